From an optimization exercise on the open Yosys and OpenROAD flow, aimed at small area, a short achievable clock period and few clock cycles per item; shortcuts taken in it are not production practice. Where RTL was checked, it was by simulation tests only, not by an equivalence proof against the original. The runs stand in the order in which they began. Some may have run side by side, so a run need not build on the results above it, and the first need not be the original design. The series may have gaps, and a smaller design here may also do less where the tests do not look. For runs 3 to 12, only the layout was checked, not whether the RTL still works.

===== design/flow/design.v =====
module binary_division #(
    parameter   INTEGER_SIZE = 16,
                FRACT_SIZE = 16
) (
    input   wire                                            clk, rst, start_div,
    input   wire signed[INTEGER_SIZE+FRACT_SIZE-1:0]        dividend, divisor,
    output  reg  signed[INTEGER_SIZE+FRACT_SIZE-1:0]        Q_output,        
    output  reg                                             end_div
);
localparam NO_ITERATIONS = INTEGER_SIZE+2*FRACT_SIZE;
localparam  IDLE = 0,
            SHIFT_A = 1,
            END_OPERATION = 2;
reg  signed [NO_ITERATIONS-1:0]             Q_comb, Q_reg;
reg         [NO_ITERATIONS-1:0]             A_comb, A_reg;
reg  signed [INTEGER_SIZE+FRACT_SIZE-1:0]   M_comb, M_reg;
reg         [$clog2(NO_ITERATIONS):0]       counter, counter_seq;
reg         [1:0]                           current_state, next_state;
reg                                         sign_comb, sign_seq;
always @(posedge clk or negedge rst) begin
    if(!rst) begin
        Q_reg <= 'b0;
        M_reg <= 'b0;
        A_reg <= 'b0;
        counter_seq <= 'b0;
        current_state <= 'b0;
        sign_seq <= 1'b0;
    end
    else begin
        Q_reg <= Q_comb;
        M_reg <= M_comb;
        A_reg <= A_comb;
        counter_seq <= counter;
        current_state <= next_state;
        sign_seq <= sign_comb;
    end
end
always @(*) begin
    Q_output = 'b0;
    end_div = 'b0;
    Q_comb = 'b0;
    M_comb = 'b0;
    A_comb = 'b0;
    counter = 'b0;
    next_state = IDLE;
    sign_comb = 1'b0;
    case (current_state)
    IDLE: begin
        if(start_div) begin
            next_state = SHIFT_A;
            sign_comb = dividend[INTEGER_SIZE+FRACT_SIZE-1] ^ divisor[INTEGER_SIZE+FRACT_SIZE-1];
            if(dividend[INTEGER_SIZE+FRACT_SIZE-1]) begin
                Q_comb = (-dividend)<<FRACT_SIZE;
            end
            else begin
                Q_comb = (dividend)<<FRACT_SIZE;
            end
            if(divisor[INTEGER_SIZE+FRACT_SIZE-1]) begin
                M_comb = -divisor;
            end
            else begin
                M_comb = divisor;
            end
            A_comb = 'b0;
        end
        else begin
            next_state = IDLE;
        end
    end 
    SHIFT_A: begin
        M_comb = M_reg;
        sign_comb = sign_seq;
        if(A_reg[NO_ITERATIONS-1]) begin
            A_comb = {A_reg[NO_ITERATIONS-2:0],Q_reg[NO_ITERATIONS-1]} + M_reg;
        end
        else begin
            A_comb = {A_reg[NO_ITERATIONS-2:0],Q_reg[NO_ITERATIONS-1]} - M_reg;
        end
        if(A_comb[NO_ITERATIONS-1]) begin
            Q_comb = (Q_reg<<1);
        end
        else begin
            Q_comb = (Q_reg<<1) + 1'b1;
        end
        counter = counter_seq + 1'b1;
        if(counter == NO_ITERATIONS) begin
            next_state = END_OPERATION;
        end 
        else begin
            next_state = SHIFT_A;
        end
    end
    END_OPERATION: begin
        if(sign_seq) begin
            Q_output = -Q_reg[NO_ITERATIONS-1:0];
        end
        else begin
            Q_output = Q_reg[NO_ITERATIONS-1:0];
        end
        end_div = 1'b1;
        next_state = IDLE;
    end
    endcase
end
endmodule

===== design/flow/run.sh =====
#!/bin/bash
# synth_recipe.tcl (not shown) runs the flow's synth.tcl, then flattens the netlist and writes it again
# the make line also repeats each setting of config.mk as NAME=value (left out here)
make -C /OpenROAD-flow-scripts/flow DESIGN_CONFIG=/design/flow/config.mk WORK_HOME=/design/flow/orfs CLKGATE_MAP_FILE= SYNTH_SCRIPT=/design/flow/synth_recipe.tcl finish

===== design/flow/config.mk =====
export PLATFORM = sky130hd
export DESIGN_NAME = binary_division
export DESIGN_NICKNAME = binary_division
export VERILOG_FILES = /design/flow/design.v
export SDC_FILE = /design/flow/constraint.sdc
export NUM_CORES = 4
export LEC_CHECK = 0
export CAP_MARGIN = 20
export CORE_MARGIN = 2
export CORE_UTILIZATION = 40
export SLEW_MARGIN = 20

===== design/flow/constraint.sdc =====
create_clock -name core_clock -period 6.0 [get_ports {clk}]
set_input_delay 1.2000 -clock core_clock [delete_from_list [all_inputs] [get_ports {clk}]]
set_output_delay 1.2000 -clock core_clock [all_outputs]
set_load 0.01 [all_outputs]

==> results of run 1 <==
-- path summary, 6_finish.rpt --
| check | from | to | cells after the start |
|---|---|---|---|
| worst max register to register | M_reg[5]$_DFFE_PN0N_ | A_reg[45]$_DFF_PN0_ | 15 |
| min in group asynchronous | rst | Q_reg[42]$_DFF_PN0_ | 1 |
| max in group asynchronous | rst | A_reg[30]$_DFF_PN0_ | 2 |
| worst min-delay path | Q_reg[44]$_DFF_PN0_ | Q_reg[45]$_DFF_PN0_ | 2 |
| worst min register to register | Q_reg[44]$_DFF_PN0_ | Q_reg[45]$_DFF_PN0_ | 2 |
| worst max-delay path | Q_reg[0]$_DFF_PN0_ | Q_output[30] | 11 |
-- logic make-up after synthesis --
group | count (synthesis) | synth area share, %
AOI/OAI and AO/OA | 349 | 21.1
xor gates and xnor gates | 158 | 13.4
adders and majority gates | 54 | 6.61
buffers and inverters | 99 | 3.59
DFF | 138 | 33.4
muxes | 5 | 0.496
and+or+nand+nor | 460 | 21.4
-- cell type report --
cell class,count,area (um2)
Fill cell,2507,13100
Timing Repair Buffer,110,1070
Tap cell,330,413
Multi-Input combinational cell,1026,6540
Clock inverter,14,150
Sequential cell,138,3450
Clock buffer,18,439
Inverter,36,135
-- through the flow --
step	utilization, %	cell area (um2)	std cells
after floorplan	-	10300	1263
after global placement	46.0	11600	1640
after detailed placement	46.0	11600	1640
after CTS	48.3	12200	1672
after global routing	48.3	12200	1672
final	48.3	12200	1672
-- layout by cell type (no fill, tap or decap), drive strengths merged, types with 13 or more instances in the layout --
| cell | instances |
|---|---|
| nand2 | 140 |
| nor2 | 139 |
| dfrtp | 138 |
| o21ai | 118 |
| xor2 | 117 |
| clkdlybuf4s50 | 97 |
| a21oi | 81 |
| ha | 53 |
| inv | 45 |
| xnor2 | 41 |
| o31ai | 30 |
| nor3 | 26 |
| a21o | 26 |
| and2 | 22 |
| nand4 | 20 |
| or4 | 20 |
| nand3 | 19 |
| or3 | 19 |
| clkbuf | 18 |
| o21a | 14 |
| o41ai | 13 |
| buf | 13 |
-- per-layer routing --
metal  wire [um]  GRT usage [%]
met5           0              0
met4         380           5.14
met3        1520           4.82
met2       12400           33.4
met1       13600           30.5
-- critical path, cell delays in order, from the launching register on --
cell	delay (ns)
sky130_fd_sc_hd__dfrtp_1	0.39
sky130_fd_sc_hd__inv_1	0.12
sky130_fd_sc_hd__ha_1	0.18
sky130_fd_sc_hd__or3b_2	0.48
sky130_fd_sc_hd__or4_1	0.50
sky130_fd_sc_hd__or4_1	0.52
sky130_fd_sc_hd__nor4_1	0.21
sky130_fd_sc_hd__nand2_1	0.15
sky130_fd_sc_hd__o41ai_1	0.34
sky130_fd_sc_hd__xor2_1	0.13
sky130_fd_sc_hd__nor2_1	0.11
sky130_fd_sc_hd__clkdlybuf4s50_1	0.55
==> impl_metrics.tcl, run 1 <==
set metrics [dict create \
    antennaDiodeCount 0 \
    drt_first_iter_violations 578 \
    timing.final.ws_setup_ns 0.683 \
    synth-seq-area-share_pct 33.4 \
    timing.slew.headroom_pct 39.2 \
    drt-total-wl_mm 27.9 \
    final_antenna_net_count 0 \
    antenna_found_initial 1 \
    path_max_fanout 5 \
    place.gp.congestion 0.892 \
    synthArstFlopShare_pct 100 \
    min_hold_slack_ns 0.456 \
    fp.dieH_um 165 \
    final_period_minus_worst_setup_slack_ns 5.32 \
    reg2reg_slack_ns 1.10 \
    report.final.slew_viol_count 0 \
    die_w_um 165 \
    worst_skew_pair.late_latency_ns 0.43 \
    type_of_the_setup_path_with_the_least_slack "reg -> out" \
    maxClockFrequency_mhz 188 \
    design.die.area_mm2 0.0271 \
    synth_largest_area_cell "sky130_fd_sc_hd__dfrtp_1" \
    postSynthNetCount 1384 \
    ratio_of_cells_with_drive_above_1_in_the_final_layout_pct 5.37 \
    cts.clk_slew.worst_paths_ns 0.07 \
    endpoint_class_of_the_critical_path "primary output" \
    timing.setup.tns_ns 0 \
    worst_pin_slew_ns 0.912 \
    ys_warn_count 1 \
    postSynthRegisterBits 138 \
    max_cap_viol_count 0 \
    setup_viol 0 \
    hpwl_mm 20.4 \
    grt_util_all_layers_pct 21.5 \
    finalCritPeriodShare_pct 88.6 \
    first_pass_grt_wire_length_mm 46.5 \
    io-pin-count 100 \
    grt_overflow 0 \
    post_drt_wl_per_cell_um 16.7 \
    final.setup_skew_ns 0.0136 \
    ys_dominant_reg_cell "sky130_fd_sc_hd__dfrtp_1" \
    htree_num_levels 4 \
    post_synthesis_cells 1263 \
    net_total_in_the_final_layout 1450 \
    core_area_mm2 0.0253 \
    start_util_pct 40.9 \
    cts_sinks 138 \
    cp.required_ns 4.80 \
    place_worst_setup_slack_ns 1.17 \
    synth-edff-count 0 \
    cts_tree "yes" \
    numPortBuffers 99 \
    ys_types 67 \
    grt_start_max_net_pins 97 \
    first_global_vias 9012 \
    ys_top_cells_by_area "sky130_fd_sc_hd__dfrtp_1, sky130_fd_sc_hd__xor2_1, sky130_fd_sc_hd__ha_1, sky130_fd_sc_hd__o21ai_0, sky130_fd_sc_hd__nand2_1" \
    final-hold-violation-count 0 \
    critPathArrivalTime_ns 4.12 \
    drt-pass1-iter-count 5 \
    start_kind "register" \
    clock_tree.root_cell "sky130_fd_sc_hd__clkbuf_16" \
    cts_buffers 17 \
    post-cts-setup-buffer-count 0 \
    drc_errors 0 \
    post_cts_resize_count 0 \
    syn-cell-area_mm2 0.0103 \
    outcome "finished clean" \
    hold_path.class "reg -> reg" \
    vias_per_cell 5.53 \
    postSynthAreaPerCell_um2 8.19 \
    dominant_cell_by_count_in_the_synthesized_netlist "sky130_fd_sc_hd__nand2_1" \
    cts.hold.buffers_added 0 \
    detailed_route_via_count 9241 \
    placementRows 58 \
    post_synth_most_frequent_cells "sky130_fd_sc_hd__nand2_1, sky130_fd_sc_hd__nor2_1, sky130_fd_sc_hd__dfrtp_1" \
    area_growth_syn_to_layout_pct 18.0 \
    synth.top_cell.area_share_pct 33.4 \
    cts_max_path_buffers 2 \
    unrepaired_setup_endpoints_after_global_routing "false" \
]
Testbench counts, summed over its fixed seeds: cycles 79,992, items 1,600.
Power of run 1 is not shown: the default activity estimate is doubtful for this run.
==> inputs of run 2 (changes only) <==
==> design/flow/design.v (replaced) <==
module binary_division #(
    parameter   INTEGER_SIZE = 16,
                FRACT_SIZE = 16
) (
    input   wire                                            clk, rst, start_div,
    input   wire signed[INTEGER_SIZE+FRACT_SIZE-1:0]        dividend, divisor,
    output  reg  signed[INTEGER_SIZE+FRACT_SIZE-1:0]        Q_output,
    output  reg                                             end_div
);
localparam W = INTEGER_SIZE+FRACT_SIZE;        
localparam NBITS = INTEGER_SIZE+2*FRACT_SIZE;  
localparam [2:0] IDLE = 3'd0, ABS = 3'd1, ITER = 3'd2, NEG = 3'd3, DONE = 3'd4;
reg  [2:0]   st;
reg  [5:0]   cnt;       
reg  [W-1:0] R;         
reg  [W-1:0] Q;         
reg  [W-1:0] M;         
reg          s;         
reg          nmin;      
wire         neg_en = (st == ABS) ? Q[W-1] : s;
wire [W-1:0] Qneg   = neg_en ? (~Q + 1'b1) : Q;
wire [W-1:0] mc = M ^ {W{M[W-1]}};             
reg  [W-1:0] mhi;                               
integer k;
always @(*) begin
    mhi[W-1] = mc[W-1];
    for (k = W-2; k >= 0; k = k - 1)
        mhi[k] = mhi[k+1] | mc[k];
end
wire [W-1:0] mmask = ~{1'b0, mhi[W-1:1]};       
wire mzero = ~mhi[0] & ~M[W-1];                 
wire         b    = Q[W-1] & ~cnt[5];           
wire         sub  = ~R[W-1] ^ M[W-1];
wire [W:0]   sum  = {R, b} + ({M[W-1], M} ^ {(W+1){sub}}) + sub;
wire         last = (cnt == NBITS-1);
wire         qbit = mzero ? ~(nmin & last) : ~sum[W-1];
reg  [7:0]   fed;
integer j;
always @(*)
    for (j = 0; j < 8; j = j + 1)
        fed[7-j] = Q[W-1-j] & ~cnt[5] & ({1'b0, cnt[4:0]} + j < 32);
wire [W-1:0] R8   = {R[W-9:0], fed};
wire         skip = ~R[W-1] & ~|R[W-2:W-9] & ~|(R8 & mmask) & ~mzero & (cnt <= NBITS-8);
wire [5:0]   cnt_n = cnt + (skip ? 6'd8 : 6'd1);
always @(posedge clk or negedge rst) begin
    if (!rst)
        st <= IDLE;
    else case (st)
        IDLE: if (start_div) st <= dividend[W-1] ? ABS : ITER;
        ABS:  st <= ITER;
        ITER: if (cnt_n == NBITS) st <= s ? NEG : DONE;
        NEG:  st <= DONE;
        default: st <= IDLE;
    endcase
end
always @(posedge clk) begin
    case (st)
        IDLE: begin
            Q    <= dividend;
            M    <= divisor;
            R    <= 0;
            cnt  <= 0;
            s    <= dividend[W-1] ^ divisor[W-1];
            nmin <= (dividend == {1'b1, {(W-1){1'b0}}});
        end
        ITER: begin
            cnt <= cnt_n;
            if (skip) begin
                R <= R8;
                Q <= Q << 8;
            end else begin
                R <= sum[W-1:0];
                Q <= {Q[W-2:0], qbit};
            end
        end
        default: Q <= Qneg;    
    endcase
end
always @(*) begin
    Q_output = Q;
    end_div  = (st == DONE);
end
endmodule
==> run 2 against run 1 <==
  * Worst hold slack better by 0.090 ns
  * Non-clock buffer count decreased by 2
  * Synthesized area decreased by 22%
  * Flip-flop and latch count is 31 lower
  * Register-to-register slack improved by 0.15 ns
  * First-iteration DRC count shrank 5.5%
  * Final area is 21% lower
  * Wire length decreased by 14%
  * Critical path depth up 3
  * Die area fell by 21%
  * Count of clock-buffer cells in the layout decreased by 6
  * Synthesized cell count fell by 34%
  * Critical path type is now reg -> reg
==> impl_metrics.tcl, run 2 <==
set metrics [dict create \
    hold_path.class "reg -> reg" \
    area_growth_syn_to_layout_pct 18.6 \
    worst_skew_pair.late_latency_ns 0.37 \
    cp.required_ns 6.10 \
    numPortBuffers 99 \
    layout.cells.most_common "sky130_fd_sc_hd__edfxtp_1" \
    place.gp.congestion 0.868 \
    unrepaired_setup_endpoints_after_global_routing "false" \
    cts_sinks 107 \
    grt_overflow 0 \
    postSynthRegisterBits 107 \
    syn-cell-area_mm2 0.00809 \
    rr_worst_depth 14 \
    final.setup_skew_ns 0.0138 \
    io-pin-count 100 \
    ys_types 66 \
    synth_largest_area_cell "sky130_fd_sc_hd__edfxtp_1" \
    cts_buffers 9 \
    critPathMaxStageDelay_ns 1.04 \
    synth.top_cell.area_share_pct 38.6 \
    first_global_vias 6599 \
    endpoint_class_of_the_critical_path "register" \
    cts_tree "yes" \
    finalCritPeriodShare_pct 79.1 \
    routed.top_layer "met4" \
    setup_viol 0 \
    cts.clk_slew.worst_paths_ns 0.08 \
    timing.slew.headroom_pct 30.3 \
    htree_num_levels 3 \
    postSynthAreaPerCell_um2 9.67 \
    worstHoldStart "st[2]$_DFFE_PN0P_" \
    met2_length_mm 11.0 \
    type_of_the_setup_path_with_the_least_slack "reg -> reg" \
    timing.setup.tns_ns 0 \
    grt_start_max_net_pins 54 \
    synth-seq-area-share_pct 39.5 \
    first_pass_grt_wire_length_mm 37.5 \
    core_area_mm2 0.0200 \
    drt_first_iter_violations 546 \
    hold_endpoint "st[2]$_DFFE_PN0P_" \
    die_w_um 146 \
    path_max_fanout 28 \
    hold_path_depth 1 \
    final_period_minus_worst_setup_slack_ns 4.75 \
    grt_util_all_layers_pct 22.2 \
    dominant_cell_by_count_in_the_synthesized_netlist "sky130_fd_sc_hd__edfxtp_1" \
    reg2reg_slack_ns 1.25 \
    net_total_in_the_final_layout 1018 \
    postSynthNetCount 939 \
    start_kind "register" \
    fp.dieH_um 146 \
    clock_tree.root_cell "sky130_fd_sc_hd__clkbuf_16" \
    outcome "finished clean" \
    cts.hold.buffers_added 0 \
    worst_pin_slew_ns 1.05 \
    ratio_of_cells_with_drive_above_1_in_the_final_layout_pct 3.80 \
    antennaDiodeCount 0 \
    regToRegStartpoint "M[31]$_DFFE_PP_" \
    detail_route.wirelength.met1_mm 11.2 \
    antenna_found_initial 0 \
    post_drt_wl_per_cell_um 20.1 \
    final_cell_mix "sky130_fd_sc_hd__edfxtp_1, sky130_fd_sc_hd__clkdlybuf4s50_1, sky130_fd_sc_hd__xnor2_1" \
    maxClockFrequency_mhz 211 \
    detailed_route_via_count 6947 \
    detailroute.wirelength.met3_mm 1.16 \
    path_cells "xor2_4 -> buf_4 -> xnor2_1 -> ha_1 -> a21o_1 -> a21o_1 -> a21oi_1 -> nor2b_1 -> a21oi_1 -> o211ai_1 -> a221oi_1 -> xnor2_1 -> mux2i_1 -> o21ai_0" \
    post_cts_resize_count 0 \
    cts_max_path_buffers 2 \
    design.die.area_mm2 0.0214 \
    drt-pass1-iter-count 5 \
    max_cap_viol_count 0 \
    final_antenna_net_count 0 \
    synthArstFlopShare_pct 2.80 \
    ys_dominant_reg_cell "sky130_fd_sc_hd__edfxtp_1" \
    synth-edff-count 104 \
    post-cts-setup-buffer-count 0 \
    hpwl_mm 17.2 \
    critical_path_s_slowest_cell "sky130_fd_sc_hd__edfxtp_1" \
    start_util_pct 40.4 \
    vias_per_cell 5.83 \
    placementRows 52 \
    ys_warn_count 1 \
    final-hold-violation-count 0 \
    report.final.slew_viol_count 0 \
    drc_errors 0 \
    critPathArrivalTime_ns 4.84 \
    ys_top_cells_by_area "sky130_fd_sc_hd__edfxtp_1, sky130_fd_sc_hd__xnor2_1, sky130_fd_sc_hd__mux2i_1, sky130_fd_sc_hd__ha_1, sky130_fd_sc_hd__o21ai_0" \
    post_synth_most_frequent_cells "sky130_fd_sc_hd__edfxtp_1, sky130_fd_sc_hd__xnor2_1, sky130_fd_sc_hd__nor2_1" \
    drt-total-wl_mm 23.9 \
    post_synthesis_cells 837 \
]
==> run 2: cell types whose count changed after synthesis, sizes merged, moves of 20 or more <==
cell	before	now
nor2	139	64
edfxtp	0	104
xor2	117	21
nor3b	1	27
clkbuf	52	23
nand2	140	40
dfrtp	138	3
a21oi	81	61
mux2i	4	43
xnor2	41	74
o21ai	118	66
o31ai	30	7
==> run 2: worst max-delay path: cells and delay by family, from the launching register on <==
family                     cells  cell delay (ns)
DFF                            1             1.04
and+or+nand+nor                1             0.07
xor gates and xnor gates       3             0.81
muxes                          1             0.14
AOI/OAI and AO/OA              7             1.65
adders and majority gates      1             0.31
buffers and inverters          1             0.46
==> run 2: worst max-delay path by stage <==
stage,start,endpoint,slack [ns]
2_1_floorplan,M[31]$_DFFE_PP_,R[30]$_SDFFCE_PN0N_,2.22
3_3_place_gp,M[31]$_DFFE_PP_,register,1.53
3_5_place_dp,M[31]$_DFFE_PP_,register,1.33
4_1_cts,M[31]$_DFFE_PP_,register,1.32
5_1_grt,M[31]$_DFFE_PP_,st[2]$_DFFE_PN0P_,0.91
6_report,M[31]$_DFFE_PP_,register,1.25
==> run 2: routing by layer <==
metal | global-route usage, % | up-vias
met5 | 0 | -
met4 | 6.84 | 0
met3 | 3.56 | 36
met2 | 35.2 | 230
met1 | 31.2 | 3368
li1 | - | 3313
==> run 2: final cells by class <==
cell class	count	area, um2
multi-input cells	672	4650
repair buffers	108	1060
fillers	1929	10400
clock inverters	4	31.3
inverters	18	67.6
well taps	270	338
flip-flops and latches	107	3200
clock buffers	12	256
==> run 2: through the flow <==
step	instance area, um2	hold slack (ns)	setup WS (ns)	utilization (%)	std cells
after global routing	9600	0.608	0.907	47.9	1191
after detailed placement	9310	0.545	1.33	46.5	1175
after floorplan	8090	0.474	2.22	-	837
final	9600	0.546	1.25	47.9	1191
after CTS	9600	0.555	1.32	47.9	1191
after global placement	9310	0.530	1.53	46.5	1175
==> run 2: cells by family (layout without fill, tap and decap cells) <==
logic type	count (synthesis)	after routing	share of synthesized area (%)
AOI/OAI and AO/OA	227	227	17.8
xor gates and xnor gates	95	95	10.3
adders and majority gates	35	35	5.50
buffers and inverters	58	142	3.56
DFF	107	107	39.5
muxes	43	43	5.32
and+or+nand+nor	272	272	18.0
Testbench counts for the RTL of run 2, summed over its fixed seeds: cycles 45,623, items 1,600.
Power of run 2 is not shown: the default activity estimate is doubtful for this run.
==> inputs of run 3 (changes only) <==
--- a/design/flow/design.v
+++ b/design/flow/design.v
@@ -55,25 +55,14 @@
 end
 always @(posedge clk) begin
-    case (st)
-        IDLE: begin
-            Q    <= dividend;
-            M    <= divisor;
-            R    <= 0;
-            cnt  <= 0;
-            s    <= dividend[W-1] ^ divisor[W-1];
-            nmin <= (dividend == {1'b1, {(W-1){1'b0}}});
-        end
-        ITER: begin
-            cnt <= cnt_n;
-            if (skip) begin
-                R <= R8;
-                Q <= Q << 8;
-            end else begin
-                R <= sum[W-1:0];
-                Q <= {Q[W-2:0], qbit};
-            end
-        end
-        default: Q <= Qneg;    
-    endcase
+    if (st == IDLE) begin
+        M    <= divisor;
+        s    <= dividend[W-1] ^ divisor[W-1];
+        nmin <= (dividend == {1'b1, {(W-1){1'b0}}});
+    end
+    R   <= (st != ITER) ? {W{1'b0}} : skip ? R8 : sum[W-1:0];
+    cnt <= (st != ITER) ? 6'd0 : cnt_n;
+    Q   <= (st == IDLE) ? dividend :
+           (st != ITER) ? Qneg :
+           skip         ? Q << 8 : {Q[W-2:0], qbit};
 end
 always @(*) begin
--- a/design/flow/config.mk
+++ b/design/flow/config.mk
@@ -9,3 +9,4 @@
 export CORE_MARGIN = 2
 export CORE_UTILIZATION = 40
+export SETUP_SLACK_MARGIN = 3.0
 export SLEW_MARGIN = 20
==> run 3 against run 2 <==
  * Synthesized area decreased by 0.94%
  * Wire length increased by 21%
  * Synthesized cell count increased by 9.1%
  * Utilization increased by 11 points
  * First-iteration DRC count increased by 58%
  * Register-to-register slack improved by 1.0 ns
  * Highest routed layer unchanged
  * Flip-flop and latch count unchanged
  * Maximum frequency increased by 27%
  * Sequential share of layout area decreased by 8.8 points
  * Largest cell class unchanged
  * Final area increased by 20%
  * Count of clock-buffer cells in the layout decreased by 2
  * Still clean on timing, DRC and antenna
  * Global-route usage increased by 3.1 points
==> impl_metrics.tcl, run 3 <==
set metrics [dict create \
    outcome "finished clean" \
    synth-edff-count 66 \
    hold_endpoint "st[2]$_DFFE_PN0P_" \
    antenna_found_initial 0 \
    worst_skew_pair.late_latency_ns 0.37 \
    ys_dominant_reg_cell "sky130_fd_sc_hd__edfxtp_1" \
    die_w_um 146 \
    grt_overflow 0 \
    max_cap_viol_count 0 \
    first_pass_grt_wire_length_mm 42.9 \
    placementRows 51 \
    reg2reg_slack_ns 2.28 \
    final_antenna_net_count 0 \
    core_area_mm2 0.0196 \
    maxClockFrequency_mhz 268 \
    final-hold-violation-count 0 \
    path_max_fanout 5 \
    net_total_in_the_final_layout 1201 \
    hold_path.class "reg -> reg" \
    drt_first_iter_violations 862 \
    cts_buffers 9 \
    synthArstFlopShare_pct 2.80 \
    endpoint_class_of_the_critical_path "register" \
    n_fill_cell 1688 \
    hold_path_depth 1 \
    antennaDiodeCount 0 \
    design.die.area_mm2 0.0212 \
    grt_util_all_layers_pct 25.3 \
    regToRegStartpoint "M[31]$_DFFE_PP_" \
    syn-cell-area_mm2 0.00802 \
    cts_sinks 107 \
    finalCritPeriodShare_pct 62.1 \
    timing.slew.headroom_pct 37.3 \
    cts.hold.buffers_added 0 \
    drc_errors 0 \
    detailed_route_via_count 8275 \
    postSynthRegisterBits 107 \
    synth.top_cell.area_share_pct 24.7 \
    hpwl_mm 17.9 \
    drt-total-wl_mm 29.0 \
    postSynthAreaPerCell_um2 8.78 \
    ys_top_cells_by_area "sky130_fd_sc_hd__edfxtp_1, sky130_fd_sc_hd__dfxtp_1, sky130_fd_sc_hd__xnor2_1, sky130_fd_sc_hd__ha_1, sky130_fd_sc_hd__mux2i_1" \
    synth_largest_area_cell "sky130_fd_sc_hd__edfxtp_1" \
    worstHoldStart "st[2]$_DFFE_PN0P_" \
    place.gp.congestion 0.893 \
    numPortBuffers 99 \
    postSynthNetCount 1015 \
    ys_types 75 \
    final_design_area_no_fill_mm2 0.0115 \
    start_kind "register" \
    clock_tree.root_cell "sky130_fd_sc_hd__clkbuf_16" \
    unrepaired_setup_endpoints_after_global_routing "true" \
    worstReg2RegEnd "st[1]$_DFFE_PN0P_" \
    vias_per_cell 6.04 \
    first_global_vias 7703 \
    ys_warn_count 1 \
    critPathArrivalTime_ns 3.97 \
    fin_cells 1369 \
    grt_start_max_net_pins 48 \
    layout.cells.most_common "sky130_fd_sc_hd__clkdlybuf4s50_1" \
    io-pin-count 100 \
    cp.required_ns 6.25 \
    timing.final.ws_setup_ns 2.28 \
    drt-pass1-iter-count 7 \
    worst_pin_slew_ns 0.939 \
    cts.clk_slew.worst_paths_ns 0.07 \
    start_util_pct 40.9 \
    final_cell_mix "sky130_fd_sc_hd__clkdlybuf4s50_1, sky130_fd_sc_hd__buf_4, sky130_fd_sc_hd__nand2_1" \
    type_of_the_setup_path_with_the_least_slack "reg -> reg" \
    final_period_minus_worst_setup_slack_ns 3.73 \
    place_worst_setup_slack_ns 1.90 \
    timing.setup.tns_ns 0 \
    fp.dieH_um 146 \
    final.setup_skew_ns 0.00791 \
    setup_viol 0 \
    cts_max_path_buffers 2 \
    ratio_of_cells_with_drive_above_1_in_the_final_layout_pct 25.4 \
    placement.cell_area_mm2 0.00932 \
    synth-seq-area-share_pct 35.1 \
    post_synth_most_frequent_cells "sky130_fd_sc_hd__nand2_1, sky130_fd_sc_hd__edfxtp_1, sky130_fd_sc_hd__nor2_1" \
    post_drt_wl_per_cell_um 21.2 \
    cell_count_after_placement 1242 \
    dominant_cell_by_count_in_the_synthesized_netlist "sky130_fd_sc_hd__nand2_1" \
    cts_tree "yes" \
    htree_num_levels 3 \
    post_synthesis_cells 913 \
    report.final.slew_viol_count 0 \
    area_growth_syn_to_layout_pct 43.5 \
    rr_worst_depth 15 \
]
## run 3: cell type report
| type | count | area (um2) | area share, % |
|---|---|---|---|
| clock buffer | 10 | 229 | 1.99 |
| clock inverter | 6 | 41.3 | 0.359 |
| inverter | 29 | 111 | 0.968 |
| multi-input combinational | 734 | 5810 | 50.5 |
| sequential | 107 | 2820 | 24.5 |
| tap | 265 | 332 | 2.88 |
| timing repair buffer | 218 | 2160 | 18.8 |
## run 3: worst max path at each step
stage | from | to | slack, ns | cells past startpoint
2_1_floorplan | M[31]$_DFFE_PP_ | R[20]$_SDFF_PN0_ | 2.38 | 15
3_3_place_gp | M[31]$_DFFE_PP_ | R[20]$_SDFF_PN0_ | 1.95 | 13
3_5_place_dp | M[31]$_DFFE_PP_ | R[20]$_SDFF_PN0_ | 1.90 | 13
4_1_cts | M[31]$_DFFE_PP_ | st[1]$_DFFE_PN0P_ | 2.38 | 19
5_1_grt | M[31]$_DFFE_PP_ | st[1]$_DFFE_PN0P_ | 2.11 | 15
6_report | M[31]$_DFFE_PP_ | st[1]$_DFFE_PN0P_ | 2.28 | 15
## run 3: metrics by stage
step / util (%) / hold WS (ns)
6_report: 58.7 / 0.487
5_1_grt: 58.7 / 0.519
4_1_cts: 54.1 / 0.473
3_5_place_dp: 47.6 / 0.464
3_3_place_gp: 47.6 / 0.468
2_1_floorplan: - / 0.434
## run 3: cells by family (layout without fill, tap and decap cells)
family	after synthesis	in the layout	synth area share, %
XOR/XNOR	90	90	9.83
AO/OA/AOI/OAI	245	245	20.3
flip-flops	107	107	35.1
AND/OR/NAND/NOR	335	336	21.8
adder cells (fa/ha/maj)	35	35	5.56
multiplexers	28	28	3.50
buffers and inverters	73	263	3.85
## run 3: per-layer routing
metal | track usage, % | routed length [um] | share of wire [%] | vias up
li1 | - | - | - | 3818
met1 | 35.4 | 12700 | 44 | 4033
met2 | 39.7 | 13300 | 46 | 351
met3 | 4.80 | 2080 | 7.2 | 73
met4 | 7.75 | 883 | 3.0 | 0
met5 | 0 | 0 | 0 | -
## run 3: critical path, stage by stage (launching register included)
cell and delay (ns):
sky130_fd_sc_hd__edfxtp_1 0.46, sky130_fd_sc_hd__buf_12 0.18, sky130_fd_sc_hd__or3_4 0.33, sky130_fd_sc_hd__or4_4 0.51, sky130_fd_sc_hd__a2111oi_4 0.43, sky130_fd_sc_hd__o21a_1 0.24, sky130_fd_sc_hd__or4_4 0.16, sky130_fd_sc_hd__nor2_4 0.05
sky130_fd_sc_hd__ha_4 0.29, sky130_fd_sc_hd__inv_4 0.05, sky130_fd_sc_hd__o21ai_2 0.14, sky130_fd_sc_hd__nand2_1 0.11, sky130_fd_sc_hd__xnor2_2 0.18, sky130_fd_sc_hd__nor4_2 0.22, sky130_fd_sc_hd__o21ai_1 0.12, sky130_fd_sc_hd__o311a_1 0.14
## run 3: what timing repair did
item,4_1_cts,5_1_grt
pin swaps,64,78
setup buffers,65,38
endpoints found under the setup margin,74,73
cloned,3,4
gates resized for setup,111,117
Power of run 3 is not shown: the default activity estimate is doubtful for this run.
==> inputs of run 4 (changes only) <==
--- a/design/flow/config.mk
+++ b/design/flow/config.mk
@@ -9,4 +9,4 @@
 export CORE_MARGIN = 2
 export CORE_UTILIZATION = 40
-export SETUP_SLACK_MARGIN = 3.0
+export SETUP_SLACK_MARGIN = 3.6
 export SLEW_MARGIN = 20
==> run 4 against run 3 <==
  * Utilization rose by 1.6 points
  * Flip-flop and latch count did not move
  * Non-clock buffer count rose by 50
  * First-iteration DRC count rose by 11%
  * Wire length rose by 7.3%
  * Maximum frequency fell by 3.2%
==> impl_metrics.tcl, run 4 <==
set metrics [dict create \
    outcome "finished clean" \
    unrepaired_setup_endpoints_after_global_routing "true" \
    worstReg2RegEnd "st[1]$_DFFE_PN0P_" \
    synth-edff-count 66 \
    worst_skew_pair.late_latency_ns 0.37 \
    grt_start_max_net_pins 48 \
    area_growth_syn_to_layout_pct 47.4 \
    hold_path.class "reg -> reg" \
    net_total_in_the_final_layout 1253 \
    drt_first_iter_violations 957 \
    first_global_vias 7812 \
    finalCritPeriodShare_pct 64.2 \
    maxClockFrequency_mhz 260 \
    final-hold-violation-count 0 \
    fin_cells 1421 \
    synth.top_cell.area_share_pct 24.7 \
    numPortBuffers 99 \
    path_max_fanout 6 \
    post_synth_most_frequent_cells "sky130_fd_sc_hd__nand2_1, sky130_fd_sc_hd__edfxtp_1, sky130_fd_sc_hd__nor2_1" \
    critical_path_s_slowest_cell "sky130_fd_sc_hd__or4_4" \
    hold_endpoint "R[11]$_SDFF_PN0_" \
    critPathArrivalTime_ns 4.10 \
    worstHoldStart "R[3]$_SDFF_PN0_" \
    path_cells "buf_6 -> buf_12 -> or3_4 -> or4_4 -> a2111oi_4 -> o21a_1 -> or4_4 -> nor2_4 -> inv_2 -> ha_4 -> ha_4 -> xnor2_2 -> nand2_1 -> a21oi_2 -> a31oi_2 -> nor4_2 -> o21ai_1 -> o311a_1" \
    cts_max_path_buffers 2 \
    grt_overflow 0 \
    syn-cell-area_mm2 0.00802 \
    ys_dominant_reg_cell "sky130_fd_sc_hd__edfxtp_1" \
    io-pin-count 100 \
    antenna_found_initial 0 \
    finalCoreUtilization_pct 60.3 \
    grt_util_all_layers_pct 26.4 \
    hold_path_depth 2 \
    post_synthesis_cells 913 \
    start_kind "register" \
    final_period_minus_worst_setup_slack_ns 3.85 \
    start_util_pct 40.9 \
    ys_warn_count 1 \
    fp.dieH_um 146 \
    postSynthNetCount 1015 \
    postSynthAreaPerCell_um2 8.78 \
    timing.final.ws_setup_ns 2.15 \
    setup_viol 0 \
    die_w_um 146 \
    drc_errors 0 \
    type_of_the_setup_path_with_the_least_slack "reg -> reg" \
    postSynthRegisterBits 107 \
    final_antenna_net_count 0 \
    core_area_mm2 0.0196 \
    placementRows 51 \
    timing.setup.tns_ns 0 \
    worst_pin_slew_ns 0.749 \
    critPathMaxStageDelay_ns 0.50 \
    drt-pass1-iter-count 12 \
    cts.clk_slew.worst_paths_ns 0.08 \
    hpwl_mm 18.2 \
    synth_largest_area_cell "sky130_fd_sc_hd__edfxtp_1" \
    endpoint_class_of_the_critical_path "register" \
    dominant_cell_by_count_in_the_synthesized_netlist "sky130_fd_sc_hd__nand2_1" \
    final.setup_skew_ns 0.0127 \
    report.final.slew_viol_count 0 \
    drt-total-wl_mm 31.1 \
    rr_worst_depth 18 \
    clock_tree.root_cell "sky130_fd_sc_hd__clkbuf_16" \
    vias_per_cell 6.17 \
    cell_count_after_placement 1242 \
    ys_types 75 \
    synthArstFlopShare_pct 2.80 \
    reg2reg_slack_ns 2.15 \
    post_drt_wl_per_cell_um 21.9 \
    place.gp.congestion 0.903 \
    cts_sinks 107 \
    first_pass_grt_wire_length_mm 44.3 \
    design.die.area_mm2 0.0212 \
    cp.required_ns 6.25 \
    layout.cells.most_common "sky130_fd_sc_hd__buf_4" \
    htree_num_levels 3 \
    final_cell_mix "sky130_fd_sc_hd__buf_4, sky130_fd_sc_hd__edfxtp_1, sky130_fd_sc_hd__nand2_1" \
    timing.slew.headroom_pct 50.0 \
    regToRegStartpoint "M[31]$_DFFE_PP_" \
    place_worst_setup_slack_ns 1.95 \
    synth-seq-area-share_pct 35.1 \
    ratio_of_cells_with_drive_above_1_in_the_final_layout_pct 29.3 \
    detailed_route_via_count 8765 \
    cts_buffers 9 \
    antennaDiodeCount 0 \
    max_cap_viol_count 0 \
    cts_tree "yes" \
    ys_top_cells_by_area "sky130_fd_sc_hd__edfxtp_1, sky130_fd_sc_hd__dfxtp_1, sky130_fd_sc_hd__xnor2_1, sky130_fd_sc_hd__ha_1, sky130_fd_sc_hd__mux2i_1" \
]
[run 4: cell count changes in the layout (fill, tap and decap cells not counted), moves of 7 or more]
cell / change
sky130_fd_sc_hd__o21ai_1: +13
sky130_fd_sc_hd__o21ai_0: -13
sky130_fd_sc_hd__clkdlybuf4s50_1: -34
sky130_fd_sc_hd__buf_4: +33
sky130_fd_sc_hd__ha_1: +8
sky130_fd_sc_hd__buf_2: +7
sky130_fd_sc_hd__dlygate4sd2_1: +9
sky130_fd_sc_hd__buf_6: +29
[run 4: cell families (layout without fill, tap and decap cells)]
kind of cell | Yosys count | in the layout | share of synthesized area, %
AO/OA/AOI/OAI | 245 | 245 | 20.3
flip-flops | 107 | 107 | 35.1
XOR/XNOR | 90 | 91 | 9.83
AND/OR/NAND/NOR | 335 | 337 | 21.8
multiplexers | 28 | 28 | 3.50
adder cells (fa/ha/maj) | 35 | 35 | 5.56
buffers and inverters | 73 | 313 | 3.85
[run 4: area by class of cell]
class                           count  area, um2
Clock inverter                      5       37.5
Tap cell                          265        332
Fill cell                        1665       7770
Multi-Input combinational cell    736       5720
Sequential cell                   107       2830
Clock buffer                       11        233
Timing Repair Buffer              268       2560
Inverter                           29        111
[run 4: per-stage QoR]
stage	area, um2	hold slack (ns)
2_1_floorplan	8250	0.434
3_3_place_gp	9360	0.482
3_5_place_dp	9360	0.468
4_1_cts	10800	0.477
5_1_grt	11800	0.525
6_report	11800	0.522
[run 4: repair_timing]
item                       in CTS  in global routing
setup buffers                  95                 56
pin swaps                      33                 62
setup endpoints to repair     107                 93
hold buffers                    0                  0
resized for setup             183                127
cloned                          6                  5
[run 4: worst max-delay path by stage]
stage / startpoint / end / slack, ns / depth (start not counted)
2_1_floorplan: M[31]$_DFFE_PP_ / R[20]$_SDFF_PN0_ / 2.38 / 15
3_3_place_gp: M[31]$_DFFE_PP_ / st[1]$_DFFE_PN0P_ / 2.05 / 15
3_5_place_dp: M[31]$_DFFE_PP_ / st[1]$_DFFE_PN0P_ / 1.95 / 15
4_1_cts: M[31]$_DFFE_PP_ / st[1]$_DFFE_PN0P_ / 2.39 / 19
5_1_grt: M[31]$_DFFE_PP_ / st[1]$_DFFE_PN0P_ / 2.02 / 19
6_report: M[31]$_DFFE_PP_ / st[1]$_DFFE_PN0P_ / 2.15 / 18
[run 4: metal layers]
metal | up-vias | part of all wire, % | track usage, %
met4 | 0 | 2.7 | 7.45
met2 | 499 | 46 | 41.2
met5 | - | 0 | 0
li1 | 3924 | - | -
met1 | 4252 | 42 | 37.6
met3 | 90 | 9.2 | 4.80
[run 4: worst max-delay path: cells and delay by family (launching register included)]
kind,cells,cell delay [ns]
AO/OA/AOI/OAI,6,1.25
XOR/XNOR,1,0.12
adder cells (fa/ha/maj),2,0.31
buffers and inverters,3,0.34
flip-flops,1,0.42
AND/OR/NAND/NOR,6,1.31
Power of run 4 is not shown: the default activity estimate is doubtful for this run.
==> inputs of run 5 (changes only) <==
--- a/design/flow/design.v
+++ b/design/flow/design.v
@@ -18,19 +18,23 @@
 reg          s;         
 reg          nmin;      
+reg          sub;       
 wire         neg_en = (st == ABS) ? Q[W-1] : s;
-wire [W-1:0] Qneg   = neg_en ? (~Q + 1'b1) : Q;
+wire [W-1:0] qor;                               
+pfor #(.N(W)) u_qor (.x(Q), .y(qor));
+wire [W-1:0] qlow = {qor[W-2:0], 1'b0};         
+wire [W-1:0] Qneg = Q ^ (qlow & {W{neg_en}});
 wire [W-1:0] mc = M ^ {W{M[W-1]}};             
-reg  [W-1:0] mhi;                               
-integer k;
-always @(*) begin
-    mhi[W-1] = mc[W-1];
-    for (k = W-2; k >= 0; k = k - 1)
-        mhi[k] = mhi[k+1] | mc[k];
-end
+wire [W-1:0] mcr, mhir, mhi;                    
+genvar gi;
+generate for (gi = 0; gi < W; gi = gi + 1) begin : g_rev
+    assign mcr[gi] = mc[W-1-gi];
+    assign mhi[gi] = mhir[W-1-gi];
+end endgenerate
+pfor #(.N(W)) u_mhi (.x(mcr), .y(mhir));
 wire [W-1:0] mmask = ~{1'b0, mhi[W-1:1]};       
 wire mzero = ~mhi[0] & ~M[W-1];                 
 wire         b    = Q[W-1] & ~cnt[5];           
-wire         sub  = ~R[W-1] ^ M[W-1];
-wire [W:0]   sum  = {R, b} + ({M[W-1], M} ^ {(W+1){sub}}) + sub;
+wire [W-1:0] sum;
+padd #(.N(W), .KIND(1)) u_add (.a({R[W-2:0], b}), .b(M ^ {W{sub}}), .cin(sub), .s(sum));
 wire         last = (cnt == NBITS-1);
 wire         qbit = mzero ? ~(nmin & last) : ~sum[W-1];
@@ -43,4 +47,6 @@
 wire         skip = ~R[W-1] & ~|R[W-2:W-9] & ~|(R8 & mmask) & ~mzero & (cnt <= NBITS-8);
 wire [5:0]   cnt_n = cnt + (skip ? 6'd8 : 6'd1);
+wire [W-1:0] R_n   = skip ? R8 : sum;
+wire         fin = skip ? (cnt == NBITS-8) : last;
 always @(posedge clk or negedge rst) begin
     if (!rst)
@@ -49,5 +55,5 @@
         IDLE: if (start_div) st <= dividend[W-1] ? ABS : ITER;
         ABS:  st <= ITER;
-        ITER: if (cnt_n == NBITS) st <= s ? NEG : DONE;
+        ITER: if (fin) st <= s ? NEG : DONE;
         NEG:  st <= DONE;
         default: st <= IDLE;
@@ -60,5 +66,6 @@
         nmin <= (dividend == {1'b1, {(W-1){1'b0}}});
     end
-    R   <= (st != ITER) ? {W{1'b0}} : skip ? R8 : sum[W-1:0];
+    R   <= (st != ITER) ? {W{1'b0}} : R_n;
+    sub <= (st == IDLE) ? ~divisor[W-1] : (st != ITER) ? ~M[W-1] : ~(R_n[W-1] ^ M[W-1]);
     cnt <= (st != ITER) ? 6'd0 : cnt_n;
     Q   <= (st == IDLE) ? dividend :
@@ -71,2 +78,68 @@
 end
 endmodule
+module padd #(parameter N = 33, parameter KIND = 0) (
+    input  wire [N-1:0] a, b,
+    input  wire         cin,
+    output wire [N-1:0] s
+);
+    reg [N-1:0] G, P, Gn, Pn;
+    integer i, l, j, d;
+    wire [N-1:0] p = a ^ b;
+    wire [N-1:0] g = a & b;
+    always @(*) begin
+        G = g; P = p;
+        G[0] = g[0] | (p[0] & cin);
+        if (KIND == 0) begin             
+            for (i = 1; i < N; i = i + 1) begin G[i] = G[i] | (P[i] & G[i-1]); P[i] = P[i] & P[i-1]; end
+        end else if (KIND == 1) begin    
+            for (l = 0; (1 << l) < N; l = l + 1) begin
+                Gn = G; Pn = P;
+                for (i = 0; i < N; i = i + 1)
+                    if ((i >> l) & 1) begin
+                        j = ((i >> l) << l) - 1;
+                        Gn[i] = G[i] | (P[i] & G[j]); Pn[i] = P[i] & P[j];
+                    end
+                G = Gn; P = Pn;
+            end
+        end else if (KIND == 2) begin    
+            for (l = 0; (1 << l) < N; l = l + 1) begin
+                Gn = G; Pn = P;
+                for (i = 0; i < N; i = i + 1)
+                    if (i >= (1 << l)) begin
+                        j = i - (1 << l);
+                        Gn[i] = G[i] | (P[i] & G[j]); Pn[i] = P[i] & P[j];
+                    end
+                G = Gn; P = Pn;
+            end
+        end else begin                   
+            for (l = 0; (1 << l) < N; l = l + 1)
+                for (i = 0; i < N; i = i + 1)
+                    if ((i % (2 << l)) == (2 << l) - 1) begin
+                        G[i] = G[i] | (P[i] & G[i-(1<<l)]); P[i] = P[i] & P[i-(1<<l)];
+                    end
+            for (l = 5; l >= 0; l = l - 1)
+                for (i = 0; i < N; i = i + 1)
+                    if (i >= (3 << l) - 1 && (i % (2 << l)) == (1 << l) - 1) begin
+                        G[i] = G[i] | (P[i] & G[i-(1<<l)]); P[i] = P[i] & P[i-(1<<l)];
+                    end
+        end
+    end
+    assign s = p ^ {G[N-2:0], cin};
+endmodule
+module pfor #(parameter N = 32) (
+    input  wire [N-1:0] x,
+    output reg  [N-1:0] y
+);
+    reg [N-1:0] t;
+    integer i, l;
+    always @(*) begin
+        y = x;
+        for (l = 0; (1 << l) < N; l = l + 1) begin
+            t = y;
+            for (i = 0; i < N; i = i + 1)
+                if ((i >> l) & 1)
+                    t[i] = y[i] | y[((i >> l) << l) - 1];
+            y = t;
+        end
+    end
+endmodule
--- a/design/flow/config.mk
+++ b/design/flow/config.mk
@@ -9,4 +9,3 @@
 export CORE_MARGIN = 2
 export CORE_UTILIZATION = 40
-export SETUP_SLACK_MARGIN = 3.6
 export SLEW_MARGIN = 20
==> run 5 against run 4 <==
  * Still clean on timing, DRC and antenna
  * Count of clock-buffer cells in the layout stayed put
  * Via count fell by 26%
  * Clock skew decreased by 0.0015 ns
  * Worst setup slack lost 0.28 ns
  * Critical path depth down 8
  * Sequential share of layout area rose by 4.4 points
  * Global-route usage shrank 4.6 points
  * Register-to-register slack worse by 0.28 ns
  * First-iteration DRC count is 54% lower
  * Wire length fell by 33%
  * Worst hold slack better by 0.0028 ns
  * Die area down 7.1%
==> impl_metrics.tcl, run 5 <==
set metrics [dict create \
    postSynthAreaPerCell_um2 8.82 \
    timing.setup.tns_ns 0 \
    start_kind "register" \
    first_global_vias 6353 \
    numPortBuffers 99 \
    maxClockFrequency_mhz 242 \
    ys_types 73 \
    cts.clk_slew.worst_paths_ns 0.08 \
    clock_tree.root_cell "sky130_fd_sc_hd__clkbuf_16" \
    dominant_cell_by_count_in_the_synthesized_netlist "sky130_fd_sc_hd__nor2_1" \
    cts_tree "yes" \
    ratio_of_cells_with_drive_above_1_in_the_final_layout_pct 4.97 \
    cts_buffers 9 \
    synth.top_cell.area_share_pct 18.9 \
    type_of_the_setup_path_with_the_least_slack "reg -> reg" \
    rr_worst_depth 10 \
    regArea_mm2 0.00253 \
    placementRows 49 \
    grt_overflow 0 \
    post_synthesis_cells 843 \
    vias_per_cell 5.62 \
    final_period_minus_worst_setup_slack_ns 4.13 \
    unrepaired_setup_endpoints_after_global_routing "false" \
    regToRegStartpoint "sub$_DFF_P_" \
    ys_top_cells_by_area "sky130_fd_sc_hd__dfxtp_1, sky130_fd_sc_hd__edfxtp_1, sky130_fd_sc_hd__mux2i_1, sky130_fd_sc_hd__xor2_1, sky130_fd_sc_hd__ha_1" \
    post-cts-setup-buffer-count 0 \
    drt_first_iter_violations 437 \
    cts_max_path_buffers 2 \
    area_growth_syn_to_layout_pct 19.9 \
    cp.required_ns 6.11 \
    setup_viol 0 \
    multi_input_comb_area_mm2 0.00459 \
    synth-edff-count 35 \
    worstHoldStart "st[2]$_DFFE_PN0P_" \
    net_total_in_the_final_layout 1025 \
    first_pass_grt_wire_length_mm 34.3 \
    report.final.slew_viol_count 0 \
    drt-pass1-iter-count 5 \
    hold_path_depth 1 \
    postSynthNetCount 947 \
    drt-total-wl_mm 21.0 \
    synth-seq-area-share_pct 34.0 \
    detailed_route_via_count 6495 \
    hpwl_mm 15.3 \
    max_cap_viol_count 0 \
    io-pin-count 100 \
    final.setup_skew_ns 0.0111 \
    n_fill_cell 1667 \
    worst_skew_pair.late_latency_ns 0.36 \
    antenna_found_initial 0 \
    timing.slew.headroom_pct 31.5 \
    layout.cells.most_common "sky130_fd_sc_hd__clkdlybuf4s50_1" \
    cts.hold.buffers_added 0 \
    syn-cell-area_mm2 0.00743 \
    final-hold-violation-count 0 \
    path_max_fanout 32 \
    worst_pin_slew_ns 1.03 \
    reg2reg_slack_ns 1.87 \
    cts_sinks 108 \
    htree_num_levels 3 \
    post_cts_resize_count 0 \
    hold_endpoint "st[2]$_DFFE_PN0P_" \
    drc_errors 0 \
    final_cell_mix "sky130_fd_sc_hd__clkdlybuf4s50_1, sky130_fd_sc_hd__nor2_1, sky130_fd_sc_hd__a21oi_1" \
    ys_warn_count 3 \
    antennaDiodeCount 0 \
    fp.dieH_um 140 \
    synthArstFlopShare_pct 2.78 \
    postSynthRegisterBits 108 \
    synth_largest_area_cell "sky130_fd_sc_hd__dfxtp_1" \
    post_synth_most_frequent_cells "sky130_fd_sc_hd__nor2_1, sky130_fd_sc_hd__a21oi_1, sky130_fd_sc_hd__dfxtp_1" \
    post_drt_wl_per_cell_um 18.1 \
    hold_path.class "reg -> reg" \
    final_antenna_net_count 0 \
    grt_util_all_layers_pct 21.8 \
    die_w_um 140 \
    endpoint_class_of_the_critical_path "register" \
    critPathArrivalTime_ns 4.24 \
    outcome "finished clean" \
    grt_start_max_net_pins 42 \
    core_area_mm2 0.0181 \
    ys_dominant_reg_cell "sky130_fd_sc_hd__dfxtp_1" \
    start_util_pct 41.1 \
    finalCritPeriodShare_pct 68.9 \
    place.gp.congestion 0.852 \
    design.die.area_mm2 0.0197 \
    worstReg2RegEnd "Q[0]$_DFFE_PP_" \
]
run 5: worst max path at each step:
stage,startpoint,endpoint,cells past startpoint
floorplan,sub$_DFF_P_,Q[0]$_DFFE_PP_,13
global placement,sub$_DFF_P_,Q[0]$_DFFE_PP_,10
detailed placement,sub$_DFF_P_,Q[0]$_DFFE_PP_,10
CTS,M[31]$_DFFE_PP_,st[2]$_DFFE_PN0P_,10
global route,sub$_DFF_P_,Q[0]$_DFFE_PP_,10
finish,sub$_DFF_P_,Q[0]$_DFFE_PP_,10
run 5: per-stage QoR:
stage / instances / worst slack, ns / hold WS [ns] / instance area (um2) / util [%]
after floorplan: 843 / 2.57 / 0.454 / 7430 / -
after global placement: 1137 / 1.96 / 0.505 / 8560 / 47.3
after detailed placement: 1137 / 1.87 / 0.504 / 8560 / 47.3
after CTS: 1153 / 1.84 / 0.522 / 8880 / 49.1
after global routing: 1155 / 1.44 / 0.541 / 8920 / 49.3
final: 1155 / 1.87 / 0.524 / 8920 / 49.3
run 5: per-layer routing:
| layer | vias up | global-route usage (%) | routed length, um |
|---|---|---|---|
| met4 | 0 | 6.01 | 347 |
| met1 | 3056 | 30.6 | 10000 |
| li1 | 3239 | - | - |
| met3 | 26 | 4.14 | 1050 |
| met5 | - | 0 | 0 |
| met2 | 174 | 34.5 | 9530 |
run 5: cells by family after synthesis:
| logic type | synth area share, % |
|---|---|
| AOI/OAI and AO/OA | 17.8 |
| xor gates and xnor gates | 11.2 |
| adders and majority gates | 6.73 |
| buffers and inverters | 4.44 |
| DFF | 34.0 |
| muxes | 6.35 |
| and+or+nand+nor | 19.5 |
run 5: area by class of cell:
cell class / instances / area share, %
clock inverters: 5 / 0.758
multi-input cells: 667 / 51.4
inverters: 24 / 1.01
repair buffers: 111 / 12.4
flip-flops and latches: 108 / 28.4
clock buffers: 11 / 2.83
well taps: 229 / 3.21
run 5: worst max-delay path, cell delays in order (launching register included):
cell	delay (ns)
sky130_fd_sc_hd__dfxtp_2	0.94
sky130_fd_sc_hd__mux2i_1	0.23
sky130_fd_sc_hd__fa_1	0.46
sky130_fd_sc_hd__nand2b_1	0.18
sky130_fd_sc_hd__a21oi_1	0.31
sky130_fd_sc_hd__o211ai_1	0.25
sky130_fd_sc_hd__a2111oi_0	0.82
sky130_fd_sc_hd__nor2_1	0.15
sky130_fd_sc_hd__o211a_1	0.31
sky130_fd_sc_hd__mux2i_1	0.14
sky130_fd_sc_hd__o21ai_0	0.08
Power of run 5 is not shown: the default activity estimate is doubtful for this run.
==> inputs of run 6 (changes only) <==
--- a/design/flow/config.mk
+++ b/design/flow/config.mk
@@ -9,3 +9,4 @@
 export CORE_MARGIN = 2
 export CORE_UTILIZATION = 40
+export SETUP_SLACK_MARGIN = 3.0
 export SLEW_MARGIN = 20
==> run 6 against run 5 <==
  * Still clean
  * Utilization is 5.0 points higher
  * Global-route usage up 1.4 points
  * Final cell count up 4.6%
  * Flip-flop and latch count did not move
  * Die area stayed put
  * Critical endpoint is now cnt[4]$_SDFF_PN0_
  * Largest cell class unchanged
  * Highest routed layer unchanged
==> impl_metrics.tcl, run 6 <==
set metrics [dict create \
    ratio_of_cells_with_drive_above_1_in_the_final_layout_pct 15.0 \
    critPathMaxStageDelay_ns 0.50 \
    final_cell_mix "sky130_fd_sc_hd__clkdlybuf4s50_1, sky130_fd_sc_hd__nor2_1, sky130_fd_sc_hd__dfxtp_1, sky130_fd_sc_hd__a21oi_1, sky130_fd_sc_hd__xor2_1" \
    drt-pass1-iter-count 5 \
    drt-total-wl_mm 24.2 \
    path_cells "buf_12 -> and4_4 -> mux2i_4 -> a211oi_2 -> o2bb2ai_1 -> o2111ai_2 -> a31oi_2 -> nor2b_4 -> or2_4 -> ha_1 -> ha_2 -> a31oi_1 -> xor2_1 -> nor2_1" \
    start_kind "register" \
    grt_overflow 0 \
    numPortBuffers 99 \
    postSynthRegisterBits 108 \
    critical_path_s_slowest_cell "sky130_fd_sc_hd__edfxtp_1" \
    outcome "finished clean" \
    unrepaired_setup_endpoints_after_global_routing "true" \
    syn-cell-area_mm2 0.00743 \
    hpwl_mm 15.6 \
    timing.critical_path.max_delay_family "compound AO/OA/AOI/OAI gates" \
    antennaDiodeCount 0 \
    layout.cells.most_common "sky130_fd_sc_hd__clkdlybuf4s50_1" \
    final_period_minus_worst_setup_slack_ns 3.05 \
    synthArstFlopShare_pct 2.78 \
    final-hold-violation-count 0 \
    cts_buffers 9 \
    worstReg2RegEnd "cnt[4]$_SDFF_PN0_" \
    first_pass_grt_wire_length_mm 35.9 \
    maxClockFrequency_mhz 328 \
    final_antenna_net_count 0 \
    finalCritPeriodShare_pct 50.9 \
    core_area_mm2 0.0181 \
    hold_path.class "reg -> reg" \
    ys_top_cells_by_area "sky130_fd_sc_hd__dfxtp_1, sky130_fd_sc_hd__edfxtp_1, sky130_fd_sc_hd__mux2i_1, sky130_fd_sc_hd__xor2_1, sky130_fd_sc_hd__ha_1" \
    vias_per_cell 5.71 \
    cp-startpoint "M[31]$_DFFE_PP_" \
    postSynthNetCount 947 \
    crit_path_end "cnt[4]$_SDFF_PN0_" \
    drc_errors 0 \
    dominant_cell_by_count_in_the_synthesized_netlist "sky130_fd_sc_hd__nor2_1" \
    ys_warn_count 3 \
    crit_cells 14 \
    synth-edff-count 35 \
    critPathArrivalTime_ns 3.30 \
    worst_pin_slew_ns 0.914 \
    net_total_in_the_final_layout 1078 \
    type_of_the_setup_path_with_the_least_slack "reg -> reg" \
    start_util_pct 41.1 \
    post_drt_wl_per_cell_um 20.0 \
    grt_start_max_net_pins 41 \
    path_max_fanout 15 \
    synth.top_cell.area_share_pct 18.9 \
    report.final.slew_viol_count 0 \
    cts.clk_slew.worst_paths_ns 0.07 \
    grt_util_all_layers_pct 23.3 \
    regToRegStartpoint "M[31]$_DFFE_PP_" \
    place.gp.congestion 0.871 \
    crit_buf_inv 1 \
    timing.setup.tns_ns 0 \
    ys_dominant_reg_cell "sky130_fd_sc_hd__dfxtp_1" \
    htree_num_levels 3 \
    reg2reg_slack_ns 2.95 \
    setup_viol 0 \
    placementRows 49 \
    timing.slew.headroom_pct 38.9 \
    io-pin-count 100 \
    endpoint_class_of_the_critical_path "register" \
    cts_max_path_buffers 2 \
    die_w_um 140 \
    max_cap_viol_count 0 \
    detailed_route_via_count 6902 \
    postSynthAreaPerCell_um2 8.82 \
    post_synth_most_frequent_cells "sky130_fd_sc_hd__nor2_1, sky130_fd_sc_hd__a21oi_1, sky130_fd_sc_hd__dfxtp_1" \
    rr_worst_depth 14 \
    post_synthesis_cells 843 \
    synth-seq-area-share_pct 34.0 \
    design.die.area_mm2 0.0197 \
    area_growth_syn_to_layout_pct 32.2 \
    clock_tree.root_cell "sky130_fd_sc_hd__clkbuf_16" \
    first_global_vias 6337 \
    final.setup_skew_ns 0.0127 \
    cts_tree "yes" \
    cts.hold.buffers_added 0 \
    synth_largest_area_cell "sky130_fd_sc_hd__dfxtp_1" \
    antenna_found_initial 0 \
    ys_types 73 \
    fp.dieH_um 140 \
    drt_first_iter_violations 634 \
    cp.required_ns 6.25 \
    cts_sinks 108 \
    worst_skew_pair.late_latency_ns 0.37 \
]
run 6: cell type report:
| cell class | count | area, um2 |
|---|---|---|
| Timing Repair Buffer | 164 | 1710 |
| Inverter | 24 | 90.1 |
| Fill cell | 1663 | 8260 |
| Clock inverter | 5 | 52.6 |
| Tap cell | 229 | 287 |
| Multi-Input combinational cell | 667 | 4910 |
| Sequential cell | 108 | 2540 |
| Clock buffer | 11 | 233 |
run 6: timing repair:
item	4_1_cts	5_1_grt
gates cloned	2	5
setup endpoints to repair	74	64
pin swaps	15	38
setup buffers	18	31
gates resized for setup	35	51
run 6: cell families (layout without fill, tap and decap cells):
kind of cell | Yosys count | after routing | share of synthesized area (%)
buffers and inverters | 68 | 204 | 4.44
XOR/XNOR | 95 | 95 | 11.2
AND/OR/NAND/NOR | 281 | 281 | 19.5
adder cells (fa/ha/maj) | 37 | 37 | 6.73
multiplexers | 47 | 47 | 6.35
flip-flops | 108 | 108 | 34.0
AO/OA/AOI/OAI | 207 | 207 | 17.8
run 6: metrics by stage:
| step | utilization [%] | cell area (um2) | setup WS [ns] | cells | hold WS [ns] |
|---|---|---|---|---|---|
| floorplan | - | 7460 | 2.95 | 843 | 0.454 |
| global placement | 47.3 | 8560 | 2.30 | 1135 | 0.503 |
| detailed placement | 47.3 | 8560 | 2.24 | 1135 | 0.506 |
| CTS | 51.1 | 9240 | 2.97 | 1171 | 0.508 |
| global route | 54.3 | 9830 | 2.81 | 1208 | 0.527 |
| finish | 54.3 | 9830 | 2.95 | 1208 | 0.516 |
run 6: worst min-delay path, cell delays in order (launching register included):
cell and delay (ns):
sky130_fd_sc_hd__dfxtp_1 0.34, sky130_fd_sc_hd__nand2_1 0.07, sky130_fd_sc_hd__a21oi_1 0.06
run 6: how the worst min path moves through the flow:
stage	slack [ns]	from	to	depth (start not counted)
final	0.52	R[6]$_SDFF_PN0_	R[14]$_SDFF_PN0_	2
after global routing	0.53	R[14]$_SDFF_PN0_	R[22]$_SDFF_PN0_	2
after CTS	0.51	R[14]$_SDFF_PN0_	R[22]$_SDFF_PN0_	2
after detailed placement	0.51	R[14]$_SDFF_PN0_	R[22]$_SDFF_PN0_	2
after global placement	0.50	st[2]$_DFFE_PN0P_	st[2]$_DFFE_PN0P_	1
after floorplan	0.45	R[6]$_SDFF_PN0_	R[14]$_SDFF_PN0_	2
run 6: per-layer routing:
metal | GRT usage (%) | part of all wire, %
met5 | 0 | 0
met4 | 6.54 | 2.2
met2 | 35.1 | 45
met1 | 34.0 | 47
met3 | 4.38 | 5.4
Power of run 6 is not shown: the default activity estimate is doubtful for this run.
==> inputs of run 7 (changes only) <==
--- a/design/flow/config.mk
+++ b/design/flow/config.mk
@@ -9,4 +9,4 @@
 export CORE_MARGIN = 2
 export CORE_UTILIZATION = 40
-export SETUP_SLACK_MARGIN = 3.0
+export SETUP_SLACK_MARGIN = 4.0
 export SLEW_MARGIN = 20
==> run 7 against run 6 <==
  * Synthesized cell count is the same
  * Count of clock-buffer cells in the layout grew 1
  * Critical path type unchanged
  * Die area is the same
  * Utilization grew 11 points
  * Register-to-register slack gained 0.02 ns
  * Highest routed layer unchanged
  * Still clean on timing, DRC and antenna
==> impl_metrics.tcl, run 7 <==
set metrics [dict create \
    outcome "finished clean" \
    max_cap_viol_count 0 \
    finalCritPeriodShare_pct 50.6 \
    vias_per_cell 5.89 \
    synth_largest_area_cell "sky130_fd_sc_hd__dfxtp_1" \
    grt_overflow 0 \
    busiest_metal_layer_after_global_routing "met2" \
    final_cell_mix "sky130_fd_sc_hd__buf_4, sky130_fd_sc_hd__buf_6, sky130_fd_sc_hd__nor2_1" \
    postSynthRegisterBits 108 \
    worst_pin_slew_ns 0.662 \
    final-hold-violation-count 0 \
    start_util_pct 41.1 \
    io-pin-count 100 \
    drt_first_iter_violations 791 \
    final.setup_skew_ns 0.0123 \
    hpwl_mm 16.1 \
    syn-cell-area_mm2 0.00743 \
    antenna_found_initial 0 \
    core_area_mm2 0.0181 \
    cts_sinks 108 \
    detailed_route_via_count 7743 \
    postSynthAreaPerCell_um2 8.82 \
    placementRows 49 \
    die_w_um 140 \
    post_drt_wl_per_cell_um 21.4 \
    use_met2_pct 42.9 \
    area_growth_syn_to_layout_pct 58.2 \
    synth-edff-count 35 \
    synthArstFlopShare_pct 2.78 \
    post_synth_most_frequent_cells "sky130_fd_sc_hd__nor2_1, sky130_fd_sc_hd__a21oi_1, sky130_fd_sc_hd__dfxtp_1" \
    dominant_cell_by_count_in_the_synthesized_netlist "sky130_fd_sc_hd__nor2_1" \
    grt_util_all_layers_pct 27.2 \
    place.gp.congestion 0.895 \
    reg2reg_slack_ns 2.97 \
    clock_tree.root_cell "sky130_fd_sc_hd__clkbuf_16" \
    unrepaired_setup_endpoints_after_global_routing "true" \
    cts.clk_slew.worst_paths_ns 0.07 \
    ys_dominant_reg_cell "sky130_fd_sc_hd__dfxtp_1" \
    ys_top_cells_by_area "sky130_fd_sc_hd__dfxtp_1, sky130_fd_sc_hd__edfxtp_1, sky130_fd_sc_hd__mux2i_1, sky130_fd_sc_hd__xor2_1, sky130_fd_sc_hd__ha_1" \
    drc_errors 0 \
    cts_max_path_buffers 2 \
    final_design_area_no_fill_mm2 0.0118 \
    postSynthNetCount 947 \
    grt_start_max_net_pins 40 \
    ys_types 73 \
    net_total_in_the_final_layout 1185 \
    timing.setup.tns_ns 0 \
    path_max_fanout 8 \
    drt-total-wl_mm 28.2 \
    final_period_minus_worst_setup_slack_ns 3.03 \
    cp.required_ns 6.29 \
    cts.hold.buffers_added 0 \
    placement.cell_area_mm2 0.00875 \
    post_synthesis_cells 843 \
    endpoint_class_of_the_critical_path "register" \
    cts_buffers 9 \
    antennaDiodeCount 0 \
    type_of_the_setup_path_with_the_least_slack "reg -> reg" \
    cell_count_after_placement 1136 \
    timing.slew.headroom_pct 55.8 \
    design.die.area_mm2 0.0197 \
    final_antenna_net_count 0 \
    fp.dieH_um 140 \
    fin_cells 1315 \
    layout.cells.most_common "sky130_fd_sc_hd__buf_4" \
    synth.top_cell.area_share_pct 18.9 \
    met1_usage_pct 38.4 \
    ys_warn_count 3 \
    synth-seq-area-share_pct 34.0 \
    regArea_mm2 0.00266 \
    critPathArrivalTime_ns 3.33 \
    worst_skew_pair.late_latency_ns 0.37 \
    globalRouteMet3Util_pct 4.68 \
    start_kind "register" \
    maxClockFrequency_mhz 330 \
    ratio_of_cells_with_drive_above_1_in_the_final_layout_pct 36.9 \
    n_fill_cell 1381 \
    cts_tree "yes" \
    drt-pass1-iter-count 7 \
    setup_viol 0 \
    numPortBuffers 99 \
    finalCoreUtilization_pct 65.0 \
    hold_path.class "reg -> reg" \
    first_global_vias 7346 \
    htree_num_levels 3 \
    first_pass_grt_wire_length_mm 41.6 \
    report.final.slew_viol_count 0 \
    multi_input_comb_area_mm2 0.00552 \
]
==> run 7: kinds of logic (layout without fill, tap and decap cells) <==
kind of cell	Yosys count	count (layout)	synth area share, %
buffers and inverters	68	310	4.44
adder cells (fa/ha/maj)	37	37	6.73
AND/OR/NAND/NOR	281	282	19.5
multiplexers	47	47	6.35
XOR/XNOR	95	95	11.2
flip-flops	108	108	34.0
AO/OA/AOI/OAI	207	207	17.8
==> run 7: critical path, stage by stage (launching register included) <==
cell                       delay (ns)
sky130_fd_sc_hd__edfxtp_1        0.43
sky130_fd_sc_hd__buf_12          0.18
sky130_fd_sc_hd__buf_6           0.12
sky130_fd_sc_hd__nor4_4          0.19
sky130_fd_sc_hd__mux2i_4         0.13
sky130_fd_sc_hd__a21oi_4         0.18
sky130_fd_sc_hd__nor3b_4         0.35
sky130_fd_sc_hd__and3_4          0.28
sky130_fd_sc_hd__a221oi_4        0.07
sky130_fd_sc_hd__buf_6           0.15
sky130_fd_sc_hd__buf_6           0.12
sky130_fd_sc_hd__buf_16          0.13
sky130_fd_sc_hd__or4_1           0.51
sky130_fd_sc_hd__o211ai_1        0.10
==> run 7: metal layers <==
metal  wire length (um)  up-vias
li1                   -     3562
met1              12500     3797
met2              13200      325
met3               1760       59
met4                776        0
met5                  0        -
==> run 7: through the flow <==
step / setup slack [ns] / hold WS (ns)
floorplan: 2.96 / 0.454
global placement: 2.32 / 0.503
detailed placement: 2.25 / 0.506
CTS: 3.00 / 0.518
global route: 2.82 / 0.572
finish: 2.97 / 0.532
==> run 7: final timing paths <==
kind | startpoint | to | cells past startpoint
worst min register to register | st[2]$_DFFE_PN0P_ | st[2]$_DFFE_PN0P_ | 1
worst max register to register | M[31]$_DFFE_PP_ | R[23]$_SDFF_PN0_ | 13
worst max-delay path | M[31]$_DFFE_PP_ | R[23]$_SDFF_PN0_ | 13
worst min-delay path | st[2]$_DFFE_PN0P_ | st[2]$_DFFE_PN0P_ | 1
max in group asynchronous | rst | st[1]$_DFFE_PN0P_ | 1
min in group asynchronous | rst | st[2]$_DFFE_PN0P_ | 1
==> run 7: what timing repair did <==
item                       4_1_cts  5_1_grt
resized for setup              349      108
cloned                          11        2
pin swaps                       57       78
setup endpoints to repair      142      127
setup buffers                  103       47
==> run 7: final cells by class <==
| class | instances | share of cell area, % |
|---|---|---|
| flip-flops and latches | 108 | 22.6 |
| inverters | 24 | 0.766 |
| well taps | 229 | 2.44 |
| clock buffers | 12 | 2.01 |
| multi-input cells | 668 | 46.9 |
| repair buffers | 270 | 24.8 |
| clock inverters | 4 | 0.426 |
Power of run 7 is not shown: the default activity estimate is doubtful for this run.
==> inputs of run 8 (changes only) <==
--- a/design/flow/config.mk
+++ b/design/flow/config.mk
@@ -9,4 +9,4 @@
 export CORE_MARGIN = 2
 export CORE_UTILIZATION = 40
-export SETUP_SLACK_MARGIN = 4.0
+export SETUP_SLACK_MARGIN = 3.5
 export SLEW_MARGIN = 20
==> run 8 against run 7 <==
  * Synthesized area unchanged
  * Critical path type unchanged
  * Die area unchanged
  * Flip-flop and latch count unchanged
  * Maximum frequency down 1.3%
  * Still clean on timing, DRC and antenna
  * Utilization down 5.3 points
  * Largest cell class unchanged
  * Worst setup slack worse by 0.040 ns
  * Via count down 4.2%
==> impl_metrics.tcl, run 8 <==
set metrics [dict create \
    synth_largest_area_cell "sky130_fd_sc_hd__dfxtp_1" \
    ys_top_cells_by_area "sky130_fd_sc_hd__dfxtp_1, sky130_fd_sc_hd__edfxtp_1, sky130_fd_sc_hd__mux2i_1, sky130_fd_sc_hd__xor2_1, sky130_fd_sc_hd__ha_1" \
    outcome "finished clean" \
    net_total_in_the_final_layout 1128 \
    grt_start_max_net_pins 40 \
    ys_warn_count 3 \
    ys_dominant_reg_cell "sky130_fd_sc_hd__dfxtp_1" \
    area_growth_syn_to_layout_pct 45.4 \
    critPathMaxStageDelay_ns 0.37 \
    htree_num_levels 3 \
    drt-pass1-iter-count 5 \
    cell_count_after_placement 1136 \
    synthArstFlopShare_pct 2.78 \
    synth-simple-area-share_pct 19.5 \
    report.final.slew_viol_count 0 \
    final-hold-violation-count 0 \
    post_synthesis_cells 843 \
    grt_overflow 0 \
    yosys.area_share.xor_xnor_pct 11.2 \
    timing.slew.headroom_pct 55.1 \
    path_max_fanout 4 \
    multi_input_comb_area_mm2 0.00524 \
    syn-cell-area_mm2 0.00743 \
    timing.critical_path.max_delay_family "compound AO/OA/AOI/OAI gates" \
    final.setup_skew_ns 0.0110 \
    postSynthAreaPerCell_um2 8.82 \
    placementRows 49 \
    path_cells "buf_12 -> buf_8 -> xor2_2 -> ha_1 -> o211ai_1 -> a21oi_4 -> buf_6 -> o211ai_1 -> nand3b_1 -> a221oi_2 -> o21ai_2 -> buf_4 -> or3b_1 -> a21oi_1" \
    rr_worst_depth 14 \
    antenna_found_initial 0 \
    crit_path_end "R[22]$_SDFF_PN0_" \
    die_w_um 140 \
    final_cell_mix "sky130_fd_sc_hd__nor2_1, sky130_fd_sc_hd__clkdlybuf4s50_1, sky130_fd_sc_hd__buf_4" \
    first_pass_grt_wire_length_mm 38.9 \
    regArea_mm2 0.00260 \
    synth.top_cell.area_share_pct 18.9 \
    hold_path.class "reg -> reg" \
    start_util_pct 41.1 \
    final_period_minus_worst_setup_slack_ns 3.07 \
    synth_top_family_by_area "simple AND/OR/NAND/NOR gates" \
    design.die.area_mm2 0.0197 \
    drt-total-wl_mm 26.3 \
    crit_cells 14 \
    worst_pin_slew_ns 0.667 \
    endpoint_class_of_the_critical_path "register" \
    timing.setup.tns_ns 0 \
    drt_first_iter_violations 684 \
    maxClockFrequency_mhz 325 \
    synth.area.mux_share_pct 6.35 \
    fp.dieH_um 140 \
    drc_errors 0 \
    vias_per_cell 5.90 \
    finalCritPeriodShare_pct 51.2 \
    antennaDiodeCount 0 \
    cp-startpoint "sub$_DFF_P_" \
    first_global_vias 6781 \
    timing.final.ws_setup_ns 2.93 \
    cp.required_ns 6.30 \
    cts_tree "yes" \
    synth-edff-count 35 \
    cts_sinks 108 \
    worstReg2RegEnd "R[22]$_SDFF_PN0_" \
    post_drt_wl_per_cell_um 20.9 \
    synth_compound_area_share_pct 17.8 \
    setup_viol 0 \
    synthAdderAreaFrac_pct 6.73 \
    n_fill_cell 1496 \
    timing.critical_path.mode_cell "sky130_fd_sc_hd__o211ai_1" \
    reg2reg_slack_ns 2.93 \
    cts.hold.buffers_added 0 \
    ratio_of_cells_with_drive_above_1_in_the_final_layout_pct 27.0 \
    postSynthNetCount 947 \
    core_area_mm2 0.0181 \
    postSynthRegisterBits 108 \
    post_synth_most_frequent_cells "sky130_fd_sc_hd__nor2_1, sky130_fd_sc_hd__a21oi_1, sky130_fd_sc_hd__dfxtp_1" \
    type_of_the_setup_path_with_the_least_slack "reg -> reg" \
    critPathArrivalTime_ns 3.38 \
    regToRegStartpoint "sub$_DFF_P_" \
    ys_types 73 \
    start_kind "register" \
    fin_cells 1258 \
    layout.cells.most_common "sky130_fd_sc_hd__nor2_1" \
    unrepaired_setup_endpoints_after_global_routing "true" \
    cts.clk_slew.worst_paths_ns 0.08 \
    io-pin-count 100 \
    numPortBuffers 99 \
    place_worst_setup_slack_ns 2.19 \
    critical_path_s_slowest_cell "sky130_fd_sc_hd__dfxtp_4" \
    hpwl_mm 15.8 \
    max_cap_viol_count 0 \
    cts_buffers 9 \
    grt_util_all_layers_pct 25.3 \
    worst_skew_pair.late_latency_ns 0.37 \
    crit_buf_inv 4 \
    detailed_route_via_count 7420 \
    clock_tree.root_cell "sky130_fd_sc_hd__clkbuf_16" \
    dominant_cell_by_count_in_the_synthesized_netlist "sky130_fd_sc_hd__nor2_1" \
    synth-seq-area-share_pct 34.0 \
    place.gp.congestion 0.863 \
    cts_max_path_buffers 2 \
    final_antenna_net_count 0 \
]
==> run 8: repair_timing <==
| item | 4_1_cts | 5_1_grt |
|---|---|---|
| cloned | 8 | 3 |
| buffers inserted | 67 | 27 |
| gates resized for setup | 186 | 63 |
| pin swaps | 76 | 70 |
| endpoints found under the setup margin | 107 | 76 |
| hold endpoints to repair | 0 | 0 |
==> run 8: worst min-delay path, stage by stage, from the launching register on <==
cell and delay [ns]:
sky130_fd_sc_hd__dfxtp_1 0.35, sky130_fd_sc_hd__nand2_1 0.07, sky130_fd_sc_hd__a21oi_1 0.05
==> run 8: cell families after synthesis <==
family                     count (synthesis)
AOI/OAI and AO/OA                        207
buffers and inverters                     68
adders and majority gates                 37
xor gates and xnor gates                  95
DFF                                      108
muxes                                     47
and+or+nand+nor                          281
==> run 8: metal layers <==
metal  GRT usage [%]  routed length (um)  vias up
li1                -                   -     3441
met1            36.1               11600     3609
met2            40.3               12500      322
met3            3.86                1640       48
met4            6.38                 522        0
met5               0                   0        -
==> run 8: metrics by stage <==
step,cell area (um2),hold slack [ns],utilization (%)
3_3_place_gp,8650,0.502,47.8
2_1_floorplan,7580,0.454,-
5_1_grt,10800,0.537,59.8
4_1_cts,10200,0.513,56.5
6_report,10800,0.510,59.8
3_5_place_dp,8650,0.500,47.8
==> run 8: worst min path at each step <==
stage	from	end	slack (ns)	cells past startpoint
after detailed placement	st[2]$_DFFE_PN0P_	st[2]$_DFFE_PN0P_	0.50	1
after floorplan	R[6]$_SDFF_PN0_	R[14]$_SDFF_PN0_	0.45	2
final	R[14]$_SDFF_PN0_	R[22]$_SDFF_PN0_	0.51	2
after global placement	st[2]$_DFFE_PN0P_	st[2]$_DFFE_PN0P_	0.50	1
after CTS	R[14]$_SDFF_PN0_	R[22]$_SDFF_PN0_	0.51	2
after global routing	R[14]$_SDFF_PN0_	R[22]$_SDFF_PN0_	0.54	2
==> run 8: final cells by class <==
class | instances | area share [%]
clock buffer | 12 | 2.48
clock inverter | 4 | 0.475
inverter | 24 | 0.834
multi-input combinational | 667 | 48.4
sequential | 108 | 24.0
tap | 229 | 2.65
timing repair buffer | 214 | 21.1
Power of run 8 is not shown: the default activity estimate is doubtful for this run.
==> inputs of run 9 (changes only) <==
--- a/design/flow/design.v
+++ b/design/flow/design.v
@@ -11,9 +11,11 @@
 localparam NBITS = INTEGER_SIZE+2*FRACT_SIZE;  
 localparam [2:0] IDLE = 3'd0, ABS = 3'd1, ITER = 3'd2, NEG = 3'd3, DONE = 3'd4;
+localparam SA = 8, SB = 16;               
 reg  [2:0]   st;
 reg  [5:0]   cnt;       
 reg  [W-1:0] R;         
 reg  [W-1:0] Q;         
-reg  [W-1:0] M;         
+reg  [W-2:0] Mc;        
+reg          mneg;      
 reg          s;         
 reg          nmin;      
@@ -22,31 +24,37 @@
 wire [W-1:0] qor;                               
 pfor #(.N(W)) u_qor (.x(Q), .y(qor));
-wire [W-1:0] qlow = {qor[W-2:0], 1'b0};         
-wire [W-1:0] Qneg = Q ^ (qlow & {W{neg_en}});
-wire [W-1:0] mc = M ^ {W{M[W-1]}};             
-wire [W-1:0] mcr, mhir, mhi;                    
+wire [W-1:0] Qneg = Q ^ ({qor[W-2:0], 1'b0} & {W{neg_en}});
+wire [W-2:0] mcr, mhir, mhi;                    
 genvar gi;
-generate for (gi = 0; gi < W; gi = gi + 1) begin : g_rev
-    assign mcr[gi] = mc[W-1-gi];
-    assign mhi[gi] = mhir[W-1-gi];
+generate for (gi = 0; gi < W-1; gi = gi + 1) begin : g_rev
+    assign mcr[gi] = Mc[W-2-gi];
+    assign mhi[gi] = mhir[W-2-gi];
 end endgenerate
-pfor #(.N(W)) u_mhi (.x(mcr), .y(mhir));
-wire [W-1:0] mmask = ~{1'b0, mhi[W-1:1]};       
-wire mzero = ~mhi[0] & ~M[W-1];                 
+pfor #(.N(W-1)) u_mhi (.x(mcr), .y(mhir));
+wire [W-1:0] mmask = ~{2'b00, mhi[W-2:1]};      
+wire         mzero = ~mhi[0] & ~mneg;           
 wire         b    = Q[W-1] & ~cnt[5];           
 wire [W-1:0] sum;
-padd #(.N(W), .KIND(1)) u_add (.a({R[W-2:0], b}), .b(M ^ {W{sub}}), .cin(sub), .s(sum));
+padd #(.N(W), .KIND(1)) u_add (.a({R[W-2:0], b}), .b({sub, Mc ^ {(W-1){sub}}}),
+                                   .cin(sub ^ mneg), .s(sum));
 wire         last = (cnt == NBITS-1);
 wire         qbit = mzero ? ~(nmin & last) : ~sum[W-1];
-reg  [7:0]   fed;
+reg  [SA-1:0] fedA;
+reg  [SB-1:0] fedB;
 integer j;
-always @(*)
-    for (j = 0; j < 8; j = j + 1)
-        fed[7-j] = Q[W-1-j] & ~cnt[5] & ({1'b0, cnt[4:0]} + j < 32);
-wire [W-1:0] R8   = {R[W-9:0], fed};
-wire         skip = ~R[W-1] & ~|R[W-2:W-9] & ~|(R8 & mmask) & ~mzero & (cnt <= NBITS-8);
-wire [5:0]   cnt_n = cnt + (skip ? 6'd8 : 6'd1);
-wire [W-1:0] R_n   = skip ? R8 : sum;
-wire         fin = skip ? (cnt == NBITS-8) : last;
+always @(*) begin
+    for (j = 0; j < SA; j = j + 1)
+        fedA[SA-1-j] = Q[W-1-j] & ~cnt[5] & ({1'b0, cnt[4:0]} + j < 32);
+    for (j = 0; j < SB; j = j + 1)
+        fedB[SB-1-j] = Q[W-1-j] & ~cnt[5] & ({1'b0, cnt[4:0]} + j < 32);
+end
+wire [W-1:0] RA  = {R[W-1-SA:0], fedA};
+wire [W-1:0] RB  = {R[W-1-SB:0], fedB};
+wire         okA = ~R[W-1] & ~|R[W-2:W-1-SA] & ~|(RA & mmask) & ~mzero & (cnt <= NBITS-SA);
+wire         okB = ~R[W-1] & ~|R[W-2:W-1-SB] & ~|(RB & mmask) & ~mzero & (cnt <= NBITS-SB);
+wire         skip = okA | okB;
+wire [5:0]   cnt_n = cnt + (okB ? SB : okA ? SA : 6'd1);
+wire [W-1:0] R_n   = skip ? (okB ? RB : RA) : sum;
+wire         fin   = okB ? (cnt == NBITS-SB) : okA ? (cnt == NBITS-SA) : last;
 always @(posedge clk or negedge rst) begin
     if (!rst)
@@ -62,14 +70,16 @@
 always @(posedge clk) begin
     if (st == IDLE) begin
-        M    <= divisor;
+        Mc   <= divisor[W-2:0] ^ {(W-1){divisor[W-1]}};
+        mneg <= divisor[W-1];
         s    <= dividend[W-1] ^ divisor[W-1];
         nmin <= (dividend == {1'b1, {(W-1){1'b0}}});
     end
     R   <= (st != ITER) ? {W{1'b0}} : R_n;
-    sub <= (st == IDLE) ? ~divisor[W-1] : (st != ITER) ? ~M[W-1] : ~(R_n[W-1] ^ M[W-1]);
+    sub <= (st != ITER) ? 1'b1 : ~R_n[W-1];
     cnt <= (st != ITER) ? 6'd0 : cnt_n;
     Q   <= (st == IDLE) ? dividend :
            (st != ITER) ? Qneg :
-           skip         ? Q << 8 : {Q[W-2:0], qbit};
+           okB          ? Q << SB :
+           okA          ? Q << SA : {Q[W-2:0], qbit};
 end
 always @(*) begin
--- a/design/flow/config.mk
+++ b/design/flow/config.mk
@@ -9,4 +9,4 @@
 export CORE_MARGIN = 2
 export CORE_UTILIZATION = 40
-export SETUP_SLACK_MARGIN = 3.5
+export SETUP_SLACK_MARGIN = 3.0
 export SLEW_MARGIN = 20
==> run 9 against run 8 <==
  * First-iteration DRC count increased by 42%
  * Critical path depth decreased by 3
  * Critical endpoint is now Q[14]$_DFF_P_
  * Maximum frequency decreased by 5.0%
  * Register-to-register slack got worse by 0.16 ns
  * Utilization decreased by 3.5 points
  * Via count increased by 15%
  * Final area increased by 4.7%
  * Die area increased by 8.9%
  * Wire length increased by 15%
  * Sequential share of layout area decreased by 1.5 points
  * Worst hold slack improved by 0.045 ns
==> impl_metrics.tcl, run 9 <==
set metrics [dict create \
    area_growth_syn_to_layout_pct 39.4 \
    min_hold_slack_ns 0.555 \
    synthArstFlopShare_pct 2.78 \
    hold_path.class "reg -> reg" \
    drt_first_iter_violations 973 \
    timing.critical_path.mode_cell "sky130_fd_sc_hd__buf_4" \
    n_fill_cell 1752 \
    net_total_in_the_final_layout 1222 \
    ys_dominant_reg_cell "sky130_fd_sc_hd__dfxtp_1" \
    type_of_the_setup_path_with_the_least_slack "reg -> reg" \
    timing.critical_path.max_delay_family "compound AO/OA/AOI/OAI gates" \
    drt-pass1-iter-count 6 \
    synth_largest_area_cell "sky130_fd_sc_hd__dfxtp_1" \
    outcome "finished clean" \
    cts.clk_slew.worst_paths_ns 0.08 \
    worst_pin_slew_ns 1.02 \
    critical_path_s_slowest_cell "sky130_fd_sc_hd__o311ai_1" \
    post_synth_most_frequent_cells "sky130_fd_sc_hd__a21oi_1, sky130_fd_sc_hd__nand2_1, sky130_fd_sc_hd__xor2_1" \
    endpoint_class_of_the_critical_path "register" \
    ys_types 78 \
    cp.required_ns 6.30 \
    postSynthNetCount 1069 \
    critPathArrivalTime_ns 3.54 \
    detailed_route_via_count 8556 \
    start_kind "register" \
    syn-cell-area_mm2 0.00812 \
    synth-edff-count 35 \
    post_drt_wl_per_cell_um 21.7 \
    layout.cells.most_common "sky130_fd_sc_hd__clkdlybuf4s50_1" \
    clock_tree.root_cell "sky130_fd_sc_hd__clkbuf_16" \
    placement.cell_area_mm2 0.00933 \
    unrepaired_setup_endpoints_after_global_routing "true" \
    grt_overflow 0 \
    worst_skew_pair.late_latency_ns 0.37 \
    ys_warn_count 4 \
    cts_sinks 108 \
    setup_viol 0 \
    htree_num_levels 3 \
    ys_top_cells_by_area "sky130_fd_sc_hd__dfxtp_1, sky130_fd_sc_hd__edfxtp_1, sky130_fd_sc_hd__xor2_1, sky130_fd_sc_hd__a21oi_1, sky130_fd_sc_hd__ha_1" \
    antennaDiodeCount 0 \
    max_cap_viol_count 0 \
    antenna_found_initial 1 \
    synth-seq-area-share_pct 31.1 \
    hpwl_mm 20.3 \
    finalCritPeriodShare_pct 53.9 \
    postSynthAreaPerCell_um2 8.43 \
    final_period_minus_worst_setup_slack_ns 3.23 \
    start_util_pct 40.4 \
    cts_tree "yes" \
    first_global_vias 7872 \
    first_pass_grt_wire_length_mm 44.7 \
    io-pin-count 100 \
    critPathMaxStageDelay_ns 0.75 \
    ratio_of_cells_with_drive_above_1_in_the_final_layout_pct 23.6 \
    crit_buf_inv 3 \
    die_w_um 146 \
    core_area_mm2 0.0201 \
    drt-total-wl_mm 30.2 \
    final_design_area_no_fill_mm2 0.0113 \
    place.gp.congestion 0.945 \
    maxClockFrequency_mhz 309 \
    final_antenna_net_count 0 \
    cts.hold.buffers_added 0 \
    post_synthesis_cells 963 \
    numPortBuffers 99 \
    place_worst_setup_slack_ns 2.13 \
    final.setup_skew_ns 0.0113 \
    path_cells "buf_4 -> buf_4 -> o211ai_1 -> and4_1 -> a31oi_1 -> o311ai_1 -> a311o_2 -> nor2_4 -> buf_6 -> or4_1 -> a21oi_1" \
    design.die.area_mm2 0.0215 \
    final_cell_mix "sky130_fd_sc_hd__clkdlybuf4s50_1, sky130_fd_sc_hd__xor2_1, sky130_fd_sc_hd__a21oi_1" \
    grt_util_all_layers_pct 26.4 \
    timing.setup.tns_ns 0 \
    cts_buffers 9 \
    drc_errors 0 \
    timing.final.ws_setup_ns 2.77 \
    report.final.slew_viol_count 0 \
    vias_per_cell 6.15 \
    synth.top_cell.area_share_pct 17.3 \
    dominant_cell_by_count_in_the_synthesized_netlist "sky130_fd_sc_hd__a21oi_1" \
    postSynthRegisterBits 108 \
    final-hold-violation-count 0 \
    path_max_fanout 27 \
    grt_start_max_net_pins 59 \
    fp.dieH_um 146 \
    placementRows 52 \
    timing.slew.headroom_pct 32.1 \
    cts_max_path_buffers 2 \
]
## run 9: metrics by stage
| stage | util (%) | instances |
|---|---|---|
| 6_report | 56.3 | 1391 |
| 5_1_grt | 56.3 | 1391 |
| 3_3_place_gp | 46.4 | 1281 |
| 4_1_cts | 52.1 | 1357 |
| 2_1_floorplan | - | 963 |
| 3_5_place_dp | 46.4 | 1281 |
## run 9: cell type report
cell class / instances / area (um2) / area share (%)
clock buffers: 13 / 294 / 2.60
clock inverters: 3 / 47.5 / 0.420
inverters: 34 / 131 / 1.16
multi-input cells: 760 / 5970 / 52.8
flip-flops and latches: 108 / 2550 / 22.6
well taps: 270 / 338 / 2.99
repair buffers: 203 / 1980 / 17.5
## run 9: tightest hold or removal path, cell delays in order, from the launching register on
cell and delay (ns):
sky130_fd_sc_hd__dfxtp_1 0.37, sky130_fd_sc_hd__nand2_1 0.08, sky130_fd_sc_hd__a21oi_1 0.06
## run 9: kinds of logic after synthesis
kind of cell / after synthesis / synth area share, %
AOI/OAI and AO/OA: 318 / 26.0
and+or+nand+nor: 284 / 18.5
xor gates and xnor gates: 114 / 12.3
DFF: 108 / 31.1
buffers and inverters: 96 / 4.96
adders and majority gates: 39 / 6.57
muxes: 4 / 0.524
## run 9: timing repair
item / CTS / global route
endpoints found under the hold margin: 0 / 0
gates cloned: 3 / 1
resized for setup: 82 / 118
endpoints found under the setup margin: 73 / 67
pin swaps: 34 / 61
setup buffers: 57 / 33
## run 9: routing by layer
| metal | share of wire (%) | global-route usage (%) |
|---|---|---|
| met5 | 0 | 0 |
| met4 | 3.4 | 10.3 |
| met3 | 7.8 | 5.25 |
| met2 | 46 | 41.0 |
| met1 | 43 | 36.2 |
## run 9: final timing paths
check	from	endpoint	slack (ns)	depth (start not counted)
worst max register to register	cnt[1]$_SDFF_PN0_	Q[14]$_DFF_P_	2.77	11
worst min-delay path	R[5]$_SDFF_PN0_	R[13]$_SDFF_PN0_	0.55	2
worst min register to register	R[5]$_SDFF_PN0_	R[13]$_SDFF_PN0_	0.55	2
min in group asynchronous	rst	st[1]$_DFFE_PN0P_	1.01	1
max in group asynchronous	rst	st[0]$_DFFE_PN0P_	4.85	1
worst max-delay path	cnt[1]$_SDFF_PN0_	Q[14]$_DFF_P_	2.77	11
Power of run 9 is not shown: the default activity estimate is doubtful for this run.
==> inputs of run 10 (changes only) <==
--- a/design/flow/design.v
+++ b/design/flow/design.v
@@ -11,5 +11,5 @@
 localparam NBITS = INTEGER_SIZE+2*FRACT_SIZE;  
 localparam [2:0] IDLE = 3'd0, ABS = 3'd1, ITER = 3'd2, NEG = 3'd3, DONE = 3'd4;
-localparam SA = 8, SB = 16;               
+localparam SA = 3, SB = 14;               
 reg  [2:0]   st;
 reg  [5:0]   cnt;       
==> run 10 against run 9 <==
  * Synthesized area rose by 2.3%
  * Critical endpoint is now R[22]$_SDFF_PN0_
  * Highest routed layer unchanged
  * Synthesized cell count unchanged
  * Critical path type unchanged
  * Maximum frequency grew 3.2%
  * Final cell count fell by 1.8%
  * Worst setup slack improved by 0.10 ns
==> impl_metrics.tcl, run 10 <==
set metrics [dict create \
    grt_start_max_net_pins 45 \
    synth.area.mux_share_pct 2.43 \
    critPathArrivalTime_ns 3.38 \
    cts.hold.buffers_added 0 \
    first_global_vias 7805 \
    path_cells "or4_1 -> or3_4 -> buf_4 -> a311oi_4 -> a21boi_0 -> mux2i_1 -> a21oi_1" \
    cp-startpoint "R[28]$_SDFF_PN0_" \
    synth-simple-area-share_pct 20.3 \
    drt_first_iter_violations 1176 \
    hold_path.class "reg -> reg" \
    detailed_route_via_count 8518 \
    yosys.area_share.xor_xnor_pct 11.9 \
    cts.clk_slew.worst_paths_ns 0.08 \
    outcome "finished clean" \
    antennaDiodeCount 0 \
    cts_sinks 108 \
    post_drt_wl_per_cell_um 23.7 \
    core_area_mm2 0.0203 \
    unrepaired_setup_endpoints_after_global_routing "true" \
    ys_types 84 \
    crit_buf_inv 1 \
    maxClockFrequency_mhz 319 \
    clock_tree.root_cell "sky130_fd_sc_hd__clkbuf_16" \
    ratio_of_cells_with_drive_above_1_in_the_final_layout_pct 19.3 \
    htree_num_levels 3 \
    postSynthNetCount 1070 \
    n_fill_cell 1884 \
    drt-pass1-iter-count 7 \
    synth-seq-area-share_pct 30.4 \
    timing.setup.tns_ns 0 \
    ys_top_cells_by_area "sky130_fd_sc_hd__dfxtp_1, sky130_fd_sc_hd__edfxtp_1, sky130_fd_sc_hd__xor2_1, sky130_fd_sc_hd__ha_1, sky130_fd_sc_hd__a21oi_1" \
    grt_util_all_layers_pct 27.7 \
    fp.dieH_um 148 \
    report.final.slew_viol_count 0 \
    drt-total-wl_mm 32.3 \
    worst_skew_pair.late_latency_ns 0.38 \
    numPortBuffers 99 \
    dominant_cell_by_count_in_the_synthesized_netlist "sky130_fd_sc_hd__xor2_1" \
    area_growth_syn_to_layout_pct 32.0 \
    final.setup_skew_ns 0.0135 \
    cts_buffers 9 \
    postSynthAreaPerCell_um2 8.62 \
    drc_errors 0 \
    synth_largest_area_cell "sky130_fd_sc_hd__dfxtp_1" \
    postSynthRegisterBits 108 \
    start_kind "register" \
    start_util_pct 40.9 \
    timing.slew.headroom_pct 21.8 \
    hpwl_mm 21.6 \
    cp.required_ns 6.25 \
    finalCritPeriodShare_pct 52.2 \
    final_antenna_net_count 0 \
    placementRows 52 \
    net_total_in_the_final_layout 1198 \
    post_synthesis_cells 963 \
    type_of_the_setup_path_with_the_least_slack "reg -> reg" \
    design.die.area_mm2 0.0219 \
    critPathMaxStageDelay_ns 0.93 \
    placement.cell_area_mm2 0.00945 \
    worstHoldStart "R[25]$_SDFF_PN0_" \
    cts_tree "yes" \
    regToRegStartpoint "R[28]$_SDFF_PN0_" \
    vias_per_cell 6.24 \
    layout.cells.most_common "sky130_fd_sc_hd__clkdlybuf4s50_1" \
    io-pin-count 100 \
    worst_pin_slew_ns 1.17 \
    final-hold-violation-count 0 \
    place.gp.congestion 0.978 \
    final_cell_mix "sky130_fd_sc_hd__clkdlybuf4s50_1, sky130_fd_sc_hd__xor2_1, sky130_fd_sc_hd__dfxtp_1, sky130_fd_sc_hd__a21oi_1, sky130_fd_sc_hd__buf_4" \
    timing.critical_path.max_delay_family "compound AO/OA/AOI/OAI gates" \
    cts_max_path_buffers 2 \
    path_max_fanout 20 \
    setup_viol 0 \
    synth.top_cell.area_share_pct 16.9 \
    ys_dominant_reg_cell "sky130_fd_sc_hd__dfxtp_1" \
    endpoint_class_of_the_critical_path "register" \
    syn-cell-area_mm2 0.00830 \
    die_w_um 148 \
    grt_overflow 0 \
    synth-edff-count 35 \
    first_pass_grt_wire_length_mm 46.8 \
    min_hold_slack_ns 0.538 \
    post_synth_most_frequent_cells "sky130_fd_sc_hd__xor2_1, sky130_fd_sc_hd__dfxtp_1, sky130_fd_sc_hd__a21oi_1" \
    synth_compound_area_share_pct 23.0 \
    antenna_found_initial 0 \
    final_period_minus_worst_setup_slack_ns 3.13 \
    synthArstFlopShare_pct 2.78 \
    synthAdderAreaFrac_pct 6.66 \
    critical_path_s_slowest_cell "sky130_fd_sc_hd__a311oi_4" \
    synth_top_family_by_area "compound AO/OA/AOI/OAI gates" \
    max_cap_viol_count 0 \
    ys_warn_count 4 \
    final_design_area_no_fill_mm2 0.0110 \
]
==> run 10: changes by cell type in the layout (fill, tap and decap cells not counted), moves of 10 or more <==
| cell | previous run | this run |
|---|---|---|
| sky130_fd_sc_hd__nor3_1 | 15 | 28 |
| sky130_fd_sc_hd__buf_4 | 70 | 58 |
| sky130_fd_sc_hd__nand2_1 | 63 | 40 |
| sky130_fd_sc_hd__a21oi_2 | 22 | 3 |
| sky130_fd_sc_hd__xnor2_1 | 40 | 28 |
| sky130_fd_sc_hd__a211oi_1 | 1 | 11 |
| sky130_fd_sc_hd__mux2i_1 | 2 | 19 |
| sky130_fd_sc_hd__nand3_1 | 20 | 52 |
| sky130_fd_sc_hd__buf_6 | 24 | 3 |
==> run 10: worst paths after layout <==
path / to / slack [ns] / depth (start not counted)
max in group asynchronous: st[0]$_DFFE_PN0P_ / 4.86 / 1
min in group asynchronous: st[1]$_DFFE_PN0P_ / 1.00 / 1
setup reg to reg: R[22]$_SDFF_PN0_ / 2.87 / 7
hold / removal: R[28]$_SDFF_PN0_ / 0.54 / 2
hold reg to reg: R[28]$_SDFF_PN0_ / 0.54 / 2
setup / recovery: R[22]$_SDFF_PN0_ / 2.87 / 7
==> run 10: final cells by class <==
| type | instances | area (um2) | share of cell area [%] |
|---|---|---|---|
| Multi-Input combinational cell | 759 | 5950 | 54.3 |
| Sequential cell | 108 | 2550 | 23.3 |
| Timing Repair Buffer | 168 | 1620 | 14.7 |
| Tap cell | 270 | 338 | 3.08 |
| Clock buffer | 11 | 254 | 2.32 |
| Inverter | 44 | 181 | 1.66 |
| Clock inverter | 5 | 57.6 | 0.525 |
| Timing Repair inverter | 1 | 8.76 | 0.0799 |
==> run 10: per-stage QoR <==
stage	util (%)	setup slack, ns	std cells
floorplan	-	3.01	963
global placement	46.5	2.01	1284
detailed placement	46.5	1.90	1284
CTS	50.4	2.76	1326
global route	54.0	2.76	1366
finish	54.0	2.87	1366
==> run 10: metal layers <==
layer	global-route usage [%]	routed length [um]	up-vias
met3	6.63	3390	87
li1	-	-	3851
met5	0	0	-
met4	9.81	1060	0
met1	40.5	13900	4067
met2	39.9	14000	513
==> run 10: tightest hold or removal path: stages, from the launching register on <==
cell and delay, ns:
sky130_fd_sc_hd__dfxtp_1 0.36, sky130_fd_sc_hd__nand2_1 0.07, sky130_fd_sc_hd__a21oi_1 0.06
==> run 10: logic make-up after synthesis <==
logic type,Yosys count
fa+ha+maj,40
mux,20
buf+inv,100
xor+xnor,113
simple gates,302
flops,108
compound gates,280
==> run 10: what timing repair did <==
item,CTS,global route
hold endpoints to repair,0,0
gates resized for setup,53,89
endpoints found under the setup margin,107,102
pin swaps,18,50
buffers inserted,24,36
gates cloned,2,4
Power of run 10 is not shown: the default activity estimate is doubtful for this run.
==> inputs of run 11 (changes only) <==
--- a/design/flow/design.v
+++ b/design/flow/design.v
@@ -11,5 +11,4 @@
 localparam NBITS = INTEGER_SIZE+2*FRACT_SIZE;  
 localparam [2:0] IDLE = 3'd0, ABS = 3'd1, ITER = 3'd2, NEG = 3'd3, DONE = 3'd4;
-localparam SA = 3, SB = 14;               
 reg  [2:0]   st;
 reg  [5:0]   cnt;       
@@ -40,21 +39,20 @@
 wire         last = (cnt == NBITS-1);
 wire         qbit = mzero ? ~(nmin & last) : ~sum[W-1];
-reg  [SA-1:0] fedA;
-reg  [SB-1:0] fedB;
+localparam SK = 8;
+reg          skp;
+reg  [2*SK-1:0] fed2;                            
 integer j;
-always @(*) begin
-    for (j = 0; j < SA; j = j + 1)
-        fedA[SA-1-j] = Q[W-1-j] & ~cnt[5] & ({1'b0, cnt[4:0]} + j < 32);
-    for (j = 0; j < SB; j = j + 1)
-        fedB[SB-1-j] = Q[W-1-j] & ~cnt[5] & ({1'b0, cnt[4:0]} + j < 32);
-end
-wire [W-1:0] RA  = {R[W-1-SA:0], fedA};
-wire [W-1:0] RB  = {R[W-1-SB:0], fedB};
-wire         okA = ~R[W-1] & ~|R[W-2:W-1-SA] & ~|(RA & mmask) & ~mzero & (cnt <= NBITS-SA);
-wire         okB = ~R[W-1] & ~|R[W-2:W-1-SB] & ~|(RB & mmask) & ~mzero & (cnt <= NBITS-SB);
-wire         skip = okA | okB;
-wire [5:0]   cnt_n = cnt + (okB ? SB : okA ? SA : 6'd1);
-wire [W-1:0] R_n   = skip ? (okB ? RB : RA) : sum;
-wire         fin   = okB ? (cnt == NBITS-SB) : okA ? (cnt == NBITS-SA) : last;
+always @(*)
+    for (j = 0; j < 2*SK; j = j + 1)
+        fed2[2*SK-1-j] = Q[W-1-j] & ~cnt[5] & ({1'b0, cnt[4:0]} + j < 32);
+wire [W-1:0] RS   = {R[W-1-SK:0], fed2[2*SK-1:SK]};        
+wire [W-1:0] RS2  = {R[W-1-2*SK:0], fed2};                 
+wire         ok2  = ~|R[W-1:W-2*SK] & ~|(RS2 & mmask) & (cnt <= NBITS-2*SK);
+wire [W-2:0] mc_in  = divisor[W-2:0] ^ {(W-1){divisor[W-1]}};
+wire         top0   = dividend[W-1] ? &dividend[W-1:W-1-SK] : ~|dividend[W-1:W-SK];
+wire         ok_in  = (top0 | (|mc_in[W-2:SK])) & (|divisor);
+wire [5:0]   cnt_n = skp ? cnt + SK : cnt + 1'b1;
+wire [W-1:0] R_n   = skp ? RS : sum;
+wire         fin   = skp ? (cnt == NBITS-SK) : last;
 always @(posedge clk or negedge rst) begin
     if (!rst)
@@ -78,8 +76,8 @@
     sub <= (st != ITER) ? 1'b1 : ~R_n[W-1];
     cnt <= (st != ITER) ? 6'd0 : cnt_n;
+    skp <= (st == IDLE) ? ok_in : (st == ITER) ? skp & ok2 : skp;
     Q   <= (st == IDLE) ? dividend :
            (st != ITER) ? Qneg :
-           okB          ? Q << SB :
-           okA          ? Q << SA : {Q[W-2:0], qbit};
+           skp          ? Q << SK : {Q[W-2:0], qbit};
 end
 always @(*) begin
==> run 11 against run 10 <==
  * Still clean
  * Final cell count is 16% lower
  * Global-route usage is 5.5 points lower
  * Critical path depth is 5 higher
  * Via count is 24% lower
  * Synthesized area is 11% lower
  * Wire length is 32% lower
  * Worst hold slack worse by 0.029 ns
  * Sequential share of layout area is 4.6 points higher
  * Utilization is 3.1 points lower
  * Worst setup slack better by 0.011 ns
  * Critical path type unchanged
==> impl_metrics.tcl, run 11 <==
set metrics [dict create \
    outcome "finished clean" \
    worstReg2RegEnd "R[20]$_SDFF_PN0_" \
    dominant_cell_by_count_in_the_synthesized_netlist "sky130_fd_sc_hd__xor2_1" \
    final_design_area_no_fill_mm2 0.00917 \
    net_total_in_the_final_layout 1017 \
    grt_util_all_layers_pct 22.3 \
    start_util_pct 40.9 \
    place_worst_setup_slack_ns 2.26 \
    regToRegStartpoint "Mc[0]$_DFFE_PP_" \
    detailed_route_via_count 6448 \
    cts.hold.buffers_added 0 \
    postSynthRegisterBits 109 \
    synth-seq-area-share_pct 34.7 \
    synth_top_family_by_area "compound AO/OA/AOI/OAI gates" \
    timing.final.ws_setup_ns 2.88 \
    postSynthNetCount 927 \
    finalCoreUtilization_pct 50.9 \
    placementRows 49 \
    ys_types 62 \
    synth_largest_area_cell "sky130_fd_sc_hd__dfxtp_1" \
    first_pass_grt_wire_length_mm 34.5 \
    postSynthAreaPerCell_um2 9.01 \
    ratio_of_cells_with_drive_above_1_in_the_final_layout_pct 9.08 \
    rr_worst_depth 12 \
    cts_sinks 109 \
    worst_skew_pair.late_latency_ns 0.37 \
    antennaDiodeCount 0 \
    final.setup_skew_ns 0.0117 \
    type_of_the_setup_path_with_the_least_slack "reg -> reg" \
    path_max_fanout 6 \
    numPortBuffers 99 \
    drt_first_iter_violations 493 \
    yosys.area_share.xor_xnor_pct 14.4 \
    area_growth_syn_to_layout_pct 24.3 \
    hold_path_depth 2 \
    worst_pin_slew_ns 1.10 \
    io-pin-count 100 \
    drt-pass1-iter-count 4 \
    finalCritPeriodShare_pct 52.0 \
    clock_tree.root_cell "sky130_fd_sc_hd__clkbuf_16" \
    antenna_found_initial 0 \
    timing.slew.headroom_pct 24.6 \
    ys_warn_count 4 \
    setup_viol 0 \
    hpwl_mm 16.2 \
    report.final.slew_viol_count 0 \
    grt_overflow 0 \
    max_cap_viol_count 0 \
    place.gp.congestion 0.937 \
    post_synthesis_cells 819 \
    cp.required_ns 6.27 \
    drt-total-wl_mm 22.0 \
    cts_max_path_buffers 2 \
    final_period_minus_worst_setup_slack_ns 3.12 \
    synthArstFlopShare_pct 2.75 \
    htree_num_levels 3 \
    vias_per_cell 5.64 \
    drc_errors 0 \
    synth.top_cell.area_share_pct 19.0 \
    final_cell_mix "sky130_fd_sc_hd__clkdlybuf4s50_1, sky130_fd_sc_hd__xor2_1, sky130_fd_sc_hd__nor2_1" \
    cts.clk_slew.worst_paths_ns 0.09 \
    cts_tree "yes" \
    synth.area.mux_share_pct 4.51 \
    synth-edff-count 36 \
    endpoint_class_of_the_critical_path "register" \
    hold_path.class "reg -> reg" \
    cp-startpoint "Mc[0]$_DFFE_PP_" \
    placement.cell_area_mm2 0.00857 \
    crit_path_end "R[20]$_SDFF_PN0_" \
    fp.dieH_um 140 \
    synthAdderAreaFrac_pct 7.56 \
    grt_start_max_net_pins 65 \
    post_synth_most_frequent_cells "sky130_fd_sc_hd__xor2_1, sky130_fd_sc_hd__nor2_1, sky130_fd_sc_hd__a21oi_1, sky130_fd_sc_hd__dfxtp_1, sky130_fd_sc_hd__edfxtp_1" \
    start_kind "register" \
    maxClockFrequency_mhz 320 \
    unrepaired_setup_endpoints_after_global_routing "true" \
    final-hold-violation-count 0 \
    ys_top_cells_by_area "sky130_fd_sc_hd__dfxtp_1, sky130_fd_sc_hd__edfxtp_1, sky130_fd_sc_hd__xor2_1, sky130_fd_sc_hd__ha_1, sky130_fd_sc_hd__a21oi_1" \
    cts_buffers 9 \
    timing.setup.tns_ns 0 \
    reg2reg_slack_ns 2.88 \
    final_antenna_net_count 0 \
    post_drt_wl_per_cell_um 19.2 \
    die_w_um 140 \
    layout.cells.most_common "sky130_fd_sc_hd__clkdlybuf4s50_1" \
    first_global_vias 6201 \
    design.die.area_mm2 0.0195 \
    synth_compound_area_share_pct 18.3 \
    syn-cell-area_mm2 0.00738 \
    core_area_mm2 0.0180 \
    ys_dominant_reg_cell "sky130_fd_sc_hd__dfxtp_1" \
    critPathArrivalTime_ns 3.39 \
    synth-simple-area-share_pct 16.8 \
]
-- run 11: cell count changes after synthesis, moves of 14 or more --
cell,delta
sky130_fd_sc_hd__nand3_1,-46
sky130_fd_sc_hd__nor2_1,+33
sky130_fd_sc_hd__a211oi_1,+16
sky130_fd_sc_hd__nor3_1,-14
sky130_fd_sc_hd__nand2_1,-14
sky130_fd_sc_hd__o21ai_0,-21
-- run 11: kinds of logic after synthesis --
logic type	Yosys count
flip-flops	109
adder cells (fa/ha/maj)	41
AND/OR/NAND/NOR	237
multiplexers	33
AO/OA/AOI/OAI	202
buffers and inverters	76
XOR/XNOR	121
-- run 11: final cells by class --
| type | instances | area [um2] |
|---|---|---|
| tap | 229 | 287 |
| inverter | 35 | 131 |
| clock inverter | 7 | 91.3 |
| clock buffer | 9 | 225 |
| multi-input combinational | 634 | 4710 |
| timing repair buffer | 120 | 1170 |
| fill | 1733 | 8850 |
| sequential | 109 | 2560 |
-- run 11: metrics by stage --
stage,hold WS (ns),instances
after floorplan,0.459,819
after global placement,0.504,1112
after detailed placement,0.498,1112
after CTS,0.510,1136
after global routing,0.532,1143
final,0.508,1143
-- run 11: worst max-delay path, stage by stage, from the launching register on --
cell	delay [ns]
sky130_fd_sc_hd__edfxtp_1	0.53
sky130_fd_sc_hd__xor2_2	0.20
sky130_fd_sc_hd__fa_2	0.37
sky130_fd_sc_hd__inv_2	0.06
sky130_fd_sc_hd__fa_2	0.22
sky130_fd_sc_hd__nor2b_4	0.06
sky130_fd_sc_hd__o2111ai_4	0.19
sky130_fd_sc_hd__a311oi_2	0.12
sky130_fd_sc_hd__buf_4	0.17
sky130_fd_sc_hd__o211ai_1	0.32
sky130_fd_sc_hd__a31oi_4	0.19
sky130_fd_sc_hd__or3_1	0.34
sky130_fd_sc_hd__a32o_1	0.26
-- run 11: routing by layer --
layer | track usage (%) | wire length [um] | part of all wire, % | vias to the layer above
met5 | 0 | 0 | 0 | -
met2 | 34.7 | 9780 | 45 | 176
met1 | 32.1 | 10800 | 49 | 3084
li1 | - | - | - | 3175
met3 | 4.58 | 1210 | 5.5 | 13
met4 | 4.32 | 174 | 0.79 | 0
-- run 11: worst min path at each step --
stage	start	to
6_report	R[0]$_SDFF_PN0_	R[8]$_SDFF_PN0_
5_1_grt	st[2]$_DFFE_PN0P_	st[2]$_DFFE_PN0P_
4_1_cts	st[2]$_DFFE_PN0P_	st[2]$_DFFE_PN0P_
3_5_place_dp	st[2]$_DFFE_PN0P_	st[2]$_DFFE_PN0P_
3_3_place_gp	st[2]$_DFFE_PN0P_	st[2]$_DFFE_PN0P_
2_1_floorplan	R[11]$_SDFF_PN0_	R[19]$_SDFF_PN0_
-- run 11: repair_timing --
action,4_1_cts,5_1_grt
setup endpoints to repair,30,23
pin swaps,10,13
cloned,0,0
gates resized for setup,16,18
setup buffers,8,7
Power of run 11 is not shown: the default activity estimate is doubtful for this run.
==> inputs of run 12 (changes only) <==
--- a/design/flow/design.v
+++ b/design/flow/design.v
@@ -35,5 +35,5 @@
 wire         b    = Q[W-1] & ~cnt[5];           
 wire [W-1:0] sum;
-padd #(.N(W), .KIND(1)) u_add (.a({R[W-2:0], b}), .b({sub, Mc ^ {(W-1){sub}}}),
+padd #(.N(W), .KIND(3)) u_add (.a({R[W-2:0], b}), .b({sub, Mc ^ {(W-1){sub}}}),
                                    .cin(sub ^ mneg), .s(sum));
 wire         last = (cnt == NBITS-1);
==> run 12 against run 11 <==
  * Utilization fell by 0.25 points
  * Register-to-register slack got worse by 0.45 ns
  * First-iteration DRC count fell by 1.4%
  * Highest routed layer unchanged
  * Still clean
==> impl_metrics.tcl, run 12 <==
set metrics [dict create \
    worstReg2RegEnd "Q[0]$_DFFE_PP_" \
    first_global_vias 6090 \
    ys_dominant_reg_cell "sky130_fd_sc_hd__dfxtp_1" \
    reg2reg_slack_ns 2.43 \
    crit_buf_inv 1 \
    endpoint_class_of_the_critical_path "register" \
    start_util_pct 40.4 \
    rr_worst_depth 16 \
    final_cell_mix "sky130_fd_sc_hd__nor2_1, sky130_fd_sc_hd__clkdlybuf4s50_1, sky130_fd_sc_hd__xor2_1" \
    min_hold_slack_ns 0.497 \
    finalCritPeriodShare_pct 59.5 \
    postSynthRegisterBits 109 \
    ys_warn_count 4 \
    vias_per_cell 5.58 \
    fp.dieH_um 141 \
    critPathMaxStageDelay_ns 0.44 \
    cts.clk_slew.worst_paths_ns 0.08 \
    cts.hold.buffers_added 0 \
    cp-startpoint "Mc[0]$_DFFE_PP_" \
    crit_cells 16 \
    crit_path_end "Q[0]$_DFFE_PP_" \
    path_max_fanout 2 \
    placement.cell_area_mm2 0.00871 \
    type_of_the_setup_path_with_the_least_slack "reg -> reg" \
    timing.slew.headroom_pct 36.8 \
    htree_num_levels 3 \
    n_fill_cell 1772 \
    path_cells "xor2_2 -> fa_2 -> inv_2 -> fa_2 -> nand2b_4 -> a21oi_4 -> o21ai_2 -> a211oi_2 -> o2111ai_2 -> nand3_2 -> o41ai_2 -> fa_2 -> xor2_2 -> xnor2_1 -> mux2i_1 -> a22o_1" \
    setup_viol 0 \
    area_growth_syn_to_layout_pct 25.3 \
    numPortBuffers 99 \
    syn-cell-area_mm2 0.00748 \
    max_cap_viol_count 0 \
    final-hold-violation-count 0 \
    outcome "finished clean" \
    drc_errors 0 \
    timing.critical_path.max_delay_family "compound AO/OA/AOI/OAI gates" \
    timing.critical_path.mode_cell "sky130_fd_sc_hd__fa_2" \
    synth.top_cell.area_share_pct 18.7 \
    io-pin-count 100 \
    antennaDiodeCount 0 \
    unrepaired_setup_endpoints_after_global_routing "true" \
    final_antenna_net_count 0 \
    worst_skew_pair.late_latency_ns 0.37 \
    core_area_mm2 0.0185 \
    place.gp.congestion 0.874 \
    final_period_minus_worst_setup_slack_ns 3.57 \
    antenna_found_initial 0 \
    critical_path_s_slowest_cell "sky130_fd_sc_hd__edfxtp_1" \
    die_w_um 141 \
    design.die.area_mm2 0.0198 \
    cts_sinks 109 \
    final.setup_skew_ns 0.0134 \
    drt-pass1-iter-count 5 \
    regToRegStartpoint "Mc[0]$_DFFE_PP_" \
    first_pass_grt_wire_length_mm 33.8 \
    maxClockFrequency_mhz 280 \
    ys_top_cells_by_area "sky130_fd_sc_hd__dfxtp_1, sky130_fd_sc_hd__edfxtp_1, sky130_fd_sc_hd__xor2_1, sky130_fd_sc_hd__ha_1, sky130_fd_sc_hd__nor2_1" \
    ratio_of_cells_with_drive_above_1_in_the_final_layout_pct 11.6 \
    hpwl_mm 15.8 \
    post_drt_wl_per_cell_um 18.4 \
    layout.cells.most_common "sky130_fd_sc_hd__nor2_1" \
    grt_start_max_net_pins 77 \
    post_synthesis_cells 854 \
    ys_types 60 \
    placementRows 50 \
    critPathArrivalTime_ns 3.70 \
    cts_max_path_buffers 2 \
    postSynthAreaPerCell_um2 8.76 \
    hold_path.class "reg -> reg" \
    drt-total-wl_mm 21.8 \
    cp.required_ns 6.13 \
    synth-seq-area-share_pct 34.2 \
    clock_tree.root_cell "sky130_fd_sc_hd__clkbuf_16" \
    start_kind "register" \
    synth_largest_area_cell "sky130_fd_sc_hd__dfxtp_1" \
    timing.setup.tns_ns 0 \
    net_total_in_the_final_layout 1061 \
    postSynthNetCount 972 \
    detailed_route_via_count 6592 \
    grt_overflow 0 \
    synthArstFlopShare_pct 2.75 \
    worst_pin_slew_ns 0.948 \
    cts_tree "yes" \
    fin_cells 1182 \
    dominant_cell_by_count_in_the_synthesized_netlist "sky130_fd_sc_hd__nor2_1" \
    final_design_area_no_fill_mm2 0.00938 \
    drt_first_iter_violations 486 \
    report.final.slew_viol_count 0 \
    cell_count_after_placement 1150 \
    post_synth_most_frequent_cells "sky130_fd_sc_hd__nor2_1, sky130_fd_sc_hd__xor2_1, sky130_fd_sc_hd__a21oi_1" \
    synth-edff-count 36 \
    cts_buffers 9 \
    grt_util_all_layers_pct 21.7 \
    hold_path_depth 1 \
]
[run 12: cells by family (layout without fill, tap and decap cells)]
logic type	Yosys count	after routing	share of synthesized area [%]
mux	30	30	4.23
simple gates	272	272	18.3
xor+xnor	111	111	13.0
fa+ha+maj	51	51	10.2
buf+inv	87	181	4.45
flops	109	109	34.2
compound gates	194	194	15.6
[run 12: worst min path at each step]
stage,startpoint,to,slack (ns)
6_report,st[2]$_DFFE_PN0P_,st[2]$_DFFE_PN0P_,0.50
5_1_grt,st[2]$_DFFE_PN0P_,st[2]$_DFFE_PN0P_,0.52
4_1_cts,st[2]$_DFFE_PN0P_,st[2]$_DFFE_PN0P_,0.50
3_5_place_dp,st[2]$_DFFE_PN0P_,st[2]$_DFFE_PN0P_,0.48
3_3_place_gp,st[2]$_DFFE_PN0P_,st[2]$_DFFE_PN0P_,0.48
2_1_floorplan,st[2]$_DFFE_PN0P_,st[2]$_DFFE_PN0P_,0.45
[run 12: area by class of cell]
class | instances | area, um2 | area share (%)
Timing Repair Buffer | 122 | 1200 | 12.8
Clock inverter | 7 | 72.6 | 0.774
Inverter | 43 | 161 | 1.72
Multi-Input combinational cell | 658 | 4860 | 51.8
Clock buffer | 9 | 225 | 2.40
Sequential cell | 109 | 2570 | 27.4
Tap cell | 234 | 293 | 3.12
[run 12: metal layers]
metal	track usage [%]	vias up	wire, um
li1	-	3205	-
met1	30.4	3171	10100
met2	34.9	191	10200
met3	3.91	25	1100
met4	5.11	0	313
met5	0	-	0
[run 12: timing repair]
item	4_1_cts	5_1_grt
pin swaps	2	11
setup buffers	10	6
setup endpoints to repair	36	32
resized for setup	16	34
[run 12: through the flow]
stage	utilization (%)	worst slack, ns
after floorplan	-	2.54
after global placement	47.0	1.87
after CTS	49.6	2.46
after detailed placement	47.0	1.84
after global routing	50.6	2.26
final	50.6	2.43
Power of run 12 is not shown: the default activity estimate is doubtful for this run.
==> inputs of run 13 (changes only) <==
--- a/design/flow/design.v
+++ b/design/flow/design.v
@@ -35,5 +35,5 @@
 wire         b    = Q[W-1] & ~cnt[5];           
 wire [W-1:0] sum;
-padd #(.N(W), .KIND(3)) u_add (.a({R[W-2:0], b}), .b({sub, Mc ^ {(W-1){sub}}}),
+padd #(.N(W), .KIND(1)) u_add (.a({R[W-2:0], b}), .b({sub, Mc ^ {(W-1){sub}}}),
                                    .cin(sub ^ mneg), .s(sum));
 wire         last = (cnt == NBITS-1);
@@ -73,5 +73,5 @@
         nmin <= (dividend == {1'b1, {(W-1){1'b0}}});
     end
-    R   <= (st != ITER) ? {W{1'b0}} : R_n;
+    R   <= (skp | (st != ITER)) ? (RS & {W{st == ITER}}) : sum;
     sub <= (st != ITER) ? 1'b1 : ~R_n[W-1];
     cnt <= (st != ITER) ? 6'd0 : cnt_n;
@@ -152,2 +152,53 @@
     end
 endmodule
+module nradd #(parameter N = 33, parameter KIND = 0) (
+    input  wire [N-1:0] a, m,
+    input  wire         sub,
+    input  wire         cin,
+    output wire [N-1:0] s
+);
+    reg [N-1:0] G, P, Gn, Pn;
+    integer i, l, j, d;
+    wire [N-1:0] x = a ^ m;
+    wire [N-1:0] p = x ^ {N{sub}};
+    wire [N-1:0] g = sub ? (a & ~m) : (a & m);
+    always @(*) begin
+        G = g; P = p;
+        G[0] = g[0] | (p[0] & cin);
+        if (KIND == 0) begin             
+            for (i = 1; i < N; i = i + 1) begin G[i] = G[i] | (P[i] & G[i-1]); P[i] = P[i] & P[i-1]; end
+        end else if (KIND == 1) begin    
+            for (l = 0; (1 << l) < N; l = l + 1) begin
+                Gn = G; Pn = P;
+                for (i = 0; i < N; i = i + 1)
+                    if ((i >> l) & 1) begin
+                        j = ((i >> l) << l) - 1;
+                        Gn[i] = G[i] | (P[i] & G[j]); Pn[i] = P[i] & P[j];
+                    end
+                G = Gn; P = Pn;
+            end
+        end else if (KIND == 2) begin    
+            for (l = 0; (1 << l) < N; l = l + 1) begin
+                Gn = G; Pn = P;
+                for (i = 0; i < N; i = i + 1)
+                    if (i >= (1 << l)) begin
+                        j = i - (1 << l);
+                        Gn[i] = G[i] | (P[i] & G[j]); Pn[i] = P[i] & P[j];
+                    end
+                G = Gn; P = Pn;
+            end
+        end else begin                   
+            for (l = 0; (1 << l) < N; l = l + 1)
+                for (i = 0; i < N; i = i + 1)
+                    if ((i % (2 << l)) == (2 << l) - 1) begin
+                        G[i] = G[i] | (P[i] & G[i-(1<<l)]); P[i] = P[i] & P[i-(1<<l)];
+                    end
+            for (l = 5; l >= 0; l = l - 1)
+                for (i = 0; i < N; i = i + 1)
+                    if (i >= (3 << l) - 1 && (i % (2 << l)) == (1 << l) - 1) begin
+                        G[i] = G[i] | (P[i] & G[i-(1<<l)]); P[i] = P[i] & P[i-(1<<l)];
+                    end
+        end
+    end
+    assign s = p ^ {G[N-2:0], cin};
+endmodule
==> run 13 against run 12 <==
  * Still clean
  * Synthesized area is 0.87% higher
  * Final cell count grew 4.1%
  * Wire length grew 4.9%
  * Flip-flop and latch count is the same
==> impl_metrics.tcl, run 13 <==
set metrics [dict create \
    min_hold_slack_ns 0.513 \
    final-hold-violation-count 0 \
    synthArstFlopShare_pct 2.75 \
    report.final.slew_viol_count 0 \
    final_antenna_net_count 0 \
    unrepaired_setup_endpoints_after_global_routing "true" \
    first_pass_grt_wire_length_mm 34.8 \
    placementRows 50 \
    reg2reg_slack_ns 2.80 \
    first_global_vias 6384 \
    cts_tree "yes" \
    worst_skew_pair.late_latency_ns 0.36 \
    io-pin-count 100 \
    ys_top_cells_by_area "sky130_fd_sc_hd__dfxtp_1, sky130_fd_sc_hd__edfxtp_1, sky130_fd_sc_hd__xor2_1, sky130_fd_sc_hd__a21oi_1, sky130_fd_sc_hd__ha_1" \
    clock_tree.root_cell "sky130_fd_sc_hd__clkbuf_16" \
    post_synth_most_frequent_cells "sky130_fd_sc_hd__nor2_1, sky130_fd_sc_hd__a21oi_1, sky130_fd_sc_hd__xor2_1" \
    postSynthAreaPerCell_um2 8.46 \
    final_period_minus_worst_setup_slack_ns 3.20 \
    finalCritPeriodShare_pct 53.4 \
    numPortBuffers 99 \
    antenna_found_initial 0 \
    dominant_cell_by_count_in_the_synthesized_netlist "sky130_fd_sc_hd__nor2_1" \
    final.setup_skew_ns 0.0100 \
    cts_max_path_buffers 2 \
    layout.cells.most_common "sky130_fd_sc_hd__nor2_1" \
    timing.setup.tns_ns 0 \
    vias_per_cell 5.65 \
    rr_worst_depth 14 \
    post_synthesis_cells 892 \
    timing.slew.headroom_pct 46.0 \
    area_growth_syn_to_layout_pct 26.9 \
    maxClockFrequency_mhz 312 \
    hpwl_mm 16.2 \
    hold_endpoint "R[19]$_DFF_P_" \
    cts.hold.buffers_added 0 \
    postSynthRegisterBits 109 \
    place.gp.congestion 0.851 \
    cp.required_ns 6.30 \
    worstReg2RegEnd "R[22]$_DFF_P_" \
    cts.clk_slew.worst_paths_ns 0.07 \
    endpoint_class_of_the_critical_path "register" \
    fp.dieH_um 141 \
    drt-pass1-iter-count 5 \
    antennaDiodeCount 0 \
    synth-seq-area-share_pct 33.9 \
    hold_path_depth 2 \
    final_cell_mix "sky130_fd_sc_hd__nor2_1, sky130_fd_sc_hd__xor2_1, sky130_fd_sc_hd__clkdlybuf4s50_1" \
    synth.top_cell.area_share_pct 18.6 \
    ratio_of_cells_with_drive_above_1_in_the_final_layout_pct 10.7 \
    post_drt_wl_per_cell_um 18.6 \
    grt_start_max_net_pins 47 \
    postSynthNetCount 1000 \
    hold_path.class "reg -> reg" \
    ys_types 62 \
    design.die.area_mm2 0.0200 \
    regToRegStartpoint "sub$_SDFF_PN1_" \
    critPathArrivalTime_ns 3.50 \
    grt_util_all_layers_pct 22.4 \
    cts_buffers 9 \
    grt_overflow 0 \
    outcome "finished clean" \
    net_total_in_the_final_layout 1101 \
    start_util_pct 40.5 \
    syn-cell-area_mm2 0.00755 \
    drt-total-wl_mm 22.8 \
    detailed_route_via_count 6958 \
    place_worst_setup_slack_ns 2.22 \
    ys_warn_count 4 \
    die_w_um 141 \
    drc_errors 0 \
    synth_largest_area_cell "sky130_fd_sc_hd__dfxtp_1" \
    htree_num_levels 3 \
    fin_cells 1231 \
    drt_first_iter_violations 456 \
    setup_viol 0 \
    core_area_mm2 0.0186 \
    timing.final.ws_setup_ns 2.80 \
    worstHoldStart "R[11]$_DFF_P_" \
    type_of_the_setup_path_with_the_least_slack "reg -> reg" \
    start_kind "register" \
    synth-edff-count 36 \
    path_max_fanout 6 \
    worst_pin_slew_ns 0.787 \
    ys_dominant_reg_cell "sky130_fd_sc_hd__dfxtp_1" \
    max_cap_viol_count 0 \
    cell_count_after_placement 1186 \
    cts_sinks 109 \
]
## run 13: changes by cell type in the layout (fill, tap and decap cells not counted), sizes merged, moves of 8 or more
cell	change
mux2i	+11
a21o	+9
inv	-17
nand2	+9
fa	-11
buf	+13
clkdlybuf4s50	-9
dlymetal6s2s	+9
and2	+8
o22ai	-13
mux2	-12
a21oi	+11
## run 13: layout make-up
type	count	area [um2]
tap	234	293
fill	1777	9060
inverter	31	120
sequential	109	2570
timing repair buffer	135	1360
multi-input combinational	707	4930
clock inverter	5	76.3
clock buffer	10	229
## run 13: metal layers
metal  track usage, %  share of wire, %  vias up
met5                0                 0        -
met3             4.15               7.3       30
met4             6.05               2.1        0
met2             35.6                45      257
li1                 -                 -     3413
met1             31.4                45     3258
## run 13: kinds of logic after synthesis
kind of cell,synth area share (%)
simple gates,20.9
compound gates,17.5
xor+xnor,12.6
flops,33.9
buf+inv,3.78
fa+ha+maj,7.39
mux,3.86
## run 13: worst max path at each step
stage                              start        endpoint  slack (ns)  cells after the start
after global placement    sub$_SDFF_PN1_   R[26]$_DFF_P_        2.26                     12
after global routing      sub$_SDFF_PN1_   R[22]$_DFF_P_        2.71                     14
after floorplan           sub$_SDFF_PN1_   R[22]$_DFF_P_        2.96                     14
final                     sub$_SDFF_PN1_   R[22]$_DFF_P_        2.80                     14
after CTS                 sub$_SDFF_PN1_  Q[0]$_DFFE_PP_        2.87                     13
after detailed placement  sub$_SDFF_PN1_   R[26]$_DFF_P_        2.22                     12
## run 13: stage by stage
| step | util [%] | cell area (um2) |
|---|---|---|
| 2_1_floorplan | - | 7700 |
| 3_3_place_gp | 46.9 | 8750 |
| 3_5_place_dp | 46.9 | 8750 |
| 4_1_cts | 50.1 | 9330 |
| 5_1_grt | 51.4 | 9580 |
| 6_report | 51.4 | 9580 |
## run 13: what timing repair did
item / 4_1_cts / 5_1_grt
setup endpoints to repair: 53 / 25
gates resized for setup: 21 / 47
pin swaps: 12 / 32
setup buffers: 20 / 10
## run 13: worst max-delay path, stage by stage, from the launching register on
cell,delay (ns)
sky130_fd_sc_hd__dfxtp_4,0.42
sky130_fd_sc_hd__buf_6,0.14
sky130_fd_sc_hd__xor2_2,0.16
sky130_fd_sc_hd__fa_2,0.22
sky130_fd_sc_hd__inv_2,0.04
sky130_fd_sc_hd__fa_2,0.34
sky130_fd_sc_hd__nand2b_4,0.15
sky130_fd_sc_hd__a21o_1,0.19
sky130_fd_sc_hd__a211o_4,0.36
sky130_fd_sc_hd__buf_6,0.12
sky130_fd_sc_hd__a21o_1,0.17
sky130_fd_sc_hd__a211oi_2,0.24
sky130_fd_sc_hd__o22ai_1,0.12
sky130_fd_sc_hd__or4_1,0.40
sky130_fd_sc_hd__nand3_1,0.07
Testbench counts for the RTL of run 13, summed over its fixed seeds: cycles 46,113, items 1,600.
Power of run 13 is not shown: the default activity estimate is doubtful for this run.
==> inputs of run 14 (changes only) <==
==> design/flow/flow/run.sh (new file) <==
#!/bin/bash
# The standard ORFS layout, with one change: the port buffers that
# global placement adds use the smallest buffer cell (buf_1) instead of the
# resizer's default pick. Every port still gets its own buffer.
set -euo pipefail
export BUFFER_PORTS_ARGS="-buffer_cell sky130_fd_sc_hd__buf_1"
bash standard.sh finish > standard_flow.log 2>&1
==> design/flow/standard.sh (new file) <==
#!/bin/bash
# synth_recipe.tcl (not shown) runs the flow's synth.tcl, then flattens the netlist and writes it again
# the make line also repeats each setting of config.mk as NAME=value (left out here)
make -C /OpenROAD-flow-scripts/flow DESIGN_CONFIG=/design/flow/config.mk WORK_HOME=/design/flow/orfs CLKGATE_MAP_FILE= SYNTH_SCRIPT=/design/flow/synth_recipe.tcl "${@:-finish}"
removed: design/flow/run.sh
==> run 14 against run 13 <==
  * Still clean on timing, DRC and antenna
  * Utilization fell by 3.7 points
  * Non-clock buffer count rose by 6
  * Die area did not move
  * First-iteration DRC count rose by 4.6%
  * Worst setup slack improved by 0.072 ns
  * Wire length fell by 0.17%
  * Critical path type unchanged
  * Critical endpoint is now R[8]$_DFF_P_
  * Highest routed layer unchanged
==> impl_metrics.tcl, run 14 <==
set metrics [dict create \
    ys_top_cells_by_area "sky130_fd_sc_hd__dfxtp_1, sky130_fd_sc_hd__edfxtp_1, sky130_fd_sc_hd__xor2_1, sky130_fd_sc_hd__a21oi_1, sky130_fd_sc_hd__ha_1" \
    final_antenna_net_count 0 \
    dominant_cell_by_count_in_the_synthesized_netlist "sky130_fd_sc_hd__nor2_1" \
    worstHoldStart "R[9]$_DFF_P_" \
    ratio_of_cells_with_drive_above_1_in_the_final_layout_pct 10.8 \
    detailed_route_via_count 6959 \
    timing.slew.headroom_pct 42.9 \
    fp.dieH_um 141 \
    cp.required_ns 6.29 \
    worst_skew_pair.late_latency_ns 0.37 \
    placement.cell_area_mm2 0.00814 \
    vias_per_cell 5.62 \
    post_synthesis_cells 892 \
    htree_num_levels 3 \
    synth_largest_area_cell "sky130_fd_sc_hd__dfxtp_1" \
    cts.hold.buffers_added 0 \
    numPortBuffers 99 \
    path_max_fanout 13 \
    ys_dominant_reg_cell "sky130_fd_sc_hd__dfxtp_1" \
    grt_overflow 0 \
    synth-edff-count 36 \
    cp-startpoint "sub$_SDFF_PN1_" \
    synthArstFlopShare_pct 2.75 \
    grt_start_max_net_pins 62 \
    regToRegStartpoint "sub$_SDFF_PN1_" \
    start_util_pct 40.5 \
    grt_util_all_layers_pct 22.3 \
    cts_max_path_buffers 2 \
    timing.critical_path.max_delay_family "adder cells" \
    rr_worst_depth 15 \
    place.gp.congestion 0.888 \
    postSynthNetCount 1000 \
    drt_first_iter_violations 477 \
    cts_tree "yes" \
    post_drt_wl_per_cell_um 18.4 \
    cts_buffers 9 \
    outcome "finished clean" \
    ys_warn_count 4 \
    hold_path.class "reg -> reg" \
    layout.cells.most_common "sky130_fd_sc_hd__nor2_1" \
    antenna_found_initial 0 \
    first_pass_grt_wire_length_mm 34.8 \
    timing.final.ws_setup_ns 2.87 \
    clock_tree.root_cell "sky130_fd_sc_hd__clkbuf_16" \
    design.die.area_mm2 0.0200 \
    final-hold-violation-count 0 \
    hpwl_mm 16.2 \
    synth-seq-area-share_pct 33.9 \
    cts.clk_slew.worst_paths_ns 0.07 \
    core_area_mm2 0.0186 \
    hold_path_depth 2 \
    start_kind "register" \
    setup_viol 0 \
    hold_endpoint "R[17]$_DFF_P_" \
    multi_input_comb_area_mm2 0.00487 \
    first_global_vias 6340 \
    critical_path_s_slowest_cell "sky130_fd_sc_hd__fa_2" \
    maxClockFrequency_mhz 320 \
    final_period_minus_worst_setup_slack_ns 3.13 \
    placementRows 50 \
    postSynthRegisterBits 109 \
    critPathMaxStageDelay_ns 0.53 \
    path_cells "buf_4 -> buf_12 -> buf_16 -> xor2_1 -> ha_1 -> o211ai_1 -> a21o_1 -> buf_4 -> buf_4 -> nand2_1 -> a21o_1 -> a21o_1 -> fa_2 -> mux2i_1 -> nor2_1" \
    reg2reg_slack_ns 2.87 \
    place_worst_setup_slack_ns 2.26 \
    ys_types 62 \
    post_synth_most_frequent_cells "sky130_fd_sc_hd__nor2_1, sky130_fd_sc_hd__a21oi_1, sky130_fd_sc_hd__xor2_1" \
    synth.top_cell.area_share_pct 18.6 \
    timing.setup.tns_ns 0 \
    antennaDiodeCount 0 \
    postSynthAreaPerCell_um2 8.46 \
    report.final.slew_viol_count 0 \
    area_growth_syn_to_layout_pct 17.8 \
    drt-total-wl_mm 22.8 \
    regArea_mm2 0.00257 \
    final.setup_skew_ns 0.0146 \
    die_w_um 141 \
    n_fill_cell 1859 \
    worstReg2RegEnd "R[8]$_DFF_P_" \
    net_total_in_the_final_layout 1107 \
    unrepaired_setup_endpoints_after_global_routing "true" \
    syn-cell-area_mm2 0.00755 \
    max_cap_viol_count 0 \
    cts_sinks 109 \
    critPathArrivalTime_ns 3.42 \
    finalCritPeriodShare_pct 52.1 \
    type_of_the_setup_path_with_the_least_slack "reg -> reg" \
    final_cell_mix "sky130_fd_sc_hd__nor2_1, sky130_fd_sc_hd__buf_1, sky130_fd_sc_hd__xor2_1" \
    final_design_area_no_fill_mm2 0.00889 \
    crit_buf_inv 5 \
    worst_pin_slew_ns 0.832 \
    drc_errors 0 \
    endpoint_class_of_the_critical_path "register" \
    io-pin-count 100 \
    drt-pass1-iter-count 5 \
]
run 14: cell counts after synthesis:
No cell type changed its count.
run 14: layout make-up:
| class | count | area share (%) |
|---|---|---|
| Clock buffer | 11 | 3.09 |
| Clock inverter | 5 | 0.408 |
| Inverter | 31 | 1.32 |
| Multi-Input combinational cell | 707 | 54.8 |
| Sequential cell | 109 | 28.9 |
| Tap cell | 234 | 3.29 |
| Timing Repair Buffer | 141 | 8.26 |
run 14: repair_timing:
action / 4_1_cts / 5_1_grt
pin swaps: 13 / 24
setup buffers: 22 / 14
resized for setup: 20 / 25
endpoints found under the setup margin: 43 / 23
run 14: worst register-to-register path: stages, from the launching register on:
cell and delay, ns:
sky130_fd_sc_hd__dfxtp_4 0.38, sky130_fd_sc_hd__buf_4 0.15, sky130_fd_sc_hd__buf_12 0.12, sky130_fd_sc_hd__buf_16 0.15, sky130_fd_sc_hd__xor2_1 0.17, sky130_fd_sc_hd__ha_1 0.31, sky130_fd_sc_hd__o211ai_1 0.17, sky130_fd_sc_hd__a21o_1 0.16
sky130_fd_sc_hd__buf_4 0.13, sky130_fd_sc_hd__buf_4 0.10, sky130_fd_sc_hd__nand2_1 0.08, sky130_fd_sc_hd__a21o_1 0.21, sky130_fd_sc_hd__a21o_1 0.19, sky130_fd_sc_hd__fa_2 0.53, sky130_fd_sc_hd__mux2i_1 0.07, sky130_fd_sc_hd__nor2_1 0.13
run 14: cells by family (layout without fill, tap and decap cells):
kind of cell	count (synthesis)	after routing	synth area share, %
fa+ha+maj	41	41	7.39
buf+inv	76	188	3.78
flops	109	109	33.9
mux	29	29	3.86
simple gates	310	310	20.9
xor+xnor	109	109	12.6
compound gates	218	218	17.5
run 14: worst max-delay path by stage:
stage | slack [ns] | end | cells past startpoint
after CTS | 2.92 | R[22]$_DFF_P_ | 13
after floorplan | 2.96 | R[22]$_DFF_P_ | 14
after global placement | 2.31 | R[26]$_DFF_P_ | 12
after global routing | 2.77 | R[22]$_DFF_P_ | 13
final | 2.87 | R[8]$_DFF_P_ | 15
after detailed placement | 2.26 | R[26]$_DFF_P_ | 12
run 14: routing by layer:
metal | track usage (%) | part of all wire, %
met5 | 0 | 0
met4 | 6.47 | 1.5
met3 | 3.75 | 6.9
met2 | 35.4 | 46
met1 | 31.5 | 46
run 14: through the flow:
step	utilization [%]	hold WS, ns	instances
4_1_cts	46.7	0.505	1224
3_3_place_gp	43.6	0.491	1186
5_1_grt	47.7	0.546	1238
6_report	47.7	0.507	1238
2_1_floorplan	-	0.458	892
3_5_place_dp	43.6	0.495	1186
Power of run 14 is not shown: the default activity estimate is doubtful for this run.
==> inputs of run 15 (changes only) <==
--- a/design/flow/config.mk
+++ b/design/flow/config.mk
@@ -8,5 +8,5 @@
 export CAP_MARGIN = 20
 export CORE_MARGIN = 2
-export CORE_UTILIZATION = 40
+export CORE_UTILIZATION = 60
 export SETUP_SLACK_MARGIN = 3.0
 export SLEW_MARGIN = 20
==> run 15 against run 14 <==
  * Flip-flop and latch count unchanged
  * Sequential share of layout area is 0.69 points higher
  * Via count is 1.5% higher
  * Clock skew shrank 0.0047 ns
  * Highest routed layer unchanged
  * Largest cell class unchanged
  * Utilization rose by 24 points
  * Critical endpoint is now Q[0]$_DFFE_PP_
==> impl_metrics.tcl, run 15 <==
set metrics [dict create \
    outcome "finished clean" \
    finalCritPeriodShare_pct 51.8 \
    cts_buffers 9 \
    postSynthRegisterBits 109 \
    hold_path_depth 2 \
    placementRows 40 \
    design.die.area_mm2 0.0135 \
    final_period_minus_worst_setup_slack_ns 3.11 \
    area_growth_syn_to_layout_pct 15.2 \
    regToRegStartpoint "sub$_SDFF_PN1_" \
    regArea_mm2 0.00257 \
    start_util_pct 62.1 \
    hpwl_mm 15.7 \
    synth-edff-count 36 \
    core_area_mm2 0.0122 \
    synth.top_cell.area_share_pct 18.6 \
    drt_first_iter_violations 870 \
    worst_pin_slew_ns 0.982 \
    ys_dominant_reg_cell "sky130_fd_sc_hd__dfxtp_1" \
    net_total_in_the_final_layout 1091 \
    postSynthAreaPerCell_um2 8.46 \
    setup_viol 0 \
    timing.setup.tns_ns 0 \
    grt_overflow 0 \
    dominant_cell_by_count_in_the_synthesized_netlist "sky130_fd_sc_hd__nor2_1" \
    max_cap_viol_count 0 \
    cts_sinks 109 \
    ys_top_cells_by_area "sky130_fd_sc_hd__dfxtp_1, sky130_fd_sc_hd__edfxtp_1, sky130_fd_sc_hd__xor2_1, sky130_fd_sc_hd__a21oi_1, sky130_fd_sc_hd__ha_1" \
    cp-startpoint "sub$_SDFF_PN1_" \
    report.final.slew_viol_count 0 \
    cts.hold.buffers_added 0 \
    unrepaired_setup_endpoints_after_global_routing "true" \
    postSynthNetCount 1000 \
    multi_input_comb_area_mm2 0.00492 \
    drt-total-wl_mm 22.5 \
    type_of_the_setup_path_with_the_least_slack "reg -> reg" \
    final_cell_mix "sky130_fd_sc_hd__nor2_1, sky130_fd_sc_hd__buf_1, sky130_fd_sc_hd__xor2_1" \
    cts_tree "yes" \
    start_kind "register" \
    final_antenna_net_count 0 \
    ys_types 62 \
    drc_errors 0 \
    endpoint_class_of_the_critical_path "register" \
    worstReg2RegEnd "Q[0]$_DFFE_PP_" \
    cts_max_path_buffers 2 \
    grt_start_max_net_pins 74 \
    antenna_found_initial 0 \
    drt-pass1-iter-count 5 \
    clock_tree.root_cell "sky130_fd_sc_hd__clkbuf_16" \
    rr_worst_depth 12 \
    final.setup_skew_ns 0.00992 \
    post_drt_wl_per_cell_um 19.4 \
    ys_warn_count 4 \
    numPortBuffers 99 \
    place.gp.congestion 0.934 \
    final-hold-violation-count 0 \
    finalCoreUtilization_pct 71.5 \
    path_max_fanout 6 \
    antennaDiodeCount 0 \
    worst_skew_pair.late_latency_ns 0.37 \
    post_synth_most_frequent_cells "sky130_fd_sc_hd__nor2_1, sky130_fd_sc_hd__a21oi_1, sky130_fd_sc_hd__xor2_1" \
    maxClockFrequency_mhz 322 \
    min_hold_slack_ns 0.518 \
    hold_path.class "reg -> reg" \
    htree_num_levels 3 \
    layout.cells.most_common "sky130_fd_sc_hd__nor2_1" \
    synth_largest_area_cell "sky130_fd_sc_hd__dfxtp_1" \
    reg2reg_slack_ns 2.89 \
    die_w_um 116 \
    io-pin-count 100 \
    vias_per_cell 6.11 \
    n_fill_cell 1023 \
    grt_util_all_layers_pct 33.1 \
    detailed_route_via_count 7062 \
    critPathArrivalTime_ns 3.23 \
    crit_path_end "Q[0]$_DFFE_PP_" \
    synth-seq-area-share_pct 33.9 \
    first_pass_grt_wire_length_mm 33.9 \
    post_synthesis_cells 892 \
    timing.slew.headroom_pct 34.6 \
    fp.dieH_um 116 \
    synthArstFlopShare_pct 2.75 \
    first_global_vias 6380 \
    syn-cell-area_mm2 0.00755 \
    cp.required_ns 6.12 \
    cts.clk_slew.worst_paths_ns 0.08 \
    ratio_of_cells_with_drive_above_1_in_the_final_layout_pct 9.72 \
]
run 15: cell types whose count changed in the layout (fill, tap and decap cells not counted), sizes merged:
cell	change
or2	+1
clkbuf	-2
inv	-1
clkinvlp	+1
buf	-16
clkinv	+1
run 15: worst min-delay path by stage:
| stage | startpoint | slack (ns) | endpoint |
|---|---|---|---|
| final | R[12]$_DFF_P_ | 0.52 | R[20]$_DFF_P_ |
| after CTS | R[12]$_DFF_P_ | 0.51 | R[20]$_DFF_P_ |
| after global placement | R[12]$_DFF_P_ | 0.49 | R[20]$_DFF_P_ |
| after detailed placement | R[12]$_DFF_P_ | 0.50 | R[20]$_DFF_P_ |
| after floorplan | R[9]$_DFF_P_ | 0.46 | R[17]$_DFF_P_ |
| after global routing | R[9]$_DFF_P_ | 0.54 | R[17]$_DFF_P_ |
run 15: repair_timing:
| action | in CTS | in global routing |
|---|---|---|
| setup buffers | 17 | 4 |
| gates resized for setup | 30 | 20 |
| hold endpoints to repair | 0 | 0 |
| pin swaps | 18 | 13 |
| gates cloned | 0 | 1 |
| setup endpoints to repair | 39 | 25 |
run 15: through the flow:
step / area [um2] / setup slack (ns) / instances
after floorplan: 7700 / 2.96 / 892
after global placement: 8040 / 2.31 / 1118
after detailed placement: 8040 / 2.25 / 1118
after CTS: 8580 / 2.97 / 1151
after global routing: 8700 / 2.81 / 1156
final: 8700 / 2.89 / 1156
run 15: logic make-up (layout without fill, tap and decap cells):
group | count (synthesis) | in the layout | share of synthesized area [%]
compound gates | 218 | 218 | 17.5
xor+xnor | 109 | 109 | 12.6
fa+ha+maj | 41 | 41 | 7.39
buf+inv | 76 | 171 | 3.78
flops | 109 | 109 | 33.9
mux | 29 | 29 | 3.86
simple gates | 310 | 311 | 20.9
run 15: routing by layer:
metal	up-vias	global-route usage [%]	share of wire, %
met5	-	0	0
met3	36	5.24	7.5
met1	3307	47.3	44
li1	3386	-	-
met4	0	7.94	1.6
met2	333	53.1	47
run 15: layout make-up:
class | count | area share (%)
repair buffers | 124 | 6.89
multi-input cells | 708 | 56.6
well taps | 168 | 2.42
inverters | 31 | 1.34
clock inverters | 6 | 0.618
flip-flops and latches | 109 | 29.6
clock buffers | 10 | 2.63
run 15: critical path, stage by stage (launching register included):
cell and delay, ns:
sky130_fd_sc_hd__dfxtp_4 0.46, sky130_fd_sc_hd__xor2_2 0.18, sky130_fd_sc_hd__fa_2 0.22, sky130_fd_sc_hd__inv_2 0.04, sky130_fd_sc_hd__fa_2 0.33, sky130_fd_sc_hd__nand2b_4 0.15
sky130_fd_sc_hd__a21o_1 0.20, sky130_fd_sc_hd__a211o_4 0.38, sky130_fd_sc_hd__a211oi_4 0.31, sky130_fd_sc_hd__nor2_4 0.08, sky130_fd_sc_hd__a21oi_2 0.19, sky130_fd_sc_hd__o21ai_2 0.10
sky130_fd_sc_hd__a31o_2 0.23
Power of run 15 is not shown: the default activity estimate is doubtful for this run.
==> inputs of run 16 (changes only) <==
--- a/design/flow/config.mk
+++ b/design/flow/config.mk
@@ -8,5 +8,5 @@
 export CAP_MARGIN = 20
 export CORE_MARGIN = 2
-export CORE_UTILIZATION = 60
+export CORE_UTILIZATION = 70
 export SETUP_SLACK_MARGIN = 3.0
 export SLEW_MARGIN = 20
==> run 16 against run 15 <==
  * Still clean
  * Flip-flop and latch count unchanged
  * First-iteration DRC count increased by 43%
  * Register-to-register slack got worse by 0.02 ns
  * Final area decreased by 0.32%
  * Final cell count decreased by 1.9%
  * Non-clock buffer count increased by 10
  * Maximum frequency decreased by 0.73%
  * Critical path depth decreased by 1
  * Synthesized cell count unchanged
  * Highest routed layer unchanged
==> impl_metrics.tcl, run 16 <==
set metrics [dict create \
    grt_util_all_layers_pct 39.1 \
    drt-total-wl_mm 23.4 \
    ys_types 62 \
    timing.slew.headroom_pct 28.1 \
    synth-seq-area-share_pct 33.9 \
    clock_tree.root_cell "sky130_fd_sc_hd__clkbuf_8" \
    setup_viol 0 \
    core_area_mm2 0.0104 \
    maxClockFrequency_mhz 319 \
    critPathArrivalTime_ns 3.30 \
    antenna_found_initial 0 \
    cts.clk_slew.worst_paths_ns 0.11 \
    fp.dieH_um 108 \
    synthArstFlopShare_pct 2.75 \
    type_of_the_setup_path_with_the_least_slack "reg -> reg" \
    cts.hold.buffers_added 0 \
    dominant_cell_by_count_in_the_synthesized_netlist "sky130_fd_sc_hd__nor2_1" \
    cts_tree "yes" \
    htree_num_levels 3 \
    reg2reg_slack_ns 2.87 \
    n_fill_cell 623 \
    endpoint_class_of_the_critical_path "register" \
    postSynthNetCount 1000 \
    final_period_minus_worst_setup_slack_ns 3.13 \
    design.die.area_mm2 0.0116 \
    final_antenna_net_count 0 \
    cts_buffers 9 \
    hold_path.class "reg -> reg" \
    final.setup_skew_ns 0.00822 \
    grt_start_max_net_pins 74 \
    detailed_route_via_count 7603 \
    drc_errors 0 \
    report.final.slew_viol_count 0 \
    first_pass_grt_wire_length_mm 34.9 \
    min_hold_slack_ns 0.524 \
    ratio_of_cells_with_drive_above_1_in_the_final_layout_pct 11.0 \
    synth.top_cell.area_share_pct 18.6 \
    antennaDiodeCount 0 \
    die_w_um 108 \
    regArea_mm2 0.00257 \
    max_cap_viol_count 0 \
    synth-edff-count 36 \
    start_util_pct 72.5 \
    worst_skew_pair.late_latency_ns 0.40 \
    numPortBuffers 99 \
    drt-pass1-iter-count 6 \
    cts_sinks 109 \
    place.gp.congestion 0.955 \
    start_kind "register" \
    ys_top_cells_by_area "sky130_fd_sc_hd__dfxtp_1, sky130_fd_sc_hd__edfxtp_1, sky130_fd_sc_hd__xor2_1, sky130_fd_sc_hd__a21oi_1, sky130_fd_sc_hd__ha_1" \
    ys_warn_count 4 \
    grt_overflow 0 \
    ys_dominant_reg_cell "sky130_fd_sc_hd__dfxtp_1" \
    synth_largest_area_cell "sky130_fd_sc_hd__dfxtp_1" \
    postSynthAreaPerCell_um2 8.46 \
    placement.cell_area_mm2 0.00800 \
    finalCoreUtilization_pct 83.3 \
    cp.required_ns 6.17 \
    final_cell_mix "sky130_fd_sc_hd__nor2_1, sky130_fd_sc_hd__buf_1, sky130_fd_sc_hd__xor2_1" \
    rr_worst_depth 11 \
    placementRows 37 \
    post_synthesis_cells 892 \
    post_drt_wl_per_cell_um 20.6 \
    hold_endpoint "R[28]$_DFF_P_" \
    unrepaired_setup_endpoints_after_global_routing "true" \
    postSynthRegisterBits 109 \
    layout.cells.most_common "sky130_fd_sc_hd__nor2_1" \
    worst_pin_slew_ns 1.08 \
    vias_per_cell 6.70 \
    path_max_fanout 9 \
    cp-startpoint "sub$_SDFF_PN1_" \
    worstHoldStart "R[20]$_DFF_P_" \
    finalCritPeriodShare_pct 52.2 \
    hold_path_depth 2 \
    regToRegStartpoint "sub$_SDFF_PN1_" \
    outcome "finished clean" \
    multi_input_comb_area_mm2 0.00495 \
    timing.setup.tns_ns 0 \
    worstReg2RegEnd "Q[0]$_DFFE_PP_" \
    net_total_in_the_final_layout 1101 \
    hpwl_mm 15.7 \
    drt_first_iter_violations 1243 \
    area_growth_syn_to_layout_pct 14.9 \
    io-pin-count 100 \
    cts_max_path_buffers 2 \
    post_synth_most_frequent_cells "sky130_fd_sc_hd__nor2_1, sky130_fd_sc_hd__a21oi_1, sky130_fd_sc_hd__xor2_1" \
    syn-cell-area_mm2 0.00755 \
    first_global_vias 6906 \
    final-hold-violation-count 0 \
    final_design_area_no_fill_mm2 0.00867 \
]
run 16: cell type report:
class,instances,share of cell area [%]
Clock buffer,9,1.43
Clock inverter,7,0.592
Inverter,31,1.34
Multi-Input combinational cell,708,57.1
Sequential cell,109,29.6
Tap cell,136,1.96
Timing Repair Buffer,134,8.01
run 16: repair_timing:
action	in CTS	in global routing
resized for setup	29	28
endpoints found under the setup margin	35	26
pin swaps	18	33
cloned	0	1
buffers inserted	16	15
run 16: worst max path at each step:
stage                           to  slack (ns)
global route         R[22]$_DFF_P_        2.75
finish              Q[0]$_DFFE_PP_        2.87
floorplan            R[22]$_DFF_P_        2.96
global placement     R[26]$_DFF_P_        2.34
detailed placement   R[26]$_DFF_P_        2.27
CTS                  R[22]$_DFF_P_        2.88
run 16: metrics by stage:
step	cells	setup slack, ns
6_report	1134	2.87
5_1_grt	1134	2.75
4_1_cts	1118	2.88
3_5_place_dp	1086	2.27
3_3_place_gp	1086	2.34
2_1_floorplan	892	2.96
run 16: cells by family (layout without fill, tap and decap cells):
| logic type | count (synthesis) | after routing | share of synthesized area, % |
|---|---|---|---|
| AO/OA/AOI/OAI | 218 | 218 | 17.5 |
| XOR/XNOR | 109 | 109 | 12.6 |
| adder cells (fa/ha/maj) | 41 | 41 | 7.39 |
| buffers and inverters | 76 | 181 | 3.78 |
| flip-flops | 109 | 109 | 33.9 |
| multiplexers | 29 | 29 | 3.86 |
| AND/OR/NAND/NOR | 310 | 311 | 20.9 |
run 16: routing by layer:
layer	part of all wire, %	track usage [%]
met5	0	0
met4	4.3	16.3
met3	12	9.26
met2	46	61.7
met1	38	51.6
run 16: critical path, stage by stage, from the launching register on:
cell and delay (ns):
sky130_fd_sc_hd__dfxtp_4 0.46, sky130_fd_sc_hd__buf_12 0.17, sky130_fd_sc_hd__xor2_1 0.19, sky130_fd_sc_hd__ha_1 0.27
sky130_fd_sc_hd__a21o_1 0.21, sky130_fd_sc_hd__a31o_2 0.25, sky130_fd_sc_hd__a221o_1 0.33, sky130_fd_sc_hd__and2_4 0.17
sky130_fd_sc_hd__nor2_4 0.11, sky130_fd_sc_hd__a21oi_2 0.08, sky130_fd_sc_hd__or3_4 0.41, sky130_fd_sc_hd__a31o_2 0.24
Power of run 16 is not shown: the default activity estimate is doubtful for this run.
==> inputs of run 17 (changes only) <==
--- a/design/flow/design.v
+++ b/design/flow/design.v
@@ -35,6 +35,12 @@
 wire         b    = Q[W-1] & ~cnt[5];           
 wire [W-1:0] sum;
-padd #(.N(W), .KIND(1)) u_add (.a({R[W-2:0], b}), .b({sub, Mc ^ {(W-1){sub}}}),
-                                   .cin(sub ^ mneg), .s(sum));
+wire [W-1:0] opv = {sub, Mc ^ {(W-1){sub}}};
+wire         a0   = b;
+wire         g0s  = (a0 & ~Mc[0]) | (a0 & ~mneg) | (~Mc[0] & ~mneg);
+wire         g0a  = (a0 & Mc[0]) | (a0 & mneg) | (Mc[0] & mneg);
+wire         c1   = sub ? g0s : g0a;
+wire [W-1:1] sumh;
+padd2 #(.N(W-1)) u_add (.a(R[W-2:0]), .b(opv[W-1:1]), .cin(c1), .s(sumh));
+assign sum = {sumh, a0 ^ Mc[0] ^ mneg};
 wire         last = (cnt == NBITS-1);
 wire         qbit = mzero ? ~(nmin & last) : ~sum[W-1];
@@ -49,7 +55,7 @@
 wire [W-1:0] RS2  = {R[W-1-2*SK:0], fed2};                 
 wire         ok2  = ~|R[W-1:W-2*SK] & ~|(RS2 & mmask) & (cnt <= NBITS-2*SK);
-wire [W-2:0] mc_in  = divisor[W-2:0] ^ {(W-1){divisor[W-1]}};
 wire         top0   = dividend[W-1] ? &dividend[W-1:W-1-SK] : ~|dividend[W-1:W-SK];
-wire         ok_in  = (top0 | (|mc_in[W-2:SK])) & (|divisor);
+wire         mbig   = divisor[W-1] ? ~&divisor[W-2:SK] : |divisor[W-2:SK];
+wire         ok_in  = (top0 | mbig) & (|divisor);
 wire [5:0]   cnt_n = skp ? cnt + SK : cnt + 1'b1;
 wire [W-1:0] R_n   = skp ? RS : sum;
@@ -86,4 +92,28 @@
 end
 endmodule
+module padd2 #(parameter N = 32) (
+    input  wire [N-1:0] a, b,
+    input  wire         cin,
+    output wire [N-1:0] s
+);
+    reg [N-1:0] G, P, Gn, Pn;
+    integer i, l, j;
+    wire [N-1:0] p = a ^ b;
+    wire [N-1:0] g = a & b;
+    always @(*) begin
+        G = g; P = p;
+        for (l = 0; (1 << l) < N; l = l + 1) begin
+            Gn = G; Pn = P;
+            for (i = 0; i < N; i = i + 1)
+                if ((i >> l) & 1) begin
+                    j = ((i >> l) << l) - 1;
+                    Gn[i] = G[i] | (P[i] & G[j]); Pn[i] = P[i] & P[j];
+                end
+            G = Gn; P = Pn;
+        end
+    end
+    wire [N-1:0] c = {G[N-2:0] | (P[N-2:0] & {(N-1){cin}}), cin};
+    assign s = p ^ c;
+endmodule
 module padd #(parameter N = 33, parameter KIND = 0) (
     input  wire [N-1:0] a, b,
--- a/design/flow/config.mk
+++ b/design/flow/config.mk
@@ -8,5 +8,5 @@
 export CAP_MARGIN = 20
 export CORE_MARGIN = 2
-export CORE_UTILIZATION = 70
+export CORE_UTILIZATION = 60
 export SETUP_SLACK_MARGIN = 3.0
 export SLEW_MARGIN = 20
==> run 17 against run 16 <==
  * Still clean on timing, DRC and antenna
  * Worst setup slack improved by 0.075 ns
  * Maximum frequency increased by 2.4%
  * Critical path depth fell by 1
  * Final cell count shrank 4.6%
  * Via count shrank 9.8%
  * Critical path type unchanged
  * Critical endpoint unchanged
==> impl_metrics.tcl, run 17 <==
set metrics [dict create \
    grt_start_max_net_pins 51 \
    cts_buffers 9 \
    postSynthNetCount 952 \
    synth-edff-count 36 \
    die_w_um 115 \
    htree_num_levels 3 \
    numPortBuffers 99 \
    detailed_route_via_count 6855 \
    ratio_of_cells_with_drive_above_1_in_the_final_layout_pct 5.78 \
    layout.cells.most_common "sky130_fd_sc_hd__buf_1" \
    grt_util_all_layers_pct 33.3 \
    ys_types 62 \
    antenna_found_initial 0 \
    cts_tree "yes" \
    cp.required_ns 6.09 \
    clock_tree.root_cell "sky130_fd_sc_hd__clkbuf_16" \
    timing.slew.headroom_pct 43.2 \
    final-hold-violation-count 0 \
    place.gp.congestion 0.975 \
    start_kind "register" \
    cts_sinks 109 \
    critical_path_s_slowest_cell "sky130_fd_sc_hd__edfxtp_1" \
    cts.hold.buffers_added 0 \
    ys_top_cells_by_area "sky130_fd_sc_hd__dfxtp_1, sky130_fd_sc_hd__edfxtp_1, sky130_fd_sc_hd__xor2_1, sky130_fd_sc_hd__ha_1, sky130_fd_sc_hd__mux2i_1" \
    type_of_the_setup_path_with_the_least_slack "reg -> reg" \
    fp.dieH_um 115 \
    first_global_vias 6399 \
    hpwl_mm 15.8 \
    ys_dominant_reg_cell "sky130_fd_sc_hd__dfxtp_1" \
    antennaDiodeCount 0 \
    worst_pin_slew_ns 0.850 \
    n_fill_cell 1003 \
    synth-seq-area-share_pct 34.8 \
    final_cell_mix "sky130_fd_sc_hd__buf_1, sky130_fd_sc_hd__nor2_1, sky130_fd_sc_hd__xor2_1" \
    ys_warn_count 4 \
    final_antenna_net_count 0 \
    path_max_fanout 6 \
    finalCritPeriodShare_pct 50.9 \
    drt-pass1-iter-count 6 \
    first_pass_grt_wire_length_mm 33.7 \
    drt_first_iter_violations 755 \
    path_cells "xor2_1 -> ha_1 -> a21o_1 -> a22o_1 -> a221o_2 -> a22oi_2 -> a211oi_2 -> or3_4 -> a31oi_1 -> o21ai_1" \
    vias_per_cell 6.34 \
    drc_errors 0 \
    unrepaired_setup_endpoints_after_global_routing "true" \
    critPathMaxStageDelay_ns 0.41 \
    timing.critical_path.max_delay_family "compound AO/OA/AOI/OAI gates" \
    syn-cell-area_mm2 0.00735 \
    dominant_cell_by_count_in_the_synthesized_netlist "sky130_fd_sc_hd__nor2_1" \
    io-pin-count 100 \
    crit_buf_inv 0 \
    setup_viol 0 \
    area_growth_syn_to_layout_pct 11.9 \
    post_synth_most_frequent_cells "sky130_fd_sc_hd__nor2_1, sky130_fd_sc_hd__xor2_1, sky130_fd_sc_hd__dfxtp_1" \
    maxClockFrequency_mhz 327 \
    core_area_mm2 0.0120 \
    net_total_in_the_final_layout 1036 \
    endpoint_class_of_the_critical_path "register" \
    synth_largest_area_cell "sky130_fd_sc_hd__dfxtp_1" \
    max_cap_viol_count 0 \
    design.die.area_mm2 0.0132 \
    start_util_pct 61.4 \
    placementRows 40 \
    post_synthesis_cells 846 \
    synthArstFlopShare_pct 2.75 \
    outcome "finished clean" \
    drt-total-wl_mm 21.6 \
    grt_overflow 0 \
    cts_max_path_buffers 2 \
    postSynthRegisterBits 109 \
    critPathArrivalTime_ns 3.15 \
    multi_input_comb_area_mm2 0.00457 \
    final.setup_skew_ns 0.00894 \
    report.final.slew_viol_count 0 \
    regArea_mm2 0.00256 \
    final_period_minus_worst_setup_slack_ns 3.06 \
    synth.top_cell.area_share_pct 19.1 \
    cts.clk_slew.worst_paths_ns 0.08 \
    post_drt_wl_per_cell_um 19.9 \
    worst_skew_pair.late_latency_ns 0.36 \
    hold_path.class "reg -> reg" \
    postSynthAreaPerCell_um2 8.69 \
    timing.setup.tns_ns 0 \
]
-- run 17: metal layers --
metal	vias up	part of all wire [%]	GRT usage, %
met1	3254	43	45.8
met3	49	8.0	8.05
li1	3244	-	-
met5	-	0	0
met2	308	46	51.6
met4	0	2.7	11.0
-- run 17: path summary, 6_finish.rpt --
check	depth (start not counted)	end	from	slack, ns
min	2	R[22]$_DFF_P_	R[14]$_DFF_P_	0.52
min in group asynchronous	1	st[2]$_DFFE_PN0P_	rst	0.63
max reg2reg	10	Q[0]$_DFFE_PP_	Mc[2]$_DFFE_PP_	2.94
max in group asynchronous	1	st[1]$_DFFE_PN0P_	rst	5.22
min reg2reg	2	R[22]$_DFF_P_	R[14]$_DFF_P_	0.52
max	10	Q[0]$_DFFE_PP_	Mc[2]$_DFFE_PP_	2.94
-- run 17: final cells by class --
cell class | instances | share of cell area, %
Clock inverter | 6 | 0.487
Sequential cell | 109 | 31.2
Clock buffer | 10 | 2.78
Multi-Input combinational cell | 661 | 55.6
Tap cell | 147 | 2.24
Inverter | 34 | 1.60
Timing Repair Buffer | 114 | 6.06
Timing Repair inverter | 1 | 0.0609
-- run 17: cells by family (layout without fill, tap and decap cells) --
group,count (synthesis),count (layout),share of synthesized area (%)
adder cells (fa/ha/maj),39,39,6.95
AND/OR/NAND/NOR,262,262,17.3
flip-flops,109,109,34.8
multiplexers,36,36,4.92
AO/OA/AOI/OAI,208,208,18.4
buffers and inverters,76,165,3.90
XOR/XNOR,116,116,13.8
-- run 17: through the flow --
step | setup WS [ns] | util, % | cell area, um2 | cells | hold slack, ns
after floorplan | 3.00 | - | 7380 | 846 | 0.448
after global placement | 2.35 | 65.3 | 7810 | 1058 | 0.494
after detailed placement | 2.23 | 65.3 | 7810 | 1058 | 0.507
after CTS | 3.01 | 68.1 | 8150 | 1080 | 0.524
after global routing | 2.86 | 68.8 | 8220 | 1082 | 0.543
final | 2.94 | 68.8 | 8220 | 1082 | 0.521
-- run 17: tightest hold or removal path: cells and delay by family, from the launching register on --
kind | cells | cell delay, ns
simple gates | 1 | 0.06
compound gates | 1 | 0.06
flops | 1 | 0.34
-- run 17: repair_timing --
action | CTS | global route
cloned | 0 | 1
buffers inserted | 6 | 1
gates resized for setup | 9 | 14
pin swaps | 4 | 8
setup endpoints to repair | 27 | 32
Testbench counts for the RTL of run 17, summed over its fixed seeds: cycles 46,113, items 1,600.
Power of run 17 is not shown: the default activity estimate is doubtful for this run.
==> inputs of run 18 (changes only) <==
--- a/design/flow/config.mk
+++ b/design/flow/config.mk
@@ -9,4 +9,4 @@
 export CORE_MARGIN = 2
 export CORE_UTILIZATION = 60
-export SETUP_SLACK_MARGIN = 3.0
+export SETUP_SLACK_MARGIN = 3.5
 export SLEW_MARGIN = 20
==> run 18 against run 17 <==
  * Clock skew hardly changed
  * Worst setup slack worse by 0.0063 ns
  * Still clean on timing, DRC and antenna
  * Synthesized area stayed put
==> impl_metrics.tcl, run 18 <==
set metrics [dict create \
    globalRouteMet3Util_pct 7.04 \
    grt_overflow 0 \
    die_w_um 115 \
    setup_viol 0 \
    fp.dieH_um 115 \
    critPathMaxStageDelay_ns 0.49 \
    design.die.area_mm2 0.0132 \
    area_growth_syn_to_layout_pct 18.7 \
    unrepaired_setup_endpoints_after_global_routing "true" \
    critical_path_s_slowest_cell "sky130_fd_sc_hd__edfxtp_1" \
    maxClockFrequency_mhz 327 \
    first_pass_grt_wire_length_mm 33.8 \
    path_cells "xor2_1 -> ha_1 -> and3_4 -> a22o_1 -> a221o_2 -> a22oi_2 -> a211oi_2 -> or3_4 -> a31oi_1 -> o21ai_1" \
    start_kind "register" \
    drt-total-wl_mm 22.2 \
    net_total_in_the_final_layout 1065 \
    endpoint_class_of_the_critical_path "register" \
    drt_first_iter_violations 765 \
    clock_tree.root_cell "sky130_fd_sc_hd__clkbuf_16" \
    synth_largest_area_cell "sky130_fd_sc_hd__dfxtp_1" \
    io-pin-count 100 \
    max_cap_viol_count 0 \
    n_fill_cell 933 \
    outcome "finished clean" \
    layout.cells.most_common "sky130_fd_sc_hd__buf_1" \
    ys_dominant_reg_cell "sky130_fd_sc_hd__dfxtp_1" \
    cp.required_ns 6.10 \
    ys_top_cells_by_area "sky130_fd_sc_hd__dfxtp_1, sky130_fd_sc_hd__edfxtp_1, sky130_fd_sc_hd__xor2_1, sky130_fd_sc_hd__ha_1, sky130_fd_sc_hd__mux2i_1" \
    grt_start_max_net_pins 49 \
    multi_input_comb_area_mm2 0.00475 \
    post_synth_most_frequent_cells "sky130_fd_sc_hd__nor2_1, sky130_fd_sc_hd__xor2_1, sky130_fd_sc_hd__dfxtp_1" \
    place.gp.congestion 0.958 \
    timing.setup.tns_ns 0 \
    hold_path.class "reg -> reg" \
    postSynthNetCount 952 \
    synth.top_cell.area_share_pct 19.1 \
    final_antenna_net_count 0 \
    rr_worst_depth 10 \
    detailed_route_via_count 7016 \
    dominant_cell_by_count_in_the_synthesized_netlist "sky130_fd_sc_hd__nor2_1" \
    final.setup_skew_ns 0.00867 \
    final_period_minus_worst_setup_slack_ns 3.06 \
    first_global_vias 6454 \
    cts_sinks 109 \
    cts_max_path_buffers 2 \
    regArea_mm2 0.00256 \
    antenna_found_initial 0 \
    busiest_metal_layer_after_global_routing "met2" \
    ys_warn_count 4 \
    met1_usage_pct 45.2 \
    synth-edff-count 36 \
    synthArstFlopShare_pct 2.75 \
    postSynthAreaPerCell_um2 8.69 \
    worst_pin_slew_ns 0.970 \
    placementRows 40 \
    cts.hold.buffers_added 0 \
    critPathArrivalTime_ns 3.16 \
    grt_util_all_layers_pct 33.2 \
    worst_skew_pair.late_latency_ns 0.36 \
    timing.slew.headroom_pct 35.1 \
    post_synthesis_cells 846 \
    hpwl_mm 15.7 \
    drc_errors 0 \
    type_of_the_setup_path_with_the_least_slack "reg -> reg" \
    synth-seq-area-share_pct 34.8 \
    cts_tree "yes" \
    cts_buffers 9 \
    report.final.slew_viol_count 0 \
    postSynthRegisterBits 109 \
    vias_per_cell 6.32 \
    hold_path_depth 2 \
    numPortBuffers 99 \
    start_util_pct 61.4 \
    finalCritPeriodShare_pct 51.0 \
    path_max_fanout 5 \
    use_met2_pct 51.2 \
    drt-pass1-iter-count 5 \
    syn-cell-area_mm2 0.00735 \
    core_area_mm2 0.0120 \
    antennaDiodeCount 0 \
    ys_types 62 \
    ratio_of_cells_with_drive_above_1_in_the_final_layout_pct 11.6 \
    cts.clk_slew.worst_paths_ns 0.07 \
    final_cell_mix "sky130_fd_sc_hd__buf_1, sky130_fd_sc_hd__nor2_1, sky130_fd_sc_hd__xor2_1" \
    post_drt_wl_per_cell_um 19.9 \
    htree_num_levels 3 \
    final-hold-violation-count 0 \
]
-- run 18: cell counts after synthesis --
No cell type changed its count.
-- run 18: cells by family after synthesis --
family,Yosys count,share of synthesized area (%)
simple gates,262,17.3
fa+ha+maj,39,6.95
mux,36,4.92
buf+inv,76,3.90
compound gates,208,18.4
xor+xnor,116,13.8
flops,109,34.8
-- run 18: critical path: cells and delay by family, from the launching register on --
kind	cells	cell delay, ns
DFF	1	0.49
adders and majority gates	1	0.37
and+or+nand+nor	2	0.57
xor gates and xnor gates	1	0.19
AOI/OAI and AO/OA	6	1.17
-- run 18: area by class of cell --
class | count | share of cell area (%)
sequential | 109 | 29.4
clock buffer | 13 | 2.98
clock inverter | 3 | 0.516
inverter | 34 | 1.51
multi-input combinational | 661 | 54.5
timing repair buffer | 144 | 8.99
tap | 147 | 2.11
-- run 18: what timing repair did --
item / in CTS / in global routing
setup buffers: 23 / 14
pin swaps: 18 / 22
gates resized for setup: 38 / 27
setup endpoints to repair: 77 / 67
cloned: 1 / 0
-- run 18: metrics by stage --
step	setup WS (ns)	instances	cell area [um2]	hold WS (ns)	util, %
finish	2.94	1111	8720	0.526	72.9
global route	2.89	1111	8720	0.538	72.9
detailed placement	2.04	1057	7830	0.513	65.4
global placement	2.15	1057	7830	0.498	65.4
floorplan	3.00	846	7400	0.448	-
CTS	3.05	1097	8500	0.524	71.0
-- run 18: layer usage --
metal	vias to the layer above	wire (um)
met5	-	0
met4	0	662
met3	49	1880
met2	342	10200
met1	3321	9430
li1	3304	-
-- run 18: worst paths after layout --
path | from | end | slack (ns)
worst max-delay path | Mc[3]$_DFFE_PP_ | Q[0]$_DFFE_PP_ | 2.94
max in group asynchronous | rst | st[1]$_DFFE_PN0P_ | 5.20
worst min register to register | R[0]$_DFF_P_ | R[8]$_DFF_P_ | 0.53
worst max register to register | Mc[3]$_DFFE_PP_ | Q[0]$_DFFE_PP_ | 2.94
worst min-delay path | R[0]$_DFF_P_ | R[8]$_DFF_P_ | 0.53
min in group asynchronous | rst | st[0]$_DFFE_PN0P_ | 0.64
Power of run 18 is not shown: the default activity estimate is doubtful for this run.
==> inputs of run 19 (changes only) <==
--- a/design/flow/design.v
+++ b/design/flow/design.v
@@ -45,4 +45,8 @@
 wire         last = (cnt == NBITS-1);
 wire         qbit = mzero ? ~(nmin & last) : ~sum[W-1];
+wire         selS  = skp | (st != ITER);       
+wire         stepq = (st == ITER) & ~skp & ~mzero;
+wire         q0_other = (st == IDLE) ? dividend[0] : (st != ITER) ? Q[0] :
+                        skp ? 1'b0 : ~(nmin & last);
 localparam SK = 8;
 reg          skp;
@@ -51,5 +55,5 @@
 always @(*)
     for (j = 0; j < 2*SK; j = j + 1)
-        fed2[2*SK-1-j] = Q[W-1-j] & ~cnt[5] & ({1'b0, cnt[4:0]} + j < 32);
+        fed2[2*SK-1-j] = Q[W-1-j];    
 wire [W-1:0] RS   = {R[W-1-SK:0], fed2[2*SK-1:SK]};        
 wire [W-1:0] RS2  = {R[W-1-2*SK:0], fed2};                 
@@ -80,10 +84,11 @@
     end
     R   <= (skp | (st != ITER)) ? (RS & {W{st == ITER}}) : sum;
-    sub <= (st != ITER) ? 1'b1 : ~R_n[W-1];
+    sub <= selS | ~sum[W-1];
     cnt <= (st != ITER) ? 6'd0 : cnt_n;
     skp <= (st == IDLE) ? ok_in : (st == ITER) ? skp & ok2 : skp;
-    Q   <= (st == IDLE) ? dividend :
-           (st != ITER) ? Qneg :
-           skp          ? Q << SK : {Q[W-2:0], qbit};
+    Q[W-1:1] <= (st == IDLE) ? dividend[W-1:1] :
+                (st != ITER) ? Qneg[W-1:1] :
+                skp          ? {Q[W-1-SK:0], {(SK-1){1'b0}}} : Q[W-2:0];
+    Q[0]     <= stepq ? ~sum[W-1] : q0_other;
 end
 always @(*) begin
--- a/design/flow/config.mk
+++ b/design/flow/config.mk
@@ -9,4 +9,4 @@
 export CORE_MARGIN = 2
 export CORE_UTILIZATION = 60
-export SETUP_SLACK_MARGIN = 3.5
+export SETUP_SLACK_MARGIN = 2.5
 export SLEW_MARGIN = 20
==> run 19 against run 18 <==
  * Still clean on timing, DRC and antenna
  * First-iteration DRC count down 23%
  * Via count down 8.2%
  * Wire length shrank 12%
  * Critical path depth is 2 lower
  * Maximum frequency down 7.8%
  * Die area decreased by 3.0%
  * Largest cell class unchanged
==> impl_metrics.tcl, run 19 <==
set metrics [dict create \
    hold_path.class "reg -> reg" \
    placementRows 39 \
    endpoint_class_of_the_critical_path "register" \
    drt-pass1-iter-count 18 \
    start_kind "input port" \
    synth-seq-area-share_pct 35.9 \
    timing.setup.tns_ns 0 \
    cts_buffers 9 \
    final_antenna_net_count 0 \
    htree_num_levels 3 \
    place.gp.congestion 0.963 \
    ys_types 58 \
    critPathArrivalTime_ns 3.43 \
    synth.top_cell.area_share_pct 19.7 \
    finalCritPeriodShare_pct 55.4 \
    cp.required_ns 6.11 \
    min_hold_slack_ns 0.494 \
    worst_pin_slew_ns 1.10 \
    timing.slew.headroom_pct 25.1 \
    core_area_mm2 0.0115 \
    postSynthAreaPerCell_um2 8.79 \
    first_global_vias 5896 \
    post_synth_most_frequent_cells "sky130_fd_sc_hd__nor2_1, sky130_fd_sc_hd__xor2_1, sky130_fd_sc_hd__a21oi_1" \
    vias_per_cell 6.24 \
    detailed_route_via_count 6441 \
    ys_top_cells_by_area "sky130_fd_sc_hd__dfxtp_1, sky130_fd_sc_hd__edfxtp_1, sky130_fd_sc_hd__xor2_1, sky130_fd_sc_hd__ha_1, sky130_fd_sc_hd__nor2_1" \
    final_cell_mix "sky130_fd_sc_hd__nor2_1, sky130_fd_sc_hd__xor2_1, sky130_fd_sc_hd__buf_1" \
    grt_overflow 0 \
    net_total_in_the_final_layout 989 \
    max_cap_viol_count 0 \
    postSynthRegisterBits 109 \
    drt-total-wl_mm 19.4 \
    post-cts-setup-buffer-count 0 \
    synth_largest_area_cell "sky130_fd_sc_hd__dfxtp_1" \
    hpwl_mm 14.3 \
    setup_viol 0 \
    syn-cell-area_mm2 0.00712 \
    drc_errors 0 \
    post_synthesis_cells 810 \
    clock_tree.root_cell "sky130_fd_sc_hd__clkbuf_16" \
    ys_warn_count 4 \
    cts_max_path_buffers 2 \
    outcome "finished clean" \
    dominant_cell_by_count_in_the_synthesized_netlist "sky130_fd_sc_hd__nor2_1" \
    ratio_of_cells_with_drive_above_1_in_the_final_layout_pct 3.60 \
    synth-edff-count 36 \
    cts.clk_slew.worst_paths_ns 0.07 \
    postSynthNetCount 914 \
    antennaDiodeCount 0 \
    io-pin-count 100 \
    final-hold-violation-count 0 \
    fin_cells 1033 \
    die_w_um 113 \
    cts_sinks 109 \
    final_period_minus_worst_setup_slack_ns 3.32 \
    n_fill_cell 973 \
    final.setup_skew_ns 0.0102 \
    maxClockFrequency_mhz 301 \
    regArea_mm2 0.00256 \
    grt_util_all_layers_pct 30.7 \
    drt_first_iter_violations 587 \
    layout.cells.most_common "sky130_fd_sc_hd__nor2_1" \
    start_util_pct 61.8 \
    design.die.area_mm2 0.0128 \
    ys_dominant_reg_cell "sky130_fd_sc_hd__dfxtp_1" \
    type_of_the_setup_path_with_the_least_slack "in -> reg" \
    numPortBuffers 99 \
    cts_tree "yes" \
    first_pass_grt_wire_length_mm 30.9 \
    path_max_fanout 34 \
    multi_input_comb_area_mm2 0.00432 \
    worst_skew_pair.late_latency_ns 0.36 \
    report.final.slew_viol_count 0 \
    cell_count_after_placement 1017 \
    fp.dieH_um 113 \
    area_growth_syn_to_layout_pct 10.1 \
    synthArstFlopShare_pct 2.75 \
    post_drt_wl_per_cell_um 18.8 \
    unrepaired_setup_endpoints_after_global_routing "false" \
    grt_start_max_net_pins 61 \
    antenna_found_initial 0 \
]
## run 19: cell count changes after synthesis, sizes merged, moves of 4 or more
cell	change
or3	-4
mux2i	-5
inv	-5
o211ai	-5
nor2	+9
or4	+4
xor2	+14
nand2	-9
clkbuf	-6
xnor2	-6
a21oi	+7
nand2b	-4
nand4	-8
## run 19: layout make-up
class                      instances  area share [%]
multi-input combinational        634            55.2
clock buffer                      10            2.92
clock inverter                     6           0.511
tap                              143            2.28
timing repair buffer             102            5.05
inverter                          29            1.39
sequential                       109            32.7
## run 19: worst paths after layout
kind / depth (start not counted) / to / from / slack (ns)
min reg2reg: 2 / R[16]$_DFF_P_ / R[8]$_DFF_P_ / 0.49
max: 8 / skp$_DFFE_PP_ / divisor[31] / 2.68
max in group asynchronous: 1 / st[1]$_DFFE_PN0P_ / rst / 5.19
min: 2 / R[16]$_DFF_P_ / R[8]$_DFF_P_ / 0.49
max reg2reg: 11 / Q[0]$_DFFE_PP_ / sub$_DFF_P_ / 2.72
min in group asynchronous: 1 / st[0]$_DFFE_PN0P_ / rst / 0.65
## run 19: metal layers
layer | vias to the layer above | track usage (%) | share of wire, %
met5 | - | 0 | 0
met1 | 3033 | 44.4 | 45
met4 | 0 | 10.0 | 1.6
li1 | 3074 | - | -
met2 | 304 | 47.3 | 46
met3 | 30 | 5.30 | 8.0
## run 19: kinds of logic after synthesis
kind of cell               share of synthesized area, %
xor gates and xnor gates                           15.3
muxes                                              4.38
DFF                                                35.9
adders and majority gates                          6.82
buffers and inverters                              3.53
and+or+nand+nor                                    17.1
AOI/OAI and AO/OA                                  17.0
## run 19: per-stage QoR
stage	area (um2)	utilization, %	setup WS (ns)
2_1_floorplan	7120	-	2.79
3_3_place_gp	7550	65.6	2.41
3_5_place_dp	7550	65.6	2.32
4_1_cts	7820	67.9	2.66
5_1_grt	7840	68.0	2.50
6_report	7840	68.0	2.68
## run 19: critical path: stages
cell	delay, ns
sky130_fd_sc_hd__clkbuf_2	0.71
sky130_fd_sc_hd__nand4_1	0.18
sky130_fd_sc_hd__or4_1	0.52
sky130_fd_sc_hd__nor3_1	0.27
sky130_fd_sc_hd__a31oi_1	0.08
sky130_fd_sc_hd__nor3_1	0.15
sky130_fd_sc_hd__a211oi_1	0.07
sky130_fd_sc_hd__a31o_2	0.23
## run 19: repair_timing
item / in CTS / in global routing
hold buffers: 0 / 0
gates resized for setup: 2 / 3
setup endpoints to repair: 7 / 5
Testbench counts for the RTL of run 19, summed over its fixed seeds: cycles 46,113, items 1,600.
Power of run 19 is not shown: the default activity estimate is doubtful for this run.
==> inputs of run 20 (changes only) <==
--- a/design/flow/config.mk
+++ b/design/flow/config.mk
@@ -9,4 +9,4 @@
 export CORE_MARGIN = 2
 export CORE_UTILIZATION = 60
-export SETUP_SLACK_MARGIN = 2.5
+export SETUP_SLACK_MARGIN = 3.0
 export SLEW_MARGIN = 20
==> run 20 against run 19 <==
  * Maximum frequency rose by 11%
  * Final area is 3.3% higher
  * Largest cell class unchanged
  * Non-clock buffer count is 8 higher
  * Critical endpoint is now R[22]$_DFF_P_
  * Synthesized cell count unchanged
  * Sequential share of layout area decreased by 1.0 points
  * Worst hold slack better by 0.0039 ns
  * Worst setup slack improved by 0.33 ns
==> impl_metrics.tcl, run 20 <==
set metrics [dict create \
    grt_start_max_net_pins 61 \
    ys_warn_count 4 \
    synth-edff-count 36 \
    die_w_um 113 \
    cts_buffers 9 \
    cts_sinks 109 \
    detail_route.wirelength.met1_mm 8.84 \
    final-hold-violation-count 0 \
    first_pass_grt_wire_length_mm 31.3 \
    place.gp.congestion 0.963 \
    detailroute.wirelength.met3_mm 1.72 \
    critPathArrivalTime_ns 3.24 \
    max_cap_viol_count 0 \
    n_fill_cell 979 \
    drc_errors 0 \
    ys_dominant_reg_cell "sky130_fd_sc_hd__dfxtp_1" \
    post_drt_wl_per_cell_um 19.5 \
    path_max_fanout 11 \
    fp.dieH_um 113 \
    post_synthesis_cells 810 \
    clock_tree.root_cell "sky130_fd_sc_hd__clkbuf_16" \
    postSynthRegisterBits 109 \
    design.die.area_mm2 0.0128 \
    layout.cells.most_common "sky130_fd_sc_hd__nor2_1" \
    vias_per_cell 6.21 \
    ratio_of_cells_with_drive_above_1_in_the_final_layout_pct 7.01 \
    final.setup_skew_ns 0.00570 \
    final_period_minus_worst_setup_slack_ns 2.99 \
    drt-pass1-iter-count 16 \
    antennaDiodeCount 0 \
    detailed_route_via_count 6470 \
    postSynthAreaPerCell_um2 8.79 \
    worst_pin_slew_ns 0.982 \
    post_synth_most_frequent_cells "sky130_fd_sc_hd__nor2_1, sky130_fd_sc_hd__xor2_1, sky130_fd_sc_hd__a21oi_1" \
    timing.slew.headroom_pct 32.7 \
    numPortBuffers 99 \
    met2_length_mm 9.26 \
    synth.top_cell.area_share_pct 19.7 \
    type_of_the_setup_path_with_the_least_slack "reg -> reg" \
    start_util_pct 61.8 \
    worst_skew_pair.late_latency_ns 0.36 \
    hpwl_mm 14.3 \
    placementRows 39 \
    postSynthNetCount 914 \
    io-pin-count 100 \
    cp.required_ns 6.25 \
    grt_overflow 0 \
    ys_types 58 \
    report.final.slew_viol_count 0 \
    antenna_found_initial 0 \
    setup_viol 0 \
    cts_tree "yes" \
    hold_path.class "reg -> reg" \
    endpoint_class_of_the_critical_path "register" \
    outcome "finished clean" \
    unrepaired_setup_endpoints_after_global_routing "true" \
    area_growth_syn_to_layout_pct 13.7 \
    core_area_mm2 0.0115 \
    grt_util_all_layers_pct 31.1 \
    first_global_vias 6120 \
    cts_max_path_buffers 2 \
    maxClockFrequency_mhz 334 \
    finalCritPeriodShare_pct 49.9 \
    final_cell_mix "sky130_fd_sc_hd__nor2_1, sky130_fd_sc_hd__xor2_1, sky130_fd_sc_hd__buf_1" \
    synthArstFlopShare_pct 2.75 \
    cts.clk_slew.worst_paths_ns 0.07 \
    synth_largest_area_cell "sky130_fd_sc_hd__dfxtp_1" \
    final_antenna_net_count 0 \
    htree_num_levels 3 \
    syn-cell-area_mm2 0.00712 \
    drt_first_iter_violations 620 \
    ys_top_cells_by_area "sky130_fd_sc_hd__dfxtp_1, sky130_fd_sc_hd__edfxtp_1, sky130_fd_sc_hd__xor2_1, sky130_fd_sc_hd__ha_1, sky130_fd_sc_hd__nor2_1" \
    drt-total-wl_mm 20.3 \
    routed.top_layer "met4" \
    net_total_in_the_final_layout 998 \
    dominant_cell_by_count_in_the_synthesized_netlist "sky130_fd_sc_hd__nor2_1" \
    timing.setup.tns_ns 0 \
    start_kind "register" \
    synth-seq-area-share_pct 35.9 \
]
==> run 20: metrics by stage <==
step | setup slack [ns] | hold WS (ns) | util [%] | instances | area, um2
5_1_grt | 2.95 | 0.535 | 70.3 | 1042 | 8100
4_1_cts | 2.97 | 0.497 | 69.1 | 1037 | 7950
2_1_floorplan | 2.99 | 0.443 | - | 810 | 7120
3_5_place_dp | 2.34 | 0.479 | 65.6 | 1017 | 7550
3_3_place_gp | 2.42 | 0.467 | 65.6 | 1017 | 7550
6_report | 3.01 | 0.498 | 70.3 | 1042 | 8100
==> run 20: final timing paths <==
path / end / from / depth (start not counted) / slack, ns
setup / recovery: R[22]$_DFF_P_ / sub$_DFF_P_ / 12 / 3.01
hold reg to reg: R[16]$_DFF_P_ / R[8]$_DFF_P_ / 2 / 0.50
setup reg to reg: R[22]$_DFF_P_ / sub$_DFF_P_ / 12 / 3.01
max in group asynchronous: st[2]$_DFFE_PN0P_ / rst / 1 / 5.20
hold / removal: R[16]$_DFF_P_ / R[8]$_DFF_P_ / 2 / 0.50
min in group asynchronous: st[0]$_DFFE_PN0P_ / rst / 1 / 0.64
==> run 20: cell type report <==
| type | instances | area, um2 | share of cell area [%] |
|---|---|---|---|
| multi-input cells | 635 | 4460 | 55.0 |
| flip-flops and latches | 109 | 2560 | 31.6 |
| clock inverters | 5 | 42.5 | 0.525 |
| repair buffers | 110 | 478 | 5.90 |
| clock buffers | 11 | 264 | 3.26 |
| inverters | 29 | 115 | 1.42 |
| well taps | 143 | 179 | 2.21 |
==> run 20: worst max-delay path, cell delays in order (launching register included) <==
cell,delay (ns)
sky130_fd_sc_hd__dfxtp_4,0.36
sky130_fd_sc_hd__buf_12,0.14
sky130_fd_sc_hd__buf_4,0.15
sky130_fd_sc_hd__xor2_1,0.17
sky130_fd_sc_hd__ha_1,0.35
sky130_fd_sc_hd__inv_1,0.10
sky130_fd_sc_hd__o22ai_1,0.10
sky130_fd_sc_hd__a221o_2,0.48
sky130_fd_sc_hd__a31oi_4,0.30
sky130_fd_sc_hd__a31oi_4,0.14
sky130_fd_sc_hd__a21o_1,0.22
sky130_fd_sc_hd__xor2_1,0.18
sky130_fd_sc_hd__a22o_1,0.19
==> run 20: per-layer routing <==
metal	vias up	GRT usage, %
met4	0	11.1
li1	3090	-
met1	3058	43.0
met2	280	48.5
met5	-	0
met3	42	6.75
==> run 20: logic make-up (layout without fill, tap and decap cells) <==
| kind of cell | Yosys count | count (layout) | synth area share [%] |
|---|---|---|---|
| mux | 31 | 31 | 4.38 |
| xor+xnor | 124 | 124 | 15.3 |
| fa+ha+maj | 37 | 37 | 6.82 |
| buf+inv | 67 | 155 | 3.53 |
| flops | 109 | 109 | 35.9 |
| compound gates | 195 | 195 | 17.0 |
| simple gates | 247 | 248 | 17.1 |
==> run 20: repair_timing <==
action | CTS | global route
resized for setup | 14 | 23
gates cloned | 0 | 1
setup endpoints to repair | 27 | 14
setup buffers | 4 | 4
hold buffers | 0 | 0
pin swaps | 0 | 9
Power of run 20 is not shown: the default activity estimate is doubtful for this run.
==> inputs of run 21 (changes only) <==
--- a/design/flow/config.mk
+++ b/design/flow/config.mk
@@ -11,2 +11,3 @@
 export SETUP_SLACK_MARGIN = 3.0
 export SLEW_MARGIN = 20
+export TNS_END_PERCENT = 20
==> run 21 against run 20 <==
  * Count of clock-buffer cells in the layout is the same
  * Die area is the same
  * Final cell count grew 0.19%
  * Critical endpoint is now Q[31]$_DFF_P_
  * Utilization grew 0.22 points
  * Maximum frequency grew 0.61%
  * Worst hold slack gained 0.0022 ns
  * Global-route usage is essentially flat
==> impl_metrics.tcl, run 21 <==
set metrics [dict create \
    clock_tree.root_cell "sky130_fd_sc_hd__clkbuf_16" \
    postSynthRegisterBits 109 \
    max_cap_viol_count 0 \
    dominant_cell_by_count_in_the_synthesized_netlist "sky130_fd_sc_hd__nor2_1" \
    first_pass_grt_wire_length_mm 31.2 \
    synth-seq-area-share_pct 35.9 \
    final_cell_mix "sky130_fd_sc_hd__nor2_1, sky130_fd_sc_hd__xor2_1, sky130_fd_sc_hd__buf_1" \
    endpoint_class_of_the_critical_path "register" \
    post_synth_most_frequent_cells "sky130_fd_sc_hd__nor2_1, sky130_fd_sc_hd__xor2_1, sky130_fd_sc_hd__a21oi_1" \
    drc_errors 0 \
    vias_per_cell 6.22 \
    final_antenna_net_count 0 \
    maxClockFrequency_mhz 336 \
    antennaDiodeCount 0 \
    postSynthAreaPerCell_um2 8.79 \
    syn-cell-area_mm2 0.00712 \
    rr_worst_depth 8 \
    layout.cells.most_common "sky130_fd_sc_hd__nor2_1" \
    antenna_found_initial 0 \
    drt_first_iter_violations 634 \
    cp.required_ns 6.22 \
    reg2reg_slack_ns 3.02 \
    worstReg2RegEnd "Q[31]$_DFF_P_" \
    ys_dominant_reg_cell "sky130_fd_sc_hd__dfxtp_1" \
    postSynthNetCount 914 \
    cts_max_path_buffers 2 \
    timing.setup.tns_ns 0 \
    first_global_vias 6101 \
    unrepaired_setup_endpoints_after_global_routing "true" \
    fp.dieH_um 113 \
    crit_cells 8 \
    detailed_route_via_count 6496 \
    htree_num_levels 3 \
    final.setup_skew_ns 0.00490 \
    hold_path.class "reg -> reg" \
    area_growth_syn_to_layout_pct 14.1 \
    cts_buffers 9 \
    die_w_um 113 \
    worst_skew_pair.late_latency_ns 0.36 \
    post_synthesis_cells 810 \
    ys_top_cells_by_area "sky130_fd_sc_hd__dfxtp_1, sky130_fd_sc_hd__edfxtp_1, sky130_fd_sc_hd__xor2_1, sky130_fd_sc_hd__ha_1, sky130_fd_sc_hd__nor2_1" \
    cp-startpoint "Q[0]$_DFFE_PP_" \
    path_cells "or4_4 -> or4_4 -> and4bb_4 -> nand3b_4 -> or4_4 -> o21ai_2 -> xor2_1 -> a21oi_1" \
    synthArstFlopShare_pct 2.75 \
    grt_overflow 0 \
    critical_path_s_slowest_cell "sky130_fd_sc_hd__or4_4" \
    synth_largest_area_cell "sky130_fd_sc_hd__dfxtp_1" \
    ratio_of_cells_with_drive_above_1_in_the_final_layout_pct 7.21 \
    crit_path_end "Q[31]$_DFF_P_" \
    grt_util_all_layers_pct 31.1 \
    synth-edff-count 36 \
    critPathArrivalTime_ns 3.20 \
    cts.clk_slew.worst_paths_ns 0.07 \
    io-pin-count 100 \
    drt-total-wl_mm 20.5 \
    ys_types 58 \
    cts_sinks 109 \
    path_max_fanout 5 \
    n_fill_cell 967 \
    hpwl_mm 14.3 \
    timing.critical_path.max_delay_family "simple AND/OR/NAND/NOR gates" \
    regToRegStartpoint "Q[0]$_DFFE_PP_" \
    place.gp.congestion 0.963 \
    post_drt_wl_per_cell_um 19.6 \
    outcome "finished clean" \
    worst_pin_slew_ns 0.964 \
    grt_start_max_net_pins 61 \
    drt-pass1-iter-count 16 \
    critPathMaxStageDelay_ns 0.54 \
    synth.top_cell.area_share_pct 19.7 \
    report.final.slew_viol_count 0 \
    crit_buf_inv 0 \
    final-hold-violation-count 0 \
    timing.slew.headroom_pct 33.9 \
    design.die.area_mm2 0.0128 \
    numPortBuffers 99 \
    cts_tree "yes" \
    finalCritPeriodShare_pct 49.6 \
    timing.critical_path.mode_cell "sky130_fd_sc_hd__or4_4" \
    core_area_mm2 0.0115 \
    setup_viol 0 \
    start_kind "register" \
    start_util_pct 61.8 \
    placementRows 39 \
    type_of_the_setup_path_with_the_least_slack "reg -> reg" \
    net_total_in_the_final_layout 1000 \
    ys_warn_count 4 \
    final_period_minus_worst_setup_slack_ns 2.98 \
]
## run 21: cell counts after synthesis
No cell type changed its count.
## run 21: worst min-delay path by stage
stage / start / endpoint / depth (start not counted)
detailed placement: st[2]$_DFFE_PN0P_ / st[2]$_DFFE_PN0P_ / 1
finish: R[8]$_DFF_P_ / R[16]$_DFF_P_ / 2
global placement: st[2]$_DFFE_PN0P_ / st[2]$_DFFE_PN0P_ / 1
global route: R[0]$_DFF_P_ / R[8]$_DFF_P_ / 2
floorplan: R[15]$_DFF_P_ / R[23]$_DFF_P_ / 2
CTS: R[8]$_DFF_P_ / R[16]$_DFF_P_ / 2
## run 21: final cells by class
type | instances | area (um2) | share of cell area, %
tap | 143 | 179 | 2.20
multi-input combinational | 635 | 4470 | 55.0
clock buffer | 11 | 264 | 3.25
sequential | 109 | 2560 | 31.6
timing repair buffer | 112 | 493 | 6.07
clock inverter | 5 | 42.5 | 0.524
inverter | 29 | 115 | 1.42
## run 21: per-layer routing
metal | part of all wire (%) | vias up | global-route usage, %
met5 | 0 | - | 0
met3 | 7.9 | 39 | 5.89
met2 | 45 | 292 | 48.3
met4 | 2.1 | 0 | 11.1
li1 | - | 3088 | -
met1 | 45 | 3077 | 43.6
## run 21: repair_timing
item	CTS	global route
cloned	0	1
pin swaps	0	10
setup buffers	3	7
setup endpoints to repair	27	15
resized for setup	13	25
hold buffers	0	0
## run 21: per-stage QoR
step	hold slack (ns)	worst slack (ns)	cells	utilization, %	cell area [um2]
final	0.500	3.02	1044	70.5	8120
after global routing	0.535	2.95	1044	70.5	8120
after CTS	0.497	2.93	1036	69.0	7940
after detailed placement	0.479	2.34	1017	65.6	7550
after global placement	0.467	2.42	1017	65.6	7550
after floorplan	0.443	2.99	810	-	7120
## run 21: cells by family (layout without fill, tap and decap cells)
kind of cell    after synthesis  after routing  synth area share, %
mux                          31             31                 4.38
buf+inv                      67            157                 3.53
fa+ha+maj                    37             37                 6.82
compound gates              195            195                 17.0
simple gates                247            248                 17.1
flops                       109            109                 35.9
xor+xnor                    124            124                 15.3
## run 21: tightest hold or removal path: stages, from the launching register on
cell and delay, ns:
sky130_fd_sc_hd__dfxtp_1 0.33, sky130_fd_sc_hd__nand2_1 0.06, sky130_fd_sc_hd__o21ai_0 0.06
Power of run 21 is not shown: the default activity estimate is doubtful for this run.
==> inputs of run 22 (changes only) <==
--- a/design/flow/config.mk
+++ b/design/flow/config.mk
@@ -6,4 +6,5 @@
 export NUM_CORES = 4
 export LEC_CHECK = 0
+export ABC_CLOCK_PERIOD_IN_PS = 2500
 export CAP_MARGIN = 20
 export CORE_MARGIN = 2
@@ -11,3 +12,2 @@
 export SETUP_SLACK_MARGIN = 3.0
 export SLEW_MARGIN = 20
-export TNS_END_PERCENT = 20
==> run 22 against run 21 <==
  * Critical path depth increased by 4
  * Flip-flop and latch count unchanged
  * Die area unchanged
  * Clock skew increased by 0.00080 ns
  * Still clean on timing, DRC and antenna
  * Wire length decreased by 0.93%
==> impl_metrics.tcl, run 22 <==
set metrics [dict create \
    ys_dominant_reg_cell "sky130_fd_sc_hd__dfxtp_1" \
    htree_num_levels 3 \
    post_synthesis_cells 810 \
    first_global_vias 6120 \
    grt_start_max_net_pins 61 \
    drt-total-wl_mm 20.3 \
    ratio_of_cells_with_drive_above_1_in_the_final_layout_pct 7.01 \
    synth_top_family_by_area "simple AND/OR/NAND/NOR gates" \
    io-pin-count 100 \
    outcome "finished clean" \
    cts_tree "yes" \
    worst_skew_pair.late_latency_ns 0.36 \
    synth-edff-count 36 \
    final_cell_mix "sky130_fd_sc_hd__nor2_1, sky130_fd_sc_hd__xor2_1, sky130_fd_sc_hd__buf_1" \
    path_cells "buf_12 -> buf_4 -> xor2_1 -> ha_1 -> inv_1 -> o22ai_1 -> a221o_2 -> a31oi_4 -> a31oi_4 -> a21o_1 -> xor2_1 -> a22o_1" \
    area_growth_syn_to_layout_pct 13.7 \
    max_cap_viol_count 0 \
    ys_types 58 \
    synth_largest_area_cell "sky130_fd_sc_hd__dfxtp_1" \
    cts_sinks 109 \
    final.setup_skew_ns 0.00570 \
    postSynthAreaPerCell_um2 8.79 \
    postSynthNetCount 914 \
    finalCritPeriodShare_pct 49.9 \
    die_w_um 113 \
    unrepaired_setup_endpoints_after_global_routing "true" \
    drc_errors 0 \
    report.final.slew_viol_count 0 \
    synth_compound_area_share_pct 17.0 \
    grt_util_all_layers_pct 31.1 \
    grt_overflow 0 \
    numPortBuffers 99 \
    cts_buffers 9 \
    timing.setup.tns_ns 0 \
    finalCoreUtilization_pct 70.3 \
    dominant_cell_by_count_in_the_synthesized_netlist "sky130_fd_sc_hd__nor2_1" \
    synth-seq-area-share_pct 35.9 \
    critPathArrivalTime_ns 3.24 \
    detailed_route_via_count 6470 \
    critical_path_s_slowest_cell "sky130_fd_sc_hd__a221o_2" \
    fp.dieH_um 113 \
    drt_first_iter_violations 620 \
    postSynthRegisterBits 109 \
    antennaDiodeCount 0 \
    design.die.area_mm2 0.0128 \
    start_kind "register" \
    clock_tree.root_cell "sky130_fd_sc_hd__clkbuf_16" \
    syn-cell-area_mm2 0.00712 \
    hpwl_mm 14.3 \
    vias_per_cell 6.21 \
    cp.required_ns 6.25 \
    final_period_minus_worst_setup_slack_ns 2.99 \
    synth.top_cell.area_share_pct 19.7 \
    start_util_pct 61.8 \
    first_pass_grt_wire_length_mm 31.3 \
    worst_pin_slew_ns 0.982 \
    net_total_in_the_final_layout 998 \
    placementRows 39 \
    endpoint_class_of_the_critical_path "register" \
    setup_viol 0 \
    critPathMaxStageDelay_ns 0.48 \
    synthAdderAreaFrac_pct 6.82 \
    post_drt_wl_per_cell_um 19.5 \
    cts.clk_slew.worst_paths_ns 0.07 \
    synth-simple-area-share_pct 17.1 \
    place.gp.congestion 0.963 \
    crit_buf_inv 3 \
    final_antenna_net_count 0 \
    ys_top_cells_by_area "sky130_fd_sc_hd__dfxtp_1, sky130_fd_sc_hd__edfxtp_1, sky130_fd_sc_hd__xor2_1, sky130_fd_sc_hd__ha_1, sky130_fd_sc_hd__nor2_1" \
    yosys.area_share.xor_xnor_pct 15.3 \
    final-hold-violation-count 0 \
    synthArstFlopShare_pct 2.75 \
    cts_max_path_buffers 2 \
    layout.cells.most_common "sky130_fd_sc_hd__nor2_1" \
    timing.critical_path.max_delay_family "compound AO/OA/AOI/OAI gates" \
    maxClockFrequency_mhz 334 \
    ys_warn_count 4 \
    type_of_the_setup_path_with_the_least_slack "reg -> reg" \
    cts.hold.buffers_added 0 \
    path_max_fanout 11 \
    drt-pass1-iter-count 16 \
    synth.area.mux_share_pct 4.38 \
    post_synth_most_frequent_cells "sky130_fd_sc_hd__nor2_1, sky130_fd_sc_hd__xor2_1, sky130_fd_sc_hd__a21oi_1" \
    core_area_mm2 0.0115 \
    hold_path.class "reg -> reg" \
    antenna_found_initial 0 \
    timing.slew.headroom_pct 32.7 \
]
==> run 22: per-stage QoR <==
stage | cells | cell area [um2] | setup slack (ns) | hold slack [ns]
after detailed placement | 1017 | 7550 | 2.34 | 0.479
after floorplan | 810 | 7120 | 2.99 | 0.443
after global routing | 1042 | 8100 | 2.95 | 0.535
after CTS | 1037 | 7950 | 2.97 | 0.497
after global placement | 1017 | 7550 | 2.42 | 0.467
final | 1042 | 8100 | 3.01 | 0.498
==> run 22: timing repair <==
action                     4_1_cts  5_1_grt
pin swaps                        0        9
cloned                           0        1
setup endpoints to repair       27       14
buffers inserted                 4        4
resized for setup               14       23
==> run 22: final cells by class <==
type	count	area, um2
Tap cell	143	179
Timing Repair Buffer	110	478
Sequential cell	109	2560
Multi-Input combinational cell	635	4460
Clock inverter	5	42.5
Inverter	29	115
Fill cell	979	3420
Clock buffer	11	264
==> run 22: worst min-delay path: cells and delay by family (launching register included) <==
| family | cells | cell delay, ns |
|---|---|---|
| flops | 1 | 0.33 |
| compound gates | 1 | 0.06 |
| simple gates | 1 | 0.06 |
==> run 22: logic make-up (layout without fill, tap and decap cells) <==
group	Yosys count	in the layout
AOI/OAI and AO/OA	195	195
xor gates and xnor gates	124	124
adders and majority gates	37	37
buffers and inverters	67	155
DFF	109	109
muxes	31	31
and+or+nand+nor	247	248
==> run 22: worst paths after layout <==
kind / from / end / slack [ns] / cells after the start
max reg2reg: sub$_DFF_P_ / R[22]$_DFF_P_ / 3.01 / 12
min reg2reg: R[8]$_DFF_P_ / R[16]$_DFF_P_ / 0.50 / 2
min in group asynchronous: rst / st[0]$_DFFE_PN0P_ / 0.64 / 1
max: sub$_DFF_P_ / R[22]$_DFF_P_ / 3.01 / 12
min: R[8]$_DFF_P_ / R[16]$_DFF_P_ / 0.50 / 2
max in group asynchronous: rst / st[2]$_DFFE_PN0P_ / 5.20 / 1
==> run 22: layer usage <==
layer	vias to the layer above	wire length, um	track usage, %
met5	-	0	0
met4	0	490	11.1
met3	42	1720	6.75
met2	280	9260	48.5
met1	3058	8840	43.0
li1	3090	-	-
Power of run 22 is not shown: the default activity estimate is doubtful for this run.
==> inputs of run 23 (changes only) <==
--- a/design/flow/config.mk
+++ b/design/flow/config.mk
@@ -6,8 +6,8 @@
 export NUM_CORES = 4
 export LEC_CHECK = 0
-export ABC_CLOCK_PERIOD_IN_PS = 2500
 export CAP_MARGIN = 20
 export CORE_MARGIN = 2
 export CORE_UTILIZATION = 60
+export CTS_BUF_LIST = sky130_fd_sc_hd__clkbuf_4 sky130_fd_sc_hd__clkbuf_8
 export SETUP_SLACK_MARGIN = 3.0
 export SLEW_MARGIN = 20
==> run 23 against run 22 <==
  * First-iteration DRC count decreased by 22%
  * Sequential share of layout area increased by 0.25 points
  * Worst setup slack improved by 0.011 ns
  * Still clean
  * Non-clock buffer count increased by 7
  * Count of clock-buffer cells in the layout decreased by 1
  * Critical path type unchanged
==> impl_metrics.tcl, run 23 <==
set metrics [dict create \
    n_fill_cell 982 \
    synthArstFlopShare_pct 2.75 \
    postSynthNetCount 914 \
    cts.hold.buffers_added 0 \
    cts.clk_slew.worst_paths_ns 0.11 \
    layout.cells.most_common "sky130_fd_sc_hd__nor2_1" \
    worstHoldStart "R[6]$_DFF_P_" \
    cp-startpoint "sub$_DFF_P_" \
    placement.cell_area_mm2 0.00755 \
    final_design_area_no_fill_mm2 0.00804 \
    worst_skew_pair.late_latency_ns 0.39 \
    synth-edff-count 36 \
    antennaDiodeCount 0 \
    place_worst_setup_slack_ns 2.34 \
    cts_sinks 109 \
    final_cell_mix "sky130_fd_sc_hd__nor2_1, sky130_fd_sc_hd__xor2_1, sky130_fd_sc_hd__buf_1" \
    hold_endpoint "R[14]$_DFF_P_" \
    die_w_um 113 \
    rr_worst_depth 12 \
    regArea_mm2 0.00256 \
    ys_top_cells_by_area "sky130_fd_sc_hd__dfxtp_1, sky130_fd_sc_hd__edfxtp_1, sky130_fd_sc_hd__xor2_1, sky130_fd_sc_hd__ha_1, sky130_fd_sc_hd__nor2_1" \
    first_pass_grt_wire_length_mm 31.2 \
    critPathArrivalTime_ns 3.13 \
    timing.final.ws_setup_ns 3.02 \
    area_growth_syn_to_layout_pct 13.0 \
    hold_path_depth 2 \
    numPortBuffers 99 \
    finalCritPeriodShare_pct 49.7 \
    timing.critical_path.mode_cell "sky130_fd_sc_hd__buf_4" \
    grt_start_max_net_pins 61 \
    met2_length_mm 9.14 \
    start_kind "register" \
    outcome "finished clean" \
    start_util_pct 61.8 \
    detail_route.wirelength.met1_mm 9.00 \
    synth_largest_area_cell "sky130_fd_sc_hd__dfxtp_1" \
    timing.critical_path.max_delay_family "compound AO/OA/AOI/OAI gates" \
    ys_dominant_reg_cell "sky130_fd_sc_hd__dfxtp_1" \
    grt_util_all_layers_pct 30.8 \
    first_global_vias 6150 \
    drc_errors 0 \
    cp.required_ns 6.15 \
    syn-cell-area_mm2 0.00712 \
    timing.setup.tns_ns 0 \
    net_total_in_the_final_layout 1005 \
    worstReg2RegEnd "Q[0]$_DFFE_PP_" \
    routed.top_layer "met4" \
    place.gp.congestion 0.963 \
    reg2reg_slack_ns 3.02 \
    synth.top_cell.area_share_pct 19.7 \
    post_synthesis_cells 810 \
    htree_num_levels 3 \
    unrepaired_setup_endpoints_after_global_routing "true" \
    ys_types 58 \
    report.final.slew_viol_count 0 \
    drt-total-wl_mm 20.2 \
    vias_per_cell 6.20 \
    hold_path.class "reg -> reg" \
    cts_max_path_buffers 2 \
    grt_overflow 0 \
    finalCoreUtilization_pct 69.8 \
    clock_tree.root_cell "sky130_fd_sc_hd__clkbuf_8" \
    crit_buf_inv 2 \
    path_cells "buf_4 -> buf_4 -> xor2_1 -> ha_1 -> nand3_2 -> o22ai_1 -> a221o_2 -> a32oi_2 -> a21oi_2 -> a31oi_2 -> xnor2_2 -> mux2i_1" \
    setup_viol 0 \
    max_cap_viol_count 0 \
    maxClockFrequency_mhz 335 \
    postSynthRegisterBits 109 \
    post_drt_wl_per_cell_um 19.3 \
    placementRows 39 \
    ratio_of_cells_with_drive_above_1_in_the_final_layout_pct 7.84 \
    final.setup_skew_ns 0.0121 \
    synth-seq-area-share_pct 35.9 \
    antenna_found_initial 0 \
    multi_input_comb_area_mm2 0.00444 \
    io-pin-count 100 \
    detailroute.wirelength.met3_mm 1.63 \
    cts_buffers 9 \
    design.die.area_mm2 0.0128 \
    path_max_fanout 5 \
    postSynthAreaPerCell_um2 8.79 \
    final-hold-violation-count 0 \
    post_synth_most_frequent_cells "sky130_fd_sc_hd__nor2_1, sky130_fd_sc_hd__xor2_1, sky130_fd_sc_hd__a21oi_1" \
    drt_first_iter_violations 484 \
    endpoint_class_of_the_critical_path "register" \
    dominant_cell_by_count_in_the_synthesized_netlist "sky130_fd_sc_hd__nor2_1" \
    drt-pass1-iter-count 17 \
    critical_path_s_slowest_cell "sky130_fd_sc_hd__a221o_2" \
    worst_pin_slew_ns 0.955 \
    type_of_the_setup_path_with_the_least_slack "reg -> reg" \
    final_antenna_net_count 0 \
    regToRegStartpoint "sub$_DFF_P_" \
    fp.dieH_um 113 \
    final_period_minus_worst_setup_slack_ns 2.98 \
    detailed_route_via_count 6500 \
    timing.slew.headroom_pct 34.5 \
    hpwl_mm 14.3 \
    ys_warn_count 4 \
    cts_tree "yes" \
    critPathMaxStageDelay_ns 0.45 \
    core_area_mm2 0.0115 \
]
==> run 23: area by class of cell <==
type | count | area share, %
flip-flops and latches | 109 | 31.9
clock inverters | 6 | 0.903
well taps | 143 | 2.23
repair buffers | 117 | 6.60
clock buffers | 10 | 1.71
multi-input cells | 635 | 55.2
inverters | 29 | 1.43
==> run 23: how the worst max path moves through the flow <==
| stage | end | slack [ns] | cells after the start |
|---|---|---|---|
| floorplan | R[24]$_DFF_P_ | 2.99 | 12 |
| global placement | skp$_DFFE_PP_ | 2.42 | 8 |
| detailed placement | skp$_DFFE_PP_ | 2.34 | 8 |
| CTS | Q[0]$_DFFE_PP_ | 2.98 | 11 |
| global route | Q[0]$_DFFE_PP_ | 2.92 | 12 |
| finish | Q[0]$_DFFE_PP_ | 3.02 | 12 |
==> run 23: cell families (layout without fill, tap and decap cells) <==
kind of cell	Yosys count	after routing	share of synthesized area (%)
AOI/OAI and AO/OA	195	195	17.0
adders and majority gates	37	37	6.82
xor gates and xnor gates	124	124	15.3
and+or+nand+nor	247	248	17.1
buffers and inverters	67	162	3.53
DFF	109	109	35.9
muxes	31	31	4.38
==> run 23: tightest hold or removal path: stages (launching register included) <==
cell	delay (ns)
sky130_fd_sc_hd__dfxtp_1	0.35
sky130_fd_sc_hd__nand2_1	0.06
sky130_fd_sc_hd__o21ai_0	0.06
==> run 23: through the flow <==
step / hold WS, ns / instances
floorplan: 0.443 / 810
global placement: 0.467 / 1017
detailed placement: 0.479 / 1017
CTS: 0.501 / 1040
global route: 0.539 / 1049
finish: 0.500 / 1049
==> run 23: repair_timing <==
action                                  in CTS  in global routing
cloned                                       0                  1
resized for setup                           14                 23
pin swaps                                    0                 13
setup buffers                                7                  8
endpoints found under the setup margin      27                 15
==> run 23: metal layers <==
| metal | global-route usage [%] | up-vias |
|---|---|---|
| li1 | - | 3103 |
| met1 | 42.7 | 3048 |
| met2 | 48.8 | 301 |
| met3 | 6.70 | 48 |
| met4 | 8.94 | 0 |
| met5 | 0 | - |
Power of run 23 is not shown: the default activity estimate is doubtful for this run.
==> inputs of run 24 (changes only) <==
--- a/design/flow/config.mk
+++ b/design/flow/config.mk
@@ -8,5 +8,5 @@
 export CAP_MARGIN = 20
 export CORE_MARGIN = 2
-export CORE_UTILIZATION = 60
+export CORE_UTILIZATION = 50
 export CTS_BUF_LIST = sky130_fd_sc_hd__clkbuf_4 sky130_fd_sc_hd__clkbuf_8
 export SETUP_SLACK_MARGIN = 3.0
==> run 24 against run 23 <==
  * Synthesized cell count unchanged
  * Non-clock buffer count shrank 4
  * Still clean on timing, DRC and antenna
  * Wire length rose by 1.6%
  * Sequential share of layout area increased by 0.20 points
  * Critical path depth is 1 lower
  * Flip-flop and latch count unchanged
==> impl_metrics.tcl, run 24 <==
set metrics [dict create \
    postSynthRegisterBits 109 \
    postSynthAreaPerCell_um2 8.79 \
    type_of_the_setup_path_with_the_least_slack "reg -> reg" \
    finalCritPeriodShare_pct 50.0 \
    crit_buf_inv 1 \
    fp.dieH_um 123 \
    final_antenna_net_count 0 \
    worstReg2RegEnd "Q[0]$_DFFE_PP_" \
    ys_top_cells_by_area "sky130_fd_sc_hd__dfxtp_1, sky130_fd_sc_hd__edfxtp_1, sky130_fd_sc_hd__xor2_1, sky130_fd_sc_hd__ha_1, sky130_fd_sc_hd__nor2_1" \
    timing.final.ws_setup_ns 3.00 \
    die_w_um 123 \
    grt_start_max_net_pins 55 \
    final_cell_mix "sky130_fd_sc_hd__xor2_1, sky130_fd_sc_hd__nor2_1, sky130_fd_sc_hd__buf_1" \
    numPortBuffers 99 \
    grt_overflow 0 \
    path_cells "buf_4 -> xor2_1 -> ha_1 -> a21oi_1 -> o21ai_0 -> a221o_1 -> a32oi_2 -> a21oi_2 -> a31oi_2 -> xnor2_1 -> mux2i_1" \
    hold_path.class "reg -> reg" \
    post_synthesis_cells 810 \
    drc_errors 0 \
    critPathArrivalTime_ns 3.14 \
    maxClockFrequency_mhz 333 \
    design.die.area_mm2 0.0152 \
    worst_skew_pair.late_latency_ns 0.40 \
    report.final.slew_viol_count 0 \
    place.gp.congestion 0.919 \
    vias_per_cell 5.90 \
    regToRegStartpoint "sub$_DFF_P_" \
    synthArstFlopShare_pct 2.75 \
    postSynthNetCount 914 \
    first_global_vias 5840 \
    place_worst_setup_slack_ns 2.21 \
    syn-cell-area_mm2 0.00712 \
    ys_types 58 \
    ys_dominant_reg_cell "sky130_fd_sc_hd__dfxtp_1" \
    synth-edff-count 36 \
    ys_warn_count 4 \
    synth-seq-area-share_pct 35.9 \
    unrepaired_setup_endpoints_after_global_routing "true" \
    final-hold-violation-count 0 \
    cts.clk_slew.worst_paths_ns 0.11 \
    post_synth_most_frequent_cells "sky130_fd_sc_hd__nor2_1, sky130_fd_sc_hd__xor2_1, sky130_fd_sc_hd__a21oi_1" \
    drt-total-wl_mm 20.5 \
    drt-pass1-iter-count 5 \
    cts_max_path_buffers 2 \
    antennaDiodeCount 0 \
    detailed_route_via_count 6382 \
    placementRows 43 \
    worst_pin_slew_ns 0.914 \
    path_max_fanout 7 \
    timing.critical_path.max_delay_family "compound AO/OA/AOI/OAI gates" \
    n_fill_cell 1286 \
    final_period_minus_worst_setup_slack_ns 3.00 \
    endpoint_class_of_the_critical_path "register" \
    start_util_pct 51.3 \
    final.setup_skew_ns 0.0181 \
    critical_path_s_slowest_cell "sky130_fd_sc_hd__a221o_1" \
    rr_worst_depth 11 \
    htree_num_levels 3 \
    cp.required_ns 6.14 \
    timing.setup.tns_ns 0 \
    crit_path_end "Q[0]$_DFFE_PP_" \
    clock_tree.root_cell "sky130_fd_sc_hd__clkbuf_8" \
    drt_first_iter_violations 443 \
    post_drt_wl_per_cell_um 19.0 \
    crit_cells 11 \
    outcome "finished clean" \
    dominant_cell_by_count_in_the_synthesized_netlist "sky130_fd_sc_hd__nor2_1" \
    reg2reg_slack_ns 3.00 \
    ratio_of_cells_with_drive_above_1_in_the_final_layout_pct 6.76 \
    first_pass_grt_wire_length_mm 31.4 \
    multi_input_comb_area_mm2 0.00441 \
    setup_viol 0 \
    critPathMaxStageDelay_ns 0.45 \
    max_cap_viol_count 0 \
    start_kind "register" \
    hpwl_mm 14.9 \
    cell_count_after_placement 1055 \
    area_growth_syn_to_layout_pct 12.3 \
    fin_cells 1082 \
    synth_largest_area_cell "sky130_fd_sc_hd__dfxtp_1" \
    cts_sinks 109 \
    io-pin-count 100 \
    cp-startpoint "sub$_DFF_P_" \
    timing.slew.headroom_pct 37.4 \
    cts_buffers 9 \
    core_area_mm2 0.0139 \
    cts_tree "yes" \
    net_total_in_the_final_layout 1001 \
    synth.top_cell.area_share_pct 19.7 \
    grt_util_all_layers_pct 27.1 \
    cts.hold.buffers_added 0 \
    antenna_found_initial 0 \
    regArea_mm2 0.00257 \
]
==> run 24: cell types whose count changed in the layout (fill, tap and decap cells not counted), sizes merged <==
cell and delta:
buf -5, clkinvlp -2, clkinv +1, inv +3, bufinv -1
==> run 24: kinds of logic after synthesis <==
group	synth area share, %
flip-flops	35.9
multiplexers	4.38
AO/OA/AOI/OAI	17.0
buffers and inverters	3.53
XOR/XNOR	15.3
AND/OR/NAND/NOR	17.1
adder cells (fa/ha/maj)	6.82
==> run 24: area by class of cell <==
class | count | share of cell area [%]
clock buffer | 9 | 1.55
clock inverter | 7 | 0.845
inverter | 29 | 1.36
multi-input combinational | 635 | 55.2
sequential | 109 | 32.1
tap | 180 | 2.82
timing repair buffer | 113 | 6.17
==> run 24: what timing repair did <==
item / CTS / global route
endpoints found under the hold margin: 0 / 0
gates cloned: 0 / 1
resized for setup: 12 / 16
pin swaps: 0 / 4
setup endpoints to repair: 65 / 17
buffers inserted: 2 / 8
==> run 24: routing by layer <==
layer | GRT usage, % | share of wire (%)
met3 | 5.72 | 6.1
met2 | 40.2 | 44
met4 | 5.68 | 1.2
met5 | 0 | 0
met1 | 40.4 | 48
==> run 24: worst min-delay path by stage <==
stage	from	to	cells past startpoint	slack, ns
5_1_grt	R[15]$_DFF_P_	R[23]$_DFF_P_	2	0.51
3_3_place_gp	st[2]$_DFFE_PN0P_	st[2]$_DFFE_PN0P_	1	0.48
4_1_cts	R[8]$_DFF_P_	R[16]$_DFF_P_	2	0.50
6_report	R[15]$_DFF_P_	R[23]$_DFF_P_	2	0.49
2_1_floorplan	R[15]$_DFF_P_	R[23]$_DFF_P_	2	0.44
3_5_place_dp	st[2]$_DFFE_PN0P_	st[2]$_DFFE_PN0P_	1	0.48
==> run 24: metrics by stage <==
step / instance area (um2) / util (%) / hold WS [ns]
after global routing: 7990 / 57.6 / 0.510
after global placement: 7600 / 54.8 / 0.480
after floorplan: 7120 / - / 0.443
final: 7990 / 57.6 / 0.494
after CTS: 7860 / 56.6 / 0.505
after detailed placement: 7600 / 54.8 / 0.480
==> run 24: worst reg2reg max path, cell delays in order, from the launching register on <==
cell and delay [ns]:
sky130_fd_sc_hd__dfxtp_4 0.40, sky130_fd_sc_hd__buf_4 0.17, sky130_fd_sc_hd__xor2_1 0.16, sky130_fd_sc_hd__ha_1 0.33, sky130_fd_sc_hd__a21oi_1 0.15, sky130_fd_sc_hd__o21ai_0 0.19, sky130_fd_sc_hd__a221o_1 0.45, sky130_fd_sc_hd__a32oi_2 0.26
sky130_fd_sc_hd__a21oi_2 0.13, sky130_fd_sc_hd__a31oi_2 0.22, sky130_fd_sc_hd__xnor2_1 0.19, sky130_fd_sc_hd__mux2i_1 0.11
Power of run 24 is not shown: the default activity estimate is doubtful for this run.
==> inputs of run 25 (changes only) <==
--- a/design/flow/design.v
+++ b/design/flow/design.v
@@ -35,5 +35,6 @@
 wire         b    = Q[W-1] & ~cnt[5];           
 wire [W-1:0] sum;
-wire [W-1:0] opv = {sub, Mc ^ {(W-1){sub}}};
+reg          subn;      
+wire [W-1:0] opv = {~subn, Mc[W-2:W/2] ^ {(W/2-1){~subn}}, Mc[W/2-1:0] ^ {(W/2){sub}}};
 wire         a0   = b;
 wire         g0s  = (a0 & ~Mc[0]) | (a0 & ~mneg) | (~Mc[0] & ~mneg);
@@ -85,4 +86,5 @@
     R   <= (skp | (st != ITER)) ? (RS & {W{st == ITER}}) : sum;
     sub <= selS | ~sum[W-1];
+    subn <= (st != ITER) ? 1'b0 : R_n[W-1];
     cnt <= (st != ITER) ? 6'd0 : cnt_n;
     skp <= (st == IDLE) ? ok_in : (st == ITER) ? skp & ok2 : skp;
@@ -97,6 +99,6 @@
 end
 endmodule
-module padd2 #(parameter N = 32) (
-    input  wire [N-1:0] a, b,
+module padd3 #(parameter N = 32) (
+    input  wire [N-1:0] p, g,
     input  wire         cin,
     output wire [N-1:0] s
@@ -104,6 +106,4 @@
     reg [N-1:0] G, P, Gn, Pn;
     integer i, l, j;
-    wire [N-1:0] p = a ^ b;
-    wire [N-1:0] g = a & b;
     always @(*) begin
         G = g; P = p;
@@ -121,4 +121,28 @@
     assign s = p ^ c;
 endmodule
+module padd2 #(parameter N = 32) (
+    input  wire [N-1:0] a, b,
+    input  wire         cin,
+    output wire [N-1:0] s
+);
+    reg [N-1:0] G, P, Gn, Pn;
+    integer i, l, j;
+    wire [N-1:0] p = a ^ b;
+    wire [N-1:0] g = a & b;
+    always @(*) begin
+        G = g; P = p;
+        for (l = 0; (1 << l) < N; l = l + 1) begin
+            Gn = G; Pn = P;
+            for (i = 0; i < N; i = i + 1)
+                if ((i >> l) & 1) begin
+                    j = ((i >> l) << l) - 1;
+                    Gn[i] = G[i] | (P[i] & G[j]); Pn[i] = P[i] & P[j];
+                end
+            G = Gn; P = Pn;
+        end
+    end
+    wire [N-1:0] c = {G[N-2:0] | (P[N-2:0] & {(N-1){cin}}), cin};
+    assign s = p ^ c;
+endmodule
 module padd #(parameter N = 33, parameter KIND = 0) (
     input  wire [N-1:0] a, b,
--- a/design/flow/config.mk
+++ b/design/flow/config.mk
@@ -8,5 +8,5 @@
 export CAP_MARGIN = 20
 export CORE_MARGIN = 2
-export CORE_UTILIZATION = 50
+export CORE_UTILIZATION = 60
 export CTS_BUF_LIST = sky130_fd_sc_hd__clkbuf_4 sky130_fd_sc_hd__clkbuf_8
 export SETUP_SLACK_MARGIN = 3.0
==> run 25 against run 24 <==
  * Worst setup slack gained 0.014 ns
  * Die area shrank 15%
  * Synthesized cell count grew 0.86%
  * Critical path depth shrank 1
  * Largest cell class unchanged
  * Final area grew 0.11%
  * Global-route usage grew 3.4 points
  * Still clean
  * First-iteration DRC count grew 30%
  * Sequential share of layout area grew 0.22 points
==> impl_metrics.tcl, run 25 <==
set metrics [dict create \
    outcome "finished clean" \
    ratio_of_cells_with_drive_above_1_in_the_final_layout_pct 5.60 \
    cts.hold.buffers_added 0 \
    postSynthAreaPerCell_um2 8.85 \
    area_growth_syn_to_layout_pct 10.6 \
    type_of_the_setup_path_with_the_least_slack "reg -> reg" \
    antenna_found_initial 0 \
    grt_util_all_layers_pct 30.5 \
    timing.setup.tns_ns 0 \
    path_max_fanout 7 \
    finalCritPeriodShare_pct 49.8 \
    core_area_mm2 0.0119 \
    ys_types 65 \
    critPathArrivalTime_ns 3.13 \
    setup_viol 0 \
    synth_largest_area_cell "sky130_fd_sc_hd__dfxtp_1" \
    place.gp.congestion 0.949 \
    postSynthRegisterBits 110 \
    detailed_route_via_count 6403 \
    min_hold_slack_ns 0.525 \
    dominant_cell_by_count_in_the_synthesized_netlist "sky130_fd_sc_hd__nor2_1" \
    worst_skew_pair.late_latency_ns 0.39 \
    cts_sinks 110 \
    cp.required_ns 6.15 \
    synthArstFlopShare_pct 2.73 \
    start_util_pct 60.7 \
    final.setup_skew_ns 0.00975 \
    final_cell_mix "sky130_fd_sc_hd__nor2_1, sky130_fd_sc_hd__buf_1, sky130_fd_sc_hd__xor2_1" \
    maxClockFrequency_mhz 335 \
    first_pass_grt_wire_length_mm 31.0 \
    final_period_minus_worst_setup_slack_ns 2.99 \
    drc_errors 0 \
    antennaDiodeCount 0 \
    rr_worst_depth 10 \
    die_w_um 114 \
    hpwl_mm 14.5 \
    start_kind "register" \
    final_antenna_net_count 0 \
    post_drt_wl_per_cell_um 18.3 \
    vias_per_cell 6.06 \
    drt-pass1-iter-count 5 \
    numPortBuffers 99 \
    cts_buffers 9 \
    hold_path_depth 1 \
    synth-seq-area-share_pct 35.6 \
    grt_start_max_net_pins 61 \
    htree_num_levels 3 \
    placementRows 40 \
    grt_overflow 0 \
    n_fill_cell 1051 \
    cts_tree "yes" \
    ys_warn_count 4 \
    max_cap_viol_count 0 \
    ys_dominant_reg_cell "sky130_fd_sc_hd__dfxtp_1" \
    report.final.slew_viol_count 0 \
    syn-cell-area_mm2 0.00723 \
    synth.top_cell.area_share_pct 19.6 \
    cts_max_path_buffers 2 \
    post_synthesis_cells 817 \
    net_total_in_the_final_layout 1009 \
    postSynthNetCount 921 \
    clock_tree.root_cell "sky130_fd_sc_hd__clkbuf_8" \
    worst_pin_slew_ns 0.892 \
    post_synth_most_frequent_cells "sky130_fd_sc_hd__nor2_1, sky130_fd_sc_hd__xor2_1, sky130_fd_sc_hd__a21oi_1" \
    fp.dieH_um 114 \
    unrepaired_setup_endpoints_after_global_routing "true" \
    first_global_vias 6014 \
    ys_top_cells_by_area "sky130_fd_sc_hd__dfxtp_1, sky130_fd_sc_hd__edfxtp_1, sky130_fd_sc_hd__xor2_1, sky130_fd_sc_hd__ha_1, sky130_fd_sc_hd__a21oi_1" \
    endpoint_class_of_the_critical_path "register" \
    drt-total-wl_mm 19.4 \
    hold_path.class "reg -> reg" \
    io-pin-count 100 \
    final-hold-violation-count 0 \
    timing.slew.headroom_pct 40.5 \
    finalCoreUtilization_pct 67.2 \
    synth-edff-count 36 \
    cts.clk_slew.worst_paths_ns 0.11 \
    design.die.area_mm2 0.0130 \
    drt_first_iter_violations 574 \
]
[run 25: cell types whose count changed after synthesis, moves of 4 or more]
cell	before	now
sky130_fd_sc_hd__xor2_1	99	80
sky130_fd_sc_hd__xnor2_1	25	43
sky130_fd_sc_hd__nor2b_1	6	10
sky130_fd_sc_hd__a21oi_1	72	76
sky130_fd_sc_hd__nand2b_1	2	8
sky130_fd_sc_hd__clkbuf_1	28	24
sky130_fd_sc_hd__nand3_1	12	7
[run 25: cell type report]
type	count	area, um2	area share [%]
Clock inverter	6	73.8	0.922
Clock buffer	10	138	1.72
Multi-Input combinational cell	644	4430	55.4
Timing Repair Buffer	113	488	6.10
Inverter	27	101	1.27
Sequential cell	110	2590	32.3
Tap cell	147	184	2.30
[run 25: metal layers]
layer  share of wire [%]  GRT usage [%]
met3                 6.1           4.89
met1                  46           43.2
met4                 2.2           10.7
met5                   0              0
met2                  45           47.5
[run 25: critical path: stages, from the launching register on]
cell and delay [ns]:
sky130_fd_sc_hd__dfxtp_2 0.40, sky130_fd_sc_hd__nor2b_1 0.21, sky130_fd_sc_hd__fa_1 0.42, sky130_fd_sc_hd__mux2i_4 0.22
sky130_fd_sc_hd__o21ai_2 0.12, sky130_fd_sc_hd__a41o_2 0.35, sky130_fd_sc_hd__a211oi_4 0.26, sky130_fd_sc_hd__o21ai_1 0.16
sky130_fd_sc_hd__o31a_1 0.29, sky130_fd_sc_hd__xnor2_2 0.22, sky130_fd_sc_hd__mux2i_1 0.10
[run 25: repair_timing]
action | CTS | global route
pin swaps | 1 | 2
gates resized for setup | 6 | 5
endpoints found under the setup margin | 26 | 6
buffers inserted | 2 | 6
[run 25: path summary, 6_finish.rpt]
| check | end | start | slack, ns |
|---|---|---|---|
| hold / removal | st[2]$_DFFE_PN0P_ | st[2]$_DFFE_PN0P_ | 0.52 |
| setup / recovery | Q[0]$_DFFE_PP_ | Q[31]$_DFF_P_ | 3.01 |
| hold reg to reg | st[2]$_DFFE_PN0P_ | st[2]$_DFFE_PN0P_ | 0.52 |
| min in group asynchronous | st[1]$_DFFE_PN0P_ | rst | 0.60 |
| setup reg to reg | Q[0]$_DFFE_PP_ | Q[31]$_DFF_P_ | 3.01 |
| max in group asynchronous | st[0]$_DFFE_PN0P_ | rst | 5.24 |
[run 25: cells by family (layout without fill, tap and decap cells)]
family / Yosys count / in the layout / share of synthesized area [%]
DFF: 110 / 110 / 35.6
xor gates and xnor gates: 124 / 124 / 15.1
buffers and inverters: 63 / 156 / 3.37
adders and majority gates: 37 / 37 / 6.71
muxes: 29 / 29 / 4.19
AOI/OAI and AO/OA: 205 / 205 / 18.0
and+or+nand+nor: 249 / 249 / 17.0
[run 25: through the flow]
step	instance area, um2	setup WS [ns]	instances
finish	8000	3.01	1057
global route	8000	2.95	1057
CTS	7930	2.88	1050
detailed placement	7690	2.36	1032
global placement	7690	2.45	1032
floorplan	7240	3.08	817
Testbench counts for the RTL of run 25, summed over its fixed seeds: cycles 46,113, items 1,600.
Power of run 25 is not shown: the default activity estimate is doubtful for this run.
==> inputs of run 26 (changes only) <==
--- a/design/flow/config.mk
+++ b/design/flow/config.mk
@@ -10,4 +10,5 @@
 export CORE_UTILIZATION = 60
 export CTS_BUF_LIST = sky130_fd_sc_hd__clkbuf_4 sky130_fd_sc_hd__clkbuf_8
+export PLACE_DENSITY = 0.75
 export SETUP_SLACK_MARGIN = 3.0
 export SLEW_MARGIN = 20
==> run 26 against run 25 <==
  * Synthesized area did not move
  * Utilization increased by 0.33 points
  * Highest routed layer unchanged
  * Sequential share of layout area decreased by 0.16 points
  * Largest cell class unchanged
  * Critical path type unchanged
  * Synthesized cell count unchanged
==> impl_metrics.tcl, run 26 <==
set metrics [dict create \
    report.final.slew_viol_count 0 \
    ys_types 65 \
    timing.slew.headroom_pct 39.6 \
    layout.cells.most_common "sky130_fd_sc_hd__buf_1" \
    ys_top_cells_by_area "sky130_fd_sc_hd__dfxtp_1, sky130_fd_sc_hd__edfxtp_1, sky130_fd_sc_hd__xor2_1, sky130_fd_sc_hd__ha_1, sky130_fd_sc_hd__a21oi_1" \
    cts_tree "yes" \
    max_cap_viol_count 0 \
    postSynthNetCount 921 \
    critPathArrivalTime_ns 3.12 \
    setup_viol 0 \
    drt-pass1-iter-count 7 \
    endpoint_class_of_the_critical_path "register" \
    place.gp.congestion 0.920 \
    synth.top_cell.area_share_pct 19.6 \
    final_cell_mix "sky130_fd_sc_hd__buf_1, sky130_fd_sc_hd__nor2_1, sky130_fd_sc_hd__xor2_1" \
    postSynthRegisterBits 110 \
    ys_dominant_reg_cell "sky130_fd_sc_hd__dfxtp_1" \
    cp.required_ns 6.15 \
    worst_skew_pair.late_latency_ns 0.40 \
    drt-total-wl_mm 19.9 \
    vias_per_cell 6.21 \
    postSynthAreaPerCell_um2 8.85 \
    synth_largest_area_cell "sky130_fd_sc_hd__dfxtp_1" \
    post_synthesis_cells 817 \
    synthAdderAreaFrac_pct 6.71 \
    synth_top_family_by_area "compound AO/OA/AOI/OAI gates" \
    n_fill_cell 995 \
    hpwl_mm 14.5 \
    detailed_route_via_count 6577 \
    outcome "finished clean" \
    synth-seq-area-share_pct 35.6 \
    grt_start_max_net_pins 68 \
    ys_warn_count 4 \
    synthArstFlopShare_pct 2.73 \
    start_kind "register" \
    cp-startpoint "Q[31]$_DFF_P_" \
    io-pin-count 100 \
    cts.hold.buffers_added 0 \
    post_drt_wl_per_cell_um 18.8 \
    design.die.area_mm2 0.0130 \
    finalCritPeriodShare_pct 49.4 \
    maxClockFrequency_mhz 337 \
    critPathMaxStageDelay_ns 0.43 \
    final_period_minus_worst_setup_slack_ns 2.97 \
    timing.critical_path.mode_cell "sky130_fd_sc_hd__o21ai_2" \
    grt_overflow 0 \
    first_pass_grt_wire_length_mm 31.2 \
    drc_errors 0 \
    synth-simple-area-share_pct 17.0 \
    start_util_pct 60.7 \
    path_cells "nor2b_1 -> fa_1 -> mux2i_4 -> o21ai_2 -> a41o_2 -> a211oi_4 -> o21ai_2 -> o31a_1 -> xnor2_2 -> mux2i_1" \
    path_max_fanout 7 \
    grt_util_all_layers_pct 30.6 \
    numPortBuffers 99 \
    placementRows 40 \
    yosys.area_share.xor_xnor_pct 15.1 \
    antenna_found_initial 0 \
    dominant_cell_by_count_in_the_synthesized_netlist "sky130_fd_sc_hd__nor2_1" \
    htree_num_levels 3 \
    final-hold-violation-count 0 \
    cts_buffers 9 \
    die_w_um 114 \
    antennaDiodeCount 0 \
    critical_path_s_slowest_cell "sky130_fd_sc_hd__fa_1" \
    clock_tree.root_cell "sky130_fd_sc_hd__clkbuf_8" \
    synth-edff-count 36 \
    post_synth_most_frequent_cells "sky130_fd_sc_hd__nor2_1, sky130_fd_sc_hd__xor2_1, sky130_fd_sc_hd__a21oi_1" \
    ratio_of_cells_with_drive_above_1_in_the_final_layout_pct 6.58 \
    drt_first_iter_violations 598 \
    net_total_in_the_final_layout 1011 \
    synth_compound_area_share_pct 18.0 \
    worstHoldStart "st[2]$_DFFE_PN0P_" \
    core_area_mm2 0.0119 \
    cts_sinks 110 \
    hold_path.class "reg -> reg" \
    cts.clk_slew.worst_paths_ns 0.11 \
    syn-cell-area_mm2 0.00723 \
    type_of_the_setup_path_with_the_least_slack "reg -> reg" \
    final.setup_skew_ns 0.0169 \
    fp.dieH_um 114 \
    synth.area.mux_share_pct 4.19 \
    final_antenna_net_count 0 \
    worst_pin_slew_ns 0.906 \
    regToRegStartpoint "Q[31]$_DFF_P_" \
    timing.setup.tns_ns 0 \
    unrepaired_setup_endpoints_after_global_routing "false" \
    first_global_vias 6079 \
    cts_max_path_buffers 2 \
    area_growth_syn_to_layout_pct 11.2 \
]
run 26: kinds of logic (layout without fill, tap and decap cells):
kind of cell    count (synthesis)  in the layout
flops                         110            110
mux                            29             29
xor+xnor                      124            124
simple gates                  249            249
compound gates                205            205
fa+ha+maj                      37             37
buf+inv                        63            158
run 26: timing repair:
action	in CTS	in global routing
buffers inserted	4	9
gates cloned	0	0
setup endpoints to repair	29	7
pin swaps	0	6
resized for setup	8	15
run 26: metrics by stage:
step / utilization, % / hold slack [ns] / instance area, um2 / instances / worst slack [ns]
final: 67.5 / 0.522 / 8040 / 1059 / 3.03
after global routing: 67.5 / 0.535 / 8040 / 1059 / 2.97
after CTS: 66.6 / 0.512 / 7930 / 1050 / 2.90
after detailed placement: 64.4 / 0.490 / 7670 / 1030 / 2.28
after global placement: 64.4 / 0.470 / 7670 / 1030 / 2.42
after floorplan: - / 0.453 / 7240 / 817 / 3.08
run 26: cell type report:
class / instances / area [um2] / area share (%)
multi-input cells: 644 / 4460 / 55.5
flip-flops and latches: 110 / 2590 / 32.2
repair buffers: 115 / 499 / 6.21
well taps: 147 / 184 / 2.29
clock buffers: 10 / 138 / 1.71
inverters: 27 / 101 / 1.26
clock inverters: 6 / 68.8 / 0.856
run 26: worst max-delay path: cells and delay by family, from the launching register on:
kind	cells	cell delay, ns
adders and majority gates	1	0.43
DFF	1	0.40
AOI/OAI and AO/OA	5	1.11
muxes	2	0.33
and+or+nand+nor	1	0.22
xor gates and xnor gates	1	0.22
run 26: final timing paths:
path,endpoint,slack (ns),cells after the start
min in group asynchronous,st[1]$_DFFE_PN0P_,0.58,1
worst max-delay path,Q[0]$_DFFE_PP_,3.03,10
worst min register to register,st[2]$_DFFE_PN0P_,0.52,1
worst max register to register,Q[0]$_DFFE_PP_,3.03,10
max in group asynchronous,st[0]$_DFFE_PN0P_,5.27,1
worst min-delay path,st[2]$_DFFE_PN0P_,0.52,1
run 26: layer usage:
metal | vias to the layer above | share of wire (%) | GRT usage (%)
met2 | 284 | 47 | 48.5
met1 | 3136 | 44 | 42.8
li1 | 3122 | - | -
met5 | - | 0 | 0
met4 | 0 | 1.8 | 8.13
met3 | 35 | 7.1 | 6.59
Power of run 26 is not shown: the default activity estimate is doubtful for this run.
==> inputs of run 27 (changes only) <==
==> design/flow/design.v (replaced) <==
module binary_division #(
    parameter   INTEGER_SIZE = 16,
                FRACT_SIZE = 16
) (
    input   wire                                            clk, rst, start_div,
    input   wire signed[INTEGER_SIZE+FRACT_SIZE-1:0]        dividend, divisor,
    output  reg  signed[INTEGER_SIZE+FRACT_SIZE-1:0]        Q_output,
    output  reg                                             end_div
);
localparam W = INTEGER_SIZE+FRACT_SIZE;        
localparam NBITS = INTEGER_SIZE+2*FRACT_SIZE;  
localparam SK = 8;                             
localparam [2:0] IDLE = 3'd0, ABS = 3'd1, ITER = 3'd2, NEG = 3'd3, DONE = 3'd4;
reg  [2:0]   st;
reg  [5:0]   cnt;       
reg  [W-1:0] R;         
reg  [W-1:0] Q;         
reg  [W-2:0] Mc;        
reg          mneg;      
reg          s;         
reg          nmin;      
reg          sub;       
reg          subn;      
reg          skp;       
wire         neg_en = (st == ABS) ? Q[W-1] : s;
wire [W-1:0] qor;                               
pfor #(.N(W)) u_qor (.x(Q), .y(qor));
wire [W-1:0] Qneg = Q ^ ({qor[W-2:0], 1'b0} & {W{neg_en}});
wire [W-2:0] mcr, mhir, mhi;                    
genvar gi;
generate for (gi = 0; gi < W-1; gi = gi + 1) begin : g_rev
    assign mcr[gi] = Mc[W-2-gi];
    assign mhi[gi] = mhir[W-2-gi];
end endgenerate
pfor #(.N(W-1)) u_mhi (.x(mcr), .y(mhir));
wire [W-1:0] mmask = ~{2'b00, mhi[W-2:1]};      
wire         mzero = ~mhi[0] & ~mneg;           
wire         b    = Q[W-1] & ~cnt[5];           
wire [W-1:0] sum;
wire [W-1:0] opv = {~subn, Mc[W-2:W/2] ^ {(W/2-1){~subn}}, Mc[W/2-1:0] ^ {(W/2){sub}}};
wire         a0   = b;
wire         g0s  = (a0 & ~Mc[0]) | (a0 & ~mneg) | (~Mc[0] & ~mneg);
wire         g0a  = (a0 & Mc[0]) | (a0 & mneg) | (Mc[0] & mneg);
wire         c1   = sub ? g0s : g0a;
wire [W-1:1] sumh;
padd2 #(.N(W-1)) u_add (.a(R[W-2:0]), .b(opv[W-1:1]), .cin(c1), .s(sumh));
assign sum = {sumh, a0 ^ Mc[0] ^ mneg};
wire         last = (cnt == NBITS-1);
wire         qbit = mzero ? ~(nmin & last) : ~sum[W-1];
wire         selS  = skp | (st != ITER);       
wire         stepq = (st == ITER) & ~skp & ~mzero;
wire         q0_other = (st == IDLE) ? dividend[0] : (st != ITER) ? Q[0] :
                        skp ? 1'b0 : ~(nmin & last);
reg  [2*SK-1:0] fed2;                            
integer j;
always @(*)
    for (j = 0; j < 2*SK; j = j + 1)
        fed2[2*SK-1-j] = Q[W-1-j];    
wire [W-1:0] RS   = {R[W-1-SK:0], fed2[2*SK-1:SK]};        
wire [W-1:0] RS2  = {R[W-1-2*SK:0], fed2};                 
wire         ok2  = ~|R[W-1:W-2*SK] & ~|(RS2 & mmask) & (cnt <= NBITS-2*SK);
wire         top0   = dividend[W-1] ? &dividend[W-1:W-1-SK] : ~|dividend[W-1:W-SK];
wire         mbig   = divisor[W-1] ? ~&divisor[W-2:SK] : |divisor[W-2:SK];
wire         ok_in  = (top0 | mbig) & (|divisor);
wire [5:0]   cnt_n = skp ? cnt + SK : cnt + 1'b1;
wire [W-1:0] R_n   = skp ? RS : sum;
wire         fin   = skp ? (cnt == NBITS-SK) : last;
always @(posedge clk or negedge rst) begin
    if (!rst)
        st <= IDLE;
    else case (st)
        IDLE: if (start_div) st <= dividend[W-1] ? ABS : ITER;
        ABS:  st <= ITER;
        ITER: if (fin) st <= s ? NEG : DONE;
        NEG:  st <= DONE;
        default: st <= IDLE;
    endcase
end
always @(posedge clk) begin
    if (st == IDLE) begin
        Mc   <= divisor[W-2:0] ^ {(W-1){divisor[W-1]}};
        mneg <= divisor[W-1];
        s    <= dividend[W-1] ^ divisor[W-1];
        nmin <= (dividend == {1'b1, {(W-1){1'b0}}});
    end
    R   <= (skp | (st != ITER)) ? (RS & {W{st == ITER}}) : sum;
    sub <= selS | ~sum[W-1];
    subn <= (st != ITER) ? 1'b0 : R_n[W-1];
    cnt <= (st != ITER) ? 6'd0 : cnt_n;
    skp <= (st == IDLE) ? ok_in : (st == ITER) ? skp & ok2 : skp;
    Q[W-1:1] <= (st == IDLE) ? dividend[W-1:1] :
                (st != ITER) ? Qneg[W-1:1] :
                skp          ? {Q[W-1-SK:0], {(SK-1){1'b0}}} : Q[W-2:0];
    Q[0]     <= stepq ? ~sum[W-1] : q0_other;
end
always @(*) begin
    Q_output = Q;
    end_div  = (st == DONE);
end
endmodule
module padd2 #(parameter N = 32) (
    input  wire [N-1:0] a, b,
    input  wire         cin,
    output wire [N-1:0] s
);
    reg [N-1:0] G, P, Gn, Pn;
    integer i, l, j;
    wire [N-1:0] p = a ^ b;
    wire [N-1:0] g = a & b;
    always @(*) begin
        G = g; P = p;
        for (l = 0; (1 << l) < N; l = l + 1) begin
            Gn = G; Pn = P;
            for (i = 0; i < N; i = i + 1)
                if ((i >> l) & 1) begin
                    j = ((i >> l) << l) - 1;
                    Gn[i] = G[i] | (P[i] & G[j]); Pn[i] = P[i] & P[j];
                end
            G = Gn; P = Pn;
        end
    end
    wire [N-1:0] c = {G[N-2:0] | (P[N-2:0] & {(N-1){cin}}), cin};
    assign s = p ^ c;
endmodule
module pfor #(parameter N = 32) (
    input  wire [N-1:0] x,
    output reg  [N-1:0] y
);
    reg [N-1:0] t;
    integer i, l;
    always @(*) begin
        y = x;
        for (l = 0; (1 << l) < N; l = l + 1) begin
            t = y;
            for (i = 0; i < N; i = i + 1)
                if ((i >> l) & 1)
                    t[i] = y[i] | y[((i >> l) << l) - 1];
            y = t;
        end
    end
endmodule
==> run 27 against run 26 <==
  * Critical path depth is the same
  * First-iteration DRC count increased by 5.9%
  * Count of clock-buffer cells in the layout unchanged
  * Still clean
==> impl_metrics.tcl, run 27 <==
set metrics [dict create \
    final-hold-violation-count 0 \
    synth.top_cell.area_share_pct 19.1 \
    timing.slew.headroom_pct 20.5 \
    cts_max_path_buffers 2 \
    fp.dieH_um 115 \
    post_synthesis_cells 848 \
    place.gp.congestion 0.959 \
    detailed_route_via_count 6822 \
    final_period_minus_worst_setup_slack_ns 2.95 \
    synth_largest_area_cell "sky130_fd_sc_hd__dfxtp_1" \
    worst_pin_slew_ns 1.16 \
    cts_buffers 9 \
    core_area_mm2 0.0121 \
    ys_dominant_reg_cell "sky130_fd_sc_hd__dfxtp_1" \
    n_fill_cell 1061 \
    clock_tree.root_cell "sky130_fd_sc_hd__clkbuf_8" \
    placementRows 40 \
    first_global_vias 6263 \
    grt_util_all_layers_pct 31.1 \
    ys_types 72 \
    hpwl_mm 15.0 \
    drc_errors 0 \
    antenna_found_initial 0 \
    finalCritPeriodShare_pct 49.2 \
    final_cell_mix "sky130_fd_sc_hd__nor2_1, sky130_fd_sc_hd__buf_1, sky130_fd_sc_hd__a21oi_1" \
    type_of_the_setup_path_with_the_least_slack "reg -> reg" \
    cp.required_ns 6.26 \
    unrepaired_setup_endpoints_after_global_routing "true" \
    post_synth_most_frequent_cells "sky130_fd_sc_hd__nor2_1, sky130_fd_sc_hd__a21oi_1, sky130_fd_sc_hd__dfxtp_1" \
    layout.cells.most_common "sky130_fd_sc_hd__nor2_1" \
    start_kind "register" \
    io-pin-count 100 \
    ratio_of_cells_with_drive_above_1_in_the_final_layout_pct 6.96 \
    post_drt_wl_per_cell_um 18.7 \
    cts_tree "yes" \
    synthArstFlopShare_pct 2.73 \
    first_pass_grt_wire_length_mm 32.3 \
    design.die.area_mm2 0.0133 \
    start_util_pct 61.7 \
    final_antenna_net_count 0 \
    drt-pass1-iter-count 5 \
    ys_warn_count 4 \
    drt_first_iter_violations 633 \
    critPathArrivalTime_ns 3.21 \
    numPortBuffers 99 \
    postSynthNetCount 952 \
    cts.clk_slew.worst_paths_ns 0.10 \
    cell_count_after_placement 1074 \
    cts_sinks 110 \
    hold_path.class "reg -> reg" \
    dominant_cell_by_count_in_the_synthesized_netlist "sky130_fd_sc_hd__nor2_1" \
    yosys.area_share.xor_xnor_pct 13.3 \
    worst_skew_pair.late_latency_ns 0.41 \
    grt_start_max_net_pins 65 \
    synth.area.mux_share_pct 5.03 \
    synth-seq-area-share_pct 34.7 \
    drt-total-wl_mm 20.6 \
    antennaDiodeCount 0 \
    max_cap_viol_count 0 \
    area_growth_syn_to_layout_pct 10.9 \
    synth-edff-count 36 \
    synthAdderAreaFrac_pct 6.53 \
    synth_compound_area_share_pct 17.1 \
    fin_cells 1102 \
    report.final.slew_viol_count 0 \
    synth-simple-area-share_pct 19.3 \
    final.setup_skew_ns 0.0179 \
    postSynthRegisterBits 110 \
    maxClockFrequency_mhz 339 \
    ys_top_cells_by_area "sky130_fd_sc_hd__dfxtp_1, sky130_fd_sc_hd__edfxtp_1, sky130_fd_sc_hd__xor2_1, sky130_fd_sc_hd__ha_1, sky130_fd_sc_hd__a21oi_1" \
    path_max_fanout 4 \
    setup_viol 0 \
    htree_num_levels 3 \
    syn-cell-area_mm2 0.00744 \
    grt_overflow 0 \
    timing.setup.tns_ns 0 \
    synth_top_family_by_area "simple AND/OR/NAND/NOR gates" \
    endpoint_class_of_the_critical_path "register" \
    die_w_um 115 \
    net_total_in_the_final_layout 1033 \
    postSynthAreaPerCell_um2 8.77 \
    vias_per_cell 6.19 \
    outcome "finished clean" \
]
[run 27: cell count changes after synthesis, moves of 4 or more]
cell / change
sky130_fd_sc_hd__o21bai_1: +4
sky130_fd_sc_hd__a21oi_1: +6
sky130_fd_sc_hd__nor4_1: +4
sky130_fd_sc_hd__or3_1: +4
sky130_fd_sc_hd__nand4b_1: +5
sky130_fd_sc_hd__a22o_1: -5
sky130_fd_sc_hd__nand3_1: +19
sky130_fd_sc_hd__clkbuf_1: +12
sky130_fd_sc_hd__xor2_1: -12
sky130_fd_sc_hd__mux2i_1: +6
sky130_fd_sc_hd__nand2_1: -12
sky130_fd_sc_hd__inv_1: +6
sky130_fd_sc_hd__nor2b_1: -4
sky130_fd_sc_hd__o21ai_0: -12
[run 27: cell type report]
cell class                      count  area (um2)  share of cell area, %
Clock buffer                       10         138                   1.67
Multi-Input combinational cell    658        4600                   55.7
Timing Repair Buffer              117         523                   6.34
Inverter                           33         124                   1.50
Tap cell                          168         210                   2.55
Clock inverter                      6        68.8                  0.834
Sequential cell                   110        2590                   31.4
[run 27: cells by family (layout without fill, tap and decap cells)]
| kind of cell | count (synthesis) | in the layout |
|---|---|---|
| adders and majority gates | 37 | 37 |
| xor gates and xnor gates | 113 | 113 |
| and+or+nand+nor | 275 | 275 |
| muxes | 36 | 36 |
| buffers and inverters | 80 | 166 |
| AOI/OAI and AO/OA | 197 | 197 |
| DFF | 110 | 110 |
[run 27: per-stage QoR]
| step | setup slack (ns) | hold slack, ns | util (%) | instance area (um2) |
|---|---|---|---|---|
| after floorplan | 3.04 | 0.463 | - | 7440 |
| after global placement | 2.60 | 0.478 | 65.4 | 7880 |
| after detailed placement | 2.50 | 0.490 | 65.4 | 7880 |
| after CTS | 3.01 | 0.513 | 67.4 | 8130 |
| after global routing | 2.89 | 0.543 | 68.4 | 8250 |
| final | 3.05 | 0.522 | 68.4 | 8250 |
[run 27: worst paths after layout]
kind	start	endpoint	slack, ns	depth (start not counted)
worst max-delay path	Mc[5]$_DFFE_PP_	R[27]$_DFF_P_	3.05	10
worst min-delay path	st[2]$_DFFE_PN0P_	st[2]$_DFFE_PN0P_	0.52	1
worst max register to register	Mc[5]$_DFFE_PP_	R[27]$_DFF_P_	3.05	10
worst min register to register	st[2]$_DFFE_PN0P_	st[2]$_DFFE_PN0P_	0.52	1
max in group asynchronous	rst	st[2]$_DFFE_PN0P_	5.24	1
min in group asynchronous	rst	st[0]$_DFFE_PN0P_	0.59	1
[run 27: critical path: stages (launching register included)]
cell and delay, ns:
sky130_fd_sc_hd__edfxtp_1 0.47, sky130_fd_sc_hd__xor2_1 0.18, sky130_fd_sc_hd__ha_1 0.36, sky130_fd_sc_hd__nand4_1 0.11, sky130_fd_sc_hd__o221ai_1 0.30, sky130_fd_sc_hd__a41oi_2 0.10
sky130_fd_sc_hd__o211a_1 0.32, sky130_fd_sc_hd__or3_1 0.43, sky130_fd_sc_hd__a21boi_2 0.18, sky130_fd_sc_hd__mux2i_1 0.20, sky130_fd_sc_hd__o311ai_0 0.15
[run 27: per-layer routing]
layer	part of all wire [%]	track usage [%]	up-vias	routed length (um)
met5	0	0	-	0
met4	1.2	7.87	0	250
met3	8.1	6.01	25	1680
met2	47	49.3	289	9620
met1	44	43.8	3263	9070
li1	-	-	3245	-
[run 27: timing repair]
action                     in CTS  in global routing
pin swaps                       0                  1
gates resized for setup         9                  8
setup endpoints to repair      21                  7
buffers inserted                3                  9
hold buffers                    0                  0
Testbench counts for the RTL of run 27, summed over its fixed seeds: cycles 46,113, items 1,600.
Power of run 27 is not shown: the default activity estimate is doubtful for this run.
==> inputs of run 28 (changes only) <==
--- a/design/flow/config.mk
+++ b/design/flow/config.mk
@@ -11,4 +11,4 @@
 export CTS_BUF_LIST = sky130_fd_sc_hd__clkbuf_4 sky130_fd_sc_hd__clkbuf_8
 export PLACE_DENSITY = 0.75
-export SETUP_SLACK_MARGIN = 3.0
+export SETUP_SLACK_MARGIN = 3.2
 export SLEW_MARGIN = 20
==> run 28 against run 27 <==
  * Clock skew is 0.0053 ns lower
  * Critical path depth is 1 higher
  * First-iteration DRC count is 5.2% higher
  * Final area is 2.4% higher
  * Wire length is 2.0% higher
  * Flip-flop and latch count stayed put
  * Die area stayed put
  * Critical path type unchanged
  * Largest cell class unchanged
==> impl_metrics.tcl, run 28 <==
set metrics [dict create \
    post_drt_wl_per_cell_um 18.8 \
    cts_buffers 9 \
    area_growth_syn_to_layout_pct 13.6 \
    timing.setup.tns_ns 0 \
    first_pass_grt_wire_length_mm 33.0 \
    cts.hold.buffers_added 0 \
    grt_overflow 0 \
    ratio_of_cells_with_drive_above_1_in_the_final_layout_pct 10.2 \
    final_antenna_net_count 0 \
    drt-pass1-iter-count 5 \
    crit_buf_inv 1 \
    synthArstFlopShare_pct 2.73 \
    postSynthAreaPerCell_um2 8.77 \
    final-hold-violation-count 0 \
    io-pin-count 100 \
    synth-edff-count 36 \
    htree_num_levels 3 \
    ys_dominant_reg_cell "sky130_fd_sc_hd__dfxtp_1" \
    setup_viol 0 \
    clock_tree.root_cell "sky130_fd_sc_hd__clkbuf_8" \
    net_total_in_the_final_layout 1050 \
    worst_skew_pair.late_latency_ns 0.40 \
    worstReg2RegEnd "Q[0]$_DFFE_PP_" \
    rr_worst_depth 11 \
    post_synthesis_cells 848 \
    numPortBuffers 99 \
    outcome "finished clean" \
    crit_path_end "Q[0]$_DFFE_PP_" \
    cts_max_path_buffers 2 \
    critPathArrivalTime_ns 3.01 \
    design.die.area_mm2 0.0133 \
    antenna_found_initial 0 \
    syn-cell-area_mm2 0.00744 \
    drc_errors 0 \
    cts_tree "yes" \
    finalCritPeriodShare_pct 47.9 \
    postSynthRegisterBits 110 \
    report.final.slew_viol_count 0 \
    path_max_fanout 7 \
    die_w_um 115 \
    final_period_minus_worst_setup_slack_ns 2.88 \
    endpoint_class_of_the_critical_path "register" \
    critPathMaxStageDelay_ns 0.37 \
    hold_path.class "reg -> reg" \
    postSynthNetCount 952 \
    ys_top_cells_by_area "sky130_fd_sc_hd__dfxtp_1, sky130_fd_sc_hd__edfxtp_1, sky130_fd_sc_hd__xor2_1, sky130_fd_sc_hd__ha_1, sky130_fd_sc_hd__a21oi_1" \
    post_synth_most_frequent_cells "sky130_fd_sc_hd__nor2_1, sky130_fd_sc_hd__a21oi_1, sky130_fd_sc_hd__dfxtp_1" \
    final.setup_skew_ns 0.0125 \
    cts_sinks 110 \
    ys_types 72 \
    cts.clk_slew.worst_paths_ns 0.10 \
    synth.top_cell.area_share_pct 19.1 \
    synth_largest_area_cell "sky130_fd_sc_hd__dfxtp_1" \
    place.gp.congestion 0.961 \
    unrepaired_setup_endpoints_after_global_routing "true" \
    fp.dieH_um 115 \
    layout.cells.most_common "sky130_fd_sc_hd__nor2_1" \
    detailed_route_via_count 6889 \
    crit_cells 11 \
    cp.required_ns 6.13 \
    grt_util_all_layers_pct 31.7 \
    regToRegStartpoint "sub$_DFF_P_" \
    worst_pin_slew_ns 0.788 \
    dominant_cell_by_count_in_the_synthesized_netlist "sky130_fd_sc_hd__nor2_1" \
    vias_per_cell 6.16 \
    type_of_the_setup_path_with_the_least_slack "reg -> reg" \
    timing.critical_path.max_delay_family "compound AO/OA/AOI/OAI gates" \
    critical_path_s_slowest_cell "sky130_fd_sc_hd__dfxtp_4" \
    drt_first_iter_violations 666 \
    timing.slew.headroom_pct 47.3 \
    max_cap_viol_count 0 \
    drt-total-wl_mm 21.0 \
    antennaDiodeCount 0 \
    start_util_pct 61.7 \
    core_area_mm2 0.0121 \
    reg2reg_slack_ns 3.12 \
    first_global_vias 6512 \
    hpwl_mm 15.1 \
    start_kind "register" \
    path_cells "buf_12 -> xor2_1 -> ha_1 -> a21oi_1 -> o221ai_2 -> a41oi_2 -> o211a_4 -> nor3_4 -> o41ai_4 -> xnor2_2 -> mux2i_1" \
    placementRows 40 \
    synth-seq-area-share_pct 34.7 \
    maxClockFrequency_mhz 348 \
    ys_warn_count 4 \
    final_cell_mix "sky130_fd_sc_hd__nor2_1, sky130_fd_sc_hd__buf_1, sky130_fd_sc_hd__a21oi_1" \
    grt_start_max_net_pins 59 \
    cp-startpoint "sub$_DFF_P_" \
]
==> run 28: cell count changes in the layout (fill, tap and decap cells not counted), moves of 2 or more <==
cell                       before  now
sky130_fd_sc_hd__inv_6          2    0
sky130_fd_sc_hd__clkinv_1       0    2
sky130_fd_sc_hd__buf_4         17   31
sky130_fd_sc_hd__buf_6          0    3
sky130_fd_sc_hd__a21oi_2        1    3
sky130_fd_sc_hd__a21oi_1       81   79
==> run 28: worst min-delay path by stage <==
| stage | from | cells past startpoint | endpoint | slack [ns] |
|---|---|---|---|---|
| 3_3_place_gp | st[2]$_DFFE_PN0P_ | 1 | st[2]$_DFFE_PN0P_ | 0.48 |
| 6_report | R[21]$_DFF_P_ | 2 | R[29]$_DFF_P_ | 0.52 |
| 2_1_floorplan | st[2]$_DFFE_PN0P_ | 1 | st[2]$_DFFE_PN0P_ | 0.46 |
| 5_1_grt | R[21]$_DFF_P_ | 2 | R[29]$_DFF_P_ | 0.54 |
| 3_5_place_dp | st[2]$_DFFE_PN0P_ | 1 | st[2]$_DFFE_PN0P_ | 0.50 |
| 4_1_cts | st[2]$_DFFE_PN0P_ | 1 | st[2]$_DFFE_PN0P_ | 0.52 |
==> run 28: layout make-up <==
type,instances,area [um2]
multi-input combinational,658,4690
inverter,33,124
clock inverter,5,26.3
sequential,110,2590
timing repair buffer,134,674
clock buffer,11,139
tap,168,210
fill,984,3610
==> run 28: tightest hold or removal path, cell delays in order, from the launching register on <==
cell and delay [ns]:
sky130_fd_sc_hd__dfxtp_1 0.35, sky130_fd_sc_hd__nand2_1 0.08, sky130_fd_sc_hd__o2bb2ai_1 0.06
==> run 28: what timing repair did <==
action	CTS	global route
gates resized for setup	15	21
pin swaps	9	23
endpoints found under the setup margin	68	50
setup buffers	13	16
==> run 28: cell families (layout without fill, tap and decap cells) <==
family	count (synthesis)	in the layout	share of synthesized area [%]
simple gates	275	275	19.3
compound gates	197	197	17.1
xor+xnor	113	113	13.3
flops	110	110	34.7
buf+inv	80	183	4.14
fa+ha+maj	37	37	6.53
mux	36	36	5.03
==> run 28: metal layers <==
| metal | vias up | track usage [%] | wire length [um] |
|---|---|---|---|
| met2 | 302 | 50.3 | 9910 |
| met5 | - | 0 | 0 |
| li1 | 3273 | - | - |
| met3 | 24 | 6.69 | 1530 |
| met4 | 0 | 8.92 | 287 |
| met1 | 3290 | 44.0 | 9320 |
==> run 28: per-stage QoR <==
step                setup slack (ns)  cell area [um2]  cells  hold WS [ns]  utilization (%)
floorplan                       3.21             7480    848         0.463                -
detailed placement              2.51             7900   1074         0.496             65.5
global placement                2.68             7900   1074         0.478             65.5
global route                    3.03             8450   1119         0.540             70.0
finish                          3.12             8450   1119         0.521             70.0
CTS                             3.07             8230   1103         0.517             68.2
Power of run 28 is not shown: the default activity estimate is doubtful for this run.

-- afterwards: timing with drivers on the ports --
The results above use ideal ports. As a check the final layouts listed here were re-extracted and re-timed, cells and wires unchanged. Step 1 assumes that a clkbuf_16 drives the clock port and a buf_2 every other input. Step 2 adds t to the input delays and takes it off the output delays; t is the mean of the earliest and latest rising clock arrival at the registers after step 1. Input paths then give back, and output paths get back, about the clock's delay inside the block. Three values: ideal, step 1, step 2; two values: the first two.
run | shift t [ns] | setup slack, ns | latest minus earliest clock arrival (ns) | worst slew at a driven data input, ns
run 1 | 0.471 | 0.683 / 0.636 / 1.102 | 0.014 / 0.014 | 0.07
run 2 | 0.405 | 1.254 / 1.254 / 1.254 | 0.014 / 0.014 | 0.04
run 3 | 0.409 | 2.275 / 2.275 / 2.275 | 0.008 / 0.008 | 0.06
run 4 | 0.411 | 2.150 / 2.150 / 2.150 | 0.013 / 0.013 | 0.07
run 5 | 0.404 | 1.866 / 1.866 / 1.866 | 0.011 / 0.011 | 0.05
run 6 | 0.404 | 2.948 / 2.948 / 2.948 | 0.012 / 0.013 | 0.04
run 7 | 0.410 | 2.967 / 2.967 / 2.967 | 0.013 / 0.012 | 0.04
run 8 | 0.404 | 2.927 / 2.927 / 2.927 | 0.011 / 0.011 | 0.04
run 9 | 0.406 | 2.766 / 2.766 / 2.766 | 0.011 / 0.011 | 0.04
run 10 | 0.418 | 2.866 / 2.866 / 2.866 | 0.014 / 0.013 | 0.04
run 11 | 0.406 | 2.877 / 2.877 / 2.728 | 0.012 / 0.012 | 0.05
run 12 | 0.405 | 2.428 / 2.428 / 2.428 | 0.014 / 0.014 | 0.04
run 13 | 0.397 | 2.799 / 2.799 / 2.684 | 0.010 / 0.010 | 0.04
run 14 | 0.411 | 2.871 / 2.871 / 2.798 | 0.016 / 0.016 | 0.05
run 15 | 0.409 | 2.892 / 2.892 / 2.697 | 0.010 / 0.010 | 0.06
run 16 | 0.437 | 2.869 / 2.869 / 2.629 | 0.008 / 0.008 | 0.05
run 17 | 0.406 | 2.944 / 2.944 / 2.882 | 0.009 / 0.009 | 0.03
run 18 | 0.398 | 2.938 / 2.938 / 2.938 | 0.009 / 0.009 | 0.05
run 19 | 0.393 | 2.679 / 2.702 / 2.309 | 0.010 / 0.010 | 0.04
run 20 | 0.398 | 3.006 / 3.006 / 2.761 | 0.006 / 0.006 | 0.04
run 21 | 0.398 | 3.024 / 3.024 / 2.775 | 0.006 / 0.006 | 0.04
run 22 | 0.398 | 3.006 / 3.006 / 2.761 | 0.006 / 0.006 | 0.04
run 23 | 0.419 | 3.017 / 3.017 / 2.803 | 0.012 / 0.012 | 0.04
run 24 | 0.433 | 3.000 / 3.000 / 2.615 | 0.018 / 0.018 | 0.04
run 25 | 0.422 | 3.015 / 3.015 / 2.702 | 0.011 / 0.011 | 0.04
run 26 | 0.434 | 3.034 / 3.034 / 2.756 | 0.017 / 0.017 | 0.04
run 27 | 0.438 | 3.048 / 3.048 / 2.915 | 0.017 / 0.018 | 0.04
run 28 | 0.433 | 3.124 / 3.124 / 2.981 | 0.013 / 0.012 | 0.05
After both steps setup and hold are still met in every run listed. For run 24, which loses most, drivers alone change the setup slack by 0.000 ns; drivers and shift together by -0.385 ns.
